Background: an optimization exercise with open tools, aiming at small area and a short achievable clock period. Do not read the settings as production practice.
At most, simulation tests tie the RTL to the original design; equivalence was not proved.
The runs stand in the order in which they began. Some may have run side by side, so a run need not build on the results above it, and the first need not be the original design.
Not every run is shown, and edits may drop behaviour that the tests do not exercise.
Only the layout flow was run in runs 5, 9, 12 and 13; the RTL was not checked for function there.
No driver is modelled on the clock port, so clocking that relies on it looks cheaper here than on a real chip.

<file path="design/flow/run.sh">
#!/bin/bash
# synth_recipe.tcl (not shown) runs the flow's synth.tcl, then flattens the netlist and writes it again
# the make line also repeats each setting of config.mk as NAME=value (left out here)
make -C /OpenROAD-flow-scripts/flow DESIGN_CONFIG=/design/flow/config.mk WORK_HOME=/design/flow/orfs CLKGATE_MAP_FILE= SYNTH_SCRIPT=/design/flow/synth_recipe.tcl finish
</file>
<file path="design/flow/config.mk">
export PLATFORM = sky130hd
export DESIGN_NAME = wrapper
export DESIGN_NICKNAME = wrapper
export VERILOG_FILES = /design/flow/design.v
export SDC_FILE = /design/flow/constraint.sdc
export NUM_CORES = 4
export LEC_CHECK = 0
export CAP_MARGIN = 20
export CORE_MARGIN = 2
export CORE_UTILIZATION = 50
export PLACE_DENSITY = 0.6
export SLEW_MARGIN = 20
</file>
<file path="design/flow/constraint.sdc">
create_clock -name core_clock -period 7.0 [get_ports {sclk}]
set_input_delay 1.4000 -clock core_clock [delete_from_list [all_inputs] [get_ports {sclk}]]
set_output_delay 1.4000 -clock core_clock [all_outputs]
set_load 0.01 [all_outputs]
</file>
<file path="design/flow/design.v">
localparam int DATA_SIZE = 8;
localparam int INST_SIZE = 16;
localparam int MEM_DEPTH = 128;
module spi_slave(sclk,rst_n,ss_n,MOSI,tx_data,tx_valid,MISO,rx_data,rx_valid);
   localparam int DATA_SIZE = 8;
localparam int INST_SIZE = 16;
localparam int MEM_DEPTH = 128;
  input sclk, rst_n;
  input ss_n;
  input MOSI;
  input tx_valid;
  input[DATA_SIZE-1:0] tx_data;
  output reg MISO;
  output reg[INST_SIZE-1:0] rx_data; 
  output reg rx_valid;
  typedef enum {IDLE, 
                WRITE_READ, 
                WRITE_ADDR, 
                READ_ADDR, 
                WRITE_DATA, 
                READ_DATA} STATE_s;
  int count_rx,count_tx;
  STATE_s curr, next;
  always@(posedge sclk or negedge rst_n)begin
    if(~rst_n)begin
      curr <= IDLE;
    end
    else begin
      curr <= next;
    end
  end
  always@(*)begin
    case(curr)
      IDLE : begin
        if(!ss_n)begin
          next = WRITE_READ;
        end
        else begin
          next = IDLE;
        end
      end
      WRITE_READ : begin
        if((ss_n == 0) && (MOSI == 1))begin
          next = WRITE_ADDR;
        end
        else if((ss_n == 0)&&(MOSI == 0))begin
          next = READ_ADDR;
        end
        else begin
          next = IDLE;
        end
      end
      WRITE_ADDR : begin
        if((ss_n == 0)&&(count_rx < 8))begin
          next = WRITE_ADDR;
        end
        else if((ss_n == 0)&&(count_rx >= 8))begin
          next = WRITE_DATA;
        end
        else begin
          next = IDLE;
        end
      end
      WRITE_DATA : begin
        if(ss_n == 0)begin
          next = WRITE_DATA;
        end
        else begin
          next = IDLE;
        end
      end
      READ_ADDR : begin
        if((ss_n == 0)&&(count_rx < 7))begin
          next = READ_ADDR;
        end
        else if((ss_n == 0)&&(count_rx >= 7))begin
          next = READ_DATA;
        end
        else begin
          next = IDLE;
        end
      end
      READ_DATA : begin
        if(ss_n == 0)begin
          next = READ_DATA;
        end
        else begin
          next = IDLE;
        end
      end
      default : begin
        next = IDLE;
      end
    endcase  
  end
  always@(posedge sclk or negedge rst_n)begin
    if(!rst_n)begin
      count_rx <= 0;
      count_tx <= 0;
      MISO <= 0;
      rx_data <= 0;
      rx_valid <= 0;
    end
    else begin
      case(curr)
        IDLE : begin
          count_rx <= 0;
          count_tx <= 0;
          MISO <= 0;
          rx_data <= 0;
          rx_valid <= 0;
        end
        WRITE_READ : begin
          rx_data[15-count_rx] <= MOSI;
          count_rx <= count_rx + 1;
        end
        WRITE_ADDR : begin
          rx_data[15-count_rx] <= MOSI;
          count_rx <= count_rx + 1;
        end
        WRITE_DATA : begin
          if(count_rx < 16)begin
            rx_data[15-count_rx] <= MOSI;
            count_rx <= count_rx + 1;
          end
          else begin
            rx_valid <= 1;
          end
        end
        READ_ADDR : begin
          rx_data[15-count_rx] <= MOSI;
          count_rx <= count_rx + 1;
        end
        READ_DATA : begin
          rx_valid <= 1;
          if(tx_valid && (count_tx < 8))begin
            MISO <= tx_data[count_tx];
            count_tx <= count_tx + 1;
          end
        end
      endcase     
    end   
  end
endmodule
module ram(clk,rst_n,rx_data,rx_valid,tx_data,tx_valid);
   localparam int DATA_SIZE = 8;
localparam int INST_SIZE = 16;
localparam int MEM_DEPTH = 128;
  input clk, rst_n;
  input[INST_SIZE-1:0] rx_data;
  input rx_valid;
  output reg[DATA_SIZE-1:0] tx_data;
  output reg tx_valid;
  reg[DATA_SIZE-1:0] mem [MEM_DEPTH-1:0];
  always@(posedge clk or negedge rst_n)begin
    if(~rst_n)begin
      tx_valid <= 0;
      tx_data <= 0;
    end
    else begin
      if(rx_valid)begin
        tx_valid <= (!rx_data[15] & rx_valid);
        case(rx_data[15])
          1 : mem[rx_data[14:8]] <= rx_data[7:0];
          0 : tx_data <= mem[rx_data[14:8]];
        endcase
      end
      else begin
        tx_valid <= 0;
      end
    end
  end
endmodule
module wrapper(sclk,rst_n,ss_n,MOSI,MISO);
   localparam int DATA_SIZE = 8;
localparam int INST_SIZE = 16;
localparam int MEM_DEPTH = 128;
  input sclk, rst_n;
  input ss_n;
  input MOSI;
  output MISO;
  reg[DATA_SIZE-1:0] tx_data;
  reg[INST_SIZE-1:0] rx_data;
  reg tx_valid, rx_valid;
  spi_slave dut1(sclk,rst_n,ss_n,MOSI,tx_data,tx_valid,MISO,rx_data,rx_valid);
  ram dut2(sclk,rst_n,rx_data,rx_valid,tx_data,tx_valid);
endmodule
</file>
==> results of run 1 <==
## registers in the layout, indices dropped and copies added (netlist names)
signal / flops
dut1.count_tx: 32
dut2.tx_valid: 1
dut1.curr: 3
dut1.rx_data: 16
dut1.rx_valid: 1
dut1.MISO: 1
dut2.tx_data: 8
dut2.mem: 1024
dut1.count_rx: 32
## layout by cell type, fill, tap and decap left out, drive strengths merged, types with 4 or more instances in the layout
cell and n:
edfxtp 1024, buf 277, nor2 232, a22oi 198, a22o 157, a221oi 156, nor3 148, clkbuf 140
nand2 114, nand4 103, dfrtp 94, o21ai 73, nand3 71, clkinv 56, nor4 55, xor2 38
xnor2 38, a21oi 34, or3 27, and3 21, inv 21, or4 15, nand2b 13, and2 13
bufinv 12, diode 10, nor2b 9, nor3b 9, o31ai 8, a31o 8, nand3b 7, or2 6
mux2i 6, and4 5, ha 5, nor4b 5, o31a 4, a211oi 4
## layout make-up
| class | instances | area (µm²) | area share |
|---|---|---|---|
| repair buffers | 282 | 2230 | 0.0432 |
| well taps | 1165 | 1460 | 0.0282 |
| multi-input cells | 1642 | 11000 | 0.214 |
| clock buffers | 138 | 2920 | 0.0566 |
| clock inverters | 73 | 758 | 0.0147 |
| inverters | 18 | 67.6 | 0.00131 |
| flip-flops and latches | 1118 | 33100 | 0.642 |
| diodes | 10 | 25.0 | 0.000485 |
## critical path, cell delays in order (launching register included)
cell	delay, ns
dfrtp_1	0.57
inv_1	0.23
ha_1	0.36
or4b_2	0.66
or4_1	0.44
a2bb2oi_1	0.42
nand3_1	0.28
or3_1	0.42
or4_1	0.41
a211oi_1	0.27
o31a_1	0.20
nor4b_4	0.23
buf_4	0.27
nor3b_2	0.40
o21ai_1	0.14
a31o_1	0.20
## logic make-up after synthesis
logic type / Yosys count / share of synthesized area
flops: 1118 / 0.748
simple gates: 860 / 0.0991
compound gates: 691 / 0.122
buf+inv: 142 / 0.0122
xor+xnor: 76 / 0.0150
mux: 10 / 0.00288
fa+ha+maj: 5 / 0.00141
## layer usage
metal  vias to the layer above  track usage  wire length (µm)
li1                      12500            -                 -
met1                     16700        0.557             68200
met2                      3248        0.611             83100
met3                       817        0.217             33400
met4                        26        0.328             18900
met5                         -       0.0153               339
## metrics by stage
| step | cells | hold slack [ns] |
|---|---|---|
| 2_1_floorplan | 2902 | 0.445 |
| 3_3_place_gp | 4212 | 0.463 |
| 3_5_place_dp | 4217 | 0.470 |
| 4_1_cts | 4428 | 0.483 |
| 5_1_grt | 4436 | 0.531 |
| 6_report | 4446 | 0.479 |
## how the worst max path moves through the flow
stage,from,to,cells after the start
3_5_place_dp,dut1.count_rx[4],dut1.rx_data[12],15
2_1_floorplan,dut1.count_rx[4],dut1.rx_data[2],17
5_1_grt,dut1.count_rx[4],dut1.rx_data[10],15
3_3_place_gp,dut1.count_rx[4],dut1.rx_data[12],15
4_1_cts,dut1.count_rx[4],dut1.rx_data[12],15
6_report,dut1.count_rx[4],dut1.rx_data[10],15
==> reports/qor.txt, run 1 <==
RSZ-0062 raised after global routing: false
DRT Pass-1 Iters: 7
syn avg cell area: 15.3 µm²
CP endpoint kind: flip-flop
dpl ws: 1.44 ns
Post-DRT Antenna Nets: 0
Cell Area, Synth: 44300 µm²
Die Area: 90900 µm²
overall global routing resource usage: 0.450
final setup margin: 1.39 ns
Final setup violation count: 0
Final Hold Fails: 0
Starting Density: 0.502
DRT iter0 DRCs: 6278
CP Data Arrival Time: 6.21 ns
H-tree depth reported by CTS: 3
crit path kind: reg -> reg
Clk pin slew, worst setup/hold paths: 0.06 ns
Worst R2R Path Depth: 15
initial antenna violation count: 19
num ports: 5
# DRC: 0
reg2reg start: dut1.count_rx[4]
Syn Inst Count: 2902
Post-synth EDFFs: 1024
nets@finish: 3183
Max FO, Critical Path: 17
post-synth cell types: 77
routed length per placed instance: 45.8 µm
GP Congestion: 1.06
ys flop type: edfxtp_1
fin crit share: 0.801
Max Clk Rate: 178 MHz
die width: 302 µm
Max Cap Viol: 0
Fin Clk Skew: 0.0572 ns
Hold Crit Class: reg -> reg
PortBufs: 4
reg-to-reg endpoint: dut1.rx_data[10]
Hold Path End: dut2.tx_data[4]
post-route cell area: 51600 µm²
DRT Wirelength: 204000 µm
worst-margin pin slew: 1.35 ns
CTS tree: built
vias in the first global route: 29.9k
Area contributors post-synth: edfxtp_1 (69%), dfrtp_1 (5.3%), a22oi_1 (3.4%), a22o_1 (3.1%), a221oi_1 (3.1%)
CP startpoint kind: flip-flop
WHS Path Cells: 2
CTS Buf Count: 112
commonest cells in the netlist: edfxtp_1 (1024), nor2_1 (232), a22oi_1 (198), a22o_1 (157), a221oi_1 (156)
post-synth top area cell: edfxtp_1
FFs w/ async S/R, synth: 0.0841
Resize count post-CTS: 0
CTS root buf: clkbuf_16
sequential area share after synthesis: 0.748
outcome: finished clean
CTS Hold Bufs: 0
postcts setup bufs: 0
Fillers: 6851
Remaining Overflow, GRT: 0
clock latency (worst-skew pair): 0.76 ns
Worst Path Required: 7.60 ns
core footprint: 88100 µm²
P&R area growth vs syn: 16.6%
YS warnings: 3
DR vias: 33.3k
Setup TNS: 0 ns
DP HPWL: 143000 µm
vias per cell: 7.48
pins over their slew limit: 0
reg-to-reg setup timing slack: 1.39 ns
Min-Delay Startpoint: dut2.tx_data[4]
Syn Nets: 2911
layout cells sized above 1: 0.169
Rows: 109
Tmin final: 5.61 ns
Util after Layout: 0.586
clock sinks: 1118
CTS Buffer Depth: 3
Relative slew margins: 0.0964
Die H: 302 µm
largest net degree at the start of global routing: 88
post-placement cell area: 47800 µm²
top-count cell post-synth: edfxtp_1
first-pass GRT wire length: 269000 µm
Yosys top cell area share: 0.695
#FFs+latches synth: 1118
Power of run 1 is not shown: the default activity estimate is doubtful for this run.
==> run 2: changes to the inputs <==
==> design/flow/design.v (replaced) <==
localparam int DATA_SIZE = 8;
localparam int INST_SIZE = 16;
localparam int MEM_DEPTH = 128;
module spi_slave (sclk, rst_n, ss_n, MOSI, col, MISO, row, wen, wbit);
   localparam int DATA_SIZE = 8;
localparam int INST_SIZE = 16;
localparam int MEM_DEPTH = 128;
  input                  sclk, rst_n;
  input                  ss_n;
  input                  MOSI;
  input  [DATA_SIZE-1:0] col;
  output reg             MISO;
  output [6:0]           row;
  output                 wen;
  output                 wbit;
  reg       act;    
  reg [4:0] cnt;    
  reg       isw;    
  reg [DATA_SIZE-1:0] sr;      
  reg [6:0]           row_q;   
  reg [DATA_SIZE-1:0] wd;      
  reg [3:0]           wcnt;    
  reg [2:0]           ph;      
  reg [DATA_SIZE-1:0] rd;      
  always @(posedge sclk) begin
    sr <= {sr[DATA_SIZE-2:0], MOSI};
    ph <= ph + 3'd1;
    rd <= col;
    if (act && cnt == 5'd8)
      row_q <= sr[6:0];
    if (act && cnt == 5'd16 && isw) begin
      wd   <= sr;
      wcnt <= 4'd8;
    end
    else if (wcnt != 4'd0)
      wcnt <= wcnt - 4'd1;
  end
  assign row  = row_q;
  assign wen  = (wcnt != 4'd0);
  assign wbit = wd[ph];
  wire [2:0] tap = cnt[2:0] - 3'd1 - ph;
  always @(posedge sclk or negedge rst_n) begin
    if (!rst_n) begin
      act  <= 1'b0;
      cnt  <= 5'd0;
      isw  <= 1'b0;
      MISO <= 1'b0;
    end
    else if (!act) begin
      MISO <= 1'b0;
      cnt  <= 5'd0;
      if (!ss_n)
        act <= 1'b1;
    end
    else begin
      if (ss_n)
        act <= 1'b0;
      if (cnt != 5'd31)
        cnt <= cnt + 5'd1;
      if (cnt == 5'd0)
        isw <= MOSI;
      if (!isw && cnt >= 5'd10 && cnt <= 5'd17)
        MISO <= rd[tap];
    end
  end
endmodule
module ram (clk, row, wen, wbit, col);
   localparam int DATA_SIZE = 8;
localparam int INST_SIZE = 16;
localparam int MEM_DEPTH = 128;
  input                  clk;
  input  [6:0]           row;    
  input                  wen;    
  input                  wbit;   
  output [DATA_SIZE-1:0] col;    
  wire [MEM_DEPTH-1:0] sel;
  wire [DATA_SIZE-1:0] part [0:MEM_DEPTH-1];
  genvar r;
  generate
    for (r = 0; r < MEM_DEPTH; r = r + 1) begin : g
      reg [DATA_SIZE-1:0] q;
      assign sel[r] = (row == r);
      always @(posedge clk)
        q <= {(sel[r] & wen) ? wbit : q[0], q[DATA_SIZE-1:1]};
      assign part[r] = q & {DATA_SIZE{sel[r]}};
    end
  endgenerate
  reg [DATA_SIZE-1:0] acc;
  integer i;
  always @(*) begin
    acc = {DATA_SIZE{1'b0}};
    for (i = 0; i < MEM_DEPTH; i = i + 1)
      acc = acc | part[i];
  end
  assign col = acc;
endmodule
module wrapper(sclk,rst_n,ss_n,MOSI,MISO);
   localparam int DATA_SIZE = 8;
localparam int INST_SIZE = 16;
localparam int MEM_DEPTH = 128;
  input sclk, rst_n;
  input ss_n;
  input MOSI;
  output MISO;
  wire [6:0]           row;
  wire                 wen, wbit;
  wire [DATA_SIZE-1:0] col;
  spi_slave dut1(sclk,rst_n,ss_n,MOSI,col,MISO,row,wen,wbit);
  ram dut2(sclk,row,wen,wbit,col);
endmodule
==> run 2 against run 1 <==
Against the previous run: still clean; clock-buffer cell count is 19 higher; setup slack better by 1.1 ns; clock skew is 0.028 ns lower; die area is 27% lower; flip-flop and latch count is 48 lower; synthesized cell count is 6.1% lower; synthesized area is 28% lower; via count is 24% lower; fmax is 24% higher; highest routed layer unchanged.
==> reports/qor.txt, run 2 <==
metal1 wirelength: 55200 µm (-19%)
initial antenna violation count: 20 (+1)
routed length per placed instance: 40.6 µm (-11%)
clock sinks: 1070 (-4.3%)
Post-synth EDFFs: 15 (-99%)
RSZ-0062 raised after global routing: false
Starting Density: 0.506 (+0.00332)
placed cells: 3406 (-19%)
top-count cell post-synth: dfxtp_1
commonest cells in the netlist: dfxtp_1 (1047), nand3_1 (249), a22oi_1 (185), a21oi_1 (184), a31oi_1 (137)
Hold Crit Class: reg -> reg
DP HPWL: 104000 µm (-27%)
Die Area: 66000 µm² (-27%)
die width: 257 µm (-15%)
# DRC: 0 (unchanged)
CTS Buf Count: 103 (-8.0%)
Resize count post-CTS: 0 (unchanged)
Levels on crit path: 7 (-8)
worst-margin pin slew: 1.12 ns (-0.233 ns)
clock latency (worst-skew pair): 0.70 ns (-0.06 ns)
Tmin final: 4.51 ns (-1.09 ns)
largest family of logic cells by synthesized area: compound AO/OA/AOI/OAI gates
Fin Clk Skew: 0.0290 ns (-0.0282 ns)
post-synthesis compound-gate area fraction: 0.159 (+0.0374)
met3 wire length: 19100 µm (-43%)
worst path cell trace: buf_4, nand4bb_1, nor2_1, a32o_1, nor4_1, nand3_1, or4_1
reg2reg start: dut1.row_q[1]
CP Data Arrival Time: 5.08 ns (-1.13 ns)
Syn Inst Count: 2724 (-6.1%)
commonest non-fill, non-tap cell in the layout: dfxtp_1
Fillers: 5226 (-24%)
CTS Hold Bufs: 0 (unchanged)
largest net degree at the start of global routing: 129 (+47%)
Max FO, Critical Path: 27 (+10)
CP startpoint kind: flip-flop
YS warnings: 2 (-1)
Cell Area, Synth: 32000 µm² (-28%)
XOR/XNOR share of the synthesized area: 0.00219 (-0.0128)
P&R area growth vs syn: 13.8%
mux cell area share after synthesis: 0.0249 (+0.0221)
Top Layer Used: met5
vias per cell: 6.99 (-6.6%)
nets@finish: 2680 (-16%)
CP endpoint kind: flip-flop
PortBufs: 4 (unchanged)
Worst Path Required: 7.57 ns (-0.03 ns)
reg-to-reg endpoint: dut1.rd[5]
GP Congestion: 1.12 (+5.9%)
Final Hold Fails: 0 (unchanged)
Yosys top cell area share: 0.656 (-0.0389)
num ports: 5 (unchanged)
syn avg cell area: 11.7 µm² (-23%)
Worst R2R Path Depth: 7 (-8)
WP buf/inv: 1 (-1)
Rows: 92 (-16%)
post-synth top area cell: dfxtp_1
Max Clk Rate: 222 MHz (+24%)
#FFs+latches synth: 1070 (-4.3%)
Synth Area in Simple Gates: 0.100 (+0.00114)
first-pass GRT wire length: 196000 µm (-27%)
post-synth cell types: 71 (-7.8%)
vias in the first global route: 23.5k (-21%)
Post-DRT Antenna Nets: 0 (unchanged)
reg-to-reg setup timing slack: 2.49 ns (+1.09 ns)
CTS root buf: clkbuf_16
Crit path largest cell delay: 0.91 ns (+0.25 ns)
ys flop type: dfxtp_1
register area: 21600 µm² (-35%)
Min-Delay Startpoint: dut2.g[116].q[3]
Setup TNS: 0 ns (unchanged)
area taken by multi-input logic gates: 9490 µm² (-14%)
final hold slack: 0.334 ns (-0.145 ns)
Crit. Startpoint: dut1.row_q[1]
CTS tree: built
Adder-Cell Fraction of Synth Area: 0.00376 (+0.00234)
Relative slew margins: 0.248 (+0.151)
sequential area share after synthesis: 0.676 (-0.0716)
most frequent cells in the layout: dfxtp_1 (1047), nand3_1 (249), a22oi_1 (185), a21oi_1 (184), a31oi_1 (137)
Hold Path End: dut2.g[116].q[2]
overall global routing resource usage: 0.434 (-0.0159)
DRT Wirelength: 146000 µm (-28%)
met2 WL: 59500 µm (-28%)
fin crit share: 0.645 (-0.156)
Area contributors post-synth: dfxtp_1 (66%), a22oi_1 (4.3%), nand3_1 (3.9%), a21oi_1 (2.9%), a31oi_1 (2.7%)
Die H: 257 µm (-15%)
postcts setup bufs: 0 (unchanged)
core footprint: 63200 µm² (-28%)
CTS Buffer Depth: 3 (unchanged)
Remaining Overflow, GRT: 0 (unchanged)
outcome: finished clean
cell at the slowest stage of the critical path: edfxtp_1
Syn Nets: 2737 (-6.0%)
Clk pin slew, worst setup/hold paths: 0.07 ns (about the same)
Final Non-Filler Cells: 3605 (-19%)
pins over their slew limit: 0 (unchanged)
Max Cap Viol: 0 (unchanged)
Final setup violation count: 0 (unchanged)
WHS Path Cells: 0 (-2)
Largest register FFs: 1024 (unchanged)
Largest delay share family, worst path: simple AND/OR/NAND/NOR gates
DRT iter0 DRCs: 4591 (-27%)
DRT Pass-1 Iters: 7 (unchanged)
crit path kind: reg -> reg
H-tree depth reported by CTS: 3 (unchanged)
layout cells sized above 1: 0.115 (-0.0533)
DR vias: 25.2k (-24%)
FFs w/ async S/R, synth: 0.00748 (-0.0766)
==> run 2: cell types whose count changed in the layout (fill, tap and decap cells not counted), sizes merged, moves of 86 or more <==
cell / previous run / this run
a31oi: 3 / 137
edfxtp: 1024 / 15
nor3: 148 / 13
nor2: 232 / 59
a22o: 157 / 37
dfxtp: 0 / 1047
nand3: 71 / 249
a21oi: 34 / 184
a221oi: 156 / 24
dfrtp: 94 / 8
buf: 277 / 74
==> run 2: kinds of logic after synthesis <==
kind of cell	count (synthesis)
AOI/OAI and AO/OA	745
DFF	1070
muxes	70
buffers and inverters	251
and+or+nand+nor	571
adders and majority gates	9
xor gates and xnor gates	8
==> run 2: layout make-up <==
class | count | area share
antenna | 4 | 0.000275
clock buffer | 157 | 0.0842
clock inverter | 36 | 0.0133
inverter | 10 | 0.00103
multi-input combinational | 1403 | 0.261
sequential | 1070 | 0.594
tap | 846 | 0.0291
timing repair buffer | 79 | 0.0175
==> run 2: metal layers <==
layer / up-vias / GRT usage
met1: 12400 / 0.561
met5: - / 0.00219
met3: 552 / 0.144
met4: 20 / 0.304
li1: 10100 / -
met2: 2056 / 0.611
==> run 2: worst max path at each step <==
stage / endpoint / slack, ns
5_1_grt: dut1.rd[1] / 2.59
3_5_place_dp: dut1.rd[1] / 2.81
6_report: dut1.rd[5] / 2.49
4_1_cts: dut1.rd[1] / 2.78
3_3_place_gp: dut1.rd[1] / 2.84
2_1_floorplan: dut1.rd[0] / 4.44
==> run 2: worst register-to-register path: cells and delay by family, from the launching register on <==
kind	cells	cell delay, ns
AO/OA/AOI/OAI	1	0.38
AND/OR/NAND/NOR	5	2.49
buffers and inverters	1	0.61
flip-flops	1	0.91
==> run 2: metrics by stage <==
| stage | utilization | instance area, µm² | setup slack [ns] |
|---|---|---|---|
| finish | 0.576 | 36400 | 2.49 |
| global placement | 0.519 | 32800 | 2.84 |
| floorplan | - | 32000 | 4.44 |
| detailed placement | 0.519 | 32800 | 2.81 |
| CTS | 0.575 | 36400 | 2.78 |
| global route | 0.576 | 36400 | 2.59 |
Power of run 2 is not shown: the default activity estimate is doubtful for this run.
==> run 3: changes to the inputs <==
--- a/design/flow/design.v
+++ b/design/flow/design.v
@@ -2,5 +2,5 @@
 localparam int INST_SIZE = 16;
 localparam int MEM_DEPTH = 128;
-module spi_slave (sclk, rst_n, ss_n, MOSI, col, MISO, row, wen, wbit);
+module spi_slave (sclk, rst_n, ss_n, MOSI, col, MISO, hi, lo, wen, wbit);
    localparam int DATA_SIZE = 8;
 localparam int INST_SIZE = 16;
@@ -11,5 +11,6 @@
   input  [DATA_SIZE-1:0] col;
   output reg             MISO;
-  output [6:0]           row;
+  output reg [15:0]      hi;
+  output reg [7:0]       lo;
   output                 wen;
   output                 wbit;
@@ -18,5 +19,4 @@
   reg       isw;    
   reg [DATA_SIZE-1:0] sr;      
-  reg [6:0]           row_q;   
   reg [DATA_SIZE-1:0] wd;      
   reg [3:0]           wcnt;    
@@ -27,6 +27,8 @@
     ph <= ph + 3'd1;
     rd <= col;
-    if (act && cnt == 5'd8)
-      row_q <= sr[6:0];
+    if (act && cnt == 5'd8) begin
+      hi <= 16'd1 << sr[6:3];
+      lo <= 8'd1 << sr[2:0];
+    end
     if (act && cnt == 5'd16 && isw) begin
       wd   <= sr;
@@ -36,5 +38,4 @@
       wcnt <= wcnt - 4'd1;
   end
-  assign row  = row_q;
   assign wen  = (wcnt != 4'd0);
   assign wbit = wd[ph];
@@ -65,14 +66,14 @@
   end
 endmodule
-module ram (clk, row, wen, wbit, col);
+module ram (clk, hi, lo, wen, wbit, col);
    localparam int DATA_SIZE = 8;
 localparam int INST_SIZE = 16;
 localparam int MEM_DEPTH = 128;
   input                  clk;
-  input  [6:0]           row;    
+  input  [15:0]          hi;
+  input  [7:0]           lo;
   input                  wen;    
   input                  wbit;   
   output [DATA_SIZE-1:0] col;    
-  wire [MEM_DEPTH-1:0] sel;
   wire [DATA_SIZE-1:0] part [0:MEM_DEPTH-1];
   genvar r;
@@ -80,8 +81,8 @@
     for (r = 0; r < MEM_DEPTH; r = r + 1) begin : g
       reg [DATA_SIZE-1:0] q;
-      assign sel[r] = (row == r);
+      wire sel = hi[r / 8] & lo[r % 8];
       always @(posedge clk)
-        q <= {(sel[r] & wen) ? wbit : q[0], q[DATA_SIZE-1:1]};
-      assign part[r] = q & {DATA_SIZE{sel[r]}};
+        q <= {(sel & wen) ? wbit : q[0], q[DATA_SIZE-1:1]};
+      assign part[r] = q & {DATA_SIZE{sel}};
     end
   endgenerate
@@ -103,8 +104,9 @@
   input MOSI;
   output MISO;
-  wire [6:0]           row;
+  wire [15:0]          hi;
+  wire [7:0]           lo;
   wire                 wen, wbit;
   wire [DATA_SIZE-1:0] col;
-  spi_slave dut1(sclk,rst_n,ss_n,MOSI,col,MISO,row,wen,wbit);
-  ram dut2(sclk,row,wen,wbit,col);
+  spi_slave dut1(sclk,rst_n,ss_n,MOSI,col,MISO,hi,lo,wen,wbit);
+  ram dut2(sclk,hi,lo,wen,wbit,col);
 endmodule
--- a/design/flow/config.mk
+++ b/design/flow/config.mk
@@ -6,7 +6,11 @@
 export NUM_CORES = 4
 export LEC_CHECK = 0
+export ABC_CLOCK_PERIOD_IN_PS = 2500
 export CAP_MARGIN = 20
 export CORE_MARGIN = 2
 export CORE_UTILIZATION = 50
+export CTS_BUF_LIST = sky130_fd_sc_hd__clkbuf_4 sky130_fd_sc_hd__clkbuf_8
+export CTS_CLUSTER_SIZE = 30
 export PLACE_DENSITY = 0.6
+export SETUP_SLACK_MARGIN = 4.5
 export SLEW_MARGIN = 20
==> run 3 against run 2 <==
Against the previous run: still clean; die area shrank 1.7%; critical path depth shrank 6; via count shrank 14%; routed wire length shrank 35%; fmax grew 66%; non-clock buffer count shrank 11; clock skew grew 0.0048 ns; global-route usage shrank 14 points; utilization grew 0.42 points; highest routed layer is now met4.
==> reports/qor.txt, run 3 <==
largest family of logic cells by synthesized area: compound AO/OA/AOI/OAI gates
overall global routing resource usage: 0.295 (-0.140)
Largest delay share family, worst path: flip-flops
Largest register FFs: 1024 (unchanged)
busiest grt layer: met2
vias per cell: 6.21 (-11%)
Levels on crit path: 1 (-6)
CTS Buf Count: 164 (+59%)
FFs w/ async S/R, synth: 0.00736 (-0.000117)
Relative slew margins: 0.429 (+0.181)
dpl ws: 4.07 ns (+1.26 ns)
ys flop type: dfxtp_1
WHS Path Cells: 0 (unchanged)
#FFs+latches synth: 1087 (+1.6%)
post-placement cell area: 32000 µm² (-2.4%)
CP Data Arrival Time: 1.32 ns (-3.76 ns)
layout cells sized above 1: 0.150 (+0.0342)
DRT Wirelength: 95700 µm (-35%)
CP startpoint kind: flip-flop
worst-margin pin slew: 0.857 ns (-0.261 ns)
Syn Nets: 2517 (-8.0%)
Synth Area in Simple Gates: 0.0412 (-0.0590)
num ports: 5 (unchanged)
first-pass GRT wire length: 139000 µm (-29%)
H-tree depth reported by CTS: 4 (+1)
worst path cell trace: buf_2
most frequent cells in the layout: dfxtp_1 (1047), a22oi_1 (238), clkbuf_8 (205), a22o_1 (170), a21oi_1 (156)
core footprint: 61900 µm² (-2.0%)
clock sinks: 1087 (+1.6%)
Post-synth EDFFs: 32 (+17)
GP Congestion: 0.972 (-13%)
Hold Crit Class: reg -> reg
Fillers: 5215 (-0.21%)
Area contributors post-synth: dfxtp_1 (67%), a22oi_1 (5.8%), a22o_1 (4.7%), edfxtp_1 (3.1%), a31oi_1 (2.6%)
DR vias: 21.7k (-14%)
outcome: finished clean
Worst R2R Path Depth: 6 (-1)
pins over their slew limit: 0 (unchanged)
Util after Layout: 0.580 (+0.00416)
YS warnings: 2 (unchanged)
met3 Resource Use GR: 0.0710 (-0.0733)
Final Hold Fails: 0 (unchanged)
sequential area share after synthesis: 0.704 (+0.0284)
mux cell area share after synthesis: 0.00450 (-0.0204)
vias in the first global route: 21.0k (-11%)
Syn Inst Count: 2504 (-8.1%)
CP endpoint kind: output port
fin crit share: 0.389 (-0.256)
Clk pin slew, worst setup/hold paths: 0.06 ns (about the same)
Max Clk Rate: 367 MHz (+66%)
syn avg cell area: 12.5 µm² (+6.9%)
Rows: 91 (-1.1%)
DRT Pass-1 Iters: 19 (+12)
commonest cells in the netlist: dfxtp_1 (1047), a22oi_1 (243), a22o_1 (170), a21oi_1 (156), a31oi_1 (130)
Cell Area, Synth: 31400 µm² (-1.8%)
Fin Clk Skew: 0.0338 ns (+0.00483 ns)
die width: 255 µm (-0.87%)
cell at the slowest stage of the critical path: dfrtp_1
post-synthesis compound-gate area fraction: 0.214 (+0.0543)
Remaining Overflow, GRT: 0 (unchanged)
grt met2 use: 0.433 (-0.178)
routed length per placed instance: 27.4 µm (-33%)
Max Cap Viol: 0 (unchanged)
top-count cell post-synth: dfxtp_1
RSZ-0062 raised after global routing: true
Worst Path Required: 5.60 ns (-1.97 ns)
initial antenna violation count: 5 (-75%)
DP HPWL: 62300 µm (-40%)
CTS Hold Bufs: 0 (unchanged)
post-route cell area: 35900 µm² (-1.3%)
# DRC: 0 (unchanged)
post-synth cell types: 59 (-17%)
commonest non-fill, non-tap cell in the layout: dfxtp_1
CTS root buf: clkbuf_8
crit path kind: reg -> out
nets@finish: 2540 (-5.2%)
CTS Buffer Depth: 3 (unchanged)
Max FO, Critical Path: 2 (-93%)
largest net degree at the start of global routing: 121 (-6.2%)
P&R area growth vs syn: 14.4%
Adder-Cell Fraction of Synth Area: 0.00383 (+0.0000675)
DRT iter0 DRCs: 2693 (-41%)
Starting Density: 0.507 (+0.00115)
Die H: 255 µm (-0.87%)
Setup TNS: 0 ns (unchanged)
final setup margin: 4.28 ns (+1.79 ns)
clock latency (worst-skew pair): 0.82 ns (+0.12 ns)
CTS tree: built
Die Area: 64800 µm² (-1.7%)
post-synth top area cell: dfxtp_1
PortBufs: 4 (unchanged)
Crit path largest cell delay: 0.37 ns (-0.54 ns)
Tmin final: 2.72 ns (-1.79 ns)
Final setup violation count: 0 (unchanged)
XOR/XNOR share of the synthesized area: 0.00223 (+0.0000394)
Post-DRT Antenna Nets: 0 (unchanged)
WP buf/inv: 1 (unchanged)
Yosys top cell area share: 0.667 (+0.0118)
global-route track usage on met1: 0.403 (-0.158)
## run 3: changes by cell type after synthesis, sizes merged, moves of 31 or more
cell | before | now
o22ai | 52 | 21
mux2i | 38 | 4
buf | 122 | 89
a22oi | 186 | 243
nand3 | 249 | 38
a22o | 37 | 170
a222oi | 16 | 53
## run 3: logic make-up after synthesis
logic type	count (synthesis)
adders and majority gates	9
buffers and inverters	233
DFF	1087
muxes	9
and+or+nand+nor	242
xor gates and xnor gates	8
AOI/OAI and AO/OA	916
## run 3: worst paths after layout
path | startpoint | end | slack (ns)
worst max-delay path | dut1.MISO | MISO | 4.28
worst min-delay path | dut2.g[106].q[2] | dut2.g[106].q[1] | 0.33
worst max register to register | dut1.lo[0] | dut1.rd[6] | 4.32
worst min register to register | dut2.g[106].q[2] | dut2.g[106].q[1] | 0.33
max in group asynchronous | rst_n | dut1.cnt[0] | 5.87
min in group asynchronous | rst_n | dut1.MISO | 0.87
## run 3: final cells by class
class	instances	area (µm²)	share of cell area
clock inverter	23	156	0.00435
inverter	22	92.6	0.00258
clock buffer	269	3300	0.0919
timing repair buffer	68	702	0.0195
antenna	4	10.0	0.000279
multi-input combinational	1184	8490	0.236
tap	837	1050	0.0292
sequential	1087	22100	0.616
## run 3: per-stage QoR
step                hold slack, ns  std cells
floorplan                    0.324       2504
global placement             0.332       3181
detailed placement           0.335       3181
CTS                          0.327       3487
global route                 0.339       3493
finish                       0.327       3494
## run 3: per-layer routing
metal,share of wire,vias up
met5,0,-
met4,0.048,0
met3,0.095,226
met2,0.43,1084
met1,0.42,10800
li1,-,9624
## run 3: repair_timing
item / 4_1_cts / 5_1_grt
buffers inserted: 11 / 3
resized for setup: 39 / 28
pin swaps: 8 / 8
endpoints found under the setup margin: 98 / 49
cloned: 3 / 0
Power of run 3 is not shown: the default activity estimate is doubtful for this run.
==> run 4: changes to the inputs <==
--- a/design/flow/config.mk
+++ b/design/flow/config.mk
@@ -10,6 +10,4 @@
 export CORE_MARGIN = 2
 export CORE_UTILIZATION = 50
-export CTS_BUF_LIST = sky130_fd_sc_hd__clkbuf_4 sky130_fd_sc_hd__clkbuf_8
-export CTS_CLUSTER_SIZE = 30
 export PLACE_DENSITY = 0.6
 export SETUP_SLACK_MARGIN = 4.5
==> run 4 against run 3 <==
Against the previous run: still clean on timing, DRC and antenna; sequential share of layout area fell by 0.65 points; cell count down 2.6%; synthesized area unchanged; routed wire length up 0.27%; via count is 0.82% lower; utilization is 0.62 points higher; fmax rose by 2.9%; synthesized cell count unchanged; setup slack better by 0.078 ns; highest routed layer is now met5.
==> reports/qor.txt, run 4 <==
DP HPWL: 62300 µm (unchanged)
overall global routing resource usage: 0.293 (-0.00180)
FFs w/ async S/R, synth: 0.00736 (unchanged)
#FFs+latches synth: 1087 (unchanged)
Tmin final: 2.65 ns (-0.0780 ns)
commonest non-fill, non-tap cell in the layout: dfxtp_1
most frequent cells in the layout: dfxtp_1 (1047), a22oi_1 (237), a22o_1 (170), a21oi_1 (156), a31oi_1 (130)
vias per cell: 6.32 (+1.8%)
mux cell area share after synthesis: 0.00450 (unchanged)
Fin Clk Skew: 0.0286 ns (-0.00515 ns)
nets@finish: 2491 (-1.9%)
post-route cell area: 36300 µm² (+1.1%)
# DRC: 0 (unchanged)
Area contributors post-synth: dfxtp_1 (67%), a22oi_1 (5.8%), a22o_1 (4.7%), edfxtp_1 (3.1%), a31oi_1 (2.6%)
layout cells sized above 1: 0.112 (-0.0374)
Remaining Overflow, GRT: 0 (unchanged)
Cell Area, Synth: 31400 µm² (unchanged)
YS warnings: 2 (unchanged)
CP Data Arrival Time: 3.19 ns (+1.87 ns)
syn avg cell area: 12.5 µm² (unchanged)
post-synth top area cell: dfxtp_1
Worst Path Required: 7.54 ns (+1.94 ns)
Setup TNS: 0 ns (unchanged)
CTS root buf: clkbuf_16
CP startpoint kind: flip-flop
Die H: 255 µm (unchanged)
largest family of logic cells by synthesized area: compound AO/OA/AOI/OAI gates
Post-synth EDFFs: 32 (unchanged)
commonest cells in the netlist: dfxtp_1 (1047), a22oi_1 (243), a22o_1 (170), a21oi_1 (156), a31oi_1 (130)
CTS Buf Count: 105 (-36%)
Max FO, Critical Path: 20 (+18)
Die Area: 64800 µm² (unchanged)
Largest register FFs: 1024 (unchanged)
largest net degree at the start of global routing: 105 (-13%)
first-pass GRT wire length: 138000 µm (-0.44%)
Synth Area in Simple Gates: 0.0412 (unchanged)
Util after Layout: 0.586 (+0.00620)
reg-to-reg setup timing slack: 4.35 ns (+0.03 ns)
Syn Nets: 2517 (unchanged)
routed length per placed instance: 28.2 µm (+2.9%)
PortBufs: 4 (unchanged)
Relative slew margins: 0.441 (+0.0118)
Clk pin slew, worst setup/hold paths: 0.06 ns (about the same)
Syn Inst Count: 2504 (unchanged)
core footprint: 61900 µm² (unchanged)
XOR/XNOR share of the synthesized area: 0.00223 (unchanged)
Final Hold Fails: 0 (unchanged)
die width: 255 µm (unchanged)
vias in the first global route: 20.5k (-2.4%)
ys flop type: dfxtp_1
Adder-Cell Fraction of Synth Area: 0.00383 (unchanged)
Post-DRT Antenna Nets: 0 (unchanged)
H-tree depth reported by CTS: 3 (-1)
pins over their slew limit: 0 (unchanged)
Yosys top cell area share: 0.667 (unchanged)
CTS tree: built
top-count cell post-synth: dfxtp_1
post-placement cell area: 32000 µm² (unchanged)
sequential area share after synthesis: 0.704 (unchanged)
clock sinks: 1087 (unchanged)
crit path kind: reg -> reg
post-synthesis compound-gate area fraction: 0.214 (unchanged)
fin crit share: 0.378 (-0.0111)
DRT iter0 DRCs: 2892 (+7.4%)
DRT Wirelength: 95900 µm (+0.27%)
CP endpoint kind: flip-flop
DRT Pass-1 Iters: 8 (-11)
initial antenna violation count: 3 (-2)
Max Clk Rate: 378 MHz (+2.9%)
Starting Density: 0.507 (unchanged)
num ports: 5 (unchanged)
RSZ-0062 raised after global routing: true
clock latency (worst-skew pair): 0.67 ns (-0.15 ns)
worst-margin pin slew: 0.838 ns (-0.0186 ns)
Hold Crit Class: reg -> reg
Final setup violation count: 0 (unchanged)
Rows: 91 (unchanged)
outcome: finished clean
post-synth cell types: 59 (unchanged)
P&R area growth vs syn: 15.6%
DR vias: 21.5k (-0.82%)
GP Congestion: 0.972 (unchanged)
Max Cap Viol: 0 (unchanged)
CTS Buffer Depth: 3 (unchanged)
-- run 4: final timing paths --
| kind | from | to | cells after the start |
|---|---|---|---|
| setup / recovery | dut1.hi[1] | dut1.rd[6] | 7 |
| hold / removal | dut2.g[39].q[1] | dut2.g[39].q[0] | 0 |
| setup reg to reg | dut1.hi[1] | dut1.rd[6] | 7 |
| hold reg to reg | dut2.g[39].q[1] | dut2.g[39].q[0] | 0 |
| max in group asynchronous | rst_n | dut1.cnt[1] | 1 |
| min in group asynchronous | rst_n | dut1.isw | 1 |
-- run 4: repair_timing --
| item | in CTS | in global routing |
|---|---|---|
| gates cloned | 4 | 1 |
| resized for setup | 44 | 28 |
| setup buffers | 14 | 8 |
| pin swaps | 9 | 9 |
| endpoints found under the setup margin | 98 | 46 |
| hold buffers | 0 | 0 |
-- run 4: per-layer routing --
layer	up-vias	part of all wire	GRT usage
met5	-	0.00030	0
met1	10600	0.42	0.410
met4	4	0.048	0.133
met2	1126	0.43	0.431
met3	246	0.10	0.0692
li1	9513	-	-
-- run 4: logic make-up after synthesis --
logic type      Yosys count
compound gates          916
xor+xnor                  8
fa+ha+maj                 9
buf+inv                 233
flops                  1087
mux                       9
simple gates            242
-- run 4: area by class of cell --
class,instances,area (µm²)
Antenna cell,1,2.50
Multi-Input combinational cell,1184,8490
Fill cell,5061,25600
Sequential cell,1087,22100
Inverter,22,92.6
Clock inverter,34,480
Clock buffer,161,3230
Tap cell,837,1050
Timing Repair Buffer,78,840
-- run 4: per-stage QoR --
step | hold WS (ns) | setup slack, ns | std cells
2_1_floorplan | 0.324 | 4.92 | 2504
3_3_place_gp | 0.332 | 4.12 | 3181
4_1_cts | 0.336 | 4.30 | 3394
6_report | 0.334 | 4.35 | 3404
3_5_place_dp | 0.335 | 4.07 | 3181
5_1_grt | 0.346 | 4.37 | 3403
-- run 4: worst max-delay path: stages (launching register included) --
cell      delay [ns]
edfxtp_1        0.52
buf_4           0.19
buf_4           0.21
a22oi_2         0.28
o22a_1          0.23
nand4_1         0.11
or4_1           0.42
or4_1           0.54
Power of run 4 is not shown: the default activity estimate is doubtful for this run.
==> run 5: changes to the inputs <==
--- a/design/flow/design.v
+++ b/design/flow/design.v
@@ -2,12 +2,14 @@
 localparam int INST_SIZE = 16;
 localparam int MEM_DEPTH = 128;
+localparam int NPART = 2;    
 module spi_slave (sclk, rst_n, ss_n, MOSI, col, MISO, hi, lo, wen, wbit);
    localparam int DATA_SIZE = 8;
 localparam int INST_SIZE = 16;
 localparam int MEM_DEPTH = 128;
+localparam int NPART = 2;    
   input                  sclk, rst_n;
   input                  ss_n;
   input                  MOSI;
-  input  [DATA_SIZE-1:0] col;
+  input  [NPART*DATA_SIZE-1:0] col;
   output reg             MISO;
   output reg [15:0]      hi;
@@ -22,5 +24,5 @@
   reg [3:0]           wcnt;    
   reg [2:0]           ph;      
-  reg [DATA_SIZE-1:0] rd;      
+  reg [NPART*DATA_SIZE-1:0] rd;   
   always @(posedge sclk) begin
     sr <= {sr[DATA_SIZE-2:0], MOSI};
@@ -41,4 +43,11 @@
   assign wbit = wd[ph];
   wire [2:0] tap = cnt[2:0] - 3'd1 - ph;
+  reg        rbit;
+  integer    b;
+  always @(*) begin
+    rbit = 1'b0;
+    for (b = 0; b < NPART; b = b + 1)
+      rbit = rbit | rd[b*DATA_SIZE + tap];
+  end
   always @(posedge sclk or negedge rst_n) begin
     if (!rst_n) begin
@@ -62,5 +71,5 @@
         isw <= MOSI;
       if (!isw && cnt >= 5'd10 && cnt <= 5'd17)
-        MISO <= rd[tap];
+        MISO <= rbit;
     end
   end
@@ -70,10 +79,12 @@
 localparam int INST_SIZE = 16;
 localparam int MEM_DEPTH = 128;
-  input                  clk;
-  input  [15:0]          hi;
-  input  [7:0]           lo;
-  input                  wen;    
-  input                  wbit;   
-  output [DATA_SIZE-1:0] col;    
+localparam int NPART = 2;    
+  input                        clk;
+  input  [15:0]                hi;
+  input  [7:0]                 lo;
+  input                        wen;    
+  input                        wbit;   
+  output [NPART*DATA_SIZE-1:0] col;    
+  localparam int ROWS = MEM_DEPTH / NPART;
   wire [DATA_SIZE-1:0] part [0:MEM_DEPTH-1];
   genvar r;
@@ -87,10 +98,11 @@
     end
   endgenerate
-  reg [DATA_SIZE-1:0] acc;
-  integer i;
+  reg [NPART*DATA_SIZE-1:0] acc;
+  integer b, i;
   always @(*) begin
-    acc = {DATA_SIZE{1'b0}};
-    for (i = 0; i < MEM_DEPTH; i = i + 1)
-      acc = acc | part[i];
+    acc = {NPART*DATA_SIZE{1'b0}};
+    for (b = 0; b < NPART; b = b + 1)
+      for (i = 0; i < ROWS; i = i + 1)
+        acc[b*DATA_SIZE +: DATA_SIZE] = acc[b*DATA_SIZE +: DATA_SIZE] | part[b*ROWS + i];
   end
   assign col = acc;
@@ -100,4 +112,5 @@
 localparam int INST_SIZE = 16;
 localparam int MEM_DEPTH = 128;
+localparam int NPART = 2;    
   input sclk, rst_n;
   input ss_n;
@@ -107,5 +120,5 @@
   wire [7:0]           lo;
   wire                 wen, wbit;
-  wire [DATA_SIZE-1:0] col;
+  wire [NPART*DATA_SIZE-1:0] col;
   spi_slave dut1(sclk,rst_n,ss_n,MOSI,col,MISO,hi,lo,wen,wbit);
   ram dut2(sclk,hi,lo,wen,wbit,col);
==> run 5 against run 4 <==
Against the previous run: routed wire length rose by 42%; clock skew down 0.0018 ns; final area up 2.3%; synthesized cell count rose by 2.9%; synthesized area hardly changed; non-clock buffer count rose by 44; critical path depth shrank 1; cell count is 3.5% higher; setup slack improved by 0.082 ns; sequential share of layout area fell by 0.93 points; utilization increased by 1.3 points; critical path type unchanged; largest cell class unchanged.
==> reports/qor.txt, run 5 <==
layout cells sized above 1: 0.131 (+0.0186)
Crit path largest cell delay: 0.68 ns (+0.14 ns)
Yosys top cell area share: 0.672 (+0.00494)
FFs w/ async S/R, synth: 0.00731 (-0.0000538)
Hold Path End: dut2.g[97].q[6]
Starting Density: 0.507 (about the same)
Post-synth EDFFs: 32 (unchanged)
post-synth cell types: 59 (unchanged)
GP Congestion: 1.05 (+8.3%)
Relative slew margins: 0.339 (-0.102)
num ports: 5 (unchanged)
CP endpoint kind: flip-flop
Max Cap Viol: 0 (unchanged)
post-route cell area: 37100 µm² (+2.3%)
Die Area: 64800 µm² (about the same)
DP HPWL: 90300 µm (+45%)
CP startpoint kind: flip-flop
CTS tree: built
syn avg cell area: 12.2 µm² (-2.8%)
YS warnings: 2 (unchanged)
CTS root buf: clkbuf_16
post-placement cell area: 32100 µm² (+0.24%)
WHS Path Cells: 0 (unchanged)
Min-Delay Startpoint: dut2.g[97].q[7]
CTS Hold Bufs: 0 (unchanged)
RSZ-0062 raised after global routing: true
largest net degree at the start of global routing: 129 (+23%)
CTS Buffer Depth: 3 (unchanged)
#FFs+latches synth: 1095 (+0.74%)
die width: 255 µm (about the same)
CP Data Arrival Time: 3.11 ns (-0.08 ns)
Syn Nets: 2589 (+2.9%)
Rows: 91 (unchanged)
commonest non-fill, non-tap cell in the layout: dfxtp_1
Setup TNS: 0 ns (unchanged)
PortBufs: 4 (unchanged)
Tmin final: 2.56 ns (-0.0816 ns)
Worst R2R Path Depth: 6 (-1)
core footprint: 61900 µm² (unchanged)
DRT Wirelength: 136000 µm (+42%)
nets@finish: 2610 (+4.8%)
Area contributors post-synth: dfxtp_1 (67%), a22oi_1 (7.5%), a21oi_1 (3.1%), edfxtp_1 (3.1%), a31oi_1 (2.4%)
first-pass GRT wire length: 177000 µm (+28%)
Final setup violation count: 0 (unchanged)
H-tree depth reported by CTS: 3 (unchanged)
clock latency (worst-skew pair): 0.67 ns (about the same)
reg-to-reg setup timing slack: 4.44 ns (+0.08 ns)
most frequent cells in the layout: dfxtp_1 (1055), a22oi_1 (305), a21oi_1 (193), a31oi_1 (121), clkbuf_16 (121)
Die H: 255 µm (about the same)
worst-margin pin slew: 0.991 ns (+0.153 ns)
cell at the slowest stage of the critical path: a222oi_1
Max FO, Critical Path: 7 (-65%)
WP buf/inv: 1 (-1)
Fin Clk Skew: 0.0268 ns (-0.00184 ns)
vias per cell: 6.73 (+6.5%)
worst path cell trace: buf_12, a222oi_1, o21ai_1, nor4_2, nand4_1, or4_1
Worst Path Required: 7.54 ns (about the same)
CTS Buf Count: 104 (-0.95%)
Clk pin slew, worst setup/hold paths: 0.06 ns (about the same)
Largest register FFs: 1024 (unchanged)
pins over their slew limit: 0 (unchanged)
DRT iter0 DRCs: 3612 (+25%)
routed length per placed instance: 38.7 µm (+37%)
Cell Area, Synth: 31400 µm² (about the same)
commonest cells in the netlist: dfxtp_1 (1055), a22oi_1 (315), a21oi_1 (194), a31oi_1 (121), nand3_1 (120)
clock sinks: 1095 (+0.74%)
DRT Pass-1 Iters: 9 (+1)
Remaining Overflow, GRT: 0 (unchanged)
outcome: finished clean
Hold Crit Class: reg -> reg
crit path kind: reg -> reg
DR vias: 23.7k (+10%)
post-synth top area cell: dfxtp_1
sequential area share after synthesis: 0.709 (+0.00493)
reg-to-reg endpoint: dut1.rd[7]
Largest delay share family, worst path: simple AND/OR/NAND/NOR gates
Syn Inst Count: 2576 (+2.9%)
# DRC: 0 (unchanged)
overall global routing resource usage: 0.402 (+0.109)
fin crit share: 0.366 (-0.0117)
ys flop type: dfxtp_1
Post-DRT Antenna Nets: 0 (unchanged)
initial antenna violation count: 6 (+3)
vias in the first global route: 22.3k (+8.7%)
P&R area growth vs syn: 18.2%
top-count cell post-synth: dfxtp_1
Max Clk Rate: 390 MHz (+3.2%)
Final Hold Fails: 0 (unchanged)
reg2reg start: dut1.lo[1]
## run 5: logic make-up (layout without fill, tap and decap cells)
family | after synthesis | count (layout) | share of synthesized area
simple gates | 327 | 328 | 0.0537
flops | 1095 | 1095 | 0.709
fa+ha+maj | 9 | 9 | 0.00382
compound gates | 890 | 890 | 0.197
other cells | 0 | 2 | 0
xor+xnor | 8 | 8 | 0.00223
mux | 6 | 6 | 0.00275
buf+inv | 241 | 347 | 0.0314
## run 5: routing by layer
| layer | global-route usage | vias up | share of wire |
|---|---|---|---|
| li1 | - | 9808 | - |
| met1 | 0.483 | 11600 | 0.36 |
| met2 | 0.622 | 1742 | 0.44 |
| met3 | 0.0734 | 522 | 0.092 |
| met4 | 0.351 | 0 | 0.11 |
| met5 | 0 | - | 0 |
## run 5: repair_timing
action                     in CTS  in global routing
buffers inserted                7                 40
gates resized for setup        90                 51
gates cloned                    6                 12
hold endpoints to repair        0                  0
pin swaps                      11                 18
setup endpoints to repair      90                 26
## run 5: worst max path at each step
stage	start	to	slack, ns	cells past startpoint
5_1_grt	dut1.MISO	MISO	4.40	1
3_3_place_gp	dut1.lo[5]	dut1.rd[5]	3.77	7
6_report	dut1.lo[1]	dut1.rd[7]	4.44	6
4_1_cts	dut1.MISO	MISO	4.42	1
3_5_place_dp	dut1.lo[1]	dut2.g[1].q[7]	3.74	6
2_1_floorplan	dut1.cnt[1]	dut1.wd[0]	4.67	4
## run 5: per-stage QoR
stage / std cells / utilization / hold slack [ns] / setup slack (ns)
6_report: 3522 / 0.600 / 0.336 / 4.44
5_1_grt: 3520 / 0.599 / 0.340 / 4.40
4_1_cts: 3468 / 0.586 / 0.332 / 4.42
3_5_place_dp: 3263 / 0.519 / 0.336 / 3.74
3_3_place_gp: 3263 / 0.519 / 0.332 / 3.77
2_1_floorplan: 2576 / - / 0.324 / 4.67
## run 5: final cells by class
cell class / count / area (µm²)
Fill cell: 4992 / 24800
Sequential cell: 1095 / 22300
Multi-Input combinational cell: 1241 / 8460
Clock buffer: 154 / 3150
Timing Repair Buffer: 122 / 1560
Tap cell: 837 / 1050
Clock inverter: 38 / 477
Inverter: 32 / 151
Timing Repair inverter: 1 / 5.00
Antenna cell: 2 / 5.00
## run 5: worst register-to-register path, cell delays in order, from the launching register on
cell and delay (ns):
edfxtp_1 0.45, buf_12 0.19, a222oi_1 0.69, o21ai_1 0.19, nor4_2 0.31, nand4_1 0.12
or4_1 0.49
Power of run 5 is not shown: the default activity estimate is doubtful for this run.
==> run 6: changes to the inputs <==
==> design/flow/design.v: back to that of run 3 <==
==> design/flow/flow/run.sh (new file) <==
#!/bin/bash
# Standard layout, with clock tree synthesis told to build larger sink
# clusters and to add no dummy loads.
set -euo pipefail
export CTS_ARGS="-sink_clustering_enable -repair_clock_nets -dont_use_dummy_load -sink_clustering_size 30 -sink_clustering_max_diameter 80"
bash standard.sh > standard.log 2>&1
==> design/flow/standard.sh (new file) <==
#!/bin/bash
# synth_recipe.tcl (not shown) runs the flow's synth.tcl, then flattens the netlist and writes it again
# the make line also repeats each setting of config.mk as NAME=value (left out here)
make -C /OpenROAD-flow-scripts/flow DESIGN_CONFIG=/design/flow/config.mk WORK_HOME=/design/flow/orfs CLKGATE_MAP_FILE= SYNTH_SCRIPT=/design/flow/synth_recipe.tcl "${@:-finish}"
removed: design/flow/run.sh
==> run 6 against run 5 <==
Against the previous run: clock skew up 0.036 ns; worst hold slack got worse by 0.040 ns; routed wire length is 31% lower; utilization down 5.7 points; non-clock buffer count shrank 44; synthesized area barely moved; critical path type unchanged; critical endpoint is now dut1.rd[6].
==> reports/qor.txt, run 6 <==
largest net degree at the start of global routing: 121 (-6.2%)
Worst Path Required: 7.51 ns (-0.03 ns)
sequential area share after synthesis: 0.704 (-0.00493)
Rows: 91 (unchanged)
clock latency (worst-skew pair): 0.63 ns (-0.04 ns)
vias per cell: 6.45 (-4.3%)
Max Clk Rate: 371 MHz (-4.9%)
die width: 255 µm (about the same)
first-pass GRT wire length: 133000 µm (-25%)
Die Area: 64800 µm² (about the same)
overall global routing resource usage: 0.281 (-0.120)
Final Hold Fails: 0 (unchanged)
initial antenna violation count: 0 (-6)
DR vias: 21.0k (-12%)
P&R area growth vs syn: 7.03%
met3 Resource Use GR: 0.0476 (-0.0258)
Hold Crit Class: reg -> reg
pins over their slew limit: 0 (unchanged)
Max Cap Viol: 0 (unchanged)
DP HPWL: 62300 µm (-31%)
final setup margin: 4.31 ns (-0.131 ns)
# diodes: 0 (-2)
PortBufs: 4 (unchanged)
Remaining Overflow, GRT: 0 (unchanged)
dpl ws: 4.07 ns (+0.325 ns)
Die H: 255 µm (about the same)
fin crit share: 0.385 (+0.0187)
H-tree depth reported by CTS: 2 (-1)
# DRC: 0 (unchanged)
Final setup violation count: 0 (unchanged)
post-synth top area cell: dfxtp_1
CP startpoint kind: flip-flop
Fillers: 5358 (+7.3%)
CTS root buf: clkbuf_16
Max FO, Critical Path: 4 (-3)
Starting Density: 0.507 (about the same)
DRT iter0 DRCs: 2750 (-24%)
DRT Pass-1 Iters: 7 (-2)
syn avg cell area: 12.5 µm² (+2.9%)
routed length per placed instance: 28.8 µm (-26%)
Setup TNS: 0 ns (unchanged)
register area: 22100 µm² (-0.72%)
commonest non-fill, non-tap cell in the layout: dfxtp_1
num ports: 5 (unchanged)
CP Data Arrival Time: 3.20 ns (+0.09 ns)
clock sinks: 1087 (-0.73%)
Post-synth EDFFs: 32 (unchanged)
grt met2 use: 0.426 (-0.196)
DRT Wirelength: 93500 µm (-31%)
RSZ-0062 raised after global routing: true
Syn Nets: 2517 (-2.8%)
GP Congestion: 0.972 (-7.7%)
Fin Clk Skew: 0.0629 ns (+0.0361 ns)
#FFs+latches synth: 1087 (-0.73%)
nets@finish: 2429 (-6.9%)
YS warnings: 2 (unchanged)
area taken by multi-input logic gates: 8480 µm² (+0.18%)
ys flop type: dfxtp_1
FFs w/ async S/R, synth: 0.00736 (+0.0000538)
Largest register FFs: 1024 (unchanged)
vias in the first global route: 19.7k (-12%)
most frequent cells in the layout: dfxtp_1 (1047), a22oi_1 (238), a22o_1 (169), a21oi_1 (156), a31oi_1 (130)
CP endpoint kind: flip-flop
Relative slew margins: 0.411 (+0.0721)
CTS Buf Count: 43 (-59%)
top-count cell post-synth: dfxtp_1
Clk pin slew, worst setup/hold paths: 0.11 ns (+0.05 ns)
outcome: finished clean
global-route track usage on met1: 0.404 (-0.0787)
Area contributors post-synth: dfxtp_1 (67%), a22oi_1 (5.8%), a22o_1 (4.7%), edfxtp_1 (3.1%), a31oi_1 (2.6%)
Syn Inst Count: 2504 (-2.8%)
crit path kind: reg -> reg
Tmin final: 2.69 ns (+0.131 ns)
CTS Hold Bufs: 0 (unchanged)
worst-margin pin slew: 0.883 ns (-0.108 ns)
Cell Area, Synth: 31400 µm² (about the same)
core footprint: 61900 µm² (unchanged)
busiest grt layer: met2
Yosys top cell area share: 0.667 (-0.00494)
layout cells sized above 1: 0.0650 (-0.0658)
CTS tree: built
post-synth cell types: 59 (unchanged)
Post-DRT Antenna Nets: 0 (unchanged)
CTS Buffer Depth: 3 (unchanged)
commonest cells in the netlist: dfxtp_1 (1047), a22oi_1 (243), a22o_1 (170), a21oi_1 (156), a31oi_1 (130)
## run 6: changes by cell type after synthesis, sizes merged, moves of 12 or more
cell,change
a22o,+130
nand3,-82
a22oi,-72
o22ai,-56
a21oi,-38
a32oi,+24
clkbuf,+22
nand4,+22
buf,-20
nor2,-16
nor3,-16
o22a,+13
a222oi,-12
## run 6: final cells by class
class | count | share of cell area
clock buffers | 43 | 0.0320
multi-input cells | 1184 | 0.252
inverters | 22 | 0.00279
flip-flops and latches | 1087 | 0.658
well taps | 837 | 0.0312
repair buffers | 78 | 0.0236
## run 6: cells by family after synthesis
logic type | Yosys count | synth area share
buffers and inverters | 233 | 0.0303
adder cells (fa/ha/maj) | 9 | 0.00383
multiplexers | 9 | 0.00450
AO/OA/AOI/OAI | 916 | 0.214
flip-flops | 1087 | 0.704
AND/OR/NAND/NOR | 242 | 0.0412
XOR/XNOR | 8 | 0.00223
## run 6: worst paths after layout
check / from / endpoint / slack (ns) / depth (start not counted)
min in group asynchronous: rst_n / dut1.cnt[4] / 1.06 / 1
worst min-delay path: dut2.g[106].q[2] / dut2.g[106].q[1] / 0.30 / 0
worst min register to register: dut2.g[106].q[2] / dut2.g[106].q[1] / 0.30 / 0
max in group asynchronous: rst_n / dut1.act / 5.69 / 1
worst max register to register: dut1.hi[1] / dut1.rd[6] / 4.31 / 6
worst max-delay path: dut1.hi[1] / dut1.rd[6] / 4.31 / 6
## run 6: worst max-delay path, stage by stage, from the launching register on
cell	delay, ns
edfxtp_1	0.53
buf_12	0.20
a222oi_1	0.78
o22ai_1	0.25
nor3_1	0.23
nand3_1	0.09
or4_1	0.48
## run 6: through the flow
stage / instances / util / instance area [µm²] / hold slack (ns)
after floorplan: 2504 / - / 31400 / 0.324
after global placement: 3181 / 0.517 / 32000 / 0.332
after detailed placement: 3181 / 0.517 / 32000 / 0.335
after CTS: 3240 / 0.540 / 33400 / 0.300
after global routing: 3251 / 0.543 / 33600 / 0.298
final: 3251 / 0.543 / 33600 / 0.295
## run 6: metal layers
metal,wire length (µm),share of wire
met4,4020,0.043
met2,40800,0.44
met5,0,0
met3,8540,0.091
met1,40100,0.43
## run 6: repair_timing
| action | in CTS | in global routing |
|---|---|---|
| cloned | 2 | 2 |
| resized for setup | 42 | 30 |
| pin swaps | 7 | 9 |
| setup endpoints to repair | 99 | 40 |
| buffers inserted | 14 | 9 |
Power of run 6 is not shown: the default activity estimate is doubtful for this run.
==> run 7: changes to the inputs <==
--- a/design/flow/config.mk
+++ b/design/flow/config.mk
@@ -9,6 +9,6 @@
 export CAP_MARGIN = 20
 export CORE_MARGIN = 2
-export CORE_UTILIZATION = 50
-export PLACE_DENSITY = 0.6
+export CORE_UTILIZATION = 70
+export PLACE_DENSITY = 0.75
 export SETUP_SLACK_MARGIN = 4.5
 export SLEW_MARGIN = 20
==> run 7 against run 6 <==
Against the previous run: cell count down 7.4%; sequential share of layout area up 0.42 points; register-to-register slack better by 0.11 ns; die area down 28%; worst hold slack worse by 0.013 ns; synthesized cell count unchanged; critical path type unchanged; largest cell class unchanged; fmax up 4.4%.
==> reports/qor.txt, run 7 <==
Max Cap Viol: 0 (unchanged)
vias per cell: 7.10 (+10%)
P&R area growth vs syn: 6.35%
Worst Path Required: 7.48 ns (-0.03 ns)
placed cells: 2933 (-7.8%)
clock sinks: 1087 (unchanged)
nets@finish: 2435 (+0.25%)
Adder-Cell Fraction of Synth Area: 0.00383 (unchanged)
pins over their slew limit: 0 (unchanged)
Synth Area in Simple Gates: 0.0412 (unchanged)
Starting Density: 0.710 (+0.203)
die width: 216 µm (-15%)
largest net degree at the start of global routing: 121 (unchanged)
Tmin final: 2.58 ns (-0.114 ns)
Setup TNS: 0 ns (unchanged)
CTS Buffer Depth: 3 (unchanged)
num ports: 5 (unchanged)
outcome: finished clean
# diodes: 0 (unchanged)
Final Hold Fails: 0 (unchanged)
CTS Buf Count: 42 (-2.3%)
Hold Crit Class: reg -> reg
FFs w/ async S/R, synth: 0.00736 (unchanged)
Syn Nets: 2517 (unchanged)
Remaining Overflow, GRT: 0 (unchanged)
largest family of logic cells by synthesized area: compound AO/OA/AOI/OAI gates
Yosys top cell area share: 0.667 (unchanged)
Die H: 216 µm (-15%)
Post-DRT Antenna Nets: 0 (unchanged)
Rows: 77 (-15%)
most frequent cells in the layout: dfxtp_1 (1047), a22oi_1 (239), a22o_1 (169), a21oi_1 (156), a31oi_1 (130)
# DRC: 0 (unchanged)
Final setup violation count: 0 (unchanged)
worst-margin pin slew: 1.01 ns (+0.129 ns)
Fin Clk Skew: 0.0731 ns (+0.0101 ns)
PortBufs: 4 (unchanged)
fin crit share: 0.369 (-0.0163)
CTS root buf: clkbuf_16
Util after Layout: 0.755 (+0.213)
commonest non-fill, non-tap cell in the layout: dfxtp_1
vias in the first global route: 20.1k (+2.2%)
post-synth top area cell: dfxtp_1
clock latency (worst-skew pair): 0.62 ns (about the same)
DRT iter0 DRCs: 3358 (+22%)
#FFs+latches synth: 1087 (unchanged)
first-pass GRT wire length: 129000 µm (-3.5%)
mux cell area share after synthesis: 0.00450 (unchanged)
DRT Wirelength: 90500 µm (-3.3%)
core footprint: 44200 µm² (-29%)
CP Data Arrival Time: 3.06 ns (-0.14 ns)
overall global routing resource usage: 0.373 (+0.0918)
Final Non-Filler Cells: 3012 (-7.4%)
Max Clk Rate: 388 MHz (+4.4%)
GP Congestion: 1.01 (+4.2%)
Relative slew margins: 0.319 (-0.0922)
CTS tree: built
Area contributors post-synth: dfxtp_1 (67%), a22oi_1 (5.8%), a22o_1 (4.7%), edfxtp_1 (3.1%), a31oi_1 (2.6%)
DR vias: 21.4k (+2.1%)
routed length per placed instance: 30.0 µm (+4.4%)
RSZ-0062 raised after global routing: true
post-synthesis compound-gate area fraction: 0.214 (unchanged)
Clk pin slew, worst setup/hold paths: 0.11 ns (about the same)
Syn Inst Count: 2504 (unchanged)
Die Area: 46600 µm² (-28%)
commonest cells in the netlist: dfxtp_1 (1047), a22oi_1 (243), a22o_1 (170), a21oi_1 (156), a31oi_1 (130)
CP endpoint kind: flip-flop
DRT Pass-1 Iters: 9 (+2)
Post-synth EDFFs: 32 (unchanged)
top-count cell post-synth: dfxtp_1
H-tree depth reported by CTS: 2 (unchanged)
post-synth cell types: 59 (unchanged)
YS warnings: 2 (unchanged)
crit path kind: reg -> reg
Max FO, Critical Path: 62 (+58)
XOR/XNOR share of the synthesized area: 0.00223 (unchanged)
sequential area share after synthesis: 0.704 (unchanged)
Cell Area, Synth: 31400 µm² (unchanged)
Largest register FFs: 1024 (unchanged)
DP HPWL: 58800 µm (-5.5%)
syn avg cell area: 12.5 µm² (unchanged)
CP startpoint kind: flip-flop
ys flop type: dfxtp_1
layout cells sized above 1: 0.0678 (+0.00273)
initial antenna violation count: 1 (+1)
-- run 7: cell counts after synthesis --
Identical to the previous run, type by type.
-- run 7: worst max-delay path: stages, from the launching register on --
cell	delay (ns)
edfxtp_1	0.38
buf_4	0.33
a222oi_1	0.65
o22ai_1	0.21
a211oi_2	0.30
and4_1	0.38
nand4_1	0.12
-- run 7: worst paths after layout --
kind / start / endpoint / slack, ns / depth (start not counted)
setup / recovery: dut1.hi[13] / dut1.rd[1] / 4.42 / 6
min in group asynchronous: rst_n / dut1.isw / 1.07 / 1
max in group asynchronous: rst_n / dut1.cnt[1] / 5.66 / 1
hold reg to reg: dut2.g[109].q[2] / dut2.g[109].q[1] / 0.28 / 0
setup reg to reg: dut1.hi[13] / dut1.rd[1] / 4.42 / 6
hold / removal: dut2.g[109].q[2] / dut2.g[109].q[1] / 0.28 / 0
-- run 7: cells by family (layout without fill, tap and decap cells) --
kind of cell               Yosys count  count (layout)
buffers and inverters              233             149
adders and majority gates            9               9
xor gates and xnor gates             8               8
muxes                                9               9
and+or+nand+nor                    242             242
AOI/OAI and AO/OA                  916             916
DFF                               1087            1087
-- run 7: final cells by class --
type                       instances  area (µm²)
sequential                      1087       22100
multi-input combinational       1184        8500
clock buffer                      42        1050
fill                            2899       10800
timing repair buffer              85         886
inverter                          22         100
tap                              592         741
-- run 7: metrics by stage --
step,setup slack (ns),hold slack (ns),instance area [µm²]
after floorplan,4.92,0.324,31400
after global placement,3.94,0.328,31700
after detailed placement,3.85,0.335,31700
after CTS,4.42,0.288,33000
after global routing,4.41,0.285,33400
final,4.42,0.283,33400
-- run 7: routing by layer --
metal  routed length [µm]  GRT usage
met5                   13          0
met4                 5350      0.190
met3                10600     0.0847
met2                39700      0.563
met1                34700      0.509
-- run 7: what timing repair did --
action                     4_1_cts  5_1_grt
setup endpoints to repair       82       30
setup buffers                   18       14
gates cloned                     0        5
resized for setup               32       42
pin swaps                        2        9
hold buffers                     0        0
Power of run 7 is not shown: the default activity estimate is doubtful for this run.
==> run 8: changes to the inputs <==
--- a/design/flow/config.mk
+++ b/design/flow/config.mk
@@ -9,6 +9,6 @@
 export CAP_MARGIN = 20
 export CORE_MARGIN = 2
-export CORE_UTILIZATION = 70
-export PLACE_DENSITY = 0.75
+export CORE_UTILIZATION = 80
+export PLACE_DENSITY = 0.85
 export SETUP_SLACK_MARGIN = 4.5
 export SLEW_MARGIN = 20
==> run 8 against run 7 <==
Against the previous run: first-iteration DRC count grew 8.2%; synthesized cell count is the same; setup slack lost 0.12 ns; die area shrank 12%; via count grew 3.6%; critical path type unchanged; fmax shrank 4.3%; global-route usage grew 6.2 points; utilization grew 10 points; final area shrank 0.28%; clock skew shrank 0.028 ns; critical endpoint is now dut1.rd[4]; still clean; highest routed layer unchanged; synthesized area is the same; non-clock buffer count shrank 7.
==> reports/qor.txt, run 8 <==
YS warnings: 2 (unchanged)
Syn Inst Count: 2504 (unchanged)
Hold Path End: dut2.g[65].q[0]
Remaining Overflow, GRT: 0 (unchanged)
CTS root buf: clkbuf_16
Final setup violation count: 0 (unchanged)
Crit. Startpoint: dut1.hi[1]
routed length per placed instance: 32.0 µm (+6.5%)
nets@finish: 2428 (-0.29%)
commonest cells in the netlist: dfxtp_1 (1047), a22oi_1 (243), a22o_1 (170), a21oi_1 (156), a31oi_1 (130)
initial antenna violation count: 4 (+3)
core footprint: 38700 µm² (-12%)
FFs w/ async S/R, synth: 0.00736 (unchanged)
CTS Buffer Depth: 3 (unchanged)
# DRC: 0 (unchanged)
met3 Resource Use GR: 0.111 (+0.0259)
post-synth top area cell: dfxtp_1
Tmin final: 2.70 ns (+0.115 ns)
vias per cell: 7.56 (+6.4%)
Cell Area, Synth: 31400 µm² (unchanged)
Final Hold Fails: 0 (unchanged)
global-route track usage on met1: 0.572 (+0.0628)
post-synth cell types: 59 (unchanged)
DRT iter0 DRCs: 3632 (+8.2%)
Clk pin slew, worst setup/hold paths: 0.11 ns (about the same)
Largest register FFs: 1024 (unchanged)
Post-DRT Antenna Nets: 0 (unchanged)
Die H: 202 µm (-6.3%)
reg-to-reg setup timing slack: 4.30 ns (-0.12 ns)
PortBufs: 4 (unchanged)
syn avg cell area: 12.5 µm² (unchanged)
Fin Clk Skew: 0.0448 ns (-0.0282 ns)
CP Data Arrival Time: 3.18 ns (+0.12 ns)
Syn Nets: 2517 (unchanged)
Min-Delay Startpoint: dut2.g[65].q[1]
reg2reg start: dut1.hi[1]
CTS Hold Bufs: 0 (unchanged)
most frequent cells in the layout: dfxtp_1 (1047), a22oi_1 (238), a22o_1 (170), a21oi_1 (156), a31oi_1 (130)
first-pass GRT wire length: 132000 µm (+2.2%)
DR vias: 22.2k (+3.6%)
fin crit share: 0.385 (+0.0165)
clock sinks: 1087 (unchanged)
ys flop type: dfxtp_1
DRT Pass-1 Iters: 10 (+1)
#FFs+latches synth: 1087 (unchanged)
Max Cap Viol: 0 (unchanged)
P&R area growth vs syn: 6.05%
clock latency (worst-skew pair): 0.63 ns (about the same)
Worst Path Required: 7.48 ns (about the same)
sequential area share after synthesis: 0.704 (unchanged)
Relative slew margins: 0.335 (+0.0162)
Setup TNS: 0 ns (unchanged)
num ports: 5 (unchanged)
DP HPWL: 57600 µm (-2.1%)
grt met2 use: 0.654 (+0.0903)
Final Non-Filler Cells: 2932 (-2.7%)
CP startpoint kind: flip-flop
reg-to-reg endpoint: dut1.rd[4]
overall global routing resource usage: 0.435 (+0.0618)
Rows: 72 (-6.5%)
CP endpoint kind: flip-flop
placed cells: 2860 (-2.5%)
Area contributors post-synth: dfxtp_1 (67%), a22oi_1 (5.8%), a22o_1 (4.7%), edfxtp_1 (3.1%), a31oi_1 (2.6%)
Worst R2R Path Depth: 6 (unchanged)
H-tree depth reported by CTS: 2 (unchanged)
busiest grt layer: met2
RSZ-0062 raised after global routing: true
post-placement cell area: 31600 µm² (-0.23%)
vias in the first global route: 20.9k (+4.0%)
Hold Crit Class: reg -> reg
Max Clk Rate: 371 MHz (-4.3%)
Starting Density: 0.811 (+0.101)
GP Congestion: 1.07 (+5.5%)
pins over their slew limit: 0 (unchanged)
outcome: finished clean
CTS Buf Count: 42 (unchanged)
Fillers: 1877 (-35%)
top-count cell post-synth: dfxtp_1
die width: 202 µm (-6.3%)
Yosys top cell area share: 0.667 (unchanged)
CTS tree: built
post-route cell area: 33300 µm² (-0.28%)
worst-margin pin slew: 0.988 ns (-0.0241 ns)
layout cells sized above 1: 0.0651 (-0.00270)
Max FO, Critical Path: 6 (-90%)
DRT Wirelength: 93800 µm (+3.6%)
WHS Path Cells: 0 (unchanged)
crit path kind: reg -> reg
Die Area: 40900 µm² (-12%)
largest net degree at the start of global routing: 90 (-26%)
Post-synth EDFFs: 32 (unchanged)
commonest non-fill, non-tap cell in the layout: dfxtp_1
run 8: changes by cell type in the layout (fill, tap and decap cells not counted), moves of 2 or more:
cell       delta
bufbuf_16     +2
inv_1         +2
buf_12        +3
clkbuf_16     -3
buf_4         -8
run 8: metal layers:
| metal | part of all wire | vias to the layer above |
|---|---|---|
| met5 | 0.00078 | - |
| met4 | 0.081 | 4 |
| met3 | 0.14 | 447 |
| met2 | 0.43 | 1737 |
| met1 | 0.35 | 10700 |
| li1 | - | 9289 |
run 8: logic make-up (layout without fill, tap and decap cells):
logic type | Yosys count | after routing | share of synthesized area
AND/OR/NAND/NOR | 242 | 242 | 0.0412
XOR/XNOR | 8 | 8 | 0.00223
buffers and inverters | 233 | 142 | 0.0303
AO/OA/AOI/OAI | 916 | 916 | 0.214
adder cells (fa/ha/maj) | 9 | 9 | 0.00383
other | 0 | 1 | 0
flip-flops | 1087 | 1087 | 0.704
multiplexers | 9 | 9 | 0.00450
run 8: final cells by class:
cell class                 count  area, µm²  share of cell area
antenna                        1       2.50           0.0000751
clock buffer                  42       1050              0.0316
inverter                      22       97.6             0.00293
multi-input combinational   1184       8520               0.256
sequential                  1087      22100               0.664
tap                          518        648              0.0195
timing repair buffer          78        861              0.0258
run 8: stage by stage:
stage                     setup WS [ns]  utilization  hold slack [ns]
final                              4.30        0.860            0.296
after global routing               4.40        0.860            0.292
after CTS                          4.44        0.851            0.296
after detailed placement           3.50        0.816            0.330
after global placement             3.67        0.816            0.327
after floorplan                    4.92            -            0.324
run 8: worst max path at each step:
stage / to / slack (ns) / cells past startpoint
final: dut1.rd[4] / 4.30 / 6
after global routing: dut1.rd[4] / 4.40 / 6
after CTS: MISO / 4.44 / 1
after detailed placement: dut2.g[45].q[7] / 3.50 / 6
after global placement: dut2.g[13].q[7] / 3.67 / 6
after floorplan: dut1.hi[0] / 4.92 / 4
run 8: repair_timing:
action                                 4_1_cts  5_1_grt
setup endpoints to repair                  105       70
gates resized for setup                     40       42
buffers inserted                            11       12
endpoints found under the hold margin        0        0
gates cloned                                 2        4
pin swaps                                    1        9
run 8: critical path: stages, from the launching register on:
cell and delay (ns):
edfxtp_1 0.47, clkbuf_16 0.22, buf_12 0.15, a222oi_1 0.82, o2111ai_2 0.28, nor4_4 0.48
nand4_1 0.12
Power of run 8 is not shown: the default activity estimate is doubtful for this run.
==> run 9: changes to the inputs <==
--- a/design/flow/design.v
+++ b/design/flow/design.v
@@ -2,5 +2,5 @@
 localparam int INST_SIZE = 16;
 localparam int MEM_DEPTH = 128;
-module spi_slave (sclk, rst_n, ss_n, MOSI, col, MISO, hi, lo, wen, wbit);
+module spi_slave (sclk, rst_n, ss_n, MOSI, col, MISO, hi, lo, lon, wen, wbit);
    localparam int DATA_SIZE = 8;
 localparam int INST_SIZE = 16;
@@ -13,4 +13,5 @@
   output reg [15:0]      hi;
   output reg [7:0]       lo;
+  output reg [7:0]       lon;
   output                 wen;
   output                 wbit;
@@ -29,5 +30,6 @@
     if (act && cnt == 5'd8) begin
       hi <= 16'd1 << sr[6:3];
-      lo <= 8'd1 << sr[2:0];
+      lo  <= 8'd1 << sr[2:0];
+      lon <= ~(8'd1 << sr[2:0]);
     end
     if (act && cnt == 5'd16 && isw) begin
@@ -66,5 +68,5 @@
   end
 endmodule
-module ram (clk, hi, lo, wen, wbit, col);
+module ram (clk, hi, lo, lon, wen, wbit, col);
    localparam int DATA_SIZE = 8;
 localparam int INST_SIZE = 16;
@@ -72,5 +74,6 @@
   input                  clk;
   input  [15:0]          hi;
-  input  [7:0]           lo;
+  input  [7:0]           lo;     
+  input  [7:0]           lon;    
   input                  wen;    
   input                  wbit;   
@@ -81,8 +84,9 @@
     for (r = 0; r < MEM_DEPTH; r = r + 1) begin : g
       reg [DATA_SIZE-1:0] q;
-      wire sel = hi[r / 8] & lo[r % 8];
+      wire wsel = hi[r / 8] & lo[r % 8];
+      wire rsel = hi[r / 8] & ~lon[r % 8];
       always @(posedge clk)
-        q <= {(sel & wen) ? wbit : q[0], q[DATA_SIZE-1:1]};
-      assign part[r] = q & {DATA_SIZE{sel}};
+        q <= {(wsel & wen) ? wbit : q[0], q[DATA_SIZE-1:1]};
+      assign part[r] = q & {DATA_SIZE{rsel}};
     end
   endgenerate
@@ -105,8 +109,8 @@
   output MISO;
   wire [15:0]          hi;
-  wire [7:0]           lo;
+  wire [7:0]           lo, lon;
   wire                 wen, wbit;
   wire [DATA_SIZE-1:0] col;
-  spi_slave dut1(sclk,rst_n,ss_n,MOSI,col,MISO,hi,lo,wen,wbit);
-  ram dut2(sclk,hi,lo,wen,wbit,col);
+  spi_slave dut1(sclk,rst_n,ss_n,MOSI,col,MISO,hi,lo,lon,wen,wbit);
+  ram dut2(sclk,hi,lo,lon,wen,wbit,col);
 endmodule
--- a/design/flow/config.mk
+++ b/design/flow/config.mk
@@ -9,6 +9,6 @@
 export CAP_MARGIN = 20
 export CORE_MARGIN = 2
-export CORE_UTILIZATION = 80
-export PLACE_DENSITY = 0.85
+export CORE_UTILIZATION = 70
+export PLACE_DENSITY = 0.75
 export SETUP_SLACK_MARGIN = 4.5
 export SLEW_MARGIN = 20
==> run 9 against run 8 <==
Against the previous run: still clean; via count grew 0.31%; clock-buffer cell count is the same; first-iteration DRC count grew 7.1%; routed wire length grew 5.9%; cell count grew 5.3%; flip-flop and latch count grew 8; synthesized cell count grew 0.32%; critical endpoint is now dut1.rd[5]; highest routed layer unchanged.
==> reports/qor.txt, run 9 <==
outcome: finished clean
Crit. Startpoint: dut1.hi[12]
DR vias: 22.2k (+0.31%)
core footprint: 44400 µm² (+15%)
overall global routing resource usage: 0.401 (-0.0343)
#FFs+latches synth: 1095 (+0.74%)
Cell Area, Synth: 31600 µm² (+0.65%)
Final Hold Fails: 0 (unchanged)
Largest register FFs: 1024 (unchanged)
routed length per placed instance: 32.2 µm (+0.62%)
CTS Buffer Depth: 3 (unchanged)
Rows: 77 (+6.9%)
CTS Buf Count: 42 (unchanged)
Max FO, Critical Path: 18 (+12)
Syn Inst Count: 2512 (+0.32%)
CTS Hold Bufs: 0 (unchanged)
Post-DRT Antenna Nets: 0 (unchanged)
initial antenna violation count: 3 (-1)
global-route track usage on met1: 0.540 (-0.0319)
Hold Crit Class: reg -> reg
Fillers: 2715 (+45%)
pins over their slew limit: 0 (unchanged)
reg2reg start: dut1.hi[12]
Area contributors post-synth: dfxtp_1 (66%), a22oi_1 (6.7%), edfxtp_1 (3.8%), a31oi_1 (2.8%), a21oi_1 (2.1%)
die width: 216 µm (+7.1%)
CP startpoint kind: flip-flop
most frequent cells in the layout: dfxtp_1 (1047), a22oi_1 (263), a31oi_1 (143), a21oi_1 (134), o22ai_1 (73)
Tmin final: 2.73 ns (+0.0339 ns)
reg-to-reg endpoint: dut1.rd[5]
largest net degree at the start of global routing: 74 (-18%)
commonest non-fill, non-tap cell in the layout: dfxtp_1
commonest cells in the netlist: dfxtp_1 (1047), a22oi_1 (282), a31oi_1 (143), a21oi_1 (134), clkbuf_1 (111)
reg-to-reg setup timing slack: 4.27 ns (-0.03 ns)
post-synth cell types: 59 (unchanged)
ys flop type: dfxtp_1
clock latency (worst-skew pair): 0.64 ns (about the same)
CP endpoint kind: flip-flop
layout cells sized above 1: 0.107 (+0.0424)
DRT iter0 DRCs: 3889 (+7.1%)
vias in the first global route: 20.7k (-1.1%)
PortBufs: 4 (unchanged)
Starting Density: 0.712 (-0.0990)
Yosys top cell area share: 0.663 (-0.00428)
DRT Pass-1 Iters: 10 (unchanged)
post-synth top area cell: dfxtp_1
DRT Wirelength: 99300 µm (+5.9%)
CTS root buf: clkbuf_16
crit path kind: reg -> reg
Clk pin slew, worst setup/hold paths: 0.12 ns (about the same)
Die H: 216 µm (+7.1%)
nets@finish: 2509 (+3.3%)
num ports: 5 (unchanged)
area taken by multi-input logic gates: 8760 µm² (+2.9%)
Syn Nets: 2525 (+0.32%)
P&R area growth vs syn: 9.99%
CTS tree: built
# DRC: 0 (unchanged)
syn avg cell area: 12.6 µm² (+0.32%)
fin crit share: 0.390 (+0.00485)
Worst Path Required: 7.49 ns (about the same)
worst-margin pin slew: 1.08 ns (+0.0926 ns)
Fin Clk Skew: 0.0499 ns (+0.00505 ns)
Final setup violation count: 0 (unchanged)
H-tree depth reported by CTS: 2 (unchanged)
first-pass GRT wire length: 136000 µm (+3.7%)
Max Cap Viol: 0 (unchanged)
top-count cell post-synth: dfxtp_1
grt met2 use: 0.591 (-0.0623)
Setup TNS: 0 ns (unchanged)
Remaining Overflow, GRT: 0 (unchanged)
met3 Resource Use GR: 0.0970 (-0.0136)
RSZ-0062 raised after global routing: true
sequential area share after synthesis: 0.708 (+0.00308)
Relative slew margins: 0.279 (-0.0566)
vias per cell: 7.20 (-4.7%)
Worst R2R Path Depth: 6 (unchanged)
YS warnings: 2 (unchanged)
GP Congestion: 1.00 (-6.3%)
FFs w/ async S/R, synth: 0.00731 (-0.0000538)
Die Area: 46900 µm² (+15%)
critical path endpoint: dut1.rd[5]
clock sinks: 1095 (+0.74%)
DP HPWL: 62600 µm (+8.6%)
Max Clk Rate: 366 MHz (-1.2%)
register area: 22400 µm² (+1.1%)
busiest grt layer: met2
CP Data Arrival Time: 3.22 ns (+0.04 ns)
Post-synth EDFFs: 40 (+25%)
-- run 9: critical path: stages (launching register included) --
cell and delay (ns):
edfxtp_1 0.44, buf_12 0.21, a22o_1 0.24, a221oi_1 0.40
a31oi_1 0.31, a2111oi_1 0.82, nand4b_1 0.17
-- run 9: cell families (layout without fill, tap and decap cells) --
| logic type | after synthesis | count (layout) | synth area share |
|---|---|---|---|
| AOI/OAI and AO/OA | 917 | 917 | 0.208 |
| xor gates and xnor gates | 7 | 7 | 0.00194 |
| adders and majority gates | 9 | 9 | 0.00380 |
| buffers and inverters | 223 | 205 | 0.0295 |
| DFF | 1095 | 1095 | 0.708 |
| muxes | 9 | 9 | 0.00447 |
| other | 0 | 1 | 0 |
| and+or+nand+nor | 252 | 252 | 0.0447 |
-- run 9: final cells by class --
type	instances	area share
sequential	1095	0.643
multi-input combinational	1194	0.252
timing repair buffer	122	0.0456
clock buffer	42	0.0302
tap	592	0.0213
inverter	41	0.00738
antenna	1	0.0000720
-- run 9: layer usage --
layer	up-vias	wire length, µm
met5	-	65
met4	2	7320
met1	10800	36700
met3	400	12900
li1	9439	-
met2	1594	42400
-- run 9: how the worst min path moves through the flow --
stage | startpoint | cells after the start | to
2_1_floorplan | dut2.g[24].q[6] | 0 | dut2.g[24].q[5]
3_3_place_gp | dut2.g[31].q[1] | 0 | dut2.g[31].q[0]
3_5_place_dp | dut2.g[25].q[7] | 0 | dut2.g[25].q[6]
4_1_cts | dut2.g[33].q[4] | 0 | dut2.g[33].q[3]
5_1_grt | dut2.g[65].q[4] | 0 | dut2.g[65].q[3]
6_report | dut2.g[33].q[4] | 0 | dut2.g[33].q[3]
-- run 9: through the flow --
step | utilization | instances | setup WS (ns) | area (µm²) | hold slack, ns
6_report | 0.783 | 3087 | 4.27 | 34800 | 0.319
5_1_grt | 0.783 | 3086 | 4.30 | 34800 | 0.323
3_3_place_gp | 0.721 | 2972 | 3.09 | 32000 | 0.324
4_1_cts | 0.762 | 3038 | 4.39 | 33800 | 0.326
3_5_place_dp | 0.722 | 2974 | 3.01 | 32000 | 0.331
2_1_floorplan | - | 2512 | 4.66 | 31600 | 0.324
-- run 9: repair_timing --
item	CTS	global route
setup endpoints to repair	104	35
gates resized for setup	102	88
pin swaps	12	14
buffers inserted	17	36
gates cloned	5	12
Power of run 9 is not shown: the default activity estimate is doubtful for this run.
==> run 10: changes to the inputs <==
--- a/design/flow/design.v
+++ b/design/flow/design.v
@@ -2,5 +2,5 @@
 localparam int INST_SIZE = 16;
 localparam int MEM_DEPTH = 128;
-module spi_slave (sclk, rst_n, ss_n, MOSI, col, MISO, hi, lo, lon, wen, wbit);
+module spi_slave (sclk, rst_n, ss_n, MOSI, col, MISO, hi, lo, wen, wbit);
    localparam int DATA_SIZE = 8;
 localparam int INST_SIZE = 16;
@@ -13,5 +13,4 @@
   output reg [15:0]      hi;
   output reg [7:0]       lo;
-  output reg [7:0]       lon;
   output                 wen;
   output                 wbit;
@@ -30,6 +29,5 @@
     if (act && cnt == 5'd8) begin
       hi <= 16'd1 << sr[6:3];
-      lo  <= 8'd1 << sr[2:0];
-      lon <= ~(8'd1 << sr[2:0]);
+      lo <= 8'd1 << sr[2:0];
     end
     if (act && cnt == 5'd16 && isw) begin
@@ -68,5 +66,5 @@
   end
 endmodule
-module ram (clk, hi, lo, lon, wen, wbit, col);
+module ram (clk, hi, lo, wen, wbit, col);
    localparam int DATA_SIZE = 8;
 localparam int INST_SIZE = 16;
@@ -74,6 +72,5 @@
   input                  clk;
   input  [15:0]          hi;
-  input  [7:0]           lo;     
-  input  [7:0]           lon;    
+  input  [7:0]           lo;
   input                  wen;    
   input                  wbit;   
@@ -84,9 +81,8 @@
     for (r = 0; r < MEM_DEPTH; r = r + 1) begin : g
       reg [DATA_SIZE-1:0] q;
-      wire wsel = hi[r / 8] & lo[r % 8];
-      wire rsel = hi[r / 8] & ~lon[r % 8];
+      wire sel = hi[r / 8] & lo[r % 8];
       always @(posedge clk)
-        q <= {(wsel & wen) ? wbit : q[0], q[DATA_SIZE-1:1]};
-      assign part[r] = q & {DATA_SIZE{rsel}};
+        q <= {(sel & wen) ? wbit : q[0], q[DATA_SIZE-1:1]};
+      assign part[r] = q & {DATA_SIZE{sel}};
     end
   endgenerate
@@ -109,8 +105,8 @@
   output MISO;
   wire [15:0]          hi;
-  wire [7:0]           lo, lon;
+  wire [7:0]           lo;
   wire                 wen, wbit;
   wire [DATA_SIZE-1:0] col;
-  spi_slave dut1(sclk,rst_n,ss_n,MOSI,col,MISO,hi,lo,lon,wen,wbit);
-  ram dut2(sclk,hi,lo,lon,wen,wbit,col);
+  spi_slave dut1(sclk,rst_n,ss_n,MOSI,col,MISO,hi,lo,wen,wbit);
+  ram dut2(sclk,hi,lo,wen,wbit,col);
 endmodule
==> design/flow/flow/run.sh (replaced) <==
#!/bin/bash
# Standard layout, with clock tree synthesis told to build larger sink
# clusters and to add no dummy loads.
set -euo pipefail
export CTS_ARGS="-sink_clustering_enable -repair_clock_nets -dont_use_dummy_load -sink_clustering_size 18 -sink_clustering_max_diameter 60 -buf_list sky130_fd_sc_hd__clkbuf_8 -root_buf sky130_fd_sc_hd__clkbuf_16"
bash standard.sh > standard.log 2>&1
==> run 10 against run 9 <==
Against the previous run: clock-buffer cell count rose by 28; still clean; final area fell by 4.7%; highest routed layer unchanged; clock skew is 0.012 ns lower; die area fell by 0.63%; setup slack better by 0.15 ns; global-route usage fell by 2.3 points; fmax grew 6.0%; utilization shrank 3.4 points.
==> reports/qor.txt, run 10 <==
Fillers: 2926 (+7.8%)
Syn Inst Count: 2504 (-0.32%)
Tmin final: 2.57 ns (-0.155 ns)
Largest delay share family, worst path: simple AND/OR/NAND/NOR gates
RSZ-0062 raised after global routing: true
Clk pin slew, worst setup/hold paths: 0.10 ns (-0.02 ns)
sequential area share after synthesis: 0.704 (-0.00308)
Area contributors post-synth: dfxtp_1 (67%), a22oi_1 (5.8%), a22o_1 (4.7%), edfxtp_1 (3.1%), a31oi_1 (2.6%)
DRT Wirelength: 88700 µm (-11%)
WP buf/inv: 1 (unchanged)
Max FO, Critical Path: 48 (+30)
WHS Path Cells: 0 (unchanged)
Yosys top cell area share: 0.667 (+0.00428)
Cell Area, Synth: 31400 µm² (-0.64%)
PortBufs: 4 (unchanged)
CTS root buf: clkbuf_16
Max Clk Rate: 388 MHz (+6.0%)
post-synth top area cell: dfxtp_1
GP Congestion: 1.01 (+1.1%)
CTS tree: built
vias per cell: 7.04 (-2.2%)
DR vias: 21.3k (-4.1%)
CTS Buffer Depth: 3 (unchanged)
most frequent cells in the layout: dfxtp_1 (1047), a22oi_1 (240), a22o_1 (170), a21oi_1 (156), a31oi_1 (130)
Levels on crit path: 6 (unchanged)
post-synth cell types: 59 (unchanged)
Fin Clk Skew: 0.0377 ns (-0.0122 ns)
overall global routing resource usage: 0.378 (-0.0229)
core footprint: 44200 µm² (-0.43%)
clock latency (worst-skew pair): 0.61 ns (-0.03 ns)
YS warnings: 2 (unchanged)
Largest register FFs: 1024 (unchanged)
Adder-Cell Fraction of Synth Area: 0.00383 (+0.0000245)
DP HPWL: 58800 µm (-5.9%)
die width: 216 µm (-0.31%)
commonest cells in the netlist: dfxtp_1 (1047), a22oi_1 (243), a22o_1 (170), a21oi_1 (156), a31oi_1 (130)
CP startpoint kind: flip-flop
clock sinks: 1087 (-0.73%)
fin crit share: 0.368 (-0.0221)
first-pass GRT wire length: 130000 µm (-4.9%)
num ports: 5 (unchanged)
Worst R2R Path Depth: 6 (unchanged)
Post-DRT Antenna Nets: 0 (unchanged)
top-count cell post-synth: dfxtp_1
vias in the first global route: 20.3k (-1.7%)
nets@finish: 2447 (-2.5%)
mux cell area share after synthesis: 0.00450 (+0.0000289)
Max Cap Viol: 0 (unchanged)
post-synthesis compound-gate area fraction: 0.214 (+0.00549)
Die H: 216 µm (-0.31%)
CTS Buf Count: 70 (+67%)
area taken by multi-input logic gates: 8480 µm² (-3.3%)
DRT Pass-1 Iters: 8 (-2)
syn avg cell area: 12.5 µm² (-0.32%)
CP Data Arrival Time: 3.05 ns (-0.17 ns)
FFs w/ async S/R, synth: 0.00736 (+0.0000538)
routed length per placed instance: 29.3 µm (-8.9%)
H-tree depth reported by CTS: 3 (+1)
crit path kind: reg -> reg
initial antenna violation count: 3 (unchanged)
Post-synth EDFFs: 32 (-20%)
CTS Hold Bufs: 0 (unchanged)
Die Area: 46600 µm² (-0.63%)
register area: 22100 µm² (-1.1%)
ys flop type: dfxtp_1
DRT iter0 DRCs: 3375 (-13%)
Crit path largest cell delay: 0.47 ns (-0.35 ns)
XOR/XNOR share of the synthesized area: 0.00223 (+0.000291)
worst-margin pin slew: 0.848 ns (-0.233 ns)
most used cell, CP: or4_1
Remaining Overflow, GRT: 0 (unchanged)
Synth Area in Simple Gates: 0.0412 (-0.00358)
#FFs+latches synth: 1087 (-0.73%)
pins over their slew limit: 0 (unchanged)
layout cells sized above 1: 0.0707 (-0.0367)
worst path cell trace: buf_4, a22oi_2, o22a_1, nand4_1, or4_1, or4_1
cell at the slowest stage of the critical path: a22oi_2
Setup TNS: 0 ns (unchanged)
Final Hold Fails: 0 (unchanged)
outcome: finished clean
CP endpoint kind: flip-flop
P&R area growth vs syn: 5.47%
Worst Path Required: 7.48 ns (about the same)
Rows: 77 (unchanged)
# DRC: 0 (unchanged)
Syn Nets: 2517 (-0.32%)
Final setup violation count: 0 (unchanged)
Starting Density: 0.710 (-0.00148)
Relative slew margins: 0.435 (+0.156)
largest family of logic cells by synthesized area: compound AO/OA/AOI/OAI gates
Hold Crit Class: reg -> reg
largest net degree at the start of global routing: 121 (+64%)
commonest non-fill, non-tap cell in the layout: dfxtp_1
## run 10: cell types whose count changed after synthesis, sizes merged, moves of 24 or more
cell / previous run / this run
a22oi: 282 / 243
a21o: 24 / 0
a22o: 57 / 170
nor2b: 63 / 4
nand4: 17 / 42
nand3: 5 / 38
a32oi: 0 / 27
o22ai: 74 / 21
## run 10: cells by family (layout without fill, tap and decap cells)
family,Yosys count,count (layout)
muxes,9,9
adders and majority gates,9,9
buffers and inverters,233,161
other,0,2
and+or+nand+nor,242,242
AOI/OAI and AO/OA,916,916
xor gates and xnor gates,8,8
DFF,1087,1087
## run 10: through the flow
stage	utilization	area [µm²]	instances	setup slack (ns)	hold slack [ns]
after floorplan	-	31400	2504	4.92	0.324
after global placement	0.717	31700	2933	3.94	0.328
after detailed placement	0.717	31700	2933	3.85	0.335
after CTS	0.747	33000	3022	4.43	0.331
after global routing	0.749	33100	3025	4.35	0.340
final	0.749	33100	3026	4.43	0.329
## run 10: cell type report
type | instances | share of cell area
Inverter | 22 | 0.00287
Clock buffer | 70 | 0.0321
Antenna cell | 2 | 0.000151
Timing Repair Buffer | 69 | 0.0186
Sequential cell | 1087 | 0.668
Multi-Input combinational cell | 1184 | 0.256
Tap cell | 592 | 0.0224
## run 10: per-layer routing
metal,track usage,routed length (µm),vias to the layer above
li1,-,-,9306
met1,0.507,34700,10400
met2,0.566,38300,1333
met3,0.104,10300,303
met4,0.190,5490,2
met5,0,13,-
## run 10: path summary, 6_finish.rpt
| check | startpoint | end | slack (ns) |
|---|---|---|---|
| worst max-delay path | dut1.hi[11] | dut1.rd[6] | 4.43 |
| worst min-delay path | dut2.g[57].q[1] | dut2.g[57].q[0] | 0.33 |
| worst max register to register | dut1.hi[11] | dut1.rd[6] | 4.43 |
| worst min register to register | dut2.g[57].q[1] | dut2.g[57].q[0] | 0.33 |
| max in group asynchronous | rst_n | dut1.cnt[1] | 5.64 |
| min in group asynchronous | rst_n | dut1.isw | 1.07 |
## run 10: what timing repair did
item | 4_1_cts | 5_1_grt
gates resized for setup | 32 | 16
cloned | 0 | 0
setup buffers | 19 | 2
pin swaps | 3 | 1
endpoints found under the setup margin | 79 | 24
Power of run 10 is not shown: the default activity estimate is doubtful for this run.
==> run 11: changes to the inputs <==
==> design/flow/flow/run.sh (replaced) <==
#!/bin/bash
# Standard layout, with clock tree synthesis told to build larger sink
# clusters and to add no dummy loads.
set -euo pipefail
export CTS_ARGS="-sink_clustering_enable -repair_clock_nets -dont_use_dummy_load -sink_clustering_size 30 -sink_clustering_max_diameter 80"
bash standard.sh > standard.log 2>&1
--- a/design/flow/config.mk
+++ b/design/flow/config.mk
@@ -11,4 +11,4 @@
 export CORE_UTILIZATION = 70
 export PLACE_DENSITY = 0.75
-export SETUP_SLACK_MARGIN = 4.5
+export SETUP_SLACK_MARGIN = 4.2
 export SLEW_MARGIN = 20
==> run 11 against run 10 <==
Against the previous run: worst hold slack got worse by 0.029 ns; largest cell class unchanged; register-to-register slack got worse by 0.27 ns; clock-buffer cell count fell by 28; still clean.
==> reports/qor.txt, run 11 <==
Post-DRT Antenna Nets: 0 (unchanged)
worst-margin pin slew: 0.907 ns (+0.0588 ns)
reg-to-reg setup timing slack: 4.16 ns (-0.27 ns)
Syn Nets: 2517 (unchanged)
sequential area share after synthesis: 0.704 (unchanged)
GP Congestion: 0.987 (-2.5%)
ys flop type: dfxtp_1
CTS tree: built
num ports: 5 (unchanged)
routed length per placed instance: 29.7 µm (+1.2%)
Fin Clk Skew: 0.0695 ns (+0.0318 ns)
post-synth top area cell: dfxtp_1
Die Area: 46600 µm² (unchanged)
largest family of logic cells by synthesized area: compound AO/OA/AOI/OAI gates
DRT Pass-1 Iters: 8 (unchanged)
DRT Wirelength: 88600 µm (about the same)
Min-Delay Startpoint: dut2.g[57].q[3]
CTS Buffer Depth: 3 (unchanged)
fin crit share: 0.406 (+0.0385)
pins over their slew limit: 0 (unchanged)
largest net degree at the start of global routing: 78 (-36%)
dpl ws: 3.95 ns (+0.107 ns)
CP endpoint kind: flip-flop
final setup margin: 4.16 ns (-0.270 ns)
Synth Area in Simple Gates: 0.0412 (unchanged)
Final setup violation count: 0 (unchanged)
Clk pin slew, worst setup/hold paths: 0.11 ns (about the same)
worst path cell trace: buf_4, a22oi_1, a21oi_1, a221oi_1, nand4_1, or4_1
Worst Path Required: 7.51 ns (+0.03 ns)
DP HPWL: 59600 µm (+1.3%)
Remaining Overflow, GRT: 0 (unchanged)
Die H: 216 µm (unchanged)
Largest register FFs: 1024 (unchanged)
Relative slew margins: 0.395 (-0.0392)
Crit path largest cell delay: 0.73 ns (+0.26 ns)
Yosys top cell area share: 0.667 (unchanged)
H-tree depth reported by CTS: 2 (-1)
core footprint: 44200 µm² (unchanged)
layout cells sized above 1: 0.0543 (-0.0165)
Post-synth EDFFs: 32 (unchanged)
Hold Crit Class: reg -> reg
cell at the slowest stage of the critical path: edfxtp_1
CP Data Arrival Time: 3.35 ns (+0.30 ns)
Max Cap Viol: 0 (unchanged)
vias in the first global route: 20.0k (-1.6%)
Starting Density: 0.710 (unchanged)
die width: 216 µm (unchanged)
nets@finish: 2411 (-1.5%)
Rows: 77 (unchanged)
crit path kind: reg -> reg
first-pass GRT wire length: 130000 µm (+0.44%)
initial antenna violation count: 2 (-1)
#FFs+latches synth: 1087 (unchanged)
commonest non-fill, non-tap cell in the layout: dfxtp_1
most frequent cells in the layout: dfxtp_1 (1047), a22oi_1 (239), a22o_1 (170), a21oi_1 (156), a31oi_1 (130)
Max Clk Rate: 352 MHz (-9.5%)
Cell Area, Synth: 31400 µm² (unchanged)
syn avg cell area: 12.5 µm² (unchanged)
mux cell area share after synthesis: 0.00450 (unchanged)
CTS root buf: clkbuf_16
reg-to-reg endpoint: dut1.rd[6]
reg2reg start: dut1.hi[9]
Worst R2R Path Depth: 6 (unchanged)
CTS Buf Count: 42 (-40%)
top-count cell post-synth: dfxtp_1
clock sinks: 1087 (unchanged)
outcome: finished clean
clock latency (worst-skew pair): 0.63 ns (+0.02 ns)
CTS Hold Bufs: 0 (unchanged)
Syn Inst Count: 2504 (unchanged)
RSZ-0062 raised after global routing: true
DRT iter0 DRCs: 3077 (-8.8%)
Final Hold Fails: 0 (unchanged)
DR vias: 21.1k (-1.0%)
XOR/XNOR share of the synthesized area: 0.00223 (unchanged)
Tmin final: 2.84 ns (+0.270 ns)
Area contributors post-synth: dfxtp_1 (67%), a22oi_1 (5.8%), a22o_1 (4.7%), edfxtp_1 (3.1%), a31oi_1 (2.6%)
post-synthesis compound-gate area fraction: 0.214 (unchanged)
post-synth cell types: 59 (unchanged)
# diodes: 0 (-2)
Adder-Cell Fraction of Synth Area: 0.00383 (unchanged)
YS warnings: 2 (unchanged)
commonest cells in the netlist: dfxtp_1 (1047), a22oi_1 (243), a22o_1 (170), a21oi_1 (156), a31oi_1 (130)
FFs w/ async S/R, synth: 0.00736 (unchanged)
vias per cell: 7.06 (+0.24%)
# DRC: 0 (unchanged)
Setup TNS: 0 ns (unchanged)
PortBufs: 4 (unchanged)
P&R area growth vs syn: 4.90%
Max FO, Critical Path: 36 (-25%)
overall global routing resource usage: 0.378 (about the same)
CP startpoint kind: flip-flop
Hold Path End: dut2.g[57].q[2]
WHS Path Cells: 0 (unchanged)
-- run 11: metrics by stage --
| stage | utilization | hold WS (ns) | instance area [µm²] | instances |
|---|---|---|---|---|
| after floorplan | - | 0.324 | 31400 | 2504 |
| after global placement | 0.717 | 0.331 | 31700 | 2933 |
| after detailed placement | 0.717 | 0.332 | 31700 | 2933 |
| after CTS | 0.742 | 0.304 | 32800 | 2981 |
| after global routing | 0.745 | 0.311 | 32900 | 2988 |
| final | 0.745 | 0.300 | 32900 | 2988 |
-- run 11: layout make-up --
| cell class | instances | area, µm² |
|---|---|---|
| Sequential cell | 1087 | 22100 |
| Tap cell | 592 | 741 |
| Multi-Input combinational cell | 1184 | 8440 |
| Fill cell | 2986 | 11300 |
| Inverter | 22 | 83.8 |
| Timing Repair Buffer | 61 | 500 |
| Clock buffer | 42 | 1050 |
-- run 11: worst max path at each step --
stage	to	startpoint	cells past startpoint	slack, ns
4_1_cts	dut1.rd[6]	dut1.lo[0]	6	4.18
2_1_floorplan	dut1.hi[0]	dut1.cnt[1]	4	4.39
6_report	dut1.rd[6]	dut1.hi[9]	6	4.16
3_5_place_dp	dut2.g[98].q[7]	dut1.lo[2]	7	3.95
5_1_grt	dut1.rd[6]	dut1.lo[0]	6	4.14
3_3_place_gp	dut1.rd[6]	dut1.lo[4]	7	4.03
-- run 11: worst max-delay path: cells and delay by family (launching register included) --
family | cells | cell delay (ns)
AOI/OAI and AO/OA | 3 | 1.00
and+or+nand+nor | 2 | 0.56
DFF | 1 | 0.73
buffers and inverters | 1 | 0.42
-- run 11: routing by layer --
metal / global-route usage / part of all wire
met1: 0.519 / 0.40
met4: 0.179 / 0.056
met3: 0.0915 / 0.11
met5: 0 / 0
met2: 0.567 / 0.44
-- run 11: cells by family (layout without fill, tap and decap cells) --
kind of cell | after synthesis | count (layout)
AO/OA/AOI/OAI | 916 | 916
XOR/XNOR | 8 | 8
adder cells (fa/ha/maj) | 9 | 9
buffers and inverters | 233 | 125
flip-flops | 1087 | 1087
multiplexers | 9 | 9
AND/OR/NAND/NOR | 242 | 242
-- run 11: timing repair --
action,CTS,global route
setup endpoints to repair,90,85
pin swaps,0,1
gates resized for setup,13,14
setup buffers,6,7
Power of run 11 is not shown: the default activity estimate is doubtful for this run.
==> run 12: changes to the inputs <==
--- a/design/flow/design.v
+++ b/design/flow/design.v
@@ -2,5 +2,5 @@
 localparam int INST_SIZE = 16;
 localparam int MEM_DEPTH = 128;
-module spi_slave (sclk, rst_n, ss_n, MOSI, col, MISO, hi, lo, wen, wbit);
+module spi_slave (sclk, rst_n, ss_n, MOSI, col, MISO, pa, pb, pc, wen, wbit);
    localparam int DATA_SIZE = 8;
 localparam int INST_SIZE = 16;
@@ -11,6 +11,7 @@
   input  [DATA_SIZE-1:0] col;
   output reg             MISO;
-  output reg [15:0]      hi;
-  output reg [7:0]       lo;
+  output reg [3:0]       pa;     
+  output reg [7:0]       pb;     
+  output reg [3:0]       pc;     
   output                 wen;
   output                 wbit;
@@ -28,6 +29,7 @@
     rd <= col;
     if (act && cnt == 5'd8) begin
-      hi <= 16'd1 << sr[6:3];
-      lo <= 8'd1 << sr[2:0];
+      pa <= 4'd1 << sr[6:5];
+      pb <= 8'd1 << sr[4:2];
+      pc <= 4'd1 << sr[1:0];
     end
     if (act && cnt == 5'd16 && isw) begin
@@ -66,11 +68,12 @@
   end
 endmodule
-module ram (clk, hi, lo, wen, wbit, col);
+module ram (clk, pa, pb, pc, wen, wbit, col);
    localparam int DATA_SIZE = 8;
 localparam int INST_SIZE = 16;
 localparam int MEM_DEPTH = 128;
   input                  clk;
-  input  [15:0]          hi;
-  input  [7:0]           lo;
+  input  [3:0]           pa;     
+  input  [7:0]           pb;     
+  input  [3:0]           pc;     
   input                  wen;    
   input                  wbit;   
@@ -81,5 +84,5 @@
     for (r = 0; r < MEM_DEPTH; r = r + 1) begin : g
       reg [DATA_SIZE-1:0] q;
-      wire sel = hi[r / 8] & lo[r % 8];
+      wire sel = pa[r / 32] & pb[(r / 4) % 8] & pc[r % 4];
       always @(posedge clk)
         q <= {(sel & wen) ? wbit : q[0], q[DATA_SIZE-1:1]};
@@ -104,9 +107,9 @@
   input MOSI;
   output MISO;
-  wire [15:0]          hi;
-  wire [7:0]           lo;
+  wire [3:0]           pa, pc;
+  wire [7:0]           pb;
   wire                 wen, wbit;
   wire [DATA_SIZE-1:0] col;
-  spi_slave dut1(sclk,rst_n,ss_n,MOSI,col,MISO,hi,lo,wen,wbit);
-  ram dut2(sclk,hi,lo,wen,wbit,col);
+  spi_slave dut1(sclk,rst_n,ss_n,MOSI,col,MISO,pa,pb,pc,wen,wbit);
+  ram dut2(sclk,pa,pb,pc,wen,wbit,col);
 endmodule
==> design/flow/flow/run.sh (replaced) <==
#!/bin/bash
# Standard layout, with clock tree synthesis told to build larger sink
# clusters and to add no dummy loads.
set -euo pipefail
export CTS_ARGS="-sink_clustering_enable -repair_clock_nets -dont_use_dummy_load -sink_clustering_size 18 -sink_clustering_max_diameter 60 -buf_list sky130_fd_sc_hd__clkbuf_8 -root_buf sky130_fd_sc_hd__clkbuf_16"
bash standard.sh > standard.log 2>&1
--- a/design/flow/config.mk
+++ b/design/flow/config.mk
@@ -11,4 +11,4 @@
 export CORE_UTILIZATION = 70
 export PLACE_DENSITY = 0.75
-export SETUP_SLACK_MARGIN = 4.2
+export SETUP_SLACK_MARGIN = 4.5
 export SLEW_MARGIN = 20
==> run 12 against run 11 <==
Against the previous run: critical path depth increased by 1; cell count increased by 5.1%; sequential share of layout area decreased by 4.8 points; critical path type unchanged; clock skew decreased by 0.0074 ns; register-to-register slack improved by 0.07 ns; utilization increased by 4.7 points; routed wire length increased by 21%; via count increased by 11%; still clean on timing, DRC and antenna; global-route usage increased by 5.8 points; fmax increased by 2.4%.
==> reports/qor.txt, run 12 <==
DRT Wirelength: 107000 µm (+21%)
Cell Area, Synth: 31400 µm² (+0.12%)
crit path kind: reg -> reg
Rows: 77 (unchanged)
post-synth top area cell: dfxtp_1
WHS Path Cells: 0 (unchanged)
placed cells: 2982 (+1.7%)
clock latency (worst-skew pair): 0.63 ns (about the same)
initial antenna violation count: 9 (+7)
Yosys top cell area share: 0.667 (-0.000823)
nets@finish: 2555 (+6.0%)
Max Cap Viol: 0 (unchanged)
cell at the slowest stage of the critical path: or4_1
CP Data Arrival Time: 3.28 ns (-0.07 ns)
CP endpoint kind: flip-flop
metal1 wirelength: 38500 µm (+9.8%)
pins over their slew limit: 0 (unchanged)
RSZ-0062 raised after global routing: true
reg-to-reg endpoint: dut1.rd[3]
Die Area: 46600 µm² (+0.12%)
num ports: 5 (unchanged)
overall global routing resource usage: 0.436 (+0.0582)
vias in the first global route: 21.8k (+8.9%)
die width: 216 µm (about the same)
Final Non-Filler Cells: 3139 (+5.1%)
P&R area growth vs syn: 11.6%
Final Hold Fails: 0 (unchanged)
worst-margin pin slew: 0.926 ns (+0.0187 ns)
Worst R2R Path Depth: 7 (+1)
DRT iter0 DRCs: 4240 (+38%)
commonest cells in the netlist: dfxtp_1 (1047), a22oi_1 (324), a21oi_1 (150), clkbuf_1 (139), a31oi_1 (110)
routed length per placed instance: 34.1 µm (+15%)
DP HPWL: 61700 µm (+3.5%)
reg-to-reg setup timing slack: 4.22 ns (+0.07 ns)
largest net degree at the start of global routing: 85 (+9.0%)
CTS tree: built
Min-Delay Startpoint: dut2.g[93].q[1]
Final setup violation count: 0 (unchanged)
layout cells sized above 1: 0.137 (+0.0828)
Relative slew margins: 0.383 (-0.0125)
PortBufs: 4 (unchanged)
Crit path largest cell delay: 0.57 ns (-0.16 ns)
YS warnings: 2 (unchanged)
clock sinks: 1079 (-0.74%)
Remaining Overflow, GRT: 0 (unchanged)
top-count cell post-synth: dfxtp_1
Max Clk Rate: 360 MHz (+2.4%)
Clk pin slew, worst setup/hold paths: 0.12 ns (about the same)
Worst Path Required: 7.51 ns (about the same)
CTS Buffer Depth: 3 (unchanged)
Max FO, Critical Path: 11 (-69%)
CP startpoint kind: flip-flop
Starting Density: 0.709 (about the same)
Levels on crit path: 7 (+1)
outcome: finished clean
Hold Crit Class: reg -> reg
Syn Nets: 2590 (+2.9%)
post-synth cell types: 57 (-3.4%)
Setup TNS: 0 ns (unchanged)
H-tree depth reported by CTS: 3 (+1)
syn avg cell area: 12.2 µm² (-2.7%)
DRT Pass-1 Iters: 9 (+1)
DR vias: 23.4k (+11%)
Largest register FFs: 1024 (unchanged)
worst path cell trace: buf_4, bufbuf_16, a22oi_1, o22ai_1, nor4_2, nand4_1, or4_1
ys flop type: dfxtp_1
CTS Buf Count: 70 (+67%)
core footprint: 44300 µm² (+0.22%)
vias per cell: 7.46 (+5.7%)
Tmin final: 2.78 ns (-0.0665 ns)
FFs w/ async S/R, synth: 0.00741 (+0.0000546)
commonest non-fill, non-tap cell in the layout: dfxtp_1
Syn Inst Count: 2577 (+2.9%)
reg2reg start: dut1.pc[0]
Post-DRT Antenna Nets: 0 (unchanged)
Area contributors post-synth: dfxtp_1 (67%), a22oi_1 (7.7%), a21oi_1 (2.4%), edfxtp_1 (2.3%), a31oi_1 (2.2%)
first-pass GRT wire length: 147000 µm (+13%)
most frequent cells in the layout: dfxtp_1 (1047), a22oi_1 (284), a21oi_1 (146), a31oi_1 (110), a22o_1 (68)
met2 WL: 43500 µm (+12%)
Hold Path End: dut2.g[93].q[0]
Die H: 216 µm (about the same)
met3 wire length: 16200 µm (+64%)
Post-synth EDFFs: 24 (-25%)
#FFs+latches synth: 1079 (-0.74%)
fin crit share: 0.397 (-0.00950)
Largest delay share family, worst path: simple AND/OR/NAND/NOR gates
WP buf/inv: 2 (+1)
GP Congestion: 1.07 (+8.8%)
Fin Clk Skew: 0.0621 ns (-0.00740 ns)
CTS root buf: clkbuf_16
# DRC: 0 (unchanged)
sequential area share after synthesis: 0.696 (-0.00851)
Top Layer Used: met5
-- run 12: changes by cell type after synthesis, sizes merged, moves of 26 or more --
cell,before,now
nor4,17,48
a222oi,53,27
a22o,170,70
a22oi,243,325
and2,10,36
o22ai,21,77
o2bb2ai,0,60
-- run 12: worst max path at each step --
stage | start | endpoint
2_1_floorplan | dut1.cnt[1] | dut1.pa[0]
3_3_place_gp | dut1.pa[3] | dut1.rd[2]
3_5_place_dp | dut1.pa[3] | dut1.rd[3]
4_1_cts | dut1.pc[1] | dut1.rd[3]
5_1_grt | dut1.pc[0] | dut1.rd[5]
6_report | dut1.pc[0] | dut1.rd[3]
-- run 12: cell families after synthesis --
kind of cell / count (synthesis) / share of synthesized area
compound gates: 914 / 0.206
xor+xnor: 7 / 0.00195
flops: 1079 / 0.696
buf+inv: 230 / 0.0307
simple gates: 329 / 0.0572
mux: 9 / 0.00450
fa+ha+maj: 9 / 0.00382
-- run 12: layer usage --
| metal | global-route usage | up-vias |
|---|---|---|
| li1 | - | 9644 |
| met1 | 0.579 | 11300 |
| met2 | 0.617 | 1988 |
| met3 | 0.154 | 496 |
| met4 | 0.261 | 6 |
| met5 | 0.00208 | - |
-- run 12: what timing repair did --
action	4_1_cts	5_1_grt
hold buffers	0	0
endpoints found under the setup margin	79	37
gates resized for setup	193	83
setup buffers	21	25
pin swaps	45	56
gates cloned	21	13
-- run 12: through the flow --
step	utilization	worst slack [ns]	instance area, µm²	hold slack (ns)
final	0.792	4.22	35100	0.299
after global routing	0.791	4.19	35100	0.318
after CTS	0.772	4.33	34200	0.309
after detailed placement	0.712	3.61	31600	0.335
after global placement	0.712	3.63	31600	0.332
after floorplan	-	4.55	31400	0.330
-- run 12: final cells by class --
cell class                 count  area, µm²
antenna                        7       17.5
tap                          592        741
clock buffer                  70       1060
sequential                  1079      21900
timing repair buffer         112       1760
fill                        2627       9230
multi-input combinational   1270       9590
inverter                       9       33.8
Power of run 12 is not shown: the default activity estimate is doubtful for this run.
==> run 13: changes to the inputs <==
==> design/flow/flow/run.sh (replaced) <==
#!/bin/bash
# Standard layout, with clock tree synthesis told to build larger sink
# clusters and to add no dummy loads.
set -euo pipefail
export CTS_ARGS="-sink_clustering_enable -repair_clock_nets -dont_use_dummy_load -sink_clustering_size 30 -sink_clustering_max_diameter 80"
bash standard.sh > standard.log 2>&1
==> run 13 against run 12 <==
Against the previous run: still clean on timing, DRC and antenna; fmax increased by 2.1%; synthesized area unchanged; clock-buffer cell count decreased by 28; utilization decreased by 1.2 points; cell count decreased by 1.8%; clock skew increased by 0.021 ns; synthesized cell count unchanged; setup slack improved by 0.056 ns.
==> reports/qor.txt, run 13 <==
worst path cell trace: buf_6, buf_12, buf_4, clkbuf_16, a22oi_1, a21oi_1, nor4_4, nand4_1, or4_1
CTS tree: built
clock latency (worst-skew pair): 0.64 ns (about the same)
GP Congestion: 1.07 (unchanged)
Area contributors post-synth: dfxtp_1 (67%), a22oi_1 (7.7%), a21oi_1 (2.4%), edfxtp_1 (2.3%), a31oi_1 (2.2%)
CP Data Arrival Time: 3.24 ns (-0.04 ns)
Crit. Startpoint: dut1.pc[0]
commonest non-fill, non-tap cell in the layout: dfxtp_1
Cell Area, Synth: 31400 µm² (unchanged)
RSZ-0062 raised after global routing: true
worst-margin pin slew: 0.940 ns (+0.0139 ns)
DRT iter0 DRCs: 3920 (-7.5%)
Max Clk Rate: 367 MHz (+2.1%)
DP HPWL: 61700 µm (unchanged)
CTS root buf: clkbuf_16
Largest register FFs: 1024 (unchanged)
Setup TNS: 0 ns (unchanged)
DR vias: 22.8k (-2.6%)
syn avg cell area: 12.2 µm² (unchanged)
first-pass GRT wire length: 141000 µm (-4.2%)
Levels on crit path: 9 (+2)
Largest delay share family, worst path: simple AND/OR/NAND/NOR gates
sequential area share after synthesis: 0.696 (unchanged)
PortBufs: 4 (unchanged)
P&R area growth vs syn: 9.94%
Clk pin slew, worst setup/hold paths: 0.11 ns (about the same)
CTS Buffer Depth: 3 (unchanged)
DRT Wirelength: 103000 µm (-3.7%)
most frequent cells in the layout: dfxtp_1 (1047), a22oi_1 (279), a21oi_1 (150), a31oi_1 (110)
top-count cell post-synth: dfxtp_1
Tmin final: 2.72 ns (-0.0562 ns)
# DRC: 0 (unchanged)
routed length per placed instance: 33.5 µm (-1.9%)
Post-synth EDFFs: 24 (unchanged)
Max FO, Critical Path: 16 (+5)
H-tree depth reported by CTS: 2 (-1)
reg-to-reg endpoint: dut1.rd[2]
#FFs+latches synth: 1079 (unchanged)
CTS Buf Count: 42 (-40%)
core footprint: 44300 µm² (unchanged)
Syn Inst Count: 2577 (unchanged)
final setup margin: 4.28 ns (+0.0562 ns)
Final Non-Filler Cells: 3083 (-1.8%)
Syn Nets: 2590 (unchanged)
CP startpoint kind: flip-flop
reg2reg start: dut1.pc[0]
largest net degree at the start of global routing: 85 (unchanged)
Worst Path Required: 7.52 ns (about the same)
outcome: finished clean
WP buf/inv: 4 (+2)
ys flop type: dfxtp_1
CP endpoint kind: flip-flop
YS warnings: 2 (unchanged)
Yosys top cell area share: 0.667 (unchanged)
die width: 216 µm (unchanged)
post-placement cell area: 31600 µm² (unchanged)
Hold Crit Class: reg -> reg
post-synth top area cell: dfxtp_1
Fin Clk Skew: 0.0834 ns (+0.0213 ns)
critical path endpoint: dut1.rd[2]
Die Area: 46600 µm² (unchanged)
Rows: 77 (unchanged)
vias per cell: 7.40 (-0.84%)
Relative slew margins: 0.374 (-0.00926)
fin crit share: 0.389 (-0.00803)
cell at the slowest stage of the critical path: or4_1
post-route cell area: 34600 µm² (-1.5%)
post-synth cell types: 57 (unchanged)
overall global routing resource usage: 0.414 (-0.0222)
Starting Density: 0.709 (unchanged)
Worst R2R Path Depth: 9 (+2)
vias in the first global route: 21.0k (-3.5%)
Final Hold Fails: 0 (unchanged)
num ports: 5 (unchanged)
initial antenna violation count: 8 (-1)
nets@finish: 2501 (-2.1%)
DRT Pass-1 Iters: 9 (unchanged)
placed cells: 2982 (unchanged)
Die H: 216 µm (unchanged)
reg-to-reg setup timing slack: 4.28 ns (+0.06 ns)
pins over their slew limit: 0 (unchanged)
Crit path largest cell delay: 0.60 ns (+0.03 ns)
FFs w/ async S/R, synth: 0.00741 (unchanged)
Max Cap Viol: 0 (unchanged)
clock sinks: 1079 (unchanged)
dpl ws: 3.61 ns (unchanged)
Post-DRT Antenna Nets: 0 (unchanged)
Remaining Overflow, GRT: 0 (unchanged)
layout cells sized above 1: 0.117 (-0.0196)
commonest cells in the netlist: dfxtp_1 (1047), a22oi_1 (324), a21oi_1 (150), clkbuf_1 (139), a31oi_1 (110)
Final setup violation count: 0 (unchanged)
crit path kind: reg -> reg
==> run 13: worst reg2reg max path, delay by kind of cell, from the launching register on <==
family,cells,cell delay [ns]
AOI/OAI and AO/OA,2,0.31
and+or+nand+nor,3,1.21
DFF,1,0.46
buffers and inverters,4,0.67
==> run 13: cell families (layout without fill, tap and decap cells) <==
| kind of cell | Yosys count | after routing | share of synthesized area |
|---|---|---|---|
| DFF | 1079 | 1079 | 0.696 |
| AOI/OAI and AO/OA | 914 | 914 | 0.206 |
| and+or+nand+nor | 329 | 330 | 0.0572 |
| buffers and inverters | 230 | 138 | 0.0307 |
| adders and majority gates | 9 | 9 | 0.00382 |
| muxes | 9 | 9 | 0.00450 |
| xor gates and xnor gates | 7 | 7 | 0.00195 |
| other | 0 | 5 | 0 |
==> run 13: worst min-delay path by stage <==
| stage | startpoint | end | slack, ns | depth (start not counted) |
|---|---|---|---|---|
| floorplan | dut2.g[10].q[1] | dut2.g[10].q[0] | 0.33 | 0 |
| global placement | dut2.g[15].q[2] | dut2.g[15].q[1] | 0.33 | 0 |
| detailed placement | dut2.g[26].q[3] | dut2.g[26].q[2] | 0.34 | 0 |
| CTS | dut2.g[121].q[2] | dut2.g[121].q[1] | 0.31 | 0 |
| global route | dut2.g[121].q[2] | dut2.g[121].q[1] | 0.29 | 0 |
| finish | dut2.g[89].q[3] | dut2.g[89].q[2] | 0.30 | 0 |
==> run 13: metrics by stage <==
step           hold WS [ns]  utilization
2_1_floorplan         0.330            -
3_3_place_gp          0.332        0.712
3_5_place_dp          0.335        0.712
4_1_cts               0.305        0.760
5_1_grt               0.294        0.780
6_report              0.302        0.780
==> run 13: what timing repair did <==
| item | CTS | global route |
|---|---|---|
| pin swaps | 28 | 45 |
| setup buffers | 15 | 15 |
| hold buffers | 0 | 0 |
| setup endpoints to repair | 79 | 44 |
| gates resized for setup | 152 | 101 |
| gates cloned | 10 | 14 |
==> run 13: layer usage <==
layer / vias up / track usage / share of wire
met5: - / 0.00104 / 0.00013
met4: 2 / 0.223 / 0.070
met3: 391 / 0.114 / 0.14
met2: 1756 / 0.602 / 0.42
met1: 11100 / 0.566 / 0.37
li1: 9528 / - / -
==> run 13: final cells by class <==
cell class / count / area [µm²]
Tap cell: 592 / 741
Multi-Input combinational cell: 1269 / 9530
Timing Repair Buffer: 87 / 1310
Antenna cell: 5 / 12.5
Clock buffer: 42 / 1050
Fill cell: 2692 / 9750
Inverter: 9 / 33.8
Sequential cell: 1079 / 21900
Power of run 13 is not shown: the default activity estimate is doubtful for this run.
==> run 14: changes to the inputs <==
--- a/design/flow/design.v
+++ b/design/flow/design.v
@@ -2,5 +2,5 @@
 localparam int INST_SIZE = 16;
 localparam int MEM_DEPTH = 128;
-module spi_slave (sclk, rst_n, ss_n, MOSI, col, MISO, pa, pb, pc, wen, wbit);
+module spi_slave (sclk, rst_n, ss_n, MOSI, col, MISO, hi, lo, wen, wbit);
    localparam int DATA_SIZE = 8;
 localparam int INST_SIZE = 16;
@@ -11,7 +11,6 @@
   input  [DATA_SIZE-1:0] col;
   output reg             MISO;
-  output reg [3:0]       pa;     
-  output reg [7:0]       pb;     
-  output reg [3:0]       pc;     
+  output reg [15:0]      hi;
+  output reg [7:0]       lo;
   output                 wen;
   output                 wbit;
@@ -29,7 +28,6 @@
     rd <= col;
     if (act && cnt == 5'd8) begin
-      pa <= 4'd1 << sr[6:5];
-      pb <= 8'd1 << sr[4:2];
-      pc <= 4'd1 << sr[1:0];
+      hi <= 16'd1 << sr[6:3];
+      lo <= 8'd1 << sr[2:0];
     end
     if (act && cnt == 5'd16 && isw) begin
@@ -68,12 +66,11 @@
   end
 endmodule
-module ram (clk, pa, pb, pc, wen, wbit, col);
+module ram (clk, hi, lo, wen, wbit, col);
    localparam int DATA_SIZE = 8;
 localparam int INST_SIZE = 16;
 localparam int MEM_DEPTH = 128;
   input                  clk;
-  input  [3:0]           pa;     
-  input  [7:0]           pb;     
-  input  [3:0]           pc;     
+  input  [15:0]          hi;
+  input  [7:0]           lo;
   input                  wen;    
   input                  wbit;   
@@ -84,5 +81,5 @@
     for (r = 0; r < MEM_DEPTH; r = r + 1) begin : g
       reg [DATA_SIZE-1:0] q;
-      wire sel = pa[r / 32] & pb[(r / 4) % 8] & pc[r % 4];
+      wire sel = hi[r / 8] & lo[r % 8];
       always @(posedge clk)
         q <= {(sel & wen) ? wbit : q[0], q[DATA_SIZE-1:1]};
@@ -107,9 +104,9 @@
   input MOSI;
   output MISO;
-  wire [3:0]           pa, pc;
-  wire [7:0]           pb;
+  wire [15:0]          hi;
+  wire [7:0]           lo;
   wire                 wen, wbit;
   wire [DATA_SIZE-1:0] col;
-  spi_slave dut1(sclk,rst_n,ss_n,MOSI,col,MISO,pa,pb,pc,wen,wbit);
-  ram dut2(sclk,pa,pb,pc,wen,wbit,col);
+  spi_slave dut1(sclk,rst_n,ss_n,MOSI,col,MISO,hi,lo,wen,wbit);
+  ram dut2(sclk,hi,lo,wen,wbit,col);
 endmodule
==> design/flow/flow/run.sh (replaced) <==
#!/bin/bash
# Standard layout, with clock tree synthesis told to build larger sink
# clusters and to add no dummy loads, and an earlier clock for the
# registers that launch the longest internal paths (flow/post_cts.tcl).
set -euo pipefail
export CTS_ARGS="-sink_clustering_enable -repair_clock_nets -dont_use_dummy_load -sink_clustering_size 18 -sink_clustering_max_diameter 60 -buf_list sky130_fd_sc_hd__clkbuf_8 -root_buf sky130_fd_sc_hd__clkbuf_16"
export POST_CTS_TCL="$(pwd)/flow/post_cts.tcl"
bash standard.sh > standard.log 2>&1
==> design/flow/flow/post_cts.tcl (new file) <==
# Useful skew for register-to-register paths inside the design: the address
# decode registers (hi, lo), the write data and write counter (wd, wcnt) and
# the ring phase (ph) launch the longest internal paths (the read tree into rd
# and the writes into the rings). They take no input port and drive no output
# port. Their clock is taken from the clock tree's root net through buffers
# of their own, one per quadrant around their centre, so it arrives earlier
# than at the leaves of the tree.
set block [ord::get_db_block]
set root_net [[[$block findInst clkbuf_0_sclk] findITerm X] getNet]
set targets {}
foreach inst [$block getInsts] {
  if {[regexp {^dut1\.(hi|lo|wd|wcnt|ph)\\?\[} [$inst getName]]} { lappend targets $inst }
}
proc centre {insts} {
  set sx 0
  set sy 0
  foreach i $insts {
    set bb [$i getBBox]
    set sx [expr {$sx + ([$bb xMin] + [$bb xMax]) / 2}]
    set sy [expr {$sy + ([$bb yMin] + [$bb yMax]) / 2}]
  }
  return [list [expr {$sx / [llength $insts]}] [expr {$sy / [llength $insts]}]]
}
lassign [centre $targets] cx cy
array set group {}
foreach i $targets {
  set bb [$i getBBox]
  set q [expr {(([$bb xMin] + [$bb xMax]) / 2 >= $cx) + 2 * ((([$bb yMin] + [$bb yMax]) / 2) >= $cy)}]
  lappend group($q) $i
}
set master [[ord::get_db] findMaster sky130_fd_sc_hd__clkbuf_8]
foreach q [array names group] {
  lassign [centre $group($q)] gx gy
  set buf [odb::dbInst_create $block $master clkbuf_early_${q}_sclk]
  $buf setLocation $gx $gy
  $buf setPlacementStatus PLACED
  set net [odb::dbNet_create $block clknet_early_${q}_sclk]
  $net setSigType CLOCK
  [$buf findITerm A] connect $root_net
  [$buf findITerm X] connect $net
  foreach i $group($q) {
    set it [$i findITerm CLK]
    $it disconnect
    $it connect $net
  }
  puts "early clock: [llength $group($q)] registers on clknet_early_${q}_sclk, buffer at $gx $gy"
}
global_connect
detailed_placement
check_placement -verbose
==> run 14 against run 13 <==
Against the previous run: final area shrank 4.2%; die area shrank 0.12%; via count shrank 6.0%; sequential share of layout area grew 3.5 points; first-iteration DRC count shrank 10%; synthesized area shrank 0.12%; synthesized cell count shrank 2.8%; clock skew grew 0.17 ns.
==> reports/qor.txt, run 14 <==
outcome: finished clean
DRT iter0 DRCs: 3519 (-10%)
Syn Nets: 2517 (-2.8%)
Worst Path Required: 7.52 ns (about the same)
CP endpoint kind: flip-flop
Fillers: 2932 (+8.9%)
nets@finish: 2450 (-2.0%)
commonest cells in the netlist: dfxtp_1 (1047), a22oi_1 (243), a22o_1 (170), a21oi_1 (156), a31oi_1 (130)
post-synth top area cell: dfxtp_1
largest net degree at the start of global routing: 121 (+42%)
first-pass GRT wire length: 131000 µm (-7.3%)
Rows: 77 (unchanged)
overall global routing resource usage: 0.381 (-0.0327)
clock latency (worst-skew pair): 0.64 ns (about the same)
DR vias: 21.4k (-6.0%)
Tmin final: 2.60 ns (-0.118 ns)
DP HPWL: 58800 µm (-4.6%)
Setup TNS: 0 ns (unchanged)
GP Congestion: 1.01 (-5.7%)
commonest non-fill, non-tap cell in the layout: dfxtp_1
DRT Pass-1 Iters: 9 (unchanged)
Area contributors post-synth: dfxtp_1 (67%), a22oi_1 (5.8%), a22o_1 (4.7%), edfxtp_1 (3.1%), a31oi_1 (2.6%)
most frequent cells in the layout: dfxtp_1 (1047), a22oi_1 (241), a22o_1 (170), a21oi_1 (156), a31oi_1 (130)
DRT Wirelength: 89000 µm (-14%)
Final setup violation count: 0 (unchanged)
FFs w/ async S/R, synth: 0.00736 (-0.0000546)
Cell Area, Synth: 31400 µm² (-0.12%)
Post-synth EDFFs: 32 (+33%)
top-count cell post-synth: dfxtp_1
PortBufs: 4 (unchanged)
pins over their slew limit: 0 (unchanged)
core footprint: 44200 µm² (-0.22%)
Max FO, Critical Path: 62 (+46)
fin crit share: 0.372 (-0.0169)
crit path kind: reg -> reg
Starting Density: 0.710 (about the same)
CP Data Arrival Time: 3.12 ns (-0.12 ns)
sequential area share after synthesis: 0.704 (+0.00851)
Relative slew margins: 0.329 (-0.0451)
Post-DRT Antenna Nets: 0 (unchanged)
#FFs+latches synth: 1087 (+0.74%)
reg-to-reg setup timing slack: 4.40 ns (+0.12 ns)
Clk pin slew, worst setup/hold paths: 0.11 ns (about the same)
CTS tree: built
Hold Crit Class: reg -> reg
vias per cell: 7.08 (-4.3%)
CP startpoint kind: flip-flop
initial antenna violation count: 1 (-7)
Final Hold Fails: 0 (unchanged)
Yosys top cell area share: 0.667 (+0.000823)
clock sinks: 1087 (+0.74%)
RSZ-0062 raised after global routing: true
Syn Inst Count: 2504 (-2.8%)
final hold slack: 0.327 ns (+0.0249 ns)
Remaining Overflow, GRT: 0 (unchanged)
Fin Clk Skew: 0.255 ns (+0.172 ns)
Die H: 216 µm (about the same)
Max Cap Viol: 0 (unchanged)
P&R area growth vs syn: 5.46%
worst-margin pin slew: 0.998 ns (+0.0587 ns)
Die Area: 46600 µm² (-0.12%)
layout cells sized above 1: 0.0686 (-0.0489)
post-synth cell types: 59 (+3.5%)
Max Clk Rate: 384 MHz (+4.5%)
num ports: 5 (unchanged)
vias in the first global route: 20.4k (-2.8%)
Largest register FFs: 1024 (unchanged)
# DRC: 0 (unchanged)
die width: 216 µm (about the same)
YS warnings: 2 (unchanged)
syn avg cell area: 12.5 µm² (+2.8%)
ys flop type: dfxtp_1
routed length per placed instance: 29.4 µm (-12%)
-- run 14: cell count changes after synthesis, sizes merged, moves of 19 or more --
cell / previous run / this run
o2bb2ai: 60 / 0
a222oi: 27 / 53
nor4: 48 / 17
o22ai: 77 / 21
nand2: 66 / 47
a22o: 70 / 170
o22a: 0 / 21
and3: 38 / 13
nand3: 16 / 38
a31oi: 110 / 130
a32oi: 2 / 27
and2: 36 / 10
a22oi: 325 / 243
-- run 14: layer usage --
| metal | vias up | wire length (µm) | track usage |
|---|---|---|---|
| li1 | 9316 | - | - |
| met1 | 10500 | 34800 | 0.511 |
| met2 | 1346 | 38800 | 0.570 |
| met3 | 301 | 10100 | 0.108 |
| met4 | 0 | 5320 | 0.193 |
| met5 | - | 0 | 0 |
-- run 14: stage by stage --
| step | instance area (µm²) | worst slack, ns | cells | utilization |
|---|---|---|---|---|
| 6_report | 33100 | 4.40 | 3028 | 0.749 |
| 5_1_grt | 33100 | 4.44 | 3027 | 0.749 |
| 2_1_floorplan | 31400 | 4.92 | 2504 | - |
| 3_3_place_gp | 31700 | 3.94 | 2933 | 0.717 |
| 3_5_place_dp | 31700 | 3.85 | 2933 | 0.717 |
-- run 14: cell type report, without the clock buffers --
class                           instances  area [µm²]  share of cell area
Buffer                                  4        55.1             0.00166
Tap cell                              592         741              0.0224
Sequential cell                      1087       22100               0.668
Antenna cell                            1        2.50           0.0000756
Multi-Input combinational cell       1184        8440               0.255
Inverter                               22        91.3             0.00276
Timing Repair Buffer                   68         606              0.0183
-- run 14: worst paths after layout --
check / from / endpoint / cells past startpoint
max in group asynchronous: rst_n / dut1.cnt[1] / 1
setup / recovery: dut1.hi[13] / dut1.rd[2] / 6
hold reg to reg: dut2.g[96].q[3] / dut2.g[96].q[2] / 0
hold / removal: dut2.g[96].q[3] / dut2.g[96].q[2] / 0
min in group asynchronous: rst_n / dut1.isw / 1
setup reg to reg: dut1.hi[13] / dut1.rd[2] / 6
-- run 14: logic make-up after synthesis --
logic type,share of synthesized area
XOR/XNOR,0.00223
adder cells (fa/ha/maj),0.00383
flip-flops,0.704
AND/OR/NAND/NOR,0.0412
multiplexers,0.00450
buffers and inverters,0.0303
AO/OA/AOI/OAI,0.214
-- run 14: worst max-delay path: stages (launching register included) --
cell      delay [ns]
edfxtp_1        0.38
buf_4           0.34
a222oi_1        0.65
o22ai_1         0.18
a211oi_1        0.53
and4_1          0.41
nand4_1         0.11
Power of run 14 is not shown: the default activity estimate is doubtful for this run.
==> run 15: changes to the inputs <==
==> design/flow/flow/run.sh (replaced) <==
#!/bin/bash
# Standard layout, with clock tree synthesis told to build larger sink
# clusters and to add no dummy loads, and an earlier clock for the
# registers that launch the longest internal paths (flow/post_cts.tcl).
set -euo pipefail
export CTS_ARGS="-sink_clustering_enable -repair_clock_nets -dont_use_dummy_load -sink_clustering_size 30 -sink_clustering_max_diameter 80"
export POST_CTS_TCL="$(pwd)/flow/post_cts.tcl"
bash standard.sh > standard.log 2>&1
==> run 15 against run 14 <==
Against the previous run: still clean on timing, DRC and antenna; global-route usage fell by 0.43 points; die area unchanged; critical path depth down 5; highest routed layer is now met5.
==> reports/qor.txt, run 15 <==
layout cells sized above 1: 0.0574 (-0.0112)
Max Clk Rate: 396 MHz (+3.1%)
Largest register FFs: 1024 (unchanged)
ys flop type: dfxtp_1
Die Area: 46600 µm² (unchanged)
Starting Density: 0.710 (unchanged)
first-pass GRT wire length: 130000 µm (-0.84%)
PortBufs: 4 (unchanged)
routed length per placed instance: 29.5 µm (+0.39%)
initial antenna violation count: 2 (+1)
vias in the first global route: 20.1k (-1.4%)
num ports: 5 (unchanged)
cell at the slowest stage of the critical path: dfrtp_1
nets@finish: 2420 (-1.2%)
Worst Path Required: 5.60 ns (-1.92 ns)
sequential area share after synthesis: 0.704 (unchanged)
largest net degree at the start of global routing: 121 (unchanged)
Crit path largest cell delay: 0.38 ns (-0.27 ns)
Yosys top cell area share: 0.667 (unchanged)
CP endpoint kind: output port
Hold Crit Class: reg -> reg
Max Cap Viol: 0 (unchanged)
FFs w/ async S/R, synth: 0.00736 (unchanged)
Remaining Overflow, GRT: 0 (unchanged)
Post-DRT Antenna Nets: 0 (unchanged)
YS warnings: 2 (unchanged)
Area contributors post-synth: dfxtp_1 (67%), a22oi_1 (5.8%), a22o_1 (4.7%), edfxtp_1 (3.1%), a31oi_1 (2.6%)
Setup TNS: 0 ns (unchanged)
pins over their slew limit: 0 (unchanged)
WP buf/inv: 1 (unchanged)
syn avg cell area: 12.5 µm² (unchanged)
Max FO, Critical Path: 2 (-97%)
outcome: finished clean
final hold slack: 0.287 ns (-0.0398 ns)
commonest non-fill, non-tap cell in the layout: dfxtp_1
GP Congestion: 1.01 (unchanged)
post-synth cell types: 59 (unchanged)
DRT Wirelength: 88500 µm (-0.61%)
Die H: 216 µm (unchanged)
post-synth top area cell: dfxtp_1
#FFs+latches synth: 1087 (unchanged)
Tmin final: 2.53 ns (-0.0775 ns)
clock sinks: 1087 (unchanged)
CTS tree: built
Final Hold Fails: 0 (unchanged)
DP HPWL: 58800 µm (unchanged)
Cell Area, Synth: 31400 µm² (unchanged)
core footprint: 44200 µm² (unchanged)
commonest cells in the netlist: dfxtp_1 (1047), a22oi_1 (243), a22o_1 (170), a21oi_1 (156), a31oi_1 (130)
clock latency (worst-skew pair): 0.66 ns (+0.02 ns)
RSZ-0062 raised after global routing: true
Relative slew margins: 0.339 (+0.0110)
DRT Pass-1 Iters: 9 (unchanged)
Post-synth EDFFs: 32 (unchanged)
CP Data Arrival Time: 1.13 ns (-1.99 ns)
P&R area growth vs syn: 5.36%
vias per cell: 7.09 (+0.15%)
CP startpoint kind: flip-flop
worst-margin pin slew: 0.990 ns (-0.00861 ns)
Clk pin slew, worst setup/hold paths: 0.10 ns (about the same)
Rows: 77 (unchanged)
die width: 216 µm (unchanged)
# DRC: 0 (unchanged)
DR vias: 21.3k (-0.84%)
fin crit share: 0.361 (-0.0111)
Fin Clk Skew: 0.327 ns (+0.0722 ns)
top-count cell post-synth: dfxtp_1
Syn Inst Count: 2504 (unchanged)
DRT iter0 DRCs: 3221 (-8.5%)
Final setup violation count: 0 (unchanged)
most frequent cells in the layout: dfxtp_1 (1047), a22oi_1 (241), a22o_1 (170), a21oi_1 (156), a31oi_1 (130)
Largest delay share family, worst path: flip-flops
Syn Nets: 2517 (unchanged)
worst path cell trace: buf_2
crit path kind: reg -> out
overall global routing resource usage: 0.377 (-0.00427)
## run 15: area by class of cell, without the clock buffers
| cell class | instances | area [µm²] |
|---|---|---|
| fill | 2957 | 11100 |
| antenna | 1 | 2.50 |
| tap | 592 | 741 |
| sequential | 1087 | 22100 |
| multi-input combinational | 1184 | 8440 |
| inverter | 22 | 91.3 |
| buffer | 4 | 55.1 |
| timing repair buffer | 66 | 581 |
## run 15: per-layer routing
metal | track usage | up-vias | wire length [µm] | share of wire
li1 | - | 9260 | - | -
met1 | 0.510 | 10400 | 34600 | 0.39
met2 | 0.562 | 1331 | 38600 | 0.44
met3 | 0.0954 | 276 | 9980 | 0.11
met4 | 0.200 | 2 | 5300 | 0.060
met5 | 0 | - | 16 | 0.00018
## run 15: path summary, 6_finish.rpt
kind | endpoint | slack, ns | cells past startpoint | startpoint
max in group asynchronous | dut1.cnt[3] | 5.67 | 1 | rst_n
min in group asynchronous | dut1.isw | 1.03 | 1 | rst_n
min | dut2.g[109].q[1] | 0.29 | 0 | dut2.g[109].q[2]
max reg2reg | dut1.rd[2] | 4.52 | 6 | dut1.hi[13]
min reg2reg | dut2.g[109].q[1] | 0.29 | 0 | dut2.g[109].q[2]
max | MISO | 4.47 | 1 | dut1.MISO
## run 15: logic make-up after synthesis
family / after synthesis / synth area share
xor gates and xnor gates: 8 / 0.00223
adders and majority gates: 9 / 0.00383
AOI/OAI and AO/OA: 916 / 0.214
buffers and inverters: 233 / 0.0303
muxes: 9 / 0.00450
and+or+nand+nor: 242 / 0.0412
DFF: 1087 / 0.704
## run 15: per-stage QoR
stage | util | area, µm² | worst slack, ns | instances
2_1_floorplan | - | 31400 | 4.92 | 2504
5_1_grt | 0.748 | 33100 | 4.43 | 2997
3_5_place_dp | 0.717 | 31700 | 3.85 | 2933
3_3_place_gp | 0.717 | 31700 | 3.94 | 2933
6_report | 0.748 | 33100 | 4.47 | 2998
Power of run 15 is not shown: the default activity estimate is doubtful for this run.
==> run 16: changes to the inputs <==
--- a/design/flow/flow/run.sh
+++ b/design/flow/flow/run.sh
@@ -6,3 +6,4 @@
 export CTS_ARGS="-sink_clustering_enable -repair_clock_nets -dont_use_dummy_load -sink_clustering_size 30 -sink_clustering_max_diameter 80"
 export POST_CTS_TCL="$(pwd)/flow/post_cts.tcl"
+export SKIP_CTS_REPAIR_TIMING=1
 bash standard.sh > standard.log 2>&1
==> run 16 against run 15 <==
Against the previous run: still clean; worst hold slack gained 0.00067 ns; fmax down 3.2%; synthesized area did not move; register-to-register slack got worse by 0.13 ns; critical path depth grew 5; flip-flop and latch count unchanged; setup slack got worse by 0.084 ns.
==> reports/qor.txt, run 16 <==
Syn Inst Count: 2504 (unchanged)
worst-margin pin slew: 0.960 ns (-0.0297 ns)
DRT Wirelength: 88200 µm (-0.30%)
ys flop type: dfxtp_1
CP Data Arrival Time: 3.16 ns (+2.03 ns)
Remaining Overflow, GRT: 0 (unchanged)
core footprint: 44200 µm² (unchanged)
reg-to-reg setup timing slack: 4.39 ns (-0.13 ns)
Rows: 77 (unchanged)
Cell Area, Synth: 31400 µm² (unchanged)
routed length per placed instance: 29.4 µm (-0.50%)
Max Cap Viol: 0 (unchanged)
post-synth cell types: 59 (unchanged)
sequential area share after synthesis: 0.704 (unchanged)
clock sinks: 1087 (unchanged)
P&R area growth vs syn: 5.21%
Adder-Cell Fraction of Synth Area: 0.00383 (unchanged)
die width: 216 µm (unchanged)
syn avg cell area: 12.5 µm² (unchanged)
DP HPWL: 58800 µm (unchanged)
post-synth top area cell: dfxtp_1
Post-DRT Antenna Nets: 0 (unchanged)
commonest cells in the netlist: dfxtp_1 (1047), a22oi_1 (243), a22o_1 (170), a21oi_1 (156), a31oi_1 (130)
vias per cell: 7.04 (-0.66%)
largest family of logic cells by synthesized area: compound AO/OA/AOI/OAI gates
nets@finish: 2425 (+0.21%)
Max Clk Rate: 383 MHz (-3.2%)
Max FO, Critical Path: 41 (+39)
Yosys top cell area share: 0.667 (unchanged)
crit path kind: reg -> reg
critical path endpoint: dut1.rd[6]
XOR/XNOR share of the synthesized area: 0.00223 (unchanged)
Syn Nets: 2517 (unchanged)
GP Congestion: 1.01 (unchanged)
YS warnings: 2 (unchanged)
Final setup violation count: 0 (unchanged)
Hold Crit Class: reg -> reg
#FFs+latches synth: 1087 (unchanged)
Setup TNS: 0 ns (unchanged)
RSZ-0062 raised after global routing: true
Tmin final: 2.61 ns (+0.0845 ns)
PortBufs: 4 (unchanged)
num ports: 5 (unchanged)
pins over their slew limit: 0 (unchanged)
Synth Area in Simple Gates: 0.0412 (unchanged)
CTS tree: built
dpl ws: 3.85 ns (unchanged)
Worst Path Required: 7.55 ns (+1.95 ns)
CP startpoint kind: flip-flop
Largest register FFs: 1024 (unchanged)
most frequent cells in the layout: dfxtp_1 (1047), a22oi_1 (243), a22o_1 (170), a21oi_1 (156), a31oi_1 (130)
layout cells sized above 1: 0.0568 (-0.000534)
FFs w/ async S/R, synth: 0.00736 (unchanged)
DRT iter0 DRCs: 3339 (+3.7%)
Area contributors post-synth: dfxtp_1 (67%), a22oi_1 (5.8%), a22o_1 (4.7%), edfxtp_1 (3.1%), a31oi_1 (2.6%)
outcome: finished clean
reg-to-reg endpoint: dut1.rd[6]
commonest non-fill, non-tap cell in the layout: dfxtp_1
Starting Density: 0.710 (unchanged)
final setup margin: 4.39 ns (-0.0845 ns)
DR vias: 21.2k (-0.46%)
Final Hold Fails: 0 (unchanged)
overall global routing resource usage: 0.373 (-0.00388)
reg2reg start: dut1.hi[3]
Util after Layout: 0.747 (-0.00105)
vias in the first global route: 20.0k (-0.64%)
DRT Pass-1 Iters: 9 (unchanged)
initial antenna violation count: 3 (+1)
mux cell area share after synthesis: 0.00450 (unchanged)
# DRC: 0 (unchanged)
Die H: 216 µm (unchanged)
Post-synth EDFFs: 32 (unchanged)
CP endpoint kind: flip-flop
Relative slew margins: 0.359 (+0.0198)
Clk pin slew, worst setup/hold paths: 0.11 ns (about the same)
Worst R2R Path Depth: 6 (unchanged)
Crit. Startpoint: dut1.hi[3]
largest net degree at the start of global routing: 121 (unchanged)
top-count cell post-synth: dfxtp_1
clock latency (worst-skew pair): 0.66 ns (about the same)
Fin Clk Skew: 0.322 ns (-0.00511 ns)
post-synthesis compound-gate area fraction: 0.214 (unchanged)
first-pass GRT wire length: 129000 µm (-0.76%)
Die Area: 46600 µm² (unchanged)
fin crit share: 0.373 (+0.0121)
==> run 16: area by class of cell, without the clock buffers <==
class,instances,area (µm²)
tap,592,741
multi-input combinational,1184,8410
inverter,22,90.1
antenna,2,5.00
sequential,1087,22100
fill,2962,11200
buffer,4,55.1
timing repair buffer,71,564
==> run 16: metrics by stage <==
| step | area [µm²] | std cells | hold WS [ns] |
|---|---|---|---|
| 6_report | 33000 | 3004 | 0.288 |
| 5_1_grt | 33000 | 3002 | 0.285 |
| 3_5_place_dp | 31700 | 2933 | 0.335 |
| 3_3_place_gp | 31700 | 2933 | 0.328 |
| 2_1_floorplan | 31400 | 2504 | 0.324 |
==> run 16: critical path, cell delays in order, from the launching register on <==
cell,delay (ns)
edfxtp_1,0.70
buf_4,0.41
a22oi_1,0.30
a21oi_1,0.12
a2111oi_0,0.63
nand4_1,0.17
or4_1,0.42
==> run 16: routing by layer <==
metal  track usage  routed length, µm
met2         0.556              38700
met3        0.0892               9290
met4         0.199               5170
met1         0.508              35100
met5             0                 19
==> run 16: worst min-delay path by stage <==
| stage | startpoint | to | slack, ns | cells after the start |
|---|---|---|---|---|
| after floorplan | dut2.g[105].q[5] | dut2.g[105].q[4] | 0.32 | 0 |
| after global placement | dut2.g[113].q[1] | dut2.g[113].q[0] | 0.33 | 0 |
| after detailed placement | dut2.g[10].q[1] | dut2.g[10].q[0] | 0.34 | 0 |
| after global routing | dut2.g[109].q[2] | dut2.g[109].q[1] | 0.29 | 0 |
| final | dut2.g[109].q[2] | dut2.g[109].q[1] | 0.29 | 0 |
==> run 16: cell families after synthesis <==
logic type               after synthesis
flip-flops                          1087
AO/OA/AOI/OAI                        916
AND/OR/NAND/NOR                      242
buffers and inverters                233
multiplexers                           9
adder cells (fa/ha/maj)                9
XOR/XNOR                               8
Power of run 16 is not shown: the default activity estimate is doubtful for this run.
==> run 17: changes to the inputs <==
==> design/flow/flow/run.sh (replaced) <==
#!/bin/bash
# Standard layout, with clock tree synthesis told to build larger sink
# clusters and to add no dummy loads, and an earlier clock for the
# registers that launch the longest internal paths and a later one for the
# read-out registers (flow/post_cts.tcl).
set -euo pipefail
export CTS_ARGS="-sink_clustering_enable -repair_clock_nets -dont_use_dummy_load -sink_clustering_size 18 -sink_clustering_max_diameter 60 -buf_list sky130_fd_sc_hd__clkbuf_8 -root_buf sky130_fd_sc_hd__clkbuf_16"
export POST_CTS_TCL="$(pwd)/flow/post_cts.tcl"
bash standard.sh > standard.log 2>&1
--- a/design/flow/flow/post_cts.tcl
+++ b/design/flow/flow/post_cts.tcl
@@ -5,5 +5,7 @@
 # port. Their clock is taken from the clock tree's root net through buffers
 # of their own, one per quadrant around their centre, so it arrives earlier
-# than at the leaves of the tree.
+# than at the leaves of the tree. The read-out registers (rd), which the read
+# tree ends in and which feed only the MISO register's logic, take their
+# clock one buffer after a leaf of the tree, so it arrives later.
 set block [ord::get_db_block]
 set root_net [[[$block findInst clkbuf_0_sclk] findITerm X] getNet]
@@ -46,4 +48,23 @@
   puts "early clock: [llength $group($q)] registers on clknet_early_${q}_sclk, buffer at $gx $gy"
 }
+set rds {}
+foreach inst [$block getInsts] {
+  if {[regexp {^dut1\.rd\\?\[} [$inst getName]]} { lappend rds $inst }
+}
+set leaf_net [[[lindex $rds 0] findITerm CLK] getNet]
+lassign [centre $rds] gx gy
+set buf [odb::dbInst_create $block [[ord::get_db] findMaster sky130_fd_sc_hd__clkbuf_8] clkbuf_late_sclk]
+$buf setLocation $gx $gy
+$buf setPlacementStatus PLACED
+set net [odb::dbNet_create $block clknet_late_sclk]
+$net setSigType CLOCK
+[$buf findITerm A] connect $leaf_net
+[$buf findITerm X] connect $net
+foreach i $rds {
+  set it [$i findITerm CLK]
+  $it disconnect
+  $it connect $net
+}
+puts "late clock: [llength $rds] registers on clknet_late_sclk, buffer at $gx $gy, from [$leaf_net getName]"
 global_connect
 detailed_placement
==> run 17 against run 16 <==
Against the previous run: still clean; clock skew up 0.11 ns; die area unchanged; utilization increased by 0.20 points; global-route usage grew 0.82 points; register-to-register slack improved by 0.12 ns; first-iteration DRC count up 2.9%; synthesized area unchanged; final area rose by 0.27%; via count up 0.86%; synthesized cell count is the same; critical path depth fell by 5; setup slack improved by 0.079 ns.
==> reports/qor.txt, run 17 <==
outcome: finished clean
reg2reg start: dut1.cnt[0]
Cell Area, Synth: 31400 µm² (unchanged)
layout cells sized above 1: 0.0686 (+0.0117)
initial antenna violation count: 1 (-2)
routed length per placed instance: 29.5 µm (+0.30%)
Post-DRT Antenna Nets: 0 (unchanged)
#FFs+latches synth: 1087 (unchanged)
# DRC: 0 (unchanged)
placed cells: 2933 (unchanged)
Max Cap Viol: 0 (unchanged)
Rows: 77 (unchanged)
Crit path largest cell delay: 0.40 ns (-0.30 ns)
most frequent cells in the layout: dfxtp_1 (1047), a22oi_1 (241), a22o_1 (170), a21oi_1 (156), a31oi_1 (130)
P&R area growth vs syn: 5.49%
DRT Pass-1 Iters: 6 (-3)
Worst Path Required: 5.60 ns (-1.95 ns)
clock sinks: 1087 (unchanged)
CTS tree: built
Area contributors post-synth: dfxtp_1 (67%), a22oi_1 (5.8%), a22o_1 (4.7%), edfxtp_1 (3.1%), a31oi_1 (2.6%)
Setup TNS: 0 ns (unchanged)
top-count cell post-synth: dfxtp_1
vias per cell: 7.04 (about the same)
DR vias: 21.3k (+0.86%)
crit path kind: reg -> out
WHS Path Cells: 0 (unchanged)
Starting Density: 0.710 (unchanged)
DP HPWL: 58800 µm (unchanged)
GP Congestion: 1.01 (unchanged)
CP startpoint kind: flip-flop
WP buf/inv: 1 (unchanged)
num ports: 5 (unchanged)
Remaining Overflow, GRT: 0 (unchanged)
PortBufs: 4 (unchanged)
post-synth cell types: 59 (unchanged)
DRT iter0 DRCs: 3436 (+2.9%)
commonest non-fill, non-tap cell in the layout: dfxtp_1
Max FO, Critical Path: 2 (-95%)
reg-to-reg setup timing slack: 4.51 ns (+0.12 ns)
Largest delay share family, worst path: flip-flops
Final setup violation count: 0 (unchanged)
Die Area: 46600 µm² (unchanged)
Post-synth EDFFs: 32 (unchanged)
pins over their slew limit: 0 (unchanged)
RSZ-0062 raised after global routing: true
FFs w/ async S/R, synth: 0.00736 (unchanged)
DRT Wirelength: 89300 µm (+1.2%)
syn avg cell area: 12.5 µm² (unchanged)
commonest cells in the netlist: dfxtp_1 (1047), a22oi_1 (243), a22o_1 (170), a21oi_1 (156), a31oi_1 (130)
vias in the first global route: 20.4k (+2.0%)
Hold Path End: dut2.g[96].q[2]
overall global routing resource usage: 0.381 (+0.00815)
first-pass GRT wire length: 131000 µm (+1.6%)
sequential area share after synthesis: 0.704 (unchanged)
worst-margin pin slew: 0.992 ns (+0.0323 ns)
die width: 216 µm (unchanged)
Tmin final: 2.53 ns (-0.0791 ns)
Yosys top cell area share: 0.667 (unchanged)
Syn Nets: 2517 (unchanged)
clock latency (worst-skew pair): 0.82 ns (+0.16 ns)
Syn Inst Count: 2504 (unchanged)
post-synth top area cell: dfxtp_1
Largest register FFs: 1024 (unchanged)
Hold Crit Class: reg -> reg
Min-Delay Startpoint: dut2.g[96].q[3]
core footprint: 44200 µm² (unchanged)
Clk pin slew, worst setup/hold paths: 0.10 ns (about the same)
fin crit share: 0.362 (-0.0113)
YS warnings: 2 (unchanged)
worst path cell trace: buf_6
largest net degree at the start of global routing: 121 (unchanged)
CP Data Arrival Time: 1.13 ns (-2.03 ns)
cell at the slowest stage of the critical path: dfrtp_1
ys flop type: dfxtp_1
Worst R2R Path Depth: 6 (unchanged)
Die H: 216 µm (unchanged)
Final Hold Fails: 0 (unchanged)
reg-to-reg endpoint: dut1.MISO
Max Clk Rate: 395 MHz (+3.1%)
Relative slew margins: 0.338 (-0.0216)
CP endpoint kind: output port
Final Non-Filler Cells: 3030 (+0.87%)
nets@finish: 2451 (+1.1%)
Fin Clk Skew: 0.429 ns (+0.107 ns)
-- run 17: cell types whose count changed in the layout (fill, tap and decap cells not counted), sizes merged --
cell	previous run	this run
buf	66	65
clkbuf	48	75
clkinvlp	2	1
inv	18	19
-- run 17: worst register-to-register path, cell delays in order, from the launching register on --
cell,delay (ns)
dfrtp_1,0.53
ha_1,0.21
inv_1,0.05
fa_1,0.63
mux4_2,0.42
mux2i_1,0.38
a21oi_1,0.13
-- run 17: layer usage --
metal  global-route usage  vias up  part of all wire
met5                    0        -                 0
met4                0.195        0             0.060
met3               0.0982      299              0.11
li1                     -     9297                 -
met1                0.516    10400              0.39
met2                0.570     1374              0.43
-- run 17: cells by family (layout without fill, tap and decap cells) --
kind of cell,count (synthesis),after routing,synth area share
other,0,2,0
AND/OR/NAND/NOR,242,242,0.0412
buffers and inverters,233,165,0.0303
AO/OA/AOI/OAI,916,916,0.214
multiplexers,9,9,0.00450
XOR/XNOR,8,8,0.00223
flip-flops,1087,1087,0.704
adder cells (fa/ha/maj),9,9,0.00383
-- run 17: layout make-up, without the clock buffers --
class / count / area [µm²]
buffer: 5 / 68.8
multi-input combinational: 1184 / 8430
antenna: 2 / 5.00
tap: 592 / 741
inverter: 22 / 91.3
sequential: 1087 / 22100
timing repair buffer: 68 / 606
fill: 2935 / 11100
-- run 17: stage by stage --
stage | cell area [µm²] | hold WS, ns | utilization | setup WS, ns
3_3_place_gp | 31700 | 0.328 | 0.717 | 3.94
5_1_grt | 33100 | 0.329 | 0.749 | 4.44
2_1_floorplan | 31400 | 0.324 | - | 4.92
6_report | 33100 | 0.321 | 0.749 | 4.47
3_5_place_dp | 31700 | 0.335 | 0.717 | 3.85
-- run 17: worst max-delay path by stage --
| stage | startpoint | end | slack (ns) | cells past startpoint |
|---|---|---|---|---|
| after global routing | dut1.MISO | MISO | 4.44 | 1 |
| after detailed placement | dut1.lo[2] | dut2.g[98].q[7] | 3.85 | 7 |
| after floorplan | dut1.cnt[1] | dut1.hi[0] | 4.92 | 4 |
| final | dut1.MISO | MISO | 4.47 | 1 |
| after global placement | dut1.lo[2] | dut2.g[98].q[7] | 3.94 | 7 |
Power of run 17 is not shown: the default activity estimate is doubtful for this run.
==> run 18: changes to the inputs <==
==> design/flow/flow/run.sh (replaced) <==
#!/bin/bash
# Standard layout, with clock tree synthesis told to build larger sink
# clusters and to add no dummy loads, and an earlier clock for the
# registers that launch the longest internal paths and a later one for the
# read-out registers (flow/post_cts.tcl).
set -euo pipefail
export CTS_ARGS="-sink_clustering_enable -repair_clock_nets -dont_use_dummy_load -sink_clustering_size 30 -sink_clustering_max_diameter 80"
export POST_CTS_TCL="$(pwd)/flow/post_cts.tcl"
bash standard.sh > standard.log 2>&1
==> run 18 against run 17 <==
Against the previous run: still clean on timing, DRC and antenna; routed wire length is 0.74% lower; first-iteration DRC count fell by 0.84%; utilization down 0.065 points.
==> reports/qor.txt, run 18 <==
Syn Inst Count: 2504 (unchanged)
DRT iter0 DRCs: 3407 (-0.84%)
ys flop type: dfxtp_1
met3 Resource Use GR: 0.0940 (-0.00423)
CP startpoint kind: flip-flop
Setup TNS: 0 ns (unchanged)
Fillers: 2954 (+0.65%)
GP Congestion: 1.01 (unchanged)
Worst R2R Path Depth: 6 (unchanged)
worst-margin pin slew: 0.966 ns (-0.0263 ns)
commonest cells in the netlist: dfxtp_1 (1047), a22oi_1 (243), a22o_1 (170), a21oi_1 (156), a31oi_1 (130)
Final Hold Fails: 0 (unchanged)
worst path cell trace: buf_2
reg-to-reg setup timing slack: 4.61 ns (+0.10 ns)
DRT Pass-1 Iters: 9 (+3)
Min-Delay Startpoint: dut2.g[109].q[2]
first-pass GRT wire length: 130000 µm (-0.66%)
Final setup violation count: 0 (unchanged)
WHS Path Cells: 0 (unchanged)
Max FO, Critical Path: 2 (unchanged)
placed cells: 2933 (unchanged)
# DRC: 0 (unchanged)
Cell Area, Synth: 31400 µm² (unchanged)
core footprint: 44200 µm² (unchanged)
overall global routing resource usage: 0.377 (-0.00399)
Area contributors post-synth: dfxtp_1 (67%), a22oi_1 (5.8%), a22o_1 (4.7%), edfxtp_1 (3.1%), a31oi_1 (2.6%)
Post-DRT Antenna Nets: 0 (unchanged)
DR vias: 21.3k (-0.29%)
nets@finish: 2421 (-1.2%)
top-count cell post-synth: dfxtp_1
sequential area share after synthesis: 0.704 (unchanged)
P&R area growth vs syn: 5.40% (about the same)
Final Non-Filler Cells: 3002 (-0.92%)
syn avg cell area: 12.5 µm² (unchanged)
#FFs+latches synth: 1087 (unchanged)
Crit path largest cell delay: 0.38 ns (-0.02 ns)
layout cells sized above 1: 0.0574 (-0.0112)
largest net degree at the start of global routing: 121 (unchanged)
Clk pin slew, worst setup/hold paths: 0.10 ns (about the same)
RSZ-0062 raised after global routing: true
Die Area: 46600 µm² (unchanged)
reg2reg start: dut1.cnt[0]
die width: 216 µm (unchanged)
commonest non-fill, non-tap cell in the layout: dfxtp_1
Largest delay share family, worst path: flip-flops
FFs w/ async S/R, synth: 0.00736 (unchanged)
Post-synth EDFFs: 32 (unchanged)
busiest grt layer: met2
Hold Path End: dut2.g[109].q[1]
Tmin final: 2.53 ns (+0.00116 ns)
vias in the first global route: 20.2k (-1.1%)
Remaining Overflow, GRT: 0 (unchanged)
outcome: finished clean
Starting Density: 0.710 (unchanged)
WP buf/inv: 1 (unchanged)
global-route track usage on met1: 0.510 (-0.00584)
vias per cell: 7.09 (+0.64%)
CP endpoint kind: output port
Yosys top cell area share: 0.667 (unchanged)
fin crit share: 0.362 (about the same)
post-route cell area: 33100 µm² (about the same)
reg-to-reg endpoint: dut1.MISO
initial antenna violation count: 4 (+3)
clock latency (worst-skew pair): 0.83 ns (about the same)
crit path kind: reg -> out
routed length per placed instance: 29.5 µm (+0.19%)
DRT Wirelength: 88600 µm (-0.74%)
Util after Layout: 0.748 (about the same)
YS warnings: 2 (unchanged)
Hold Crit Class: reg -> reg
Die H: 216 µm (unchanged)
post-synth cell types: 59 (unchanged)
pins over their slew limit: 0 (unchanged)
Syn Nets: 2517 (unchanged)
CP Data Arrival Time: 1.13 ns (about the same)
cell at the slowest stage of the critical path: dfrtp_1
num ports: 5 (unchanged)
post-placement cell area: 31700 µm² (unchanged)
Max Cap Viol: 0 (unchanged)
Rows: 77 (unchanged)
Relative slew margins: 0.350 (+0.0125)
DP HPWL: 58800 µm (unchanged)
Max Clk Rate: 395 MHz (about the same)
PortBufs: 4 (unchanged)
Fin Clk Skew: 0.490 ns (+0.0605 ns)
Worst Path Required: 5.60 ns (about the same)
Largest register FFs: 1024 (unchanged)
post-synth top area cell: dfxtp_1
clock sinks: 1087 (unchanged)
grt met2 use: 0.561 (-0.00932)
most frequent cells in the layout: dfxtp_1 (1047), a22oi_1 (241), a22o_1 (170), a21oi_1 (156), a31oi_1 (130)
CTS tree: built
==> run 18: cell counts after synthesis <==
Identical to the previous run, type by type.
==> run 18: cell families after synthesis <==
logic type                 share of synthesized area
AOI/OAI and AO/OA                              0.214
xor gates and xnor gates                     0.00223
adders and majority gates                    0.00383
buffers and inverters                         0.0303
DFF                                            0.704
muxes                                        0.00450
and+or+nand+nor                               0.0412
==> run 18: area by class of cell, without the clock buffers <==
| cell class | count | area [µm²] | area share |
|---|---|---|---|
| Sequential cell | 1087 | 22100 | 0.668 |
| Tap cell | 592 | 741 | 0.0224 |
| Inverter | 22 | 91.3 | 0.00276 |
| Buffer | 5 | 68.8 | 0.00208 |
| Multi-Input combinational cell | 1184 | 8430 | 0.255 |
| Antenna cell | 4 | 10.0 | 0.000302 |
| Timing Repair Buffer | 66 | 581 | 0.0175 |
==> run 18: metal layers <==
metal / vias up / wire [µm] / share of wire
li1: 9269 / - / -
met1: 10400 / 34900 / 0.39
met2: 1364 / 38700 / 0.44
met3: 285 / 9800 / 0.11
met4: 0 / 5240 / 0.059
met5: - / 0 / 0
==> run 18: how the worst max path moves through the flow <==
| stage | startpoint | to | slack [ns] | cells after the start |
|---|---|---|---|---|
| floorplan | dut1.cnt[1] | dut1.hi[0] | 4.92 | 4 |
| global placement | dut1.lo[2] | dut2.g[98].q[7] | 3.94 | 7 |
| detailed placement | dut1.lo[2] | dut2.g[98].q[7] | 3.85 | 7 |
| global route | dut1.MISO | MISO | 4.43 | 1 |
| finish | dut1.MISO | MISO | 4.47 | 1 |
==> run 18: per-stage QoR <==
| stage | setup WS (ns) | hold WS, ns |
|---|---|---|
| after floorplan | 4.92 | 0.324 |
| after global placement | 3.94 | 0.328 |
| after global routing | 4.43 | 0.285 |
| after detailed placement | 3.85 | 0.335 |
| final | 4.47 | 0.288 |
Power of run 18 is not shown: the default activity estimate is doubtful for this run.
==> run 19: changes to the inputs <==
==> design/flow/flow/run.sh (replaced) <==
#!/bin/bash
# Standard layout, with clock tree synthesis told to build larger sink
# clusters and to add no dummy loads, and an earlier clock for the
# registers that launch the longest internal paths (flow/post_cts.tcl).
set -euo pipefail
export CTS_ARGS="-sink_clustering_enable -repair_clock_nets -dont_use_dummy_load -sink_clustering_size 30 -sink_clustering_max_diameter 80"
export POST_CTS_TCL="$(pwd)/flow/post_cts.tcl"
bash standard.sh > standard.log 2>&1
--- a/design/flow/flow/post_cts.tcl
+++ b/design/flow/flow/post_cts.tcl
@@ -5,7 +5,5 @@
 # port. Their clock is taken from the clock tree's root net through buffers
 # of their own, one per quadrant around their centre, so it arrives earlier
-# than at the leaves of the tree. The read-out registers (rd), which the read
-# tree ends in and which feed only the MISO register's logic, take their
-# clock one buffer after a leaf of the tree, so it arrives later.
+# than at the leaves of the tree.
 set block [ord::get_db_block]
 set root_net [[[$block findInst clkbuf_0_sclk] findITerm X] getNet]
@@ -48,23 +46,4 @@
   puts "early clock: [llength $group($q)] registers on clknet_early_${q}_sclk, buffer at $gx $gy"
 }
-set rds {}
-foreach inst [$block getInsts] {
-  if {[regexp {^dut1\.rd\\?\[} [$inst getName]]} { lappend rds $inst }
-}
-set leaf_net [[[lindex $rds 0] findITerm CLK] getNet]
-lassign [centre $rds] gx gy
-set buf [odb::dbInst_create $block [[ord::get_db] findMaster sky130_fd_sc_hd__clkbuf_8] clkbuf_late_sclk]
-$buf setLocation $gx $gy
-$buf setPlacementStatus PLACED
-set net [odb::dbNet_create $block clknet_late_sclk]
-$net setSigType CLOCK
-[$buf findITerm A] connect $leaf_net
-[$buf findITerm X] connect $net
-foreach i $rds {
-  set it [$i findITerm CLK]
-  $it disconnect
-  $it connect $net
-}
-puts "late clock: [llength $rds] registers on clknet_late_sclk, buffer at $gx $gy, from [$leaf_net getName]"
 global_connect
 detailed_placement
--- a/design/flow/config.mk
+++ b/design/flow/config.mk
@@ -9,6 +9,6 @@
 export CAP_MARGIN = 20
 export CORE_MARGIN = 2
-export CORE_UTILIZATION = 70
-export PLACE_DENSITY = 0.75
+export CORE_UTILIZATION = 65
+export PLACE_DENSITY = 0.7
 export SETUP_SLACK_MARGIN = 4.5
 export SLEW_MARGIN = 20
==> run 19 against run 18 <==
Against the previous run: still clean; clock skew decreased by 0.20 ns; first-iteration DRC count fell by 13%; synthesized cell count unchanged; utilization shrank 4.8 points; register-to-register slack better by 0.03 ns.
==> reports/qor.txt, run 19 <==
Area contributors post-synth: dfxtp_1 (67%), a22oi_1 (5.8%), a22o_1 (4.7%), edfxtp_1 (3.1%), a31oi_1 (2.6%)
Syn Nets: 2517 (unchanged)
WHS Path Cells: 0 (unchanged)
crit path kind: reg -> out
layout cells sized above 1: 0.0638 (+0.00649)
largest net degree at the start of global routing: 81 (-33%)
clock sinks: 1087 (unchanged)
Hold Crit Class: reg -> reg
DP HPWL: 60200 µm (+2.4%)
GP Congestion: 1.01 (about the same)
commonest non-fill, non-tap cell in the layout: dfxtp_1
routed length per placed instance: 29.9 µm (+1.4%)
Largest delay share family, worst path: flip-flops
post-placement cell area: 31800 µm² (+0.24%)
commonest cells in the netlist: dfxtp_1 (1047), a22oi_1 (243), a22o_1 (170), a21oi_1 (156), a31oi_1 (130)
post-synth top area cell: dfxtp_1
vias in the first global route: 19.9k (-1.6%)
DRT Pass-1 Iters: 11 (+2)
num ports: 5 (unchanged)
Util after Layout: 0.700 (-0.0480)
Hold Path End: dut2.g[9].q[2]
CP Data Arrival Time: 1.11 ns (-0.02 ns)
Crit path largest cell delay: 0.37 ns (about the same)
reg-to-reg endpoint: dut1.MISO
# diodes: 0 (-4)
Post-DRT Antenna Nets: 0 (unchanged)
Starting Density: 0.658 (-0.0524)
CTS tree: built
CP startpoint kind: flip-flop
Max Cap Viol: 0 (unchanged)
clock latency (worst-skew pair): 0.66 ns (-0.17 ns)
Clk pin slew, worst setup/hold paths: 0.10 ns (about the same)
Syn Inst Count: 2504 (unchanged)
reg-to-reg setup timing slack: 4.64 ns (+0.03 ns)
core footprint: 47700 µm² (+8.0%)
die width: 224 µm (+3.7%)
worst path cell trace: buf_2
syn avg cell area: 12.5 µm² (unchanged)
fin crit share: 0.358 (-0.00334)
YS warnings: 2 (unchanged)
outcome: finished clean
Rows: 80 (+3.9%)
Cell Area, Synth: 31400 µm² (unchanged)
reg2reg start: dut1.cnt[0]
Relative slew margins: 0.459 (+0.108)
vias per cell: 6.97 (-1.7%)
cell at the slowest stage of the critical path: dfrtp_1
#FFs+latches synth: 1087 (unchanged)
Final setup violation count: 0 (unchanged)
Max FO, Critical Path: 2 (unchanged)
dpl ws: 3.72 ns (-0.124 ns)
Largest register FFs: 1024 (unchanged)
Tmin final: 2.51 ns (-0.0234 ns)
Fin Clk Skew: 0.292 ns (-0.198 ns)
ys flop type: dfxtp_1
Post-synth EDFFs: 32 (unchanged)
PortBufs: 4 (unchanged)
Die Area: 50100 µm² (+7.5%)
Max Clk Rate: 399 MHz (+0.93%)
worst-margin pin slew: 0.812 ns (-0.154 ns)
first-pass GRT wire length: 132000 µm (+1.3%)
top-count cell post-synth: dfxtp_1
Setup TNS: 0 ns (unchanged)
Remaining Overflow, GRT: 0 (unchanged)
Worst R2R Path Depth: 6 (unchanged)
overall global routing resource usage: 0.360 (-0.0175)
FFs w/ async S/R, synth: 0.00736 (unchanged)
DRT iter0 DRCs: 2959 (-13%)
P&R area growth vs syn: 6.51%
Worst Path Required: 5.60 ns (about the same)
pins over their slew limit: 0 (unchanged)
CP endpoint kind: output port
post-route cell area: 33400 µm² (+1.0%)
# DRC: 0 (unchanged)
Final Hold Fails: 0 (unchanged)
initial antenna violation count: 0 (-4)
Yosys top cell area share: 0.667 (unchanged)
nets@finish: 2427 (+0.25%)
Min-Delay Startpoint: dut2.g[9].q[3]
DR vias: 21.1k (-0.90%)
Die H: 224 µm (+3.7%)
most frequent cells in the layout: dfxtp_1 (1047), a22oi_1 (240), a22o_1 (170), a21oi_1 (155), a31oi_1 (130)
WP buf/inv: 1 (unchanged)
post-synth cell types: 59 (unchanged)
final setup margin: 4.49 ns (+0.0234 ns)
RSZ-0062 raised after global routing: true
sequential area share after synthesis: 0.704 (unchanged)
DRT Wirelength: 90600 µm (+2.2%)
==> run 19: cell count changes in the layout (fill, tap and decap cells not counted), sizes merged <==
cell      delta
clkbuf       -1
clkinvlp     +1
diode        -4
buf          +3
bufbuf       +4
inv          -1
==> run 19: layer usage <==
metal / global-route usage / vias up / wire length [µm]
met2: 0.547 / 1089 / 39800
met4: 0.162 / 0 / 4510
li1: - / 9305 / -
met1: 0.497 / 10500 / 37300
met5: 0 / - / 0
met3: 0.0799 / 213 / 9000
==> run 19: layout make-up, without the clock buffers <==
class                      instances  area, µm²
timing repair buffer              73        833
sequential                      1087      22100
buffer                             4       55.1
fill                            3440      14300
tap                              615        769
multi-input combinational       1184       8520
inverter                          22       93.8
==> run 19: cells by family (layout without fill, tap and decap cells) <==
logic type | count (synthesis) | count (layout) | share of synthesized area
AO/OA/AOI/OAI | 916 | 916 | 0.214
buffers and inverters | 233 | 141 | 0.0303
flip-flops | 1087 | 1087 | 0.704
XOR/XNOR | 8 | 8 | 0.00223
adder cells (fa/ha/maj) | 9 | 9 | 0.00383
multiplexers | 9 | 9 | 0.00450
AND/OR/NAND/NOR | 242 | 242 | 0.0412
==> run 19: worst max path at each step <==
stage / cells past startpoint / endpoint / start
3_3_place_gp: 6 / dut2.g[90].q[7] / dut1.lo[2]
5_1_grt: 1 / MISO / dut1.MISO
2_1_floorplan: 4 / dut1.hi[0] / dut1.cnt[1]
6_report: 1 / MISO / dut1.MISO
3_5_place_dp: 6 / dut2.g[42].q[7] / dut1.lo[2]
==> run 19: through the flow <==
stage                     hold WS, ns  std cells
final                           0.315       3027
after global routing            0.312       3027
after detailed placement        0.332       2961
after global placement          0.327       2960
after floorplan                 0.324       2504
Power of run 19 is not shown: the default activity estimate is doubtful for this run.
==> run 20: changes to the inputs <==
--- a/design/flow/config.mk
+++ b/design/flow/config.mk
@@ -9,6 +9,6 @@
 export CAP_MARGIN = 20
 export CORE_MARGIN = 2
-export CORE_UTILIZATION = 65
-export PLACE_DENSITY = 0.7
+export CORE_UTILIZATION = 75
+export PLACE_DENSITY = 0.8
 export SETUP_SLACK_MARGIN = 4.5
 export SLEW_MARGIN = 20
==> run 20 against run 19 <==
Against the previous run: still clean on timing, DRC and antenna; fmax shrank 0.58%; worst hold slack worse by 0.013 ns; via count is 1.6% higher.
==> reports/qor.txt, run 20 <==
FFs w/ async S/R, synth: 0.00736 (unchanged)
top-count cell post-synth: dfxtp_1
worst path cell trace: buf_2
PortBufs: 4 (unchanged)
CP endpoint kind: output port
Hold Crit Class: reg -> reg
CTS tree: built
vias in the first global route: 20.5k (+2.9%)
Rows: 74 (-7.5%)
outcome: finished clean
Syn Nets: 2517 (unchanged)
die width: 209 µm (-6.8%)
global-route track usage on met1: 0.538 (+0.0413)
grt met2 use: 0.591 (+0.0442)
initial antenna violation count: 4 (+4)
Fin Clk Skew: 0.342 ns (+0.0501 ns)
fin crit share: 0.361 (+0.00208)
Relative slew margins: 0.327 (-0.132)
busiest grt layer: met2
DP HPWL: 58000 µm (-3.7%)
ys flop type: dfxtp_1
layout cells sized above 1: 0.0539 (-0.00996)
# DRC: 0 (unchanged)
DR vias: 21.4k (+1.6%)
cell at the slowest stage of the critical path: dfrtp_1
worst-margin pin slew: 1.01 ns (+0.197 ns)
sequential area share after synthesis: 0.704 (unchanged)
Max Cap Viol: 0 (unchanged)
largest net degree at the start of global routing: 90 (+11%)
Post-synth EDFFs: 32 (unchanged)
Setup TNS: 0 ns (unchanged)
syn avg cell area: 12.5 µm² (unchanged)
commonest cells in the netlist: dfxtp_1 (1047), a22oi_1 (243), a22o_1 (170), a21oi_1 (156), a31oi_1 (130)
pins over their slew limit: 0 (unchanged)
Area contributors post-synth: dfxtp_1 (67%), a22oi_1 (5.8%), a22o_1 (4.7%), edfxtp_1 (3.1%), a31oi_1 (2.6%)
YS warnings: 2 (unchanged)
post-synth cell types: 59 (unchanged)
Max FO, Critical Path: 2 (unchanged)
clock sinks: 1087 (unchanged)
Final setup violation count: 0 (unchanged)
Worst Path Required: 5.60 ns (about the same)
#FFs+latches synth: 1087 (unchanged)
routed length per placed instance: 29.9 µm (-0.11%)
CP Data Arrival Time: 1.12 ns (about the same)
Post-DRT Antenna Nets: 0 (unchanged)
core footprint: 41100 µm² (-14%)
RSZ-0062 raised after global routing: true
GP Congestion: 1.03 (+2.1%)
Final Hold Fails: 0 (unchanged)
P&R area growth vs syn: 5.02%
commonest non-fill, non-tap cell in the layout: dfxtp_1
post-synth top area cell: dfxtp_1
Cell Area, Synth: 31400 µm² (unchanged)
Largest register FFs: 1024 (unchanged)
first-pass GRT wire length: 130000 µm (-1.1%)
crit path kind: reg -> out
clock latency (worst-skew pair): 0.69 ns (+0.03 ns)
Die H: 209 µm (-6.8%)
Starting Density: 0.764 (+0.106)
DRT Wirelength: 87500 µm (-3.4%)
overall global routing resource usage: 0.402 (+0.0425)
met3 Resource Use GR: 0.112 (+0.0324)
WP buf/inv: 1 (unchanged)
Yosys top cell area share: 0.667 (unchanged)
Max Clk Rate: 396 MHz (-0.58%)
Crit path largest cell delay: 0.37 ns (about the same)
DRT iter0 DRCs: 3665 (+24%)
Die Area: 43500 µm² (-13%)
nets@finish: 2409 (-0.74%)
Syn Inst Count: 2504 (unchanged)
vias per cell: 7.32 (+5.0%)
most frequent cells in the layout: dfxtp_1 (1047), a22oi_1 (241), a22o_1 (170), a21oi_1 (156), a31oi_1 (130)
Clk pin slew, worst setup/hold paths: 0.10 ns (about the same)
Util after Layout: 0.802 (+0.102)
Largest delay share family, worst path: flip-flops
num ports: 5 (unchanged)
DRT Pass-1 Iters: 10 (-1)
Remaining Overflow, GRT: 0 (unchanged)
Tmin final: 2.52 ns (+0.0146 ns)
CP startpoint kind: flip-flop
reg-to-reg setup timing slack: 4.53 ns (-0.11 ns)
==> run 20: cell count changes in the layout (fill, tap and decap cells not counted), sizes merged <==
cell,change
diode,+2
bufbuf,-3
clkinvlp,-2
inv,+2
buf,-15
==> run 20: worst register-to-register path, cell delays in order, from the launching register on <==
cell	delay [ns]
edfxtp_1	0.36
buf_4	0.34
a222oi_1	0.89
nor2b_1	0.14
a2111oi_2	0.37
nand4_1	0.13
or4_1	0.41
==> run 20: layer usage <==
metal,part of all wire,vias up
li1,-,9246
met1,0.38,10400
met2,0.43,1422
met3,0.12,327
met4,0.068,2
met5,0.00073,-
==> run 20: cell type report, without the clock buffers <==
type / count / area [µm²]
flip-flops and latches: 1087 / 22100
diodes: 2 / 5.00
inverters: 22 / 87.6
repair buffers: 55 / 544
multi-input cells: 1184 / 8450
well taps: 532 / 666
plain buffers: 4 / 55.1
fillers: 2479 / 8130
==> run 20: cells by family after synthesis <==
| kind of cell | after synthesis | share of synthesized area |
|---|---|---|
| buffers and inverters | 233 | 0.0303 |
| AND/OR/NAND/NOR | 242 | 0.0412 |
| multiplexers | 9 | 0.00450 |
| adder cells (fa/ha/maj) | 9 | 0.00383 |
| XOR/XNOR | 8 | 0.00223 |
| flip-flops | 1087 | 0.704 |
| AO/OA/AOI/OAI | 916 | 0.214 |
==> run 20: path summary, 6_finish.rpt <==
check                                     start              end  cells after the start
worst min register to register  dut2.g[79].q[1]  dut2.g[79].q[0]                      0
worst min-delay path            dut2.g[79].q[1]  dut2.g[79].q[0]                      0
worst max-delay path                  dut1.MISO             MISO                      1
max in group asynchronous                 rst_n      dut1.cnt[0]                      1
worst max register to register       dut1.hi[9]       dut1.rd[6]                      6
min in group asynchronous                 rst_n         dut1.isw                      1
==> run 20: stage by stage <==
step	instances	area (µm²)	setup slack, ns	hold WS [ns]
after detailed placement	2877	31700	3.96	0.333
after global placement	2877	31700	4.05	0.330
final	2928	33000	4.48	0.302
after global routing	2927	33000	4.45	0.299
after floorplan	2504	31400	4.92	0.324
Power of run 20 is not shown: the default activity estimate is doubtful for this run.

-- re-timing with driven ports --
The flow's constraints put no driver on any port. The routed layouts listed below were extracted and timed again, unchanged, in two steps. Step 1, drivers: a clkbuf_16 drives sclk and a buf_2 each remaining input, both assumed. Step 2, shift: input delay + t, output delay - t, t = (earliest + latest rising clock arrival at the registers) / 2. This alone moves slack from input paths to output paths. a / b / c = no drivers / after step 1 / after step 2; a / b = the first two.
| run | t, ns | setup WS [ns] | latest minus earliest clock arrival (ns) |
|---|---|---|---|
| run 1 | 0.801 | 1.394 / 1.394 / 1.394 | 0.060 / 0.060 |
| run 2 | 0.757 | 2.488 / 2.488 / 2.488 | 0.030 / 0.030 |
| run 3 | 0.863 | 4.277 / 4.216 / 4.317 | 0.040 / 0.039 |
| run 4 | 0.726 | 4.355 / 4.355 / 4.355 | 0.031 / 0.031 |
| run 5 | 0.723 | 4.436 / 4.375 / 4.436 | 0.030 / 0.030 |
| run 6 | 0.666 | 4.306 / 4.306 / 4.306 | 0.066 / 0.066 |
| run 7 | 0.650 | 4.420 / 4.400 / 4.420 | 0.075 / 0.075 |
| run 8 | 0.665 | 4.305 / 4.305 / 4.305 | 0.048 / 0.049 |
| run 9 | 0.674 | 4.271 / 4.271 / 4.271 | 0.052 / 0.052 |
| run 10 | 0.653 | 4.425 / 4.425 / 4.425 | 0.038 / 0.039 |
| run 11 | 0.658 | 4.156 / 4.156 / 4.156 | 0.070 / 0.070 |
| run 12 | 0.665 | 4.222 / 4.222 / 4.222 | 0.063 / 0.063 |
| run 13 | 0.670 | 4.278 / 4.278 / 4.278 | 0.086 / 0.086 |
| run 14 | 0.578 | 4.397 / 4.397 / 4.397 | 0.258 / 0.258 |
| run 15 | 0.561 | 4.474 / 4.413 / 4.518 | 0.329 / 0.329 |
| run 16 | 0.558 | 4.390 / 4.390 / 4.390 | 0.323 / 0.323 |
| run 17 | 0.664 | 4.469 / 4.406 / 4.513 | 0.429 / 0.429 |
| run 18 | 0.645 | 4.468 / 4.406 / 4.610 | 0.490 / 0.490 |
| run 19 | 0.574 | 4.491 / 4.429 / 4.645 | 0.292 / 0.292 |
| run 20 | 0.578 | 4.476 / 4.419 / 4.527 | 0.342 / 0.343 |
Clock arrivals are far apart in 5 of these runs, so t is only a midpoint there and step 2 fits no single register.
